This is an optimization exercise on Yosys and OpenROAD, whose aim is a short achievable clock period and few clock cycles, not a production implementation.
The RTL was checked by simulation tests, not by an equivalence proof against the original design.
Runs are listed by start time; runs that overlapped did not see each other's results, and the first one shown may already differ from the original design.
Not every run is shown, and edits may drop behaviour that the tests do not exercise.
No activity file was given, so power comes from the tool's default toggle rates.

### design.v
module alu(
  input      [31:0]src_a,
  input      [31:0]src_b,
  input       [2:0]op,
  input            alt,
  output reg [31:0]res
);
wire signed [31:0]a_sign;
wire signed [31:0]b_sign;
assign a_sign = src_a;
assign b_sign = src_b;
wire [4:0]shamt = src_b[4:0];
always @(*) begin
  case (op)
    3'b000: res = src_a + (alt ? (~src_b + 1) : src_b);
    3'b001: res = src_a << shamt;
    3'b010: res = a_sign < b_sign;
    3'b011: res = src_a < src_b;
    3'b100: res = src_a ^ src_b;
    3'b101: if (alt) res = a_sign >>> shamt;
            else res = src_a >> shamt;
    3'b110: res = src_a | src_b;
    3'b111: res = src_a & src_b;
    default: res = 0;
  endcase
end
endmodule
module control(
  input      [31:0]instr,
  output reg       has_imm,
  output reg [11:0]imm12,
  output reg [19:0]imm20,
  output reg  [2:0]alu_op,
  output reg       alt,
  output reg       rf_we,
  output reg       mem_we,
  output reg       mem_re,
  output reg       is_branch,
  output reg       is_check_eq,
  output reg       is_jump
);
wire [6:0]opcode = instr[6:0];
wire [2:0]funct3 = instr[14:12];
wire [6:0]funct7 = instr[31:25];
always @(*) begin
  has_imm     = 1'b0;
  imm12       = 12'b0;
  imm20       = 20'b0;
  alu_op      = 3'b000;
  alt         = 1'b0;
  rf_we       = 1'b0;
  mem_we      = 1'b0;
  mem_re      = 1'b0;
  is_branch   = 1'b0;
  is_check_eq = 1'b0;
  is_jump     = 1'b0;
  casez (opcode)
    7'b0010011: begin  
      rf_we       = 1'b1;
      alu_op      = funct3;
      imm12       = instr[31:20];
      has_imm     = 1'b1;
      alt         = (funct3 == 3'b101) && funct7[5];
    end
    7'b0110011: begin  
      rf_we       = 1'b1;
      alu_op      = funct3;
      alt         = funct7[5];
    end
    7'b0100011: begin  
      imm12       = {instr[31:25], instr[11:7]};
      has_imm     = 1'b1;
      mem_we      = (funct3 == 3'b010);
    end
    7'b0000011: begin  
      imm12       = instr[31:20];
      has_imm     = 1'b1;
      mem_re      = 1'b1;
      rf_we       = 1'b1;
    end
    7'b1100011: begin  
      alt         = ~funct3[2];
      alu_op      = {1'b0, funct3[2:1]};
      imm12       = {instr[31], instr[31], instr[7],
                    instr[30:25], instr[11:9]};
      is_branch   = 1'b1;
      is_check_eq = funct3[0] ^ ~funct3[2]; 
    end
    7'b1101111: begin  
      imm20       = {instr[31], instr[31], instr[19:12],
                    instr[20], instr[30:22]};
      is_jump     = 1'b1;
      rf_we       = 1'b1;
    end
    7'b1100111: begin  
      imm12       = instr[31:20];
      has_imm     = 1'b1;
      is_jump     = 1'b1;
      rf_we       = 1'b1;
    end
    default: ;
  endcase
end
endmodule
module reg_file(
    input        clk,
    input   [4:0]raddr0,
    input   [4:0]raddr1,
    input   [4:0]waddr,
    input  [31:0]wdata,
    input        we,
    output [31:0]rdata0,
    output [31:0]rdata1
);
reg [31:0]x[31:0];
assign rdata0 = (raddr0 == 0) ? 0 : x[raddr0];
assign rdata1 = (raddr1 == 0) ? 0 : x[raddr1];
always @(posedge clk) begin
  if (we) begin
    x[waddr] <= wdata;
  end
end
endmodule
module core(
  input        clk,
  input        rst,
  output [31:0]instr_addr,
  input  [31:0]instr_data,
  output [31:0]ram_raddr,
  input  [31:0]ram_rdata,
  output [31:0]ram_waddr,
  output [31:0]ram_wdata,
  output       ram_we
);
wire [31:0]instr = instr_data;
wire  [4:0] rd   = instr[11:7];
wire  [4:0]rs1   = instr[19:15];
wire  [4:0]rs2   = instr[24:20];
wire       ram_re;
wire [31:0]alu_result;
wire       is_jump;
reg  [31:0]pc;
wire  [4:0]rf_raddr0 = rs1;
wire [31:0]rf_rdata0;
wire  [4:0]rf_raddr1 = rs2;
wire [31:0]rf_rdata1;
wire  [4:0]rf_waddr  = rd;
wire [31:0]rf_wdata  = is_jump
                        ? pc + 1
                        : ram_re
                          ? ram_rdata
                          : alu_result;
wire rf_we;
reg_file rf(
  .clk(clk),
  .raddr0(rf_raddr0), .rdata0(rf_rdata0),
  .raddr1(rf_raddr1), .rdata1(rf_rdata1),
  .waddr (rf_waddr ), .wdata (rf_wdata ), .we(rf_we)
);
assign ram_wdata = rf_rdata1;
assign ram_waddr = alu_result;
assign ram_raddr = alu_result;
wire has_imm;
wire [11:0]imm12;
wire [19:0]imm20;
wire [31:0]imm32 = (is_jump && !has_imm)
                    ? {{12{imm20[19]}}, imm20}
                    : {{20{imm12[11]}}, imm12};
wire [31:0]alu_a_src = rf_rdata0;
wire [31:0]alu_b_src = has_imm ? imm32 : rf_rdata1;
wire  [2:0]alu_op;
wire       alu_alt;
alu alu(
  .src_a (rf_rdata0 ),
  .src_b (alu_b_src ),
  .op    (alu_op    ),
  .alt   (alu_alt   ),
  .res   (alu_result)
);
wire is_branch;
wire is_check_eq;
control control(
  .instr       (instr      ),
  .has_imm     (has_imm    ),
  .imm12       (imm12      ),
  .imm20       (imm20      ),
  .alu_op      (alu_op     ),
  .alt         (alu_alt    ),
  .rf_we       (rf_we      ),
  .mem_we      (ram_we     ),
  .mem_re      (ram_re     ),
  .is_branch   (is_branch  ),
  .is_check_eq (is_check_eq),
  .is_jump     (is_jump     )
);
reg  [31:0]pc_next;
wire       is_taken      = is_branch
                            ? (is_check_eq ^ |alu_result)
                            : 1'b0;
wire [31:0]branch_target = pc + imm32;
wire [31:0]jump_target   = has_imm
                            ? alu_result
                            : branch_target;
always @(*) begin
  if (is_jump)
    pc_next = jump_target;
  else if (is_taken)
    pc_next = branch_target;
  else
    pc_next = pc + 1;
end
always @(posedge clk) begin
  if (rst)
    pc <= 32'b0;
  else
    pc <= pc_next;
end
assign instr_addr = pc;
endmodule
### run.sh
#!/bin/bash
# synth_recipe.tcl (not shown) runs the flow's synth.tcl, then flattens the netlist and writes it again
# the make line also repeats each setting of config.mk as NAME=value (left out here)
make -C /OpenROAD-flow-scripts/flow DESIGN_CONFIG=/design/flow/config.mk WORK_HOME=/design/flow/orfs CLKGATE_MAP_FILE= SYNTH_SCRIPT=/design/flow/synth_recipe.tcl finish
### config.mk
export PLATFORM = sky130hd
export DESIGN_NAME = core
export DESIGN_NICKNAME = core
export VERILOG_FILES = /design/flow/design.v
export SDC_FILE = /design/flow/constraint.sdc
export NUM_CORES = 4
export LEC_CHECK = 0
export CAP_MARGIN = 20
export CORE_MARGIN = 2
export CORE_UTILIZATION = 40
export SETUP_SLACK_MARGIN = 0.3
export SLEW_MARGIN = 20
### constraint.sdc
create_clock -name core_clock -period 12.0 [get_ports {clk}]
set_input_delay 2.4000 -clock core_clock [delete_from_list [all_inputs] [get_ports {clk}]]
set_output_delay 2.4000 -clock core_clock [all_outputs]
set_load 0.01 [all_outputs]
==> results of run 1 <==
==> power by group through the flow <==
stage	registers (mW)	logic, mW	clock network [mW]
CTS	4.60	3.38	3.58
detailed placement	4.68	3.35	0
global route	4.60	3.61	3.72
floorplan	4.70	1.62	0
global placement	4.68	3.33	0
finish	4.60	3.49	3.54
==> layer usage <==
metal,GRT usage,wire [um],vias to the layer above,part of all wire
met5,0,25,-,0.00010
met4,0.175,16000,4,0.064
met3,0.0571,25000,655,0.10
met2,0.498,116000,3112,0.46
met1,0.404,93200,24000,0.37
li1,-,-,19000,-
==> flip-flops by register name (all words and copies together), names as in the netlist <==
name,count
pc,32
rf.x,1024
==> metrics by stage <==
stage	setup WS (ns)	instances	instance area (sq um)
after global placement	-0.407	6844	69000
after global routing	0.143	7073	73300
after CTS	0.301	7061	73000
after detailed placement	-0.419	6845	69000
final	0.378	7074	73300
after floorplan	0.303	4448	61600
==> cell usage in the layout, fill, tap and decap left out, drive strengths merged, types with 20 or more instances in the layout <==
cell type | Yosys | final
nor2 | 248 | 248
xnor2 | 84 | 84
and2 | 20 | 20
o211ai | 35 | 35
nor3 | 75 | 75
mux2 | 34 | 34
nand3 | 117 | 117
a22oi | 122 | 122
nor2b | 22 | 22
nand4 | 26 | 26
clkbuf | 155 | 133
a211oi | 60 | 60
a221oi | 28 | 28
or2 | 22 | 22
ha | 160 | 160
a21oi | 203 | 203
mux4 | 496 | 496
clkinv | 2 | 47
dfxtp | 32 | 32
a31oi | 32 | 32
o21ai | 161 | 161
edfxtp | 1024 | 1024
clkdlybuf4s50 | 0 | 176
a21o | 50 | 50
xor2 | 33 | 33
inv | 107 | 115
and3 | 32 | 32
nand2b | 23 | 23
or3 | 23 | 23
mux2i | 248 | 248
nand2 | 239 | 239
buf | 194 | 549
o21a | 21 | 21
a22o | 27 | 27
o22ai | 39 | 39
==> cells by family (layout without fill, tap and decap cells) <==
kind of cell             after synthesis  count (layout)  synth area share
AND/OR/NAND/NOR                      916             916            0.0717
buffers and inverters                458            1052            0.0346
AO/OA/AOI/OAI                        961             961             0.106
adder cells (fa/ha/maj)              162             162            0.0332
multiplexers                         778             778             0.228
XOR/XNOR                             117             117            0.0166
other                                  0               2                 0
flip-flops                          1056            1056             0.510
==> final cells by class <==
class	instances	area [sq um]
multi-input cells	2934	28700
inverters	109	409
clock inverters	78	870
fillers	13200	79100
repair buffers	738	6490
well taps	2030	2540
diodes	2	5.00
flip-flops and latches	1056	31400
clock buffers	127	2860
==> repair_timing <==
item / CTS / global route
pin swaps: 10 / 15
setup buffers: 10 / 7
gates cloned: 1 / 4
resized for setup: 36 / 41
setup endpoints to repair: 14 / 14
==> worst paths after layout <==
kind | slack (ns) | end | cells after the start
worst min register to register | 0.71 | pc[0]$_SDFF_PP0_ | 2
worst max register to register | 2.95 | pc[14]$_SDFF_PP0_ | 40
worst max-delay path | 0.38 | ram_waddr[28] | 29
worst min-delay path | 0.71 | pc[0]$_SDFF_PP0_ | 2
==> worst register-to-register path: cells and delay by family (launching register included) <==
family / cells / cell delay (ns)
compound gates: 11 / 2.03
xor+xnor: 2 / 0.32
fa+ha+maj: 1 / 0.28
buf+inv: 13 / 2.11
flops: 1 / 0.40
mux: 5 / 1.72
simple gates: 8 / 2.02
==> qor.txt, run 1 <==
final clock period utilization by the worst path = 0.969
via count = 46800
final wirelength = 251 mm
utilization of the core after routing = 0.481
Largest delay share family, worst path = compound AO/OA/AOI/OAI gates
Area growth syn-to-layout = 19.0%
fraction of layout instances using a drive strength above 1 = 0.283
Mapped Avg Cell Area = 13.8 sq um
placeable core region = 0.152 sq mm
slew margin rel. = 0.242
Vert. Die Dim = 396 um
violation count after the first detailed-route iteration = 6350
buffer levels on the longest clock path = 3
crit path launch type = input port
count of mapped cells out of synthesis = 4448
setup repair after global routing missed its margin = yes
share of total power in the clock network = 0.304
portion of the post-synthesis area used by sequential elements = 0.510
Worst IR Drop VDD = 113 uV
starting utilization of the core area = 0.404
number of synthesized flops with an enable pin = 1024
detailed-route vias per instance = 6.62
final RePlAce weighted congestion = 1.03
Period minus WS final = 11.62 ns
Crit-path slowest cell = mux4_2
clk_skew = 0.0434 ns
largest net degree at the start of global routing = 68
number of hold buffers added after cts = 0
Die Area = 0.157 sq mm
clock root cell = clkbuf_16
worst slack on hold paths = 0.711 ns
cell-internal power = 7.82 mW
actual transition at the worst max-transition pin = 1.13 ns
power density normalized to cell area = 159 mW/mm^2
total number of placement rows = 143
maximum clock frequency = 0.0860 GHz
Hold Startpoint = pc[0]$_SDFF_PP0_
status = complete, no violations
Power, Total = 11.6 mW
critical path's largest stage delay = 0.49 ns
first-pass GRT wire length = 347 mm
Final nets = 5178
reg2reg start = rf.x[15][9]$_DFFE_PP_
class of the tightest hold or removal check = flip-flop to flip-flop
share of power burned in combinational logic = 0.300
area of the mapped netlist = 0.0616 sq mm
Routed WL per cell = 35.4 um
leakage power of the design = 25.7 nW
number of routed nets with antenna violations = 0
Die X = 396 um
number of slew-limit violations in the final report = 0
Setup Crit Path Kind = input port to output pin
First-pass DRT Iterations = 6
Buf/Inv on CP = 6
number of antenna violations at the first check in global routing = 6
Synth Warn # = 4
leading area contributor after synthesis = edfxtp_1
Syn Nets = 4676
Critical Path Fanout Max = 13
grt total ovfl = 0
Port Buffer Count = 194
TritonCTS buffer count = 111
clock input transition at the sequential cells of the worst setup and hold paths = 0.06 ns
total negative slack = 0 ns
final count of negative-setup-slack endpoints = 0
# Max-Cap Violations = 0
number of clock sinks seen by CTS = 1056
required time at the worst-slack endpoint = 9.60 ns
GRT Total Usage = 0.313
net load switching power = 3.81 mW
unique cell type count in the Yosys netlist = 93
drt drc = 0
vias in the first global route = 45400
share of flip-flops with an asynchronous set or reset after synthesis = 0
Clock Latency Late Sink = 0.75 ns
ports placed on the boundary = 195
proportion of power drawn by flip-flops and latches = 0.396
number of synthesized register bits = 1056
crit end category = output pin
count of endpoints failing hold in the final timing report = 0
most instantiated cells after synthesis = 1024 x edfxtp_1, 496 x mux4_2, 248 x mux2i_1
Sw Ratio = 0.328
Crit. Startpoint = instr_data[20]
cells taking the most area after synthesis = edfxtp_1 50%, mux4_2 18%, mux2i_1 4.0%, ha_1 3.3%, a21oi_1 1.7%
arrival time at the worst endpoint = 9.22 ns
H-Tree Depth = 3
top flip-flop cell by instance count after synthesis = edfxtp_1
fraction of post-synthesis cell area in the top cell type by area = 0.499
TritonCTS clock tree = done
Detail Placement HPWL = 167 mm
most common cell in the synthesized netlist = edfxtp_1
Testbench counts, summed over its fixed seeds: cycles 287,939.
==> run 2, diff against run 1 <==
==> design.v (replaced) <==
module core(
  input        clk,
  input        rst,
  output [31:0]instr_addr,
  input  [31:0]instr_data,
  output [31:0]ram_raddr,
  input  [31:0]ram_rdata,
  output [31:0]ram_waddr,
  output [31:0]ram_wdata,
  output       ram_we
);
localparam [6:0] OPC_IMM  = 7'b0010011;
localparam [6:0] OPC_REG  = 7'b0110011;
localparam [6:0] OPC_LD   = 7'b0000011;
localparam [6:0] OPC_ST   = 7'b0100011;
localparam [6:0] OPC_BR   = 7'b1100011;
localparam [6:0] OPC_JAL  = 7'b1101111;
localparam [6:0] OPC_JALR = 7'b1100111;
reg  [31:0]pc;
reg        d_v;
reg  [31:0]d_ir;
reg  [31:0]d_pc;
reg  [31:0]d_pred;
reg        d_hit;
reg   [1:0]d_ctr;
reg        e_v;
reg  [31:0]e_a, e_b, e_s;
reg        e_fw1, e_fw2, e_fws;
reg   [2:0]e_op;
reg        e_alt;
reg   [2:0]e_f3;
reg        e_br, e_jal, e_jalr, e_ld, e_st, e_wen, e_link;
reg   [4:0]e_rd;
reg  [11:0]e_pcl;      
reg  [31:0]e_pc1;      
reg  [31:0]e_tgt;      
reg  [31:0]e_pred;     
reg        e_mseq, e_mtgt;
reg        e_hit;
reg   [1:0]e_ctr;
reg        e_call, e_ret;
reg        m_wen, m_ld;
reg   [4:0]m_rd;
reg  [31:0]m_res;
reg  [31:0]m_raddr, m_waddr, m_wdata;
reg        m_we;
reg  [31:0]rf[1:31];
reg  [63:0]bt_v;
reg   [5:0]bt_tag[0:63];
reg  [11:0]bt_tgt[0:63];
reg   [1:0]bt_ctr[0:63];
reg        bt_ret[0:63];
reg  [31:0]ras;
assign instr_addr = pc;
wire  [5:0]f_idx  = pc[5:0];
wire       f_hit  = bt_v[f_idx] && (bt_tag[f_idx] == pc[11:6]);
wire  [1:0]f_ctr  = bt_ctr[f_idx];
wire       f_take = f_hit && f_ctr[1];
wire [31:0]f_inc  = pc + 32'd1;
wire [31:0]f_pred = !f_take        ? f_inc :
                    bt_ret[f_idx]  ? ras   : {pc[31:12], bt_tgt[f_idx]};
wire  [6:0]d_opc = d_ir[6:0];
wire  [2:0]d_f3  = d_ir[14:12];
wire  [4:0]d_rd  = d_ir[11:7];
wire  [4:0]d_rs1 = d_ir[19:15];
wire  [4:0]d_rs2 = d_ir[24:20];
wire d_imm  = (d_opc == OPC_IMM);
wire d_reg  = (d_opc == OPC_REG);
wire d_ld   = (d_opc == OPC_LD);
wire d_st   = (d_opc == OPC_ST);
wire d_br   = (d_opc == OPC_BR);
wire d_jal  = (d_opc == OPC_JAL);
wire d_jalr = (d_opc == OPC_JALR);
wire d_use1 = d_imm | d_reg | d_ld | d_st | d_br | d_jalr;
wire d_use2 = d_reg | d_st | d_br;
wire d_wen  = (d_imm | d_reg | d_ld | d_jal | d_jalr) && (d_rd != 5'd0);
wire [31:0]immI = {{20{d_ir[31]}}, d_ir[31:20]};
wire [31:0]immS = {{20{d_ir[31]}}, d_ir[31:25], d_ir[11:7]};
wire [31:0]immB = {{20{d_ir[31]}}, d_ir[31], d_ir[31], d_ir[7], d_ir[30:25], d_ir[11:9]};
wire [31:0]immJ = {{12{d_ir[31]}}, d_ir[31], d_ir[31], d_ir[19:12], d_ir[20], d_ir[30:22]};
wire [31:0]m_wdat = m_ld ? ram_rdata : m_res;
wire       byp1 = m_wen && (m_rd == d_rs1);
wire       byp2 = m_wen && (m_rd == d_rs2);
wire [31:0]rv1  = byp1 ? m_wdat : (d_rs1 == 5'd0) ? 32'd0 : rf[d_rs1];
wire [31:0]rv2  = byp2 ? m_wdat : (d_rs2 == 5'd0) ? 32'd0 : rf[d_rs2];
wire       d_bimm = d_imm | d_ld | d_st | d_jalr;
wire [31:0]d_b    = !d_bimm ? rv2 : d_st ? immS : immI;
wire [31:0]d_pc1  = d_pc + 32'd1;
wire [31:0]d_tgt  = d_pc + (d_jal ? immJ : immB);
wire e_fwd_ok = e_v && e_wen && !e_ld;
wire fw1      = e_fwd_ok && (e_rd == d_rs1);
wire fw2      = e_fwd_ok && (e_rd == d_rs2);
wire ld_haz = e_v && e_ld && e_wen &&
              ((d_use1 && (e_rd == d_rs1)) || (d_use2 && (e_rd == d_rs2)));
wire stall  = d_v && ld_haz;
wire [31:0]A = e_fw1 ? m_res : e_a;
wire [31:0]B = e_fw2 ? m_res : e_b;
wire [31:0]S = e_fws ? m_res : e_s;
wire [31:0]sum  = A + B;
wire [32:0]dif  = {1'b0, A} - {1'b0, B};
wire       ltu  = dif[32];
wire       lts  = (A[31] ^ B[31]) ? A[31] : ltu;
wire [31:0]shl  = A << B[4:0];
wire [31:0]shr  = A >> B[4:0];
wire signed [31:0]A_s = A;
wire [31:0]sra  = A_s >>> B[4:0];
reg  [31:0]alu;
always @(*) begin
  case (e_op)
    3'b000: alu = e_alt ? dif[31:0] : sum;
    3'b001: alu = shl;
    3'b010: alu = {31'b0, lts};
    3'b011: alu = {31'b0, ltu};
    3'b100: alu = A ^ B;
    3'b101: alu = e_alt ? sra : shr;
    3'b110: alu = A | B;
    default: alu = A & B;
  endcase
end
wire [31:0]e_res = e_link ? e_pc1 : alu;
reg        bx;
always @(*) begin
  case (e_f3[2:1])
    2'b00: bx = (A != B);
    2'b01: bx = |shl;
    2'b10: bx = lts;
    default: bx = ltu;
  endcase
end
wire       taken  = (e_f3[0] ^ ~e_f3[2]) ^ bx;
wire       e_take = e_jal | (e_br & taken);
wire       mis    = e_v && (e_jalr ? (sum != e_pred) :
                            e_take ? !e_mtgt : !e_mseq);
wire [31:0]redir  = e_jalr ? sum : e_take ? e_tgt : e_pc1;
wire       bt_taken = e_take | e_jalr;
wire       bt_upd   = e_v && (e_br | e_jal | e_jalr) && (e_hit | bt_taken);
wire  [5:0]bt_widx  = e_pcl[5:0];
wire  [5:0]bt_wtag  = e_pcl[11:6];
wire  [1:0]bt_nctr  = !e_hit ? 2'b11 :
                      bt_taken ? ((e_ctr == 2'b11) ? 2'b11 : e_ctr + 2'd1)
                               : ((e_ctr == 2'b00) ? 2'b00 : e_ctr - 2'd1);
assign ram_raddr = m_raddr;
assign ram_waddr = m_waddr;
assign ram_wdata = m_wdata;
assign ram_we    = m_we;
always @(posedge clk) begin
  if (rst) begin
    pc   <= 32'd0;
    d_v  <= 1'b0;
    e_v  <= 1'b0;
    m_wen <= 1'b0;
    m_we <= 1'b0;
    bt_v <= 64'd0;
  end else begin
    if (mis) begin
      pc  <= redir;
      d_v <= 1'b0;
    end else if (!stall) begin
      pc  <= f_pred;
      d_v <= 1'b1;
    end
    e_v <= d_v && !stall && !mis;
    m_wen <= e_v && e_wen;
    m_we  <= e_v && e_st;
    if (bt_upd) bt_v[bt_widx] <= 1'b1;
  end
  if (!stall && !mis) begin
    d_ir   <= instr_data;
    d_pc   <= pc;
    d_pred <= f_pred;
    d_hit  <= f_hit;
    d_ctr  <= f_ctr;
  end
  e_a    <= rv1;
  e_b    <= d_b;
  e_s    <= rv2;
  e_fw1  <= fw1;
  e_fw2  <= fw2 && !d_bimm;
  e_fws  <= fw2;
  e_op   <= (d_imm | d_reg) ? d_f3 : 3'b000;
  e_alt  <= (d_reg && d_ir[30]) || (d_imm && (d_f3 == 3'b101) && d_ir[30]);
  e_f3   <= d_f3;
  e_br   <= d_br;
  e_jal  <= d_jal;
  e_jalr <= d_jalr;
  e_ld   <= d_ld;
  e_st   <= d_st && (d_f3 == 3'b010);
  e_wen  <= d_wen;
  e_link <= d_jal | d_jalr;
  e_rd   <= d_rd;
  e_pcl  <= d_pc[11:0];
  e_pc1  <= d_pc1;
  e_tgt  <= d_tgt;
  e_pred <= d_pred;
  e_mseq <= (d_pred == d_pc1);
  e_mtgt <= (d_pred == d_tgt);
  e_hit  <= d_hit;
  e_ctr  <= d_ctr;
  e_call <= (d_jal | d_jalr) && (d_rd == 5'd1);
  e_ret  <= d_jalr && (d_rd == 5'd0) && (d_rs1 == 5'd1);
  m_ld  <= e_ld;
  m_rd  <= e_rd;
  m_res <= e_res;
  if (e_ld) m_raddr <= sum;
  if (e_st) begin
    m_waddr <= sum;
    m_wdata <= S;
  end
  if (m_wen) rf[m_rd] <= m_wdat;
  if (bt_upd) begin
    bt_tag[bt_widx] <= bt_wtag;
    bt_ctr[bt_widx] <= bt_nctr;
    bt_ret[bt_widx] <= e_ret;
  end
  if (bt_upd && bt_taken) bt_tgt[bt_widx] <= redir[11:0];
  if (e_v && e_call) ras <= e_pc1;
end
endmodule
--- a/config.mk
+++ b/config.mk
@@ -7,2 +7,3 @@
 export LEC_CHECK = 0
+export ABC_CLOCK_PERIOD_IN_PS = 3000
 export CAP_MARGIN = 20
@@ -10,3 +11,3 @@
 export CORE_UTILIZATION = 40
-export SETUP_SLACK_MARGIN = 0.3
+export SETUP_SLACK_MARGIN = 5
 export SLEW_MARGIN = 20
==> qor.txt, run 2 <==
status = complete, no violations
Largest register FFs = 992
TritonCTS buffer count = 311
power density normalized to cell area = 187 mW/mm^2
vias in the first global route = 80000
count of endpoints failing hold in the final timing report = 0
grt total ovfl = 0
detailed-route vias per instance = 6.24
total number of placement rows = 212
starting utilization of the core area = 0.401
GRT Total Usage = 0.255
arrival time at the worst endpoint = 7.40 ns
TritonCTS clock tree = done
Mapped Avg Cell Area = 16.4 sq um
final setup margin = 5.11 ns
via count = 81000
Syn Nets = 8354
crit path launch type = flip-flop
Setup Crit Path Kind = flip-flop to flip-flop
most common cell after layout, fill and taps aside = edfxtp_1
final RePlAce weighted congestion = 1.04
Die X = 581 um
Critical Path Fanout Max = 37
Hold Startpoint = d_hit$_DFFE_PP_
final clock period utilization by the worst path = 0.574
drt drc = 0
portion of the post-synthesis area used by sequential elements = 0.635
Die Area = 0.338 sq mm
fraction of post-synthesis cell area in the top cell type by area = 0.577
most instantiated cells after synthesis = 2563 x edfxtp_1, 1018 x mux4_2, 562 x nor2_1
largest net degree at the start of global routing = 124
number of slew-limit violations in the final report = 0
Final nets = 8539
Reg2Reg Setup Slack = 5.11 ns
number of synthesized register bits = 2950
clk_skew = 0.0896 ns
fraction of layout instances using a drive strength above 1 = 0.234
share of flip-flops with an asynchronous set or reset after synthesis = 0
reg2reg end = bt_tag[53][0]$_DFFE_PP_
Worst IR Drop VDD = 118 uV
area of the mapped netlist = 0.133 sq mm
most common cell in the synthesized netlist = edfxtp_1
number of routed nets with antenna violations = 0
ports placed on the boundary = 195
Vert. Die Dim = 581 um
Synth Warn # = 1
commonest cells after routing, fill and taps aside = 2563 x edfxtp_1, 1018 x mux4_2, 418 x nor2_1
class of the tightest hold or removal check = flip-flop to flip-flop
number of hold buffers added after cts = 0
First-pass DRT Iterations = 6
reg2reg start = e_fw2$_DFF_P_
Hold Path Stages = 0
Area growth syn-to-layout = 13.7%
# Max-Cap Violations = 0
registers with the highest flip-flop counts = rf (992), bt_tgt (768), bt_tag (384)
count of mapped cells out of synthesis = 8151
number of clock sinks seen by CTS = 2950
maximum clock frequency = 0.145 GHz
buffer levels on the longest clock path = 4
Biggest register = rf
final wirelength = 441 mm
H-Tree Depth = 5
top flip-flop cell by instance count after synthesis = edfxtp_1
number of filler instances in the final layout = 28500
required time at the worst-slack endpoint = 12.51 ns
number of antenna violations at the first check in global routing = 30
first-pass GRT wire length = 617 mm
number of synthesized flops with an enable pin = 2563
violation count after the first detailed-route iteration = 10600
final count of negative-setup-slack endpoints = 0
Detail Placement HPWL = 285 mm
clock input transition at the sequential cells of the worst setup and hold paths = 0.06 ns
Port Buffer Count = 194
clock root cell = clkbuf_16
r2r worst-path depth = 19
worst hold endpoint = e_hit$_DFF_P_
total negative slack = 0 ns
setup repair after global routing missed its margin = yes
Period minus WS final = 6.89 ns
crit end category = flip-flop
Clock Latency Late Sink = 0.90 ns
leakage power of the design = 49.3 nW
cells taking the most area after synthesis = edfxtp_1 58%, mux4_2 17%, dfxtp_1 5.8%, mux2i_1 2.7%, nor2_1 1.6%
worst slack on hold paths = 0.344 ns
Routed WL per cell = 34.0 um
slew margin rel. = 0.180
setup slack at placement = 3.69 ns
unique cell type count in the Yosys netlist = 93
actual transition at the worst max-transition pin = 1.22 ns
placeable core region = 0.333 sq mm
leading area contributor after synthesis = edfxtp_1
run 2: changes by cell type in the layout (fill, tap and decap cells not counted), moves of 106 or more:
| cell | delta |
|---|---|
| mux4_2 | +522 |
| mux2i_1 | +110 |
| dfxtp_1 | +323 |
| clkbuf_16 | +204 |
| edfxtp_1 | +1539 |
| a22oi_1 | -106 |
| o21ai_0 | +135 |
| buf_4 | -316 |
| nor2_1 | +212 |
| nand2_1 | +140 |
run 2: power by group:
part           internal (mW)  leakage (nW)  switching [mW]
combinational           1.98          17.8            4.17
sequential              12.1          26.6           0.511
clock                   5.51          4.83            4.01
total                   19.6          49.3            8.69
run 2: final cells by class:
type,count,area [sq um],share of cell area
antenna,9,22.5,0.000148
clock buffer,405,8430,0.0556
clock inverter,154,1490,0.00984
inverter,187,707,0.00466
multi-input combinational,4480,47000,0.310
sequential,2950,84800,0.559
tap,4387,5490,0.0362
timing repair buffer,406,3770,0.0248
run 2: repair_timing:
action                      CTS  global route
gates resized for setup     172            36
setup endpoints to repair  2371          1525
pin swaps                     0             1
buffers inserted              3             1
cloned                        1             2
run 2: critical path: stages, from the launching register on:
cell	delay, ns
dfxtp_4	0.51
mux2i_4	0.26
buf_4	0.47
clkinv_1	0.14
buf_4	0.30
nor2_1	0.34
buf_4	0.30
o21ai_0	0.11
nor4_1	0.70
a2111o_1	0.27
and2_1	0.20
nand3_1	0.14
nor3_2	0.50
nor2_1	0.20
xnor2_2	0.18
buf_4	0.26
a21oi_1	0.17
buf_4	0.26
nand3_4	0.34
nor2_1	0.85
run 2: worst max-delay path by stage:
| stage | start | endpoint | slack [ns] | cells past startpoint |
|---|---|---|---|---|
| 2_1_floorplan | e_fw2$_DFF_P_ | flip-flop | 5.06 | 25 |
| 3_3_place_gp | e_fw2$_DFF_P_ | bt_tgt[30][11]$_DFFE_PP_ | 3.64 | 18 |
| 3_5_place_dp | e_fw1$_DFF_P_ | bt_tgt[29][2]$_DFFE_PP_ | 3.69 | 19 |
| 4_1_cts | e_fw1$_DFF_P_ | bt_tgt[27][1]$_DFFE_PP_ | 4.89 | 19 |
| 5_1_grt | e_fw1$_DFF_P_ | flip-flop | 4.98 | 20 |
| 6_report | e_fw2$_DFF_P_ | bt_tag[53][0]$_DFFE_PP_ | 5.11 | 19 |
run 2: per-layer routing:
layer	wire, um	track usage
met3	34800	0.0404
met1	178000	0.348
met2	207000	0.406
met5	91	0
met4	21400	0.109
run 2: through the flow:
stage | power, mW | util | area [sq um] | cells
floorplan | 16.1 | - | 133000 | 8151
global placement | 18.7 | 0.423 | 141000 | 12400
detailed placement | 18.7 | 0.423 | 141000 | 12400
CTS | 28.2 | 0.455 | 151000 | 13000
global route | 29.1 | 0.456 | 152000 | 13000
finish | 28.3 | 0.456 | 152000 | 13000
run 2: cells by family (layout without fill, tap and decap cells):
kind of cell,Yosys count,in the layout,share of synthesized area
compound gates,1252,1252,0.0612
mux,1453,1453,0.206
buf+inv,721,1152,0.0212
flops,2950,2950,0.635
simple gates,1386,1386,0.0466
fa+ha+maj,138,138,0.0131
other cells,0,9,0
xor+xnor,251,251,0.0172
Testbench counts for the RTL of run 2, summed over its fixed seeds: cycles 313,131.
==> run 3, diff against run 2 <==
--- a/design.v
+++ b/design.v
@@ -28,3 +28,3 @@
 reg        e_fw1, e_fw2, e_fws;
-reg   [2:0]e_op;
+reg   [7:0]e_op;       
 reg        e_alt;
@@ -37,3 +37,3 @@
 reg  [31:0]e_pred;     
-reg        e_mseq, e_mtgt;
+reg  [31:0]e_pmi;      
 reg        e_hit;
@@ -53,2 +53,6 @@
 reg  [31:0]ras;
+reg        u_upd, u_taken, u_hit, u_ret, u_mis;
+reg   [5:0]u_idx, u_tag;
+reg   [1:0]u_ctr;
+reg  [11:0]u_pred;
 assign instr_addr = pc;
@@ -76,2 +80,3 @@
 wire d_wen  = (d_imm | d_reg | d_ld | d_jal | d_jalr) && (d_rd != 5'd0);
+wire d_brsh = d_br && (d_f3[2:1] == 2'b01);
 wire [31:0]immI = {{20{d_ir[31]}}, d_ir[31:20]};
@@ -94,3 +99,4 @@
               ((d_use1 && (e_rd == d_rs1)) || (d_use2 && (e_rd == d_rs2)));
-wire stall  = d_v && ld_haz;
+wire sh_haz = d_brsh && e_v && e_wen && ((e_rd == d_rs1) || (e_rd == d_rs2));
+wire stall  = d_v && (ld_haz || sh_haz);
 wire [31:0]A = e_fw1 ? m_res : e_a;
@@ -106,16 +112,22 @@
 wire [31:0]sra  = A_s >>> B[4:0];
-reg  [31:0]alu;
-always @(*) begin
-  case (e_op)
-    3'b000: alu = e_alt ? dif[31:0] : sum;
-    3'b001: alu = shl;
-    3'b010: alu = {31'b0, lts};
-    3'b011: alu = {31'b0, ltu};
-    3'b100: alu = A ^ B;
-    3'b101: alu = e_alt ? sra : shr;
-    3'b110: alu = A | B;
-    default: alu = A & B;
-  endcase
-end
+wire [31:0]alu = ({32{e_op[0]}} & (e_alt ? dif[31:0] : sum)) |
+                 ({32{e_op[1]}} & shl) |
+                 ({32{e_op[2]}} & {31'b0, lts}) |
+                 ({32{e_op[3]}} & {31'b0, ltu}) |
+                 ({32{e_op[4]}} & (A ^ B)) |
+                 ({32{e_op[5]}} & (e_alt ? sra : shr)) |
+                 ({32{e_op[6]}} & (A | B)) |
+                 ({32{e_op[7]}} & (A & B));
 wire [31:0]e_res = e_link ? e_pc1 : alu;
+wire [32:0]d00 = {1'b0, e_a}   - {1'b0, e_b};
+wire [32:0]d10 = {1'b0, m_res} - {1'b0, e_b};
+wire [32:0]d01 = {1'b0, e_a}   - {1'b0, m_res};
+wire ne00 = (e_a != e_b),   ltu00 = d00[32], lts00 = (e_a[31] ^ e_b[31])   ? e_a[31]   : ltu00;
+wire ne10 = (m_res != e_b), ltu10 = d10[32], lts10 = (m_res[31] ^ e_b[31]) ? m_res[31] : ltu10;
+wire ne01 = (e_a != m_res), ltu01 = d01[32], lts01 = (e_a[31] ^ m_res[31]) ? e_a[31]   : ltu01;
+wire bne  = e_fw1 ? (e_fw2 ? 1'b0 : ne10)  : (e_fw2 ? ne01  : ne00);
+wire bltu = e_fw1 ? (e_fw2 ? 1'b0 : ltu10) : (e_fw2 ? ltu01 : ltu00);
+wire blts = e_fw1 ? (e_fw2 ? 1'b0 : lts10) : (e_fw2 ? lts01 : lts00);
+wire [31:0]shmask = 32'hffffffff >> e_b[4:0];
+wire bsh  = |(e_a & shmask);
 reg        bx;
@@ -123,6 +135,6 @@
   case (e_f3[2:1])
-    2'b00: bx = (A != B);
-    2'b01: bx = |shl;
-    2'b10: bx = lts;
-    default: bx = ltu;
+    2'b00: bx = bne;
+    2'b01: bx = bsh;
+    2'b10: bx = blts;
+    default: bx = bltu;
   endcase
@@ -131,12 +143,9 @@
 wire       e_take = e_jal | (e_br & taken);
-wire       mis    = e_v && (e_jalr ? (sum != e_pred) :
-                            e_take ? !e_mtgt : !e_mseq);
-wire [31:0]redir  = e_jalr ? sum : e_take ? e_tgt : e_pc1;
-wire       bt_taken = e_take | e_jalr;
-wire       bt_upd   = e_v && (e_br | e_jal | e_jalr) && (e_hit | bt_taken);
-wire  [5:0]bt_widx  = e_pcl[5:0];
-wire  [5:0]bt_wtag  = e_pcl[11:6];
-wire  [1:0]bt_nctr  = !e_hit ? 2'b11 :
-                      bt_taken ? ((e_ctr == 2'b11) ? 2'b11 : e_ctr + 2'd1)
-                               : ((e_ctr == 2'b00) ? 2'b00 : e_ctr - 2'd1);
+wire       ne_seq  = (e_pred != e_pc1);
+wire       ne_tgt  = (e_pred != e_tgt);
+wire       ne_jalr = e_fw1 ? (m_res != e_pmi) : (e_a != e_pmi);
+wire       mis_j   = e_v && e_jalr && ne_jalr;
+wire       mis_t   = e_v && !e_jalr && e_take && ne_tgt;
+wire       mis_n   = e_v && !e_jalr && !e_take && ne_seq;
+wire       mis     = mis_j | mis_t | mis_n;
 assign ram_raddr = m_raddr;
@@ -145,24 +154,36 @@
 assign ram_we    = m_we;
+wire [11:0]u_tgt   = u_mis ? pc[11:0] : u_pred;
+wire  [1:0]u_nctr  = !u_hit ? 2'b11 :
+                     u_taken ? ((u_ctr == 2'b11) ? 2'b11 : u_ctr + 2'd1)
+                             : ((u_ctr == 2'b00) ? 2'b00 : u_ctr - 2'd1);
+wire       u_write = u_upd && (u_hit || u_taken);
 always @(posedge clk) begin
   if (rst) begin
-    pc   <= 32'd0;
-    d_v  <= 1'b0;
-    e_v  <= 1'b0;
+    pc    <= 32'd0;
+    d_v   <= 1'b0;
+    e_v   <= 1'b0;
     m_wen <= 1'b0;
-    m_we <= 1'b0;
-    bt_v <= 64'd0;
+    m_we  <= 1'b0;
+    u_upd <= 1'b0;
+    bt_v  <= 64'd0;
   end else begin
-    if (mis) begin
-      pc  <= redir;
+    if (mis_j)
+      pc <= sum;
+    else if (mis_t)
+      pc <= e_tgt;
+    else if (mis_n)
+      pc <= e_pc1;
+    else if (!stall)
+      pc <= f_pred;
+    if (mis)
       d_v <= 1'b0;
-    end else if (!stall) begin
-      pc  <= f_pred;
+    else if (!stall)
       d_v <= 1'b1;
-    end
-    e_v <= d_v && !stall && !mis;
+    e_v   <= d_v && !stall && !mis;
     m_wen <= e_v && e_wen;
     m_we  <= e_v && e_st;
-    if (bt_upd) bt_v[bt_widx] <= 1'b1;
-  end
-  if (!stall && !mis) begin
+    u_upd <= e_v && (e_br | e_jal | e_jalr);
+    if (u_write) bt_v[u_idx] <= 1'b1;
+  end
+  if (!stall) begin
     d_ir   <= instr_data;
@@ -179,3 +200,3 @@
   e_fws  <= fw2;
-  e_op   <= (d_imm | d_reg) ? d_f3 : 3'b000;
+  e_op   <= (d_imm | d_reg) ? (8'd1 << d_f3) : 8'd1;
   e_alt  <= (d_reg && d_ir[30]) || (d_imm && (d_f3 == 3'b101) && d_ir[30]);
@@ -194,4 +215,3 @@
   e_pred <= d_pred;
-  e_mseq <= (d_pred == d_pc1);
-  e_mtgt <= (d_pred == d_tgt);
+  e_pmi  <= d_pred - immI;
   e_hit  <= d_hit;
@@ -209,8 +229,16 @@
   if (m_wen) rf[m_rd] <= m_wdat;
-  if (bt_upd) begin
-    bt_tag[bt_widx] <= bt_wtag;
-    bt_ctr[bt_widx] <= bt_nctr;
-    bt_ret[bt_widx] <= e_ret;
-  end
-  if (bt_upd && bt_taken) bt_tgt[bt_widx] <= redir[11:0];
+  u_taken <= e_take | e_jalr;
+  u_hit   <= e_hit;
+  u_ctr   <= e_ctr;
+  u_ret   <= e_ret;
+  u_mis   <= mis;
+  u_pred  <= e_pred[11:0];
+  u_idx   <= e_pcl[5:0];
+  u_tag   <= e_pcl[11:6];
+  if (u_write) begin
+    bt_tag[u_idx] <= u_tag;
+    bt_ctr[u_idx] <= u_nctr;
+    bt_ret[u_idx] <= u_ret;
+  end
+  if (u_write && u_taken) bt_tgt[u_idx] <= u_tgt;
   if (e_v && e_call) ras <= e_pc1;
==> flow/run.sh (new file) <==
#!/bin/bash
set -euo pipefail
bash standard.sh SETUP_SLACK_MARGIN=8 finish > flow_make.log 2>&1
==> standard.sh (new file) <==
#!/bin/bash
# synth_recipe.tcl (not shown) runs the flow's synth.tcl, then flattens the netlist and writes it again
# the make line also repeats each setting of config.mk as NAME=value (left out here)
make -C /OpenROAD-flow-scripts/flow DESIGN_CONFIG=/design/flow/config.mk WORK_HOME=/design/flow/orfs CLKGATE_MAP_FILE= SYNTH_SCRIPT=/design/flow/synth_recipe.tcl "${@:-finish}"
--- a/config.mk
+++ b/config.mk
@@ -7,7 +7,6 @@
 export LEC_CHECK = 0
-export ABC_CLOCK_PERIOD_IN_PS = 3000
+export ABC_CLOCK_PERIOD_IN_PS = 1500
 export CAP_MARGIN = 20
 export CORE_MARGIN = 2
-export CORE_UTILIZATION = 40
-export SETUP_SLACK_MARGIN = 5
+export CORE_UTILIZATION = 30
 export SLEW_MARGIN = 20
removed: run.sh
==> qor.txt, run 3 <==
share of flip-flops with an asynchronous set or reset after synthesis = 0
number of antenna violations at the first check in global routing = 40
first-pass GRT wire length = 663 mm
final setup margin = 7.42 ns
ports placed on the boundary = 195
final count of negative-setup-slack endpoints = 0
clock root cell = clkbuf_16
area of the multi-input gates = 0.0500 sq mm
most common cell after layout, fill and taps aside = edfxtp_1
Hold Startpoint = e_ctr[0]$_DFF_P_
Non-Filler Cell Area, Final = 0.163 sq mm
setup repair after global routing missed its margin = yes
buffer levels on the longest clock path = 4
status = complete, no violations
final RePlAce weighted congestion = 0.950
instance count after placement with tap cells included = 14400
fraction of layout instances using a drive strength above 1 = 0.286
number of synthesized register bits = 3016
Setup Crit Path Kind = flip-flop to flip-flop
number of filler instances in the final layout = 42000
Worst IR Drop VDD = 125 uV
Syn Nets = 8859
count of endpoints failing hold in the final timing report = 0
actual transition at the worst max-transition pin = 1.21 ns
most instantiated cells after synthesis = 2563 x edfxtp_1, 959 x mux4_2, 612 x nor2_1
arrival time at the worst endpoint = 5.38 ns
TritonCTS buffer count = 322
reg2reg end = pc[9]$_SDFFE_PP0N_
number of clock sinks seen by CTS = 3016
Mapped Avg Cell Area = 16.0 sq um
Power, Total = 28.4 mW
clock input transition at the sequential cells of the worst setup and hold paths = 0.07 ns
total negative slack = 0 ns
number of synthesized flops with an enable pin = 2563
Detail Placement HPWL = 301 mm
registers with the highest flip-flop counts = rf (992), bt_tgt (768), bt_tag (384)
via count = 85900
Port Buffer Count = 194
Area growth syn-to-layout = 19.3%
crit path launch type = flip-flop
required time at the worst-slack endpoint = 12.80 ns
setup slack at placement = 5.31 ns
Routed WL per cell = 31.3 um
detailed-route vias per instance = 5.62
r2r worst-path depth = 14
vias in the first global route = 84900
area of the mapped netlist = 0.136 sq mm
H-Tree Depth = 5
# Max-Cap Violations = 0
Biggest register = rf
utilization of the core after routing = 0.360
TritonCTS clock tree = done
grt total ovfl = 0
most common cell in the synthesized netlist = edfxtp_1
Clock Latency Late Sink = 0.94 ns
clk_skew = 0.0889 ns
Vert. Die Dim = 678 um
slew margin rel. = 0.195
drt drc = 0
Critical Path Fanout Max = 7
placed cell area = 0.146 sq mm
area occupied by registers = 0.0863 sq mm
placeable core region = 0.453 sq mm
GRT Total Usage = 0.200
Period minus WS final = 4.58 ns
non-filler instance count after layout = 15300
leakage power of the design = 53.4 nW
starting utilization of the core area = 0.301
commonest cells after routing, fill and taps aside = 2563 x edfxtp_1, 959 x mux4_2, 512 x nor2_1
Hold Path Stages = 0
First-pass DRT Iterations = 9
Final nets = 9368
unique cell type count in the Yosys netlist = 91
power density normalized to cell area = 175 mW/mm^2
top flip-flop cell by instance count after synthesis = edfxtp_1
Die Area = 0.460 sq mm
portion of the post-synthesis area used by sequential elements = 0.630
Die X = 678 um
crit end category = flip-flop
number of slew-limit violations in the final report = 0
maximum clock frequency = 0.218 GHz
final clock period utilization by the worst path = 0.382
worst slack on hold paths = 0.331 ns
class of the tightest hold or removal check = flip-flop to flip-flop
final wirelength = 478 mm
largest net degree at the start of global routing = 85
leading area contributor after synthesis = edfxtp_1
violation count after the first detailed-route iteration = 11200
worst hold endpoint = u_ctr[0]$_DFF_P_
fraction of post-synthesis cell area in the top cell type by area = 0.564
Synth Warn # = 1
count of mapped cells out of synthesis = 8528
Reg2Reg Setup Slack = 7.42 ns
number of hold buffers added after cts = 0
number of routed nets with antenna violations = 0
cells taking the most area after synthesis = edfxtp_1 56%, mux4_2 16%, dfxtp_1 6.6%, mux2i_1 2.5%, ha_1 2.4%
Largest register FFs = 992
total number of placement rows = 247
==> run 3: changes by cell type in the layout (fill, tap and decap cells not counted), moves of 59 or more <==
| cell | previous run | this run |
|---|---|---|
| nand2_1 | 376 | 288 |
| ha_1 | 128 | 226 |
| buf_4 | 191 | 374 |
| clkdlybuf4s50_1 | 194 | 64 |
| o21ai_0 | 280 | 195 |
| xnor2_1 | 129 | 196 |
| nor2_1 | 418 | 512 |
| mux2i_1 | 355 | 292 |
| mux4_2 | 1018 | 959 |
| inv_1 | 170 | 270 |
==> run 3: worst max-delay path, stage by stage (launching register included) <==
cell and delay, ns:
dfxtp_4 0.45, buf_16 0.16, mux4_2 0.50, mux4_2 0.52, nor2b_4 0.16, or4_4 0.55
a2bb2oi_4 0.24, a211oi_4 0.06, or4_4 0.66, buf_12 0.20, buf_12 0.16, mux2i_2 0.21
o211a_1 0.18, o31ai_1 0.06, a311oi_1 0.31
==> run 3: cells by family after synthesis <==
kind of cell             count (synthesis)  share of synthesized area
flip-flops                            3016                      0.630
AND/OR/NAND/NOR                       1428                     0.0479
multiplexers                          1385                      0.191
AO/OA/AOI/OAI                         1357                     0.0661
buffers and inverters                  812                     0.0234
XOR/XNOR                               265                     0.0170
adder cells (fa/ha/maj)                265                     0.0245
==> run 3: power by group <==
part	leakage (nW)	switching [mW]	internal (mW)	total, mW
logic	21.3	3.62	2.16	5.78
registers	26.9	0.445	12.1	12.6
clock network	5.19	4.26	5.83	10.1
total	53.4	8.33	20.1	28.4
==> run 3: final cells by class <==
cell class              instances  share of cell area
repair inverters                2           0.0000615
diodes                         13            0.000200
multi-input cells            4703               0.307
clock buffers                 411              0.0542
inverters                     295             0.00731
flip-flops and latches       3016               0.530
clock inverters               172              0.0110
repair buffers                697              0.0447
well taps                    5976              0.0459
==> run 3: layer usage <==
metal,global-route usage,wire length [um],share of wire,up-vias
met5,0,138,0.00029,-
met1,0.264,187000,0.39,44900
li1,-,-,-,35200
met2,0.317,221000,0.46,4850
met3,0.0408,43600,0.091,1002
met4,0.0940,26100,0.055,18
==> run 3: timing repair <==
item                                    in CTS  in global routing
endpoints found under the hold margin        0                  0
resized for setup                          951                203
buffers inserted                           187                 77
cloned                                      33                  3
endpoints found under the setup margin     424                326
pin swaps                                   98                 74
==> run 3: worst max path at each step <==
stage,to,slack [ns],cells after the start,startpoint
2_1_floorplan,e_tgt[29]$_DFF_P_,7.97,17,d_ir[4]$_DFFE_PN_
3_3_place_gp,pc[30]$_SDFFE_PP0N_,5.40,14,m_res[28]$_DFF_P_
3_5_place_dp,pc[30]$_SDFFE_PP0N_,5.31,14,m_res[28]$_DFF_P_
4_1_cts,pc[4]$_SDFFE_PP0N_,7.51,16,flip-flop
5_1_grt,flip-flop,7.39,14,flip-flop
6_report,pc[9]$_SDFFE_PP0N_,7.42,14,flip-flop
Testbench counts for the RTL of run 3, summed over its fixed seeds: cycles 313,003.
==> run 4, diff against run 3 <==
--- a/config.mk
+++ b/config.mk
@@ -10,3 +10,3 @@
 export CORE_MARGIN = 2
-export CORE_UTILIZATION = 30
+export CORE_UTILIZATION = 40
 export SLEW_MARGIN = 20
==> qor.txt, run 4 <==
final count of negative-setup-slack endpoints = 0
commonest cells after routing, fill and taps aside = 2563 x edfxtp_1, 959 x mux4_2, 520 x nor2_1
crit path launch type = flip-flop
number of synthesized flops with an enable pin = 2563
leading area contributor after synthesis = edfxtp_1
class of the tightest hold or removal check = flip-flop to flip-flop
Syn Nets = 8859
final wirelength = 465 mm
grt total ovfl = 0
final clock period utilization by the worst path = 0.372
number of filler instances in the final layout = 28500
Buf/Inv on CP = 2
main combinational cell family by area after synthesis = multiplexers
violation count after the first detailed-route iteration = 11400
top flip-flop cell by instance count after synthesis = edfxtp_1
H-Tree Depth = 5
Mapped Avg Cell Area = 16.0 sq um
registers with the highest flip-flop counts = rf (992), bt_tgt (768), bt_tag (384)
total negative slack = 0 ns
complex-gate fraction of the synthesized area = 0.0661
Setup Crit Path Kind = flip-flop to flip-flop
Largest register FFs = 992
Worst path most repeated cell = mux4_2
count of endpoints failing hold in the final timing report = 0
final RePlAce weighted congestion = 0.991
clock input transition at the sequential cells of the worst setup and hold paths = 0.06 ns
cells taking the most area after synthesis = edfxtp_1 56%, mux4_2 16%, dfxtp_1 6.6%, mux2i_1 2.5%, ha_1 2.4%
Crit-path slowest cell = or4_4
Hold Startpoint = e_pcl[5]$_DFF_P_
detailed-route vias per instance = 6.19
Routed WL per cell = 33.5 um
Power, Total = 28.7 mW
leakage power of the design = 53.6 nW
share of synthesized cell area in full adder, half adder and majority cells = 0.0245
actual transition at the worst max-transition pin = 1.18 ns
area of the mapped netlist = 0.136 sq mm
Die Area = 0.346 sq mm
number of clock sinks seen by CTS = 3016
Area growth syn-to-layout = 18.6%
first-pass GRT wire length = 645 mm
clk_skew = 0.0892 ns
share of flip-flops with an asynchronous set or reset after synthesis = 0
drt drc = 0
multiplexer area fraction after synthesis = 0.191
Critical Path Fanout Max = 7
power density normalized to cell area = 177 mW/mm^2
Worst IR Drop VDD = 130 uV
count of mapped cells out of synthesis = 8528
area occupied by registers = 0.0863 sq mm
Non-Filler Cell Area, Final = 0.162 sq mm
total number of placement rows = 214
Period minus WS final = 4.47 ns
share of the synthesized netlist area taken by xor and xnor gates = 0.0170
required time at the worst-slack endpoint = 12.82 ns
number of synthesized register bits = 3016
instance count after placement with tap cells included = 12900
most common cell after layout, fill and taps aside = edfxtp_1
vias in the first global route = 84000
setup repair after global routing missed its margin = yes
clock root cell = clkbuf_16
portion of the post-synthesis area used by sequential elements = 0.630
maximum clock frequency = 0.224 GHz
slew margin rel. = 0.209
Synth Warn # = 1
fraction of layout instances using a drive strength above 1 = 0.288
Die X = 588 um
TritonCTS clock tree = done
area of the multi-input gates = 0.0503 sq mm
unique cell type count in the Yosys netlist = 91
cells traversed along the worst timing path = buf_12 > buf_8 > mux4_2 > mux4_2 > nor4bb_4 > nor4_4 > nand3_2 > o2111ai_4 > or4_4 > mux2_2 > o21ai_0 > a311o_1 > a311oi_2
placed cell area = 0.144 sq mm
Biggest register = rf
status = complete, no violations
Simple-Gate Fraction of Synth Area = 0.0479
TritonCTS buffer count = 326
non-filler instance count after layout = 13900
placeable core region = 0.340 sq mm
crit end category = flip-flop
most common cell in the synthesized netlist = edfxtp_1
number of slew-limit violations in the final report = 0
# Max-Cap Violations = 0
Largest delay share family, worst path = multiplexers
starting utilization of the core area = 0.402
Vert. Die Dim = 588 um
buffer levels on the longest clock path = 4
number of routed nets with antenna violations = 0
via count = 85900
Clock Latency Late Sink = 0.95 ns
Detail Placement HPWL = 286 mm
Port Buffer Count = 194
number of antenna violations at the first check in global routing = 27
largest net degree at the start of global routing = 132
arrival time at the worst endpoint = 5.29 ns
GRT Total Usage = 0.261
most instantiated cells after synthesis = 2563 x edfxtp_1, 959 x mux4_2, 612 x nor2_1
ports placed on the boundary = 195
First-pass DRT Iterations = 13
Final nets = 9382
fraction of post-synthesis cell area in the top cell type by area = 0.564
critical path's largest stage delay = 0.66 ns
## run 4: cell types whose count changed in the layout (fill, tap and decap cells not counted), sizes merged, moves of 2 or more
| cell | change |
|---|---|
| clkdlybuf4s15 | +26 |
| or4 | +4 |
| inv | +2 |
| bufinv | +5 |
| diode | +12 |
| bufbuf | -10 |
| dlygate4sd2 | +16 |
| clkinvlp | +3 |
| clkbuf | +11 |
| buf | -37 |
## run 4: cells by family after synthesis
group / after synthesis
multiplexers: 1385
AO/OA/AOI/OAI: 1357
flip-flops: 3016
XOR/XNOR: 265
buffers and inverters: 812
adder cells (fa/ha/maj): 265
AND/OR/NAND/NOR: 1428
## run 4: through the flow
step / hold WS, ns / util / setup WS (ns)
after global routing: 0.279 / 0.476 / 7.51
final: 0.275 / 0.476 / 7.53
after global placement: 0.311 / 0.425 / 5.37
after CTS: 0.267 / 0.469 / 7.59
after detailed placement: 0.313 / 0.425 / 5.44
after floorplan: 0.310 / - / 7.97
## run 4: cell type report
class                      instances  share of cell area
clock inverter                   182              0.0115
sequential                      3016               0.533
timing repair buffer             702              0.0465
multi-input combinational       4707               0.311
inverter                         295             0.00731
clock buffer                     412              0.0551
antenna                           25            0.000387
timing repair inverter             3            0.000131
tap                             4536              0.0351
## run 4: path summary, 6_finish.rpt
kind	to	slack, ns	cells after the start
min	u_idx[5]$_DFF_P_	0.28	0
min reg2reg	u_idx[5]$_DFF_P_	0.28	0
max reg2reg	pc[1]$_SDFFE_PP0N_	7.53	13
max	pc[1]$_SDFFE_PP0N_	7.53	13
## run 4: worst reg2reg max path, stage by stage (launching register included)
cell,delay (ns)
dfxtp_4,0.47
buf_12,0.18
buf_8,0.14
mux4_2,0.52
mux4_2,0.55
nor4bb_4,0.42
nor4_4,0.09
nand3_2,0.11
o2111ai_4,0.13
or4_4,0.66
mux2_2,0.29
o21ai_0,0.08
a311o_1,0.40
a311oi_2,0.31
## run 4: layer usage
metal	global-route usage	part of all wire
met5	0	0.000058
met4	0.121	0.053
met3	0.0442	0.086
met2	0.412	0.47
met1	0.352	0.39
## run 4: timing repair
action                                  in CTS  in global routing
pin swaps                                   86                144
endpoints found under the setup margin     487                259
cloned                                      32                 12
hold buffers                                 0                  0
gates resized for setup                    824                301
buffers inserted                           158                105
## run 4: report_power, final
part | total [mW] | switching, mW | internal, mW | leakage, nW
sequential | 12.5 | 0.382 | 12.1 | 26.9
clock | 10.3 | 4.28 | 5.98 | 5.28
combinational | 5.90 | 3.70 | 2.20 | 21.4
==> run 5, diff against run 4 <==
--- a/design.v
+++ b/design.v
@@ -59,3 +59,10 @@
 wire  [5:0]f_idx  = pc[5:0];
-wire       f_hit  = bt_v[f_idx] && (bt_tag[f_idx] == pc[11:6]);
+wire [63:0]f_match;
+genvar gi;
+generate
+  for (gi = 0; gi < 64; gi = gi + 1) begin : g_bt
+    assign f_match[gi] = bt_v[gi] && (bt_tag[gi] == pc[11:6]);
+  end
+endgenerate
+wire       f_hit  = f_match[f_idx];
 wire  [1:0]f_ctr  = bt_ctr[f_idx];
@@ -63,4 +70,4 @@
 wire [31:0]f_inc  = pc + 32'd1;
-wire [31:0]f_pred = !f_take        ? f_inc :
-                    bt_ret[f_idx]  ? ras   : {pc[31:12], bt_tgt[f_idx]};
+wire [31:0]f_tgt  = bt_ret[f_idx] ? ras : {pc[31:12], bt_tgt[f_idx]};
+wire [31:0]f_pred = f_take ? f_tgt : f_inc;
 wire  [6:0]d_opc = d_ir[6:0];
@@ -93,3 +100,5 @@
 wire [31:0]d_pc1  = d_pc + 32'd1;
-wire [31:0]d_tgt  = d_pc + (d_jal ? immJ : immB);
+wire [31:0]d_tgtJ = d_pc + immJ;
+wire [31:0]d_tgtB = d_pc + immB;
+wire [31:0]d_tgt  = d_jal ? d_tgtJ : d_tgtB;
 wire e_fwd_ok = e_v && e_wen && !e_ld;
==> qor.txt, run 5 <==
TritonCTS buffer count = 328
TritonCTS clock tree = done
setup repair after global routing missed its margin = yes
drt drc = 0
Biggest register = rf
r2r worst-path depth = 17
via count = 87700
Detail Placement HPWL = 293 mm
highest metal layer used by the detailed router = met5
total met3 wirelength after detailed routing = 43.6 mm
top flip-flop cell by instance count after synthesis = edfxtp_1
detailed-route vias per instance = 6.13
number of hold buffers added after cts = 0
status = complete, no violations
leakage power of the design = 55.2 nW
Vert. Die Dim = 590 um
# Max-Cap Violations = 0
instance count after placement with tap cells included = 13400
Area growth syn-to-layout = 18.5%
number of slew-limit violations in the final report = 0
ports placed on the boundary = 195
non-filler instance count after layout = 14300
registers with the highest flip-flop counts = rf (992), bt_tgt (768), bt_tag (384)
Worst IR Drop VDD = 197 uV
most instantiated cells after synthesis = 2563 x edfxtp_1, 860 x mux4_2, 591 x nor2_1
leading area contributor after synthesis = edfxtp_1
Synth Warn # = 1
number of filler instances in the final layout = 29000
final wirelength = 475 mm
final RePlAce weighted congestion = 0.955
share of flip-flops with an asynchronous set or reset after synthesis = 0
fraction of post-synthesis cell area in the top cell type by area = 0.560
cells taking the most area after synthesis = edfxtp_1 56%, mux4_2 14%, dfxtp_1 6.6%, ha_1 2.4%, xnor2_1 2.2%
largest net degree at the start of global routing = 154
clock root cell = clkbuf_16
fraction of layout instances using a drive strength above 1 = 0.264
slew margin rel. = 0.203
share of power burned in combinational logic = 0.273
Final nets = 9793
Sw Ratio = 0.328
most common cell after layout, fill and taps aside = edfxtp_1
number of synthesized flops with an enable pin = 2563
count of mapped cells out of synthesis = 8921
detailed-route wire length on metal 1 = 191 mm
number of clock sinks seen by CTS = 3016
crit end category = flip-flop
class of the tightest hold or removal check = flip-flop to flip-flop
portion of the post-synthesis area used by sequential elements = 0.627
Hold Path Stages = 0
placeable core region = 0.342 sq mm
Mapped Avg Cell Area = 15.4 sq um
net load switching power = 10.8 mW
power density normalized to cell area = 203 mW/mm^2
Setup Crit Path Kind = flip-flop to flip-flop
vias in the first global route = 85400
most common cell in the synthesized netlist = edfxtp_1
first-pass GRT wire length = 659 mm
clk_skew = 0.108 ns
Largest register FFs = 992
GRT Total Usage = 0.266
buffer levels on the longest clock path = 4
Port Buffer Count = 194
commonest cells after routing, fill and taps aside = 2563 x edfxtp_1, 860 x mux4_2, 514 x nor2_1
total negative slack = 0 ns
unique cell type count in the Yosys netlist = 93
starting utilization of the core area = 0.401
required time at the worst-slack endpoint = 12.78 ns
final count of negative-setup-slack endpoints = 0
met2 wire len = 215 mm
H-Tree Depth = 5
Routed WL per cell = 33.2 um
area of the mapped netlist = 0.137 sq mm
maximum clock frequency = 0.231 GHz
violation count after the first detailed-route iteration = 11200
First-pass DRT Iterations = 6
utilization of the core after routing = 0.475
crit path launch type = flip-flop
proportion of power drawn by flip-flops and latches = 0.416
number of synthesized register bits = 3016
share of total power in the clock network = 0.312
cell-internal power = 22.2 mW
number of antenna violations at the first check in global routing = 29
number of routed nets with antenna violations = 0
total number of placement rows = 215
clock input transition at the sequential cells of the worst setup and hold paths = 0.07 ns
Clock Latency Late Sink = 0.96 ns
count of endpoints failing hold in the final timing report = 0
actual transition at the worst max-transition pin = 1.20 ns
Period minus WS final = 4.34 ns
Critical Path Fanout Max = 6
Die X = 590 um
arrival time at the worst endpoint = 5.12 ns
Syn Nets = 9252
grt total ovfl = 0
Die Area = 0.348 sq mm
final clock period utilization by the worst path = 0.362
## run 5: cell families (layout without fill, tap and decap cells)
logic type | Yosys count | in the layout | share of synthesized area
multiplexers | 1165 | 1166 | 0.164
other | 0 | 19 | 0
flip-flops | 3016 | 3016 | 0.627
AO/OA/AOI/OAI | 1374 | 1374 | 0.0638
buffers and inverters | 810 | 1617 | 0.0236
adder cells (fa/ha/maj) | 266 | 266 | 0.0244
AND/OR/NAND/NOR | 1632 | 1633 | 0.0556
XOR/XNOR | 658 | 658 | 0.0420
## run 5: area by class of cell
cell class,instances,area (sq um),area share
flip-flops and latches,3016,86300,0.531
clock inverters,186,2020,0.0124
repair buffers,734,7880,0.0484
multi-input cells,5097,50700,0.312
well taps,4557,5700,0.0351
diodes,19,47.5,0.000292
inverters,285,1120,0.00688
clock buffers,412,8860,0.0545
## run 5: layer usage
| layer | up-vias | track usage |
|---|---|---|
| li1 | 36100 | - |
| met1 | 45800 | 0.368 |
| met2 | 4843 | 0.407 |
| met3 | 982 | 0.0482 |
| met4 | 4 | 0.124 |
| met5 | - | 0 |
## run 5: metrics by stage
stage	instance area [sq um]	hold WS (ns)	power [mW]	setup WS, ns
finish	163000	0.317	33.0	7.66
global route	163000	0.325	33.9	7.61
CTS	161000	0.323	32.7	7.81
detailed placement	145000	0.312	21.5	6.02
global placement	145000	0.309	21.4	6.03
floorplan	137000	0.310	18.1	8.00
## run 5: critical path, stage by stage, from the launching register on
cell and delay (ns):
dfxtp_4 0.43, inv_4 0.06, ha_4 0.26, nand4_1 0.13, or4_4 0.60, or4b_4 0.56
a31oi_4 0.23, a31oi_4 0.07, xor2_2 0.17, o21ai_2 0.09, o31a_4 0.44, or2_4 0.32
buf_12 0.17, a21oi_4 0.21, buf_12 0.16, buf_4 0.11, o2bb2ai_2 0.11, nor3_2 0.06
## run 5: worst paths after layout
path                     start                 end  slack, ns
min           e_pcl[5]$_DFF_P_    u_idx[5]$_DFF_P_       0.32
min reg2reg   e_pcl[5]$_DFF_P_    u_idx[5]$_DFF_P_       0.32
max reg2reg  m_res[31]$_DFF_P_  pc[5]$_SDFFE_PP0N_       7.66
max          m_res[31]$_DFF_P_  pc[5]$_SDFFE_PP0N_       7.66
## run 5: power by group through the flow
stage | clock (mW) | combinational [mW] | sequential (mW)
floorplan | 0 | 4.83 | 13.3
global placement | 0 | 7.36 | 14.0
detailed placement | 0 | 7.45 | 14.0
CTS | 10.4 | 8.62 | 13.7
global route | 10.8 | 9.41 | 13.7
finish | 10.3 | 8.99 | 13.7
## run 5: timing repair
action                                  4_1_cts  5_1_grt
endpoints found under the setup margin      430      264
pin swaps                                   101      124
gates resized for setup                     929      191
cloned                                       35        6
buffers inserted                            204       77
Testbench counts for the RTL of run 5, summed over its fixed seeds: cycles 313,003.
==> run 6, diff against run 5 <==
--- a/design.v
+++ b/design.v
@@ -46,2 +46,4 @@
 reg        m_we;
+reg        j_mis;      
+reg  [31:0]j_tgt;      
 reg  [31:0]rf[1:31];
@@ -53,3 +55,3 @@
 reg  [31:0]ras;
-reg        u_upd, u_taken, u_hit, u_ret, u_mis;
+reg        u_upd, u_taken, u_hit, u_ret, u_mis, u_jalr;
 reg   [5:0]u_idx, u_tag;
@@ -155,6 +157,6 @@
 wire       ne_jalr = e_fw1 ? (m_res != e_pmi) : (e_a != e_pmi);
-wire       mis_j   = e_v && e_jalr && ne_jalr;
-wire       mis_t   = e_v && !e_jalr && e_take && ne_tgt;
-wire       mis_n   = e_v && !e_jalr && !e_take && ne_seq;
-wire       mis     = mis_j | mis_t | mis_n;
+wire       e_ok    = e_v && !j_mis;
+wire       mis_t   = e_ok && !e_jalr && e_take && ne_tgt;
+wire       mis_n   = e_ok && !e_jalr && !e_take && ne_seq;
+wire       mis     = mis_t | mis_n;
 assign ram_raddr = m_raddr;
@@ -163,3 +165,3 @@
 assign ram_we    = m_we;
-wire [11:0]u_tgt   = u_mis ? pc[11:0] : u_pred;
+wire [11:0]u_tgt   = u_jalr ? j_tgt[11:0] : u_mis ? pc[11:0] : u_pred;
 wire  [1:0]u_nctr  = !u_hit ? 2'b11 :
@@ -176,6 +178,7 @@
     u_upd <= 1'b0;
+    j_mis <= 1'b0;
     bt_v  <= 64'd0;
   end else begin
-    if (mis_j)
-      pc <= sum;
+    if (j_mis)
+      pc <= j_tgt;
     else if (mis_t)
@@ -186,3 +189,3 @@
       pc <= f_pred;
-    if (mis)
+    if (mis || j_mis)
       d_v <= 1'b0;
@@ -190,6 +193,7 @@
       d_v <= 1'b1;
-    e_v   <= d_v && !stall && !mis;
-    m_wen <= e_v && e_wen;
-    m_we  <= e_v && e_st;
-    u_upd <= e_v && (e_br | e_jal | e_jalr);
+    e_v   <= d_v && !stall && !mis && !j_mis;
+    m_wen <= e_ok && e_wen;
+    m_we  <= e_ok && e_st;
+    u_upd <= e_ok && (e_br | e_jal | e_jalr);
+    j_mis <= e_ok && e_jalr && ne_jalr;
     if (u_write) bt_v[u_idx] <= 1'b1;
@@ -243,2 +247,4 @@
   u_mis   <= mis;
+  u_jalr  <= e_jalr;
+  j_tgt   <= sum;
   u_pred  <= e_pred[11:0];
@@ -252,3 +258,3 @@
   if (u_write && u_taken) bt_tgt[u_idx] <= u_tgt;
-  if (e_v && e_call) ras <= e_pc1;
+  if (e_ok && e_call) ras <= e_pc1;
 end
==> qor.txt, run 6 <==
r2r worst-path depth = 18
non-filler instance count after layout = 14300
most common cell in the synthesized netlist = edfxtp_1
share of flip-flops with an asynchronous set or reset after synthesis = 0
First-pass DRT Iterations = 6
unique cell type count in the Yosys netlist = 94
Largest register FFs = 992
arrival time at the worst endpoint = 5.32 ns
clock root cell = clkbuf_16
final setup margin = 7.49 ns
crit path launch type = flip-flop
detailed-route vias per instance = 6.14
Synth Warn # = 1
Hold Path Stages = 0
GRT Total Usage = 0.263
drt drc = 0
Mapped Avg Cell Area = 15.5 sq um
count of mapped cells out of synthesis = 8915
H-Tree Depth = 5
required time at the worst-slack endpoint = 12.81 ns
buffer levels on the longest clock path = 4
number of synthesized register bits = 3050
global-route met2 utilization = 0.402
# Max-Cap Violations = 0
Area growth syn-to-layout = 18.2%
fraction of post-synthesis cell area in the top cell type by area = 0.558
cells taking the most area after synthesis = edfxtp_1 56%, mux4_2 14%, dfxtp_1 7.1%, xnor2_1 2.8%, ha_1 2.4%
fraction of layout instances using a drive strength above 1 = 0.260
via count = 87700
area of the mapped netlist = 0.138 sq mm
setup slack at placement = 6.21 ns
registers with the highest flip-flop counts = rf (992), bt_tgt (768), bt_tag (384)
total negative slack = 0 ns
power density normalized to cell area = 180 mW/mm^2
maximum clock frequency = 0.222 GHz
most common cell after layout, fill and taps aside = edfxtp_1
clock input transition at the sequential cells of the worst setup and hold paths = 0.06 ns
grt total ovfl = 0
number of hold buffers added after cts = 0
final count of negative-setup-slack endpoints = 0
portion of the post-synthesis area used by sequential elements = 0.629
reg2reg start = d_ir[4]$_DFFE_PN_
number of routed nets with antenna violations = 0
TritonCTS clock tree = done
largest net degree at the start of global routing = 135
top flip-flop cell by instance count after synthesis = edfxtp_1
Biggest register = rf
Clock Latency Late Sink = 0.94 ns
first-pass GRT wire length = 656 mm
leakage power of the design = 54.7 nW
commonest cells after routing, fill and taps aside = 2563 x edfxtp_1, 870 x mux4_2, 524 x nor2_1
Port Buffer Count = 194
Routed WL per cell = 32.9 um
Detail Placement HPWL = 285 mm
number of antenna violations at the first check in global routing = 45
Final nets = 9773
number of synthesized flops with an enable pin = 2563
Syn Nets = 9246
number of clock sinks seen by CTS = 3050
global route hottest layer = met2
GR Layer Usage met1 = 0.358
Vert. Die Dim = 591 um
starting utilization of the core area = 0.402
Critical Path Fanout Max = 5
violation count after the first detailed-route iteration = 11300
reg2reg end = e_tgt[29]$_DFF_P_
setup repair after global routing missed its margin = yes
final RePlAce weighted congestion = 0.968
TritonCTS buffer count = 320
actual transition at the worst max-transition pin = 1.32 ns
instance count after placement with tap cells included = 13400
final wirelength = 470 mm
Period minus WS final = 4.51 ns
worst hold endpoint = u_idx[4]$_DFF_P_
total number of placement rows = 215
leading area contributor after synthesis = edfxtp_1
met3 demand-to-capacity share in global routing = 0.0516
placeable core region = 0.343 sq mm
clk_skew = 0.0713 ns
number of slew-limit violations in the final report = 0
class of the tightest hold or removal check = flip-flop to flip-flop
Worst IR Drop VDD = 108 uV
most instantiated cells after synthesis = 2563 x edfxtp_1, 870 x mux4_2, 617 x nor2_1
Hold Startpoint = e_pcl[4]$_DFF_P_
status = complete, no violations
crit end category = flip-flop
Die Area = 0.349 sq mm
Reg2Reg Setup Slack = 7.49 ns
utilization of the core after routing = 0.475
final clock period utilization by the worst path = 0.376
count of endpoints failing hold in the final timing report = 0
ports placed on the boundary = 195
Setup Crit Path Kind = flip-flop to flip-flop
vias in the first global route = 85500
slew margin rel. = 0.115
Die X = 591 um
[run 6: worst max path at each step]
| stage | startpoint | end | slack (ns) | cells past startpoint |
|---|---|---|---|---|
| 2_1_floorplan | d_ir[4]$_DFFE_PN_ | e_tgt[29]$_DFF_P_ | 7.64 | 19 |
| 3_3_place_gp | e_fw1$_DFF_P_ | m_res[24]$_DFF_P_ | 5.99 | 16 |
| 3_5_place_dp | flip-flop | flip-flop | 6.21 | 11 |
| 4_1_cts | d_ir[4]$_DFFE_PN_ | e_tgt[31]$_DFF_P_ | 7.53 | 18 |
| 5_1_grt | d_ir[4]$_DFFE_PN_ | e_tgt[31]$_DFF_P_ | 7.30 | 18 |
| 6_report | d_ir[4]$_DFFE_PN_ | e_tgt[29]$_DFF_P_ | 7.49 | 18 |
[run 6: kinds of logic after synthesis]
logic type | Yosys count | synth area share
multiplexers | 1170 | 0.164
adder cells (fa/ha/maj) | 266 | 0.0243
AND/OR/NAND/NOR | 1638 | 0.0544
flip-flops | 3050 | 0.629
XOR/XNOR | 653 | 0.0415
buffers and inverters | 798 | 0.0237
AO/OA/AOI/OAI | 1340 | 0.0631
[run 6: worst max-delay path: stages, from the launching register on]
cell and delay, ns:
edfxtp_1 0.42, nor3b_2 0.22, nand3_2 0.10, inv_2 0.08, and2_4 0.17, mux2_4 0.33
ha_4 0.21, a21o_1 0.16, a21o_1 0.21, a2111oi_4 0.36, or4_1 0.18, nand3_2 0.08
o211a_1 0.24, o21a_1 0.25, a221o_1 0.39, a41o_1 0.23, o41a_1 0.40, a211oi_2 0.26
xnor2_1 0.14
[run 6: where the power goes]
group | switching, mW | internal [mW] | total (mW)
Clock | 4.24 | 5.77 | 10.0
Combinational | 3.95 | 2.21 | 6.17
Sequential | 0.563 | 12.6 | 13.1
Total | 8.75 | 20.5 | 29.3
[run 6: routing by layer]
layer  vias to the layer above  part of all wire
met1                     45800              0.39
li1                      36100                 -
met4                        12             0.055
met2                      4864              0.46
met5                         -           0.00016
met3                       982             0.096
[run 6: final cells by class]
type	instances	area [sq um]
clock inverter	176	1720
sequential	3050	87000
antenna	31	77.6
inverter	277	1090
multi-input combinational	5068	50800
fill	29000	180000
timing repair inverter	1	5.00
timing repair buffer	724	7860
clock buffer	407	8760
tap	4557	5700
[run 6: metrics by stage]
step	cell area, sq um	hold slack (ns)	total power, mW
global placement	146000	0.310	18.5
global route	163000	0.292	30.2
detailed placement	146000	0.312	18.6
floorplan	138000	0.310	16.2
finish	163000	0.270	29.3
CTS	161000	0.285	29.0
[run 6: repair_timing]
action                     CTS  global route
pin swaps                   73           124
cloned                      38             8
setup endpoints to repair  445           208
resized for setup          819           265
setup buffers              165           107
Testbench counts for the RTL of run 6, summed over its fixed seeds: cycles 314,772.
==> run 7, diff against run 6 <==
==> flow/run.sh (replaced) <==
#!/bin/bash
set -euo pipefail
bash standard.sh SETUP_SLACK_MARGIN=9.5 finish > flow_make.log 2>&1
==> qor.txt, run 7 <==
proportion of power drawn by flip-flops and latches = 0.414
number of clock sinks seen by CTS = 3050
share of total power in the clock network = 0.329
Setup Crit Path Kind = flip-flop to flip-flop
Mapped Avg Cell Area = 15.5 sq um
Synth Warn # = 1
crit end category = flip-flop
Buf/Inv on CP = 1
critical path's largest stage delay = 0.42 ns
Critical Path Fanout Max = 4
final setup margin = 7.40 ns
First-pass DRT Iterations = 6
leakage power of the design = 61.4 nW
Worst path most repeated cell = a21o_1
Sw Ratio = 0.305
final count of negative-setup-slack endpoints = 0
registers with the highest flip-flop counts = rf (992), bt_tgt (768), bt_tag (384)
required time at the worst-slack endpoint = 12.80 ns
Die Area = 0.349 sq mm
portion of the post-synthesis area used by sequential elements = 0.629
cells traversed along the worst timing path = nor3b_2 > nand3_1 > inv_2 > and2_4 > mux2_4 > ha_4 > a21o_1 > a21o_1 > a2111oi_4 > or4_4 > nand3_4 > o211a_1 > o21a_1 > a221o_1 > a41o_1 > o41a_1 > a211oi_2 > xnor2_1
Worst IR Drop VDD = 131 uV
setup slack at placement = 6.27 ns
Vert. Die Dim = 591 um
TritonCTS clock tree = done
number of synthesized register bits = 3050
via count = 93200
Power, Total = 31.6 mW
crit path launch type = flip-flop
top flip-flop cell by instance count after synthesis = edfxtp_1
number of filler instances in the final layout = 27200
most common cell after layout, fill and taps aside = edfxtp_1
power density normalized to cell area = 175 mW/mm^2
total negative slack = 0 ns
GRT Total Usage = 0.281
Largest register FFs = 992
clk_skew = 0.0943 ns
Port Buffer Count = 194
cells taking the most area after synthesis = edfxtp_1 56%, mux4_2 14%, dfxtp_1 7.1%, xnor2_1 2.8%, ha_1 2.4%
share of flip-flops with an asynchronous set or reset after synthesis = 0
leading area contributor after synthesis = edfxtp_1
total met3 wirelength after detailed routing = 53.4 mm
Final nets = 10600
Period minus WS final = 4.60 ns
setup repair after global routing missed its margin = yes
Area growth syn-to-layout = 30.5%
count of mapped cells out of synthesis = 8915
area of the mapped netlist = 0.138 sq mm
Detail Placement HPWL = 287 mm
Die X = 591 um
number of synthesized flops with an enable pin = 2563
status = complete, no violations
cell-internal power = 21.9 mW
Largest delay share family, worst path = compound AO/OA/AOI/OAI gates
slew margin rel. = 0.237
share of power burned in combinational logic = 0.257
placeable core region = 0.343 sq mm
total number of placement rows = 215
largest net degree at the start of global routing = 73
fraction of layout instances using a drive strength above 1 = 0.395
# Max-Cap Violations = 0
vias in the first global route = 89300
Syn Nets = 9246
number of routed nets with antenna violations = 0
maximum clock frequency = 0.218 GHz
final clock period utilization by the worst path = 0.383
grt total ovfl = 0
starting utilization of the core area = 0.402
count of endpoints failing hold in the final timing report = 0
Biggest register = rf
arrival time at the worst endpoint = 5.40 ns
commonest cells after routing, fill and taps aside = 2563 x edfxtp_1, 870 x mux4_2, 660 x buf_4
final wirelength = 511 mm
H-Tree Depth = 5
met2 wire len = 232 mm
number of slew-limit violations in the final report = 0
ports placed on the boundary = 195
first-pass GRT wire length = 696 mm
actual transition at the worst max-transition pin = 1.14 ns
violation count after the first detailed-route iteration = 12800
Routed WL per cell = 33.8 um
most common cell in the synthesized netlist = edfxtp_1
detailed-route vias per instance = 6.16
class of the tightest hold or removal check = flip-flop to flip-flop
Clock Latency Late Sink = 0.97 ns
TritonCTS buffer count = 330
buffer levels on the longest clock path = 4
most instantiated cells after synthesis = 2563 x edfxtp_1, 870 x mux4_2, 617 x nor2_1
number of antenna violations at the first check in global routing = 40
highest metal layer used by the detailed router = met5
clock root cell = clkbuf_16
fraction of post-synthesis cell area in the top cell type by area = 0.558
final RePlAce weighted congestion = 0.986
drt drc = 0
clock input transition at the sequential cells of the worst setup and hold paths = 0.07 ns
worst slack on hold paths = 0.321 ns
detailed-route wire length on metal 1 = 197 mm
unique cell type count in the Yosys netlist = 94
Crit-path slowest cell = a2111oi_4
net load switching power = 9.63 mW
-- run 7: changes by cell type in the layout (fill, tap and decap cells not counted), moves of 96 or more --
cell and delta:
buf_4 +289, buf_6 +202, buf_12 +176, nor2_1 -128, nor2_4 +96
-- run 7: routing by layer --
metal / GRT usage / up-vias
li1: - / 37800
met1: 0.383 / 48300
met2: 0.433 / 5842
met3: 0.0543 / 1205
met4: 0.136 / 12
met5: 0 / -
-- run 7: what timing repair did --
| action | 4_1_cts | 5_1_grt |
|---|---|---|
| resized for setup | 2038 | 724 |
| hold buffers | 0 | 0 |
| hold endpoints to repair | 0 | 0 |
| endpoints found under the setup margin | 3799 | 1978 |
| buffers inserted | 625 | 374 |
| cloned | 106 | 41 |
| pin swaps | 312 | 293 |
-- run 7: final cells by class --
type / instances / area (sq um) / area share
clock buffer: 432 / 9040 / 0.0502
inverter: 277 / 1340 / 0.00744
sequential: 3050 / 87100 / 0.484
timing repair inverter: 17 / 211 / 0.00117
tap: 4557 / 5700 / 0.0317
clock inverter: 173 / 1890 / 0.0105
antenna: 47 / 118 / 0.000653
multi-input combinational: 5076 / 56300 / 0.313
timing repair buffer: 1494 / 18400 / 0.102
-- run 7: power groups by stage --
stage          registers, mW  logic [mW]  clock network (mW)
2_1_floorplan           13.0        3.56                   0
3_3_place_gp            13.3        5.43                   0
3_5_place_dp            13.3        5.47                   0
4_1_cts                 13.1        7.18                10.5
5_1_grt                 13.1        8.42                10.9
6_report                13.1        8.12                10.4
-- run 7: cells by family (layout without fill, tap and decap cells) --
group | count (synthesis) | count (layout) | share of synthesized area
XOR/XNOR | 653 | 653 | 0.0415
multiplexers | 1170 | 1170 | 0.164
buffers and inverters | 798 | 2393 | 0.0237
AND/OR/NAND/NOR | 1638 | 1643 | 0.0544
other | 0 | 47 | 0
flip-flops | 3050 | 3050 | 0.629
AO/OA/AOI/OAI | 1340 | 1344 | 0.0631
adder cells (fa/ha/maj) | 266 | 266 | 0.0243
-- run 7: metrics by stage --
step           area [sq um]  instances   util
2_1_floorplan        141000       8915      -
3_3_place_gp         147000      13300  0.428
3_5_place_dp         147000      13300  0.428
4_1_cts              173000      14700  0.504
5_1_grt              180000      15100  0.525
6_report             180000      15100  0.525
-- run 7: path summary, 6_finish.rpt --
| path | startpoint | to | slack, ns | cells past startpoint |
|---|---|---|---|---|
| worst min register to register | e_pcl[10]$_DFF_P_ | u_tag[4]$_DFF_P_ | 0.32 | 0 |
| worst max register to register | d_ir[4]$_DFFE_PN_ | e_tgt[29]$_DFF_P_ | 7.40 | 18 |
| worst min-delay path | e_pcl[10]$_DFF_P_ | u_tag[4]$_DFF_P_ | 0.32 | 0 |
| worst max-delay path | d_ir[4]$_DFFE_PN_ | e_tgt[29]$_DFF_P_ | 7.40 | 18 |
==> run 8, diff against run 7 <==
--- a/design.v
+++ b/design.v
@@ -27,3 +27,3 @@
 reg  [31:0]e_a, e_b, e_s;
-reg        e_fw1, e_fw2, e_fws;
+reg        e_fw1, e_fw2, e_fws, e_fwsl;
 reg   [7:0]e_op;       
@@ -104,3 +104,3 @@
 wire [31:0]d_tgtB = d_pc + immB;
-wire [31:0]d_tgt  = d_jal ? d_tgtJ : d_tgtB;
+wire [31:0]d_tgt  = d_ir[2] ? d_tgtJ : d_tgtB;
 wire e_fwd_ok = e_v && e_wen && !e_ld;
@@ -109,3 +109,4 @@
 wire ld_haz = e_v && e_ld && e_wen &&
-              ((d_use1 && (e_rd == d_rs1)) || (d_use2 && (e_rd == d_rs2)));
+              ((d_use1 && (e_rd == d_rs1)) || (d_use2 && !d_st && (e_rd == d_rs2)));
+wire fwsl   = e_v && e_ld && e_wen && (e_rd == d_rs2);
 wire sh_haz = d_brsh && e_v && e_wen && ((e_rd == d_rs1) || (e_rd == d_rs2));
@@ -213,2 +214,3 @@
   e_fws  <= fw2;
+  e_fwsl <= fwsl;
   e_op   <= (d_imm | d_reg) ? (8'd1 << d_f3) : 8'd1;
@@ -239,3 +241,3 @@
     m_waddr <= sum;
-    m_wdata <= S;
+    m_wdata <= e_fwsl ? ram_rdata : S;
   end
==> qor.txt, run 8 <==
status = complete, no violations
Worst path most repeated cell = buf_6
starting utilization of the core area = 0.403
leakage power of the design = 61.4 nW
arrival time at the worst endpoint = 4.94 ns
cells traversed along the worst timing path = buf_12 > mux2i_4 > buf_12 > inv_12 > ha_4 > buf_6 > buf_6 > a21o_1 > a21oi_4 > o21ai_4 > a41o_1 > o2111ai_4 > a31o_4 > o211ai_1 > a31o_2 > buf_6 > a31oi_4 > o21ai_2 > mux2i_2 > o32a_1
unique cell type count in the Yosys netlist = 89
portion of the post-synthesis area used by sequential elements = 0.627
cells taking the most area after synthesis = edfxtp_1 56%, mux4_2 14%, dfxtp_1 7.1%, ha_1 2.4%, xnor2_1 2.2%
Mapped Avg Cell Area = 15.3 sq um
area of the mapped netlist = 0.138 sq mm
grt total ovfl = 0
maximum clock frequency = 0.239 GHz
clock root cell = clkbuf_16
leading area contributor after synthesis = edfxtp_1
fraction of post-synthesis cell area in the top cell type by area = 0.556
Biggest register = rf
Worst IR Drop VDD = 127 uV
clock input transition at the sequential cells of the worst setup and hold paths = 0.06 ns
final setup margin = 7.82 ns
Final nets = 10600
commonest cells after routing, fill and taps aside = 2563 x edfxtp_1, 863 x mux4_2, 582 x buf_4
placed cell area = 0.148 sq mm
Routed WL per cell = 34.1 um
ports placed on the boundary = 195
top flip-flop cell by instance count after synthesis = edfxtp_1
GRT Total Usage = 0.284
number of clock sinks seen by CTS = 3051
Area growth syn-to-layout = 28.9%
Syn Nets = 9400
number of routed nets with antenna violations = 0
count of mapped cells out of synthesis = 9069
Power, Total = 29.8 mW
number of slew-limit violations in the final report = 0
total negative slack = 0 ns
clk_skew = 0.0849 ns
largest net degree at the start of global routing = 69
vias in the first global route = 90400
number of filler instances in the final layout = 27500
actual transition at the worst max-transition pin = 1.14 ns
crit path launch type = flip-flop
Critical Path Fanout Max = 5
worst slack on hold paths = 0.282 ns
registers with the highest flip-flop counts = rf (992), bt_tgt (768), bt_tag (384)
share of flip-flops with an asynchronous set or reset after synthesis = 0
final count of negative-setup-slack endpoints = 0
Largest register FFs = 992
crit end category = flip-flop
Non-Filler Cell Area, Final = 0.178 sq mm
violation count after the first detailed-route iteration = 12600
Synth Warn # = 1
fraction of layout instances using a drive strength above 1 = 0.370
final RePlAce weighted congestion = 0.959
required time at the worst-slack endpoint = 12.76 ns
Vert. Die Dim = 592 um
class of the tightest hold or removal check = flip-flop to flip-flop
number of synthesized flops with an enable pin = 2563
detailed-route vias per instance = 6.18
Die Area = 0.351 sq mm
slew margin rel. = 0.239
number of antenna violations at the first check in global routing = 30
number of synthesized register bits = 3051
Die X = 592 um
first-pass GRT wire length = 703 mm
drt drc = 0
Detail Placement HPWL = 290 mm
critical path's largest stage delay = 0.38 ns
TritonCTS clock tree = done
final wirelength = 516 mm
H-Tree Depth = 5
First-pass DRT Iterations = 8
via count = 93500
most common cell in the synthesized netlist = edfxtp_1
total number of placement rows = 215
Setup Crit Path Kind = flip-flop to flip-flop
most instantiated cells after synthesis = 2563 x edfxtp_1, 863 x mux4_2, 629 x nor2_1
Port Buffer Count = 194
Crit-path slowest cell = o32a_1
setup slack at placement = 5.81 ns
most common cell after layout, fill and taps aside = edfxtp_1
# Max-Cap Violations = 0
TritonCTS buffer count = 329
Clock Latency Late Sink = 0.95 ns
setup repair after global routing missed its margin = yes
count of endpoints failing hold in the final timing report = 0
power density normalized to cell area = 167 mW/mm^2
final clock period utilization by the worst path = 0.348
Period minus WS final = 4.18 ns
buffer levels on the longest clock path = 4
placeable core region = 0.344 sq mm
## run 8: cell types whose count changed after synthesis, moves of 23 or more
cell | previous run | this run
a21oi_1 | 383 | 407
mux2_2 | 42 | 12
nand2_1 | 410 | 439
o21ai_0 | 261 | 284
xnor2_1 | 439 | 349
xor2_1 | 214 | 311
## run 8: kinds of logic (layout without fill, tap and decap cells)
logic type / count (synthesis) / after routing / share of synthesized area
other cells: 0 / 34 / 0
mux: 1159 / 1159 / 0.162
simple gates: 1744 / 1747 / 0.0581
fa+ha+maj: 267 / 267 / 0.0243
buf+inv: 815 / 2276 / 0.0235
flops: 3051 / 3051 / 0.627
compound gates: 1373 / 1374 / 0.0632
xor+xnor: 660 / 660 / 0.0418
## run 8: repair_timing
item / 4_1_cts / 5_1_grt
hold buffers: 0 / 0
setup endpoints to repair: 3886 / 1446
resized for setup: 2149 / 467
pin swaps: 269 / 226
setup buffers: 599 / 219
gates cloned: 132 / 47
## run 8: area by class of cell
type	instances	area (sq um)	area share
inverter	280	1280	0.00715
multi-input combinational	5207	56000	0.314
antenna	34	85.1	0.000477
clock buffer	434	9080	0.0509
sequential	3051	87100	0.488
timing repair buffer	1367	17300	0.0970
clock inverter	157	1590	0.00893
tap	4557	5700	0.0320
timing repair inverter	38	275	0.00154
## run 8: final timing paths
check,start,end,slack (ns),cells past startpoint
max,e_fw2$_DFF_P_,m_res[25]$_DFF_P_,7.82,20
min,e_ret$_DFF_P_,u_ret$_DFF_P_,0.28,0
max reg2reg,e_fw2$_DFF_P_,m_res[25]$_DFF_P_,7.82,20
min reg2reg,e_ret$_DFF_P_,u_ret$_DFF_P_,0.28,0
## run 8: metal layers
metal / global-route usage / share of wire / up-vias
met5: 0 / 0.00015 / -
met1: 0.374 / 0.38 / 48500
met3: 0.0685 / 0.11 / 1157
met2: 0.443 / 0.45 / 5831
li1: - / - / 38000
met4: 0.140 / 0.060 / 12
## run 8: worst max-delay path: cells and delay by family, from the launching register on
family	cells	cell delay [ns]
AO/OA/AOI/OAI	11	2.35
adder cells (fa/ha/maj)	1	0.16
buffers and inverters	6	0.67
flip-flops	1	0.37
multiplexers	2	0.49
## run 8: through the flow
| step | utilization | cells |
|---|---|---|
| floorplan | - | 9069 |
| global placement | 0.430 | 13500 |
| detailed placement | 0.431 | 13500 |
| CTS | 0.505 | 14800 |
| global route | 0.519 | 15100 |
| finish | 0.519 | 15100 |
## run 8: report_power, final
| group | switching, mW | internal, mW |
|---|---|---|
| Clock | 4.29 | 5.91 |
| Combinational | 3.96 | 2.86 |
| Sequential | 0.435 | 12.3 |
Testbench counts for the RTL of run 8, summed over its fixed seeds: cycles 313,943.
==> run 9, diff against run 8 <==
--- a/design.v
+++ b/design.v
@@ -27,3 +27,3 @@
 reg  [31:0]e_a, e_b, e_s;
-reg        e_fw1, e_fw2, e_fws, e_fwsl;
+reg        e_fwsl;
 reg   [7:0]e_op;       
@@ -89,3 +89,2 @@
 wire d_wen  = (d_imm | d_reg | d_ld | d_jal | d_jalr) && (d_rd != 5'd0);
-wire d_brsh = d_br && (d_f3[2:1] == 2'b01);
 wire [31:0]immI = {{20{d_ir[31]}}, d_ir[31:20]};
@@ -111,7 +110,6 @@
 wire fwsl   = e_v && e_ld && e_wen && (e_rd == d_rs2);
-wire sh_haz = d_brsh && e_v && e_wen && ((e_rd == d_rs1) || (e_rd == d_rs2));
-wire stall  = d_v && (ld_haz || sh_haz);
-wire [31:0]A = e_fw1 ? m_res : e_a;
-wire [31:0]B = e_fw2 ? m_res : e_b;
-wire [31:0]S = e_fws ? m_res : e_s;
+wire stall  = d_v && ld_haz;
+wire [31:0]A = e_a;
+wire [31:0]B = e_b;
+wire [31:0]S = e_s;
 wire [31:0]sum  = A + B;
@@ -133,13 +131,7 @@
 wire [31:0]e_res = e_link ? e_pc1 : alu;
-wire [32:0]d00 = {1'b0, e_a}   - {1'b0, e_b};
-wire [32:0]d10 = {1'b0, m_res} - {1'b0, e_b};
-wire [32:0]d01 = {1'b0, e_a}   - {1'b0, m_res};
-wire ne00 = (e_a != e_b),   ltu00 = d00[32], lts00 = (e_a[31] ^ e_b[31])   ? e_a[31]   : ltu00;
-wire ne10 = (m_res != e_b), ltu10 = d10[32], lts10 = (m_res[31] ^ e_b[31]) ? m_res[31] : ltu10;
-wire ne01 = (e_a != m_res), ltu01 = d01[32], lts01 = (e_a[31] ^ m_res[31]) ? e_a[31]   : ltu01;
-wire bne  = e_fw1 ? (e_fw2 ? 1'b0 : ne10)  : (e_fw2 ? ne01  : ne00);
-wire bltu = e_fw1 ? (e_fw2 ? 1'b0 : ltu10) : (e_fw2 ? ltu01 : ltu00);
-wire blts = e_fw1 ? (e_fw2 ? 1'b0 : lts10) : (e_fw2 ? lts01 : lts00);
-wire [31:0]shmask = 32'hffffffff >> e_b[4:0];
-wire bsh  = |(e_a & shmask);
+wire bne  = (A != B);
+wire bltu = ltu;
+wire blts = lts;
+wire [31:0]shmask = 32'hffffffff >> B[4:0];
+wire bsh  = |(A & shmask);
 reg        bx;
@@ -157,3 +149,3 @@
 wire       ne_tgt  = (e_pred != e_tgt);
-wire       ne_jalr = e_fw1 ? (m_res != e_pmi) : (e_a != e_pmi);
+wire       ne_jalr = (A != e_pmi);
 wire       e_ok    = e_v && !j_mis;
@@ -208,8 +200,5 @@
   end
-  e_a    <= rv1;
-  e_b    <= d_b;
-  e_s    <= rv2;
-  e_fw1  <= fw1;
-  e_fw2  <= fw2 && !d_bimm;
-  e_fws  <= fw2;
+  e_a    <= fw1 ? e_res : rv1;
+  e_b    <= (fw2 && !d_bimm) ? e_res : d_b;
+  e_s    <= fw2 ? e_res : rv2;
   e_fwsl <= fwsl;
==> flow/run.sh (replaced) <==
#!/bin/bash
set -euo pipefail
bash standard.sh SETUP_SLACK_MARGIN=8 finish > flow_make.log 2>&1
==> qor.txt, run 9 <==
number of slew-limit violations in the final report = 0
net load switching power = 10.4 mW
required time at the worst-slack endpoint = 12.72 ns
Die X = 588 um
number of filler instances in the final layout = 29000
instance count after placement with tap cells included = 13000
cells traversed along the worst timing path = buf_4 > inv_1 > ha_1 > nor2_4 > o22ai_2 > a21oi_4 > o21a_4 > o2111a_1 > or3_4 > buf_12 > nor3_4 > buf_6 > nand2_8 > nand2_4 > a221oi_1
TritonCTS clock tree = done
Hold Path Stages = 0
Synth Warn # = 1
clock input transition at the sequential cells of the worst setup and hold paths = 0.06 ns
share of flip-flops with an asynchronous set or reset after synthesis = 0
Mapped Avg Cell Area = 15.9 sq um
number of synthesized register bits = 3048
most common cell in the synthesized netlist = edfxtp_1
Port Buffer Count = 194
detailed-route vias per instance = 6.13
number of routed nets with antenna violations = 0
setup repair after global routing missed its margin = yes
count of mapped cells out of synthesis = 8580
H-Tree Depth = 5
reg2reg start = e_a[31]$_DFF_P_
reg2reg end = pc[29]$_SDFFE_PP0N_
starting utilization of the core area = 0.402
top flip-flop cell by instance count after synthesis = edfxtp_1
most common cell after layout, fill and taps aside = edfxtp_1
actual transition at the worst max-transition pin = 1.30 ns
buffer levels on the longest clock path = 4
Largest delay share family, worst path = simple AND/OR/NAND/NOR gates
leakage power of the design = 53.4 nW
count of endpoints failing hold in the final timing report = 0
Period minus WS final = 4.16 ns
Sw Ratio = 0.321
cells taking the most area after synthesis = edfxtp_1 56%, mux4_2 15%, dfxtp_1 7.1%, xnor2_1 2.6%, mux2i_1 1.8%
placeable core region = 0.340 sq mm
number of clock sinks seen by CTS = 3048
area occupied by registers = 0.0869 sq mm
Vert. Die Dim = 588 um
clk_skew = 0.0657 ns
via count = 84700
arrival time at the worst endpoint = 4.88 ns
First-pass DRT Iterations = 8
total negative slack = 0 ns
Crit. Startpoint = e_a[31]$_DFF_P_
GRT Total Usage = 0.261
non-filler instance count after layout = 13800
number of hold buffers added after cts = 0
violation count after the first detailed-route iteration = 11100
largest net degree at the start of global routing = 118
registers with the highest flip-flop counts = rf (992), bt_tgt (768), bt_tag (384)
maximum clock frequency = 0.241 GHz
Clock Latency Late Sink = 0.93 ns
final clock period utilization by the worst path = 0.346
final wirelength = 464 mm
r2r worst-path depth = 15
Syn Nets = 8815
portion of the post-synthesis area used by sequential elements = 0.635
commonest cells after routing, fill and taps aside = 2563 x edfxtp_1, 889 x mux4_2, 518 x nor2_1
# Max-Cap Violations = 0
ports placed on the boundary = 195
status = complete, no violations
Setup Crit Path Kind = flip-flop to flip-flop
most instantiated cells after synthesis = 2563 x edfxtp_1, 889 x mux4_2, 598 x nor2_1
Critical Path Fanout Max = 13
Worst IR Drop VDD = 124 uV
critical path's largest stage delay = 0.86 ns
proportion of power drawn by flip-flops and latches = 0.430
share of power burned in combinational logic = 0.265
Biggest register = rf
TritonCTS buffer count = 315
final count of negative-setup-slack endpoints = 0
final RePlAce weighted congestion = 0.969
crit end category = flip-flop
number of antenna violations at the first check in global routing = 39
crit path launch type = flip-flop
worst hold endpoint = u_tag[4]$_DFF_P_
fraction of layout instances using a drive strength above 1 = 0.260
drt drc = 0
cell-internal power = 21.9 mW
first-pass GRT wire length = 644 mm
Die Area = 0.346 sq mm
share of total power in the clock network = 0.305
number of synthesized flops with an enable pin = 2563
power density normalized to cell area = 202 mW/mm^2
Crit-path slowest cell = ha_1
Buf/Inv on CP = 4
clock root cell = clkbuf_16
slew margin rel. = 0.129
Largest register FFs = 992
total number of placement rows = 214
leading area contributor after synthesis = edfxtp_1
fraction of post-synthesis cell area in the top cell type by area = 0.564
area of the multi-input gates = 0.0488 sq mm
grt total ovfl = 0
vias in the first global route = 82900
Routed WL per cell = 33.6 um
class of the tightest hold or removal check = flip-flop to flip-flop
area of the mapped netlist = 0.136 sq mm
Final nets = 9247
unique cell type count in the Yosys netlist = 98
Reg2Reg Setup Slack = 7.84 ns
Detail Placement HPWL = 286 mm
Hold Startpoint = e_pcl[10]$_DFF_P_
Area growth syn-to-layout = 17.0%
==> run 9: worst max-delay path by stage <==
stage	depth (start not counted)	end
after floorplan	18	flip-flop
after detailed placement	15	pc[24]$_SDFFE_PP0N_
after global placement	15	pc[24]$_SDFFE_PP0N_
final	15	pc[29]$_SDFFE_PP0N_
after global routing	19	flip-flop
after CTS	18	pc[23]$_SDFFE_PP0N_
==> run 9: kinds of logic (layout without fill, tap and decap cells) <==
| family | after synthesis | in the layout | share of synthesized area |
|---|---|---|---|
| simple gates | 1477 | 1483 | 0.0511 |
| flops | 3048 | 3048 | 0.635 |
| compound gates | 1267 | 1267 | 0.0619 |
| other cells | 0 | 18 | 0 |
| fa+ha+maj | 171 | 171 | 0.0159 |
| mux | 1201 | 1201 | 0.170 |
| buf+inv | 767 | 1452 | 0.0238 |
| xor+xnor | 649 | 649 | 0.0417 |
==> run 9: area by class of cell <==
class                   count  share of cell area
diodes                     18            0.000282
clock buffers             413              0.0540
clock inverters           163              0.0103
inverters                 215             0.00531
multi-input cells        4771               0.306
flip-flops and latches   3048               0.545
well taps                4536              0.0356
repair buffers            660              0.0443
repair inverters            1           0.0000313
==> run 9: power by group through the flow <==
| stage | registers (mW) | clock network (mW) | logic, mW |
|---|---|---|---|
| finish | 13.9 | 9.86 | 8.56 |
| detailed placement | 14.2 | 0 | 6.94 |
| global placement | 14.2 | 0 | 6.84 |
| global route | 13.9 | 10.4 | 8.93 |
| floorplan | 13.5 | 0 | 4.73 |
| CTS | 13.9 | 9.99 | 8.09 |
==> run 9: what timing repair did <==
action,4_1_cts,5_1_grt
cloned,23,9
setup endpoints to repair,390,255
resized for setup,692,221
setup buffers,183,51
pin swaps,57,80
==> run 9: per-stage QoR <==
stage	util	area [sq um]	total power, mW	hold slack [ns]	worst slack [ns]
after global routing	0.470	160000	33.2	0.329	7.80
final	0.470	160000	32.3	0.325	7.84
after floorplan	-	136000	18.2	0.310	8.00
after global placement	0.424	144000	21.1	0.312	6.09
after CTS	0.465	158000	31.9	0.326	7.94
after detailed placement	0.424	144000	21.2	0.312	5.86
==> run 9: worst reg2reg max path, cell delays in order, from the launching register on <==
cell      delay [ns]
dfxtp_1         0.31
buf_4           0.32
inv_1           0.15
ha_1            0.86
nor2_4          0.15
o22ai_2         0.24
a21oi_4         0.09
o21a_4          0.26
o2111a_1        0.28
or3_4           0.39
buf_12          0.17
nor3_4          0.23
buf_6           0.20
nand2_8         0.11
nand2_4         0.14
a221oi_1        0.10
==> run 9: per-layer routing <==
layer / share of wire / GRT usage / up-vias
met5: 0.00036 / 0 / -
met4: 0.053 / 0.126 / 22
met3: 0.095 / 0.0544 / 917
met2: 0.46 / 0.402 / 4705
met1: 0.39 / 0.353 / 44300
li1: - / - / 34800
Testbench counts for the RTL of run 9, summed over its fixed seeds: cycles 313,943.
==> run 10, diff against run 9 <==
--- a/design.v
+++ b/design.v
@@ -39,2 +39,3 @@
 reg        e_hit;
+reg        e_nseq;     
 reg   [1:0]e_ctr;
@@ -147,3 +148,3 @@
 wire       e_take = e_jal | (e_br & taken);
-wire       ne_seq  = (e_pred != e_pc1);
+wire       ne_seq  = e_nseq;
 wire       ne_tgt  = (e_pred != e_tgt);
@@ -151,5 +152,11 @@
 wire       e_ok    = e_v && !j_mis;
-wire       mis_t   = e_ok && !e_jalr && e_take && ne_tgt;
-wire       mis_n   = e_ok && !e_jalr && !e_take && ne_seq;
-wire       mis     = mis_t | mis_n;
+wire       mis_nb  = e_ok && !e_br && !e_jalr && (e_jal ? ne_tgt : ne_seq);
+wire       mis_bt  = e_ok && e_br && ne_tgt;    
+wire       mis_bn  = e_ok && e_br && ne_seq;    
+wire       btaken  = e_br && taken;
+wire       mis     = btaken ? mis_bt : (mis_bn | mis_nb);
+wire [31:0]pc_hold = stall ? pc : f_pred;
+wire [31:0]pc_nb   = mis_nb ? (e_jal ? e_tgt : e_pc1) : pc_hold;
+wire [31:0]pc_t    = mis_bt ? e_tgt : pc_nb;
+wire [31:0]pc_n    = mis_bn ? e_pc1 : pc_nb;
 assign ram_raddr = m_raddr;
@@ -176,8 +183,4 @@
       pc <= j_tgt;
-    else if (mis_t)
-      pc <= e_tgt;
-    else if (mis_n)
-      pc <= e_pc1;
-    else if (!stall)
-      pc <= f_pred;
+    else
+      pc <= btaken ? pc_t : pc_n;
     if (mis || j_mis)
@@ -219,2 +222,3 @@
   e_pred <= d_pred;
+  e_nseq <= (d_pred != d_pc1);
   e_pmi  <= d_pred - immI;
==> qor.txt, run 10 <==
violation count after the first detailed-route iteration = 11300
drt drc = 0
clk_skew = 0.0921 ns
grt total ovfl = 0
Setup Crit Path Kind = flip-flop to output pin
reg2reg start = pc[1]$_SDFF_PP0_
cell-internal power = 23.5 mW
worst hold endpoint = u_ret$_DFF_P_
number of filler instances in the final layout = 28600
Largest register FFs = 992
Reg2Reg Setup Slack = 7.84 ns
Sw Ratio = 0.337
number of hold buffers added after cts = 0
first-pass GRT wire length = 663 mm
Worst IR Drop VDD = 205 uV
TritonCTS clock tree = done
slew margin rel. = 0.174
portion of the post-synthesis area used by sequential elements = 0.634
final RePlAce weighted congestion = 0.963
number of synthesized register bits = 3043
share of flip-flops with an asynchronous set or reset after synthesis = 0
top flip-flop cell by instance count after synthesis = edfxtp_1
cells taking the most area after synthesis = edfxtp_1 56%, mux4_2 15%, dfxtp_1 7.0%, xnor2_1 2.8%, mux2i_1 1.9%
crit path launch type = flip-flop
Die Area = 0.346 sq mm
First-pass DRT Iterations = 6
area occupied by registers = 0.0868 sq mm
Mapped Avg Cell Area = 15.8 sq um
most common cell in the synthesized netlist = edfxtp_1
leading area contributor after synthesis = edfxtp_1
clock root cell = clkbuf_16
Biggest register = rf
Hold Startpoint = e_ret$_DFF_P_
area of the mapped netlist = 0.136 sq mm
clock input transition at the sequential cells of the worst setup and hold paths = 0.06 ns
vias in the first global route = 84400
buffer levels on the longest clock path = 4
detailed-route wire length on metal 1 = 185 mm
Port Buffer Count = 194
number of synthesized flops with an enable pin = 2563
final wirelength = 479 mm
maximum clock frequency = 0.233 GHz
number of antenna violations at the first check in global routing = 27
arrival time at the worst endpoint = 1.90 ns
Final nets = 9372
Vert. Die Dim = 588 um
actual transition at the worst max-transition pin = 1.23 ns
commonest cells after routing, fill and taps aside = 2563 x edfxtp_1, 893 x mux4_2, 505 x nor2_1
Clock Latency Late Sink = 0.96 ns
leakage power of the design = 54.2 nW
proportion of power drawn by flip-flops and latches = 0.396
Die X = 588 um
share of total power in the clock network = 0.291
r2r worst-path depth = 16
Period minus WS final = 4.30 ns
Syn Nets = 8862
largest net degree at the start of global routing = 141
ports placed on the boundary = 195
H-Tree Depth = 5
share of power burned in combinational logic = 0.312
net load switching power = 12.0 mW
Critical Path Fanout Max = 2
Power, Total = 35.5 mW
reg2reg end = pc[1]$_SDFF_PP0_
count of endpoints failing hold in the final timing report = 0
status = complete, no violations
total met3 wirelength after detailed routing = 49.1 mm
# Max-Cap Violations = 0
count of mapped cells out of synthesis = 8627
fraction of post-synthesis cell area in the top cell type by area = 0.564
number of slew-limit violations in the final report = 0
via count = 86600
total number of placement rows = 214
most instantiated cells after synthesis = 2563 x edfxtp_1, 893 x mux4_2, 585 x nor2_1
starting utilization of the core area = 0.402
placeable core region = 0.340 sq mm
registers with the highest flip-flop counts = rf (992), bt_tgt (768), bt_tag (384)
utilization of the core after routing = 0.476
TritonCTS buffer count = 329
area of the multi-input gates = 0.0491 sq mm
GRT Total Usage = 0.269
highest metal layer used by the detailed router = met5
setup repair after global routing missed its margin = yes
Hold Path Stages = 0
met2 wire len = 214 mm
final clock period utilization by the worst path = 0.358
most common cell after layout, fill and taps aside = edfxtp_1
Detail Placement HPWL = 288 mm
class of the tightest hold or removal check = flip-flop to flip-flop
required time at the worst-slack endpoint = 9.60 ns
final count of negative-setup-slack endpoints = 0
total negative slack = 0 ns
power density normalized to cell area = 220 mW/mm^2
crit end category = output pin
number of clock sinks seen by CTS = 3043
Synth Warn # = 1
Area growth syn-to-layout = 18.4%
number of routed nets with antenna violations = 0
fraction of layout instances using a drive strength above 1 = 0.273
detailed-route vias per instance = 6.20
unique cell type count in the Yosys netlist = 88
Routed WL per cell = 34.3 um
run 10: cell types whose count changed in the layout (fill, tap and decap cells not counted), moves of 18 or more:
| cell | before | now |
|---|---|---|
| clkbuf_1 | 74 | 56 |
| a211oi_1 | 130 | 78 |
| nand3_1 | 119 | 143 |
| buf_4 | 310 | 355 |
| clkdlybuf4s15_1 | 46 | 24 |
| xor2_1 | 242 | 222 |
| bufbuf_16 | 14 | 32 |
| buf_2 | 29 | 63 |
| inv_1 | 202 | 221 |
| xnor2_1 | 399 | 426 |
| o221ai_1 | 27 | 59 |
| nand2_1 | 268 | 304 |
| o22ai_1 | 15 | 36 |
| dlygate4sd2_1 | 33 | 0 |
run 10: layer usage:
metal	up-vias	GRT usage
li1	35100	-
met2	5053	0.409
met3	1123	0.0577
met4	22	0.141
met1	45300	0.364
met5	-	0
run 10: how the worst max path moves through the flow:
stage                     startpoint                end  slack, ns  cells after the start
floorplan             e_b[2]$_DFF_P_  pc[16]$_SDFF_PP0_       8.02                     19
global placement    pc[9]$_SDFF_PP0_  pc[23]$_SDFF_PP0_       5.36                     14
CTS                 pc[1]$_SDFF_PP0_      instr_addr[1]       7.68                      4
detailed placement  pc[9]$_SDFF_PP0_  pc[23]$_SDFF_PP0_       5.35                     14
finish              pc[1]$_SDFF_PP0_      instr_addr[1]       7.70                      4
global route        pc[1]$_SDFF_PP0_      instr_addr[1]       7.71                      4
run 10: area by class of cell:
| cell class | instances | share of cell area |
|---|---|---|
| antenna | 23 | 0.000356 |
| clock buffer | 408 | 0.0548 |
| clock inverter | 192 | 0.0127 |
| inverter | 238 | 0.00600 |
| multi-input combinational | 4807 | 0.304 |
| sequential | 3043 | 0.537 |
| tap | 4536 | 0.0351 |
| timing repair buffer | 717 | 0.0501 |
| timing repair inverter | 1 | 0.0000310 |
run 10: worst max-delay path: stages, from the launching register on:
cell and delay (ns):
dfxtp_4 0.40, buf_16 0.17, buf_16 0.14, buf_16 0.12, buf_6 0.11
run 10: timing repair:
action | in CTS | in global routing
gates cloned | 43 | 7
setup buffers | 192 | 71
pin swaps | 87 | 97
resized for setup | 988 | 191
setup endpoints to repair | 432 | 294
run 10: power by group through the flow:
stage | sequential [mW] | combinational [mW] | clock, mW
3_3_place_gp | 14.4 | 8.41 | 0
5_1_grt | 14.1 | 11.5 | 10.8
6_report | 14.1 | 11.1 | 10.3
2_1_floorplan | 13.8 | 5.50 | 0
4_1_cts | 14.0 | 10.5 | 10.4
3_5_place_dp | 14.4 | 8.53 | 0
run 10: kinds of logic after synthesis:
logic type | share of synthesized area
buf+inv | 0.0238
mux | 0.171
fa+ha+maj | 0.0158
simple gates | 0.0522
compound gates | 0.0605
flops | 0.634
xor+xnor | 0.0419
run 10: through the flow:
| step | cell area, sq um | setup slack (ns) | instances | hold WS, ns |
|---|---|---|---|---|
| 2_1_floorplan | 137000 | 8.02 | 8627 | 0.310 |
| 3_3_place_gp | 144000 | 5.36 | 13000 | 0.310 |
| 3_5_place_dp | 144000 | 5.35 | 13000 | 0.312 |
| 4_1_cts | 160000 | 7.68 | 13900 | 0.301 |
| 5_1_grt | 162000 | 7.71 | 14000 | 0.303 |
| 6_report | 162000 | 7.70 | 14000 | 0.285 |
Testbench counts for the RTL of run 10, summed over its fixed seeds: cycles 313,943.
==> run 11, diff against run 10 <==
--- a/design.v
+++ b/design.v
@@ -39,3 +39,2 @@
 reg        e_hit;
-reg        e_nseq;     
 reg   [1:0]e_ctr;
@@ -148,3 +147,3 @@
 wire       e_take = e_jal | (e_br & taken);
-wire       ne_seq  = e_nseq;
+wire       ne_seq  = (e_pred != e_pc1);
 wire       ne_tgt  = (e_pred != e_tgt);
@@ -152,11 +151,5 @@
 wire       e_ok    = e_v && !j_mis;
-wire       mis_nb  = e_ok && !e_br && !e_jalr && (e_jal ? ne_tgt : ne_seq);
-wire       mis_bt  = e_ok && e_br && ne_tgt;    
-wire       mis_bn  = e_ok && e_br && ne_seq;    
-wire       btaken  = e_br && taken;
-wire       mis     = btaken ? mis_bt : (mis_bn | mis_nb);
-wire [31:0]pc_hold = stall ? pc : f_pred;
-wire [31:0]pc_nb   = mis_nb ? (e_jal ? e_tgt : e_pc1) : pc_hold;
-wire [31:0]pc_t    = mis_bt ? e_tgt : pc_nb;
-wire [31:0]pc_n    = mis_bn ? e_pc1 : pc_nb;
+wire       mis_t   = e_ok && !e_jalr && e_take && ne_tgt;
+wire       mis_n   = e_ok && !e_jalr && !e_take && ne_seq;
+wire       mis     = mis_t | mis_n;
 assign ram_raddr = m_raddr;
@@ -183,4 +176,8 @@
       pc <= j_tgt;
-    else
-      pc <= btaken ? pc_t : pc_n;
+    else if (mis_t)
+      pc <= e_tgt;
+    else if (mis_n)
+      pc <= e_pc1;
+    else if (!stall)
+      pc <= f_pred;
     if (mis || j_mis)
@@ -222,3 +219,2 @@
   e_pred <= d_pred;
-  e_nseq <= (d_pred != d_pc1);
   e_pmi  <= d_pred - immI;
--- a/config.mk
+++ b/config.mk
@@ -10,3 +10,3 @@
 export CORE_MARGIN = 2
-export CORE_UTILIZATION = 40
+export CORE_UTILIZATION = 50
 export SLEW_MARGIN = 20
==> qor.txt, run 11 <==
Syn Nets = 8815
setup repair after global routing missed its margin = yes
clock root cell = clkbuf_16
total negative slack = 0 ns
count of endpoints failing hold in the final timing report = 0
Detail Placement HPWL = 277 mm
clock input transition at the sequential cells of the worst setup and hold paths = 0.06 ns
actual transition at the worst max-transition pin = 1.36 ns
critical path's largest stage delay = 0.58 ns
area of the mapped netlist = 0.136 sq mm
fraction of post-synthesis cell area in the top cell type by area = 0.564
class of the tightest hold or removal check = flip-flop to flip-flop
registers with the highest flip-flop counts = rf (992), bt_tgt (768), bt_tag (384)
drt drc = 0
status = complete, no violations
GRT Total Usage = 0.323
leakage power of the design = 53.6 nW
number of synthesized flops with an enable pin = 2563
number of slew-limit violations in the final report = 0
final clock period utilization by the worst path = 0.347
slew margin rel. = 0.0910
arrival time at the worst endpoint = 4.93 ns
cells traversed along the worst timing path = buf_12 > clkinvlp_4 > buf_12 > o41ai_1 > o2111ai_1 > or4bb_1 > o21ai_4 > nor3b_4 > or3_4 > buf_12 > buf_16 > a222oi_1 > a211oi_1
via count = 85600
number of antenna violations at the first check in global routing = 39
number of routed nets with antenna violations = 0
top flip-flop cell by instance count after synthesis = edfxtp_1
Period minus WS final = 4.16 ns
Die Area = 0.277 sq mm
Routed WL per cell = 35.5 um
Worst path most repeated cell = buf_12
number of synthesized register bits = 3048
Buf/Inv on CP = 5
cells taking the most area after synthesis = edfxtp_1 56%, mux4_2 15%, dfxtp_1 7.1%, xnor2_1 2.6%, mux2i_1 1.8%
Port Buffer Count = 194
required time at the worst-slack endpoint = 12.77 ns
total number of placement rows = 191
Area growth syn-to-layout = 16.5%
most common cell after layout, fill and taps aside = edfxtp_1
# Max-Cap Violations = 0
Synth Warn # = 1
First-pass DRT Iterations = 8
Biggest register = rf
placeable core region = 0.271 sq mm
most instantiated cells after synthesis = 2563 x edfxtp_1, 889 x mux4_2, 598 x nor2_1
commonest cells after routing, fill and taps aside = 2563 x edfxtp_1, 890 x mux4_2, 518 x nor2_1
buffer levels on the longest clock path = 4
unique cell type count in the Yosys netlist = 98
vias in the first global route = 82900
violation count after the first detailed-route iteration = 11600
maximum clock frequency = 0.240 GHz
final RePlAce weighted congestion = 0.988
final wirelength = 458 mm
Die X = 526 um
share of flip-flops with an asynchronous set or reset after synthesis = 0
Largest register FFs = 992
portion of the post-synthesis area used by sequential elements = 0.635
Setup Crit Path Kind = flip-flop to flip-flop
power density normalized to cell area = 207 mW/mm^2
crit end category = flip-flop
first-pass GRT wire length = 635 mm
Crit-path slowest cell = or4bb_1
Clock Latency Late Sink = 0.92 ns
Final nets = 9260
final count of negative-setup-slack endpoints = 0
detailed-route vias per instance = 6.64
Critical Path Fanout Max = 16
starting utilization of the core area = 0.503
Worst IR Drop VDD = 151 uV
TritonCTS buffer count = 325
leading area contributor after synthesis = edfxtp_1
count of mapped cells out of synthesis = 8580
utilization of the core after routing = 0.586
Vert. Die Dim = 526 um
clk_skew = 0.0674 ns
ports placed on the boundary = 195
number of clock sinks seen by CTS = 3048
H-Tree Depth = 5
grt total ovfl = 0
most common cell in the synthesized netlist = edfxtp_1
largest net degree at the start of global routing = 112
Mapped Avg Cell Area = 15.9 sq um
crit path launch type = flip-flop
fraction of layout instances using a drive strength above 1 = 0.259
TritonCTS clock tree = done
Largest delay share family, worst path = compound AO/OA/AOI/OAI gates
run 11: cell families (layout without fill, tap and decap cells):
kind of cell	Yosys count	count (layout)	share of synthesized area
DFF	3048	3048	0.635
and+or+nand+nor	1477	1481	0.0511
AOI/OAI and AO/OA	1267	1267	0.0619
muxes	1201	1202	0.170
buffers and inverters	767	1481	0.0238
xor gates and xnor gates	649	649	0.0417
adders and majority gates	171	171	0.0159
other	0	15	0
run 11: layout make-up:
type,count,area [sq um]
fill,20600,112000
sequential,3048,86900
multi-input combinational,4770,48700
clock buffer,423,8850
timing repair buffer,665,7240
tap,3570,4470
clock inverter,178,1760
inverter,215,843
antenna,15,37.5
run 11: power by group:
group          switching, mW  leakage (nW)  total [mW]  internal, mW
registers              0.966          27.6        14.0          13.0
logic                   5.41          20.8        8.80          3.39
clock network           4.28          5.20        10.1          5.84
total                   10.7          53.6        32.9          22.2
run 11: worst paths after layout:
check	startpoint	slack (ns)	depth (start not counted)	endpoint
worst min register to register	e_pcl[9]$_DFF_P_	0.32	0	u_tag[3]$_DFF_P_
worst min-delay path	e_pcl[9]$_DFF_P_	0.32	0	u_tag[3]$_DFF_P_
worst max register to register	e_b[4]$_DFF_P_	7.84	13	pc[8]$_SDFFE_PP0N_
worst max-delay path	e_b[4]$_DFF_P_	7.84	13	pc[8]$_SDFFE_PP0N_
run 11: per-stage QoR:
step	setup slack (ns)	hold slack [ns]	std cells	total power, mW	area, sq um
after global placement	6.26	0.310	12000	21.4	143000
final	7.84	0.320	12900	32.9	159000
after CTS	7.90	0.318	12800	32.4	157000
after global routing	7.79	0.329	12900	33.8	159000
after floorplan	8.00	0.310	8580	18.2	136000
after detailed placement	6.13	0.312	12000	21.5	143000
run 11: metal layers:
layer / vias up / global-route usage / part of all wire
met2: 5042 / 0.487 / 0.45
li1: 34800 / - / -
met4: 18 / 0.144 / 0.052
met1: 44700 / 0.458 / 0.40
met5: - / 0 / 0.00022
met3: 1013 / 0.0654 / 0.10
run 11: timing repair:
item | CTS | global route
buffers inserted | 151 | 87
endpoints found under the setup margin | 363 | 197
resized for setup | 631 | 233
hold buffers | 0 | 0
pin swaps | 54 | 61
cloned | 24 | 11
Testbench counts for the RTL of run 11, summed over its fixed seeds: cycles 313,943.
==> run 12, diff against run 11 <==
--- a/design.v
+++ b/design.v
@@ -46,3 +46,2 @@
 reg        m_we;
-reg        j_mis;      
 reg  [31:0]j_tgt;      
@@ -150,6 +149,7 @@
 wire       ne_jalr = (A != e_pmi);
-wire       e_ok    = e_v && !j_mis;
+wire       e_ok    = e_v;
+wire       mis_j   = e_ok && e_jalr && ne_jalr;
 wire       mis_t   = e_ok && !e_jalr && e_take && ne_tgt;
 wire       mis_n   = e_ok && !e_jalr && !e_take && ne_seq;
-wire       mis     = mis_t | mis_n;
+wire       mis     = mis_j | mis_t | mis_n;
 assign ram_raddr = m_raddr;
@@ -171,7 +171,6 @@
     u_upd <= 1'b0;
-    j_mis <= 1'b0;
     bt_v  <= 64'd0;
   end else begin
-    if (j_mis)
-      pc <= j_tgt;
+    if (mis_j)
+      pc <= sum;
     else if (mis_t)
@@ -182,3 +181,3 @@
       pc <= f_pred;
-    if (mis || j_mis)
+    if (mis)
       d_v <= 1'b0;
@@ -186,3 +185,3 @@
       d_v <= 1'b1;
-    e_v   <= d_v && !stall && !mis && !j_mis;
+    e_v   <= d_v && !stall && !mis;
     m_wen <= e_ok && e_wen;
@@ -190,3 +189,2 @@
     u_upd <= e_ok && (e_br | e_jal | e_jalr);
-    j_mis <= e_ok && e_jalr && ne_jalr;
     if (u_write) bt_v[u_idx] <= 1'b1;
==> qor.txt, run 12 <==
status = complete, no violations
ports placed on the boundary = 195
leading area contributor after synthesis = edfxtp_1
Die Area = 0.275 sq mm
Final nets = 9194
final clock period utilization by the worst path = 0.359
H-Tree Depth = 5
Port Buffer Count = 194
Synth Warn # = 1
top flip-flop cell by instance count after synthesis = edfxtp_1
Largest register FFs = 992
total number of placement rows = 191
net load switching power = 8.76 mW
cells taking the most area after synthesis = edfxtp_1 57%, mux4_2 15%, dfxtp_1 6.9%, xnor2_1 2.4%, xor2_1 1.8%
violation count after the first detailed-route iteration = 11800
Area growth syn-to-layout = 16.7%
share of power burned in combinational logic = 0.210
Die X = 524 um
count of endpoints failing hold in the final timing report = 0
instance count after placement with tap cells included = 12000
Biggest register = rf
actual transition at the worst max-transition pin = 1.26 ns
maximum clock frequency = 0.232 GHz
fraction of post-synthesis cell area in the top cell type by area = 0.568
Critical Path Fanout Max = 6
via count = 85000
worst hold endpoint = u_tag[1]$_DFF_P_
cell-internal power = 20.5 mW
share of flip-flops with an asynchronous set or reset after synthesis = 0
final count of negative-setup-slack endpoints = 0
first-pass GRT wire length = 639 mm
number of antenna violations at the first check in global routing = 24
most instantiated cells after synthesis = 2563 x edfxtp_1, 889 x mux4_2, 614 x nor2_1
most common cell after layout, fill and taps aside = edfxtp_1
crit path launch type = flip-flop
number of clock sinks seen by CTS = 3027
reg2reg start = e_a[10]$_DFF_P_
Period minus WS final = 4.31 ns
Syn Nets = 8761
unique cell type count in the Yosys netlist = 94
registers with the highest flip-flop counts = rf (992), bt_tgt (768), bt_tag (384)
drt drc = 0
most common cell in the synthesized netlist = edfxtp_1
Reg2Reg Setup Slack = 7.69 ns
number of slew-limit violations in the final report = 0
r2r worst-path depth = 18
number of synthesized flops with an enable pin = 2563
number of routed nets with antenna violations = 0
clock root cell = clkbuf_16
non-filler instance count after layout = 12800
final wirelength = 461 mm
required time at the worst-slack endpoint = 12.78 ns
grt total ovfl = 0
Routed WL per cell = 36.0 um
GRT Total Usage = 0.328
placeable core region = 0.270 sq mm
Power, Total = 29.2 mW
Hold Startpoint = e_pcl[7]$_DFF_P_
First-pass DRT Iterations = 8
largest net degree at the start of global routing = 89
Detail Placement HPWL = 282 mm
utilization of the core after routing = 0.585
TritonCTS clock tree = done
proportion of power drawn by flip-flops and latches = 0.443
share of total power in the clock network = 0.347
crit end category = flip-flop
area of the mapped netlist = 0.135 sq mm
arrival time at the worst endpoint = 5.09 ns
count of mapped cells out of synthesis = 8526
detailed-route vias per instance = 6.64
Sw Ratio = 0.299
Mapped Avg Cell Area = 15.9 sq um
reg2reg end = pc[29]$_SDFFE_PP0N_
TritonCTS buffer count = 321
number of synthesized register bits = 3027
Hold Path Stages = 0
Worst IR Drop VDD = 117 uV
Vert. Die Dim = 524 um
clk_skew = 0.0766 ns
leakage power of the design = 52.9 nW
starting utilization of the core area = 0.502
portion of the post-synthesis area used by sequential elements = 0.637
setup repair after global routing missed its margin = yes
clock input transition at the sequential cells of the worst setup and hold paths = 0.07 ns
vias in the first global route = 82400
commonest cells after routing, fill and taps aside = 2563 x edfxtp_1, 889 x mux4_2, 536 x nor2_1
total negative slack = 0 ns
buffer levels on the longest clock path = 4
fraction of layout instances using a drive strength above 1 = 0.264
Clock Latency Late Sink = 0.94 ns
class of the tightest hold or removal check = flip-flop to flip-flop
power density normalized to cell area = 185 mW/mm^2
Setup Crit Path Kind = flip-flop to flip-flop
slew margin rel. = 0.155
final RePlAce weighted congestion = 0.992
# Max-Cap Violations = 0
==> run 12: stage by stage <==
step                area (sq um)  setup WS, ns  hold WS (ns)
floorplan                 136000          8.02         0.310
global placement          142000          5.88         0.310
detailed placement        142000          5.97         0.312
CTS                       157000          7.79         0.327
global route              158000          7.71         0.330
finish                    158000          7.69         0.326
==> run 12: routing by layer <==
| layer | up-vias | track usage | share of wire |
|---|---|---|---|
| li1 | 34600 | - | - |
| met5 | - | 0 | 0.00022 |
| met1 | 44300 | 0.468 | 0.40 |
| met2 | 5080 | 0.488 | 0.44 |
| met4 | 16 | 0.147 | 0.055 |
| met3 | 1015 | 0.0696 | 0.10 |
==> run 12: logic make-up (layout without fill, tap and decap cells) <==
family / after synthesis / after routing / synth area share
xor gates and xnor gates: 652 / 652 / 0.0422
and+or+nand+nor: 1500 / 1500 / 0.0520
AOI/OAI and AO/OA: 1263 / 1263 / 0.0618
muxes: 1179 / 1179 / 0.170
other: 0 / 8 / 0
buffers and inverters: 735 / 1435 / 0.0213
adders and majority gates: 170 / 170 / 0.0159
DFF: 3027 / 3027 / 0.637
==> run 12: power by group through the flow <==
stage | Combinational, mW | Clock, mW | Sequential, mW
after floorplan | 3.16 | 0 | 12.9
after global placement | 5.15 | 0 | 13.2
after detailed placement | 5.22 | 0 | 13.2
after CTS | 5.81 | 10.2 | 12.9
after global routing | 6.38 | 10.6 | 13.0
final | 6.15 | 10.1 | 12.9
==> run 12: worst max path at each step <==
| stage | from | end | slack (ns) | cells after the start |
|---|---|---|---|---|
| after floorplan | e_b[2]$_DFF_P_ | pc[20]$_SDFFE_PP0N_ | 8.02 | 20 |
| after global placement | e_b[3]$_DFF_P_ | e_b[22]$_DFF_P_ | 5.88 | 15 |
| after detailed placement | e_b[3]$_DFF_P_ | pc[20]$_SDFFE_PP0N_ | 5.97 | 17 |
| after CTS | e_a[26]$_DFF_P_ | pc[29]$_SDFFE_PP0N_ | 7.79 | 19 |
| after global routing | e_a[10]$_DFF_P_ | pc[29]$_SDFFE_PP0N_ | 7.71 | 18 |
| final | e_a[10]$_DFF_P_ | pc[29]$_SDFFE_PP0N_ | 7.69 | 18 |
==> run 12: layout make-up <==
cell class                      count  area [sq um]
Fill cell                       20300        112000
Clock buffer                      410          8670
Antenna cell                        8          20.0
Tap cell                         3570          4470
Multi-Input combinational cell   4764         48600
Timing Repair Buffer              642          6910
Timing Repair inverter              2          10.0
Clock inverter                    180          2040
Inverter                          201           803
Sequential cell                  3027         86500
==> run 12: worst max-delay path: stages (launching register included) <==
cell	delay (ns)
dfxtp_4	0.39
clkinvlp_4	0.14
ha_4	0.26
or4_4	0.49
nor3_4	0.18
nand4b_1	0.26
o31ai_4	0.43
a41oi_4	0.12
and4_4	0.26
o31a_1	0.32
buf_12	0.15
or2_4	0.28
nor2_8	0.11
inv_4	0.06
nor2_8	0.15
nor3_4	0.08
buf_6	0.18
a32oi_2	0.18
o211ai_1	0.11
==> run 12: repair_timing <==
action,in CTS,in global routing
setup endpoints to repair,489,214
endpoints found under the hold margin,0,0
buffers inserted,146,63
hold buffers,0,0
cloned,23,11
pin swaps,72,101
resized for setup,770,171
Testbench counts for the RTL of run 12, summed over its fixed seeds: cycles 312,174.
==> run 13, diff against run 12 <==
--- a/config.mk
+++ b/config.mk
@@ -10,3 +10,3 @@
 export CORE_MARGIN = 2
-export CORE_UTILIZATION = 50
+export CORE_UTILIZATION = 60
 export SLEW_MARGIN = 20
==> qor.txt, run 13 <==
area of the mapped netlist = 0.135 sq mm
placeable core region = 0.225 sq mm
class of the tightest hold or removal check = flip-flop to flip-flop
grt total ovfl = 0
number of filler instances in the final layout = 14500
Vert. Die Dim = 479 um
buffer levels on the longest clock path = 4
violation count after the first detailed-route iteration = 13600
ports placed on the boundary = 195
final wirelength = 451 mm
vias in the first global route = 83400
Biggest register = rf
Area growth syn-to-layout = 16.2%
most common cell in the synthesized netlist = edfxtp_1
number of slew-limit violations in the final report = 0
Worst IR Drop VDD = 172 uV
setup repair after global routing missed its margin = yes
final count of negative-setup-slack endpoints = 0
TritonCTS buffer count = 325
total number of placement rows = 174
most instantiated cells after synthesis = 2563 x edfxtp_1, 889 x mux4_2, 614 x nor2_1
# Max-Cap Violations = 0
Critical Path Fanout Max = 64
maximum clock frequency = 0.229 GHz
largest net degree at the start of global routing = 124
TritonCTS clock tree = done
non-filler instance count after layout = 12200
slew margin rel. = 0.155
total negative slack = 0 ns
H-Tree Depth = 5
area occupied by registers = 0.0865 sq mm
area of the multi-input gates = 0.0487 sq mm
leakage power of the design = 52.9 nW
crit path launch type = flip-flop
Mapped Avg Cell Area = 15.9 sq um
fraction of post-synthesis cell area in the top cell type by area = 0.568
first-pass GRT wire length = 629 mm
top flip-flop cell by instance count after synthesis = edfxtp_1
status = complete, no violations
unique cell type count in the Yosys netlist = 94
most common cell after layout, fill and taps aside = edfxtp_1
Routed WL per cell = 36.9 um
leading area contributor after synthesis = edfxtp_1
instance count after placement with tap cells included = 11400
Die X = 479 um
Synth Warn # = 1
fraction of layout instances using a drive strength above 1 = 0.262
via count = 87000
global-route met2 utilization = 0.561
number of synthesized register bits = 3027
global route hottest layer = met2
drt drc = 0
clk_skew = 0.0912 ns
number of hold buffers added after cts = 0
Detail Placement HPWL = 269 mm
Final nets = 9230
Die Area = 0.230 sq mm
met3 demand-to-capacity share in global routing = 0.105
final RePlAce weighted congestion = 0.993
Setup Crit Path Kind = flip-flop to flip-flop
number of routed nets with antenna violations = 0
clock root cell = clkbuf_16
GRT Total Usage = 0.389
Clock Latency Late Sink = 0.96 ns
worst slack on hold paths = 0.309 ns
crit end category = flip-flop
Hold Path Stages = 0
count of mapped cells out of synthesis = 8526
registers with the highest flip-flop counts = rf (992), bt_tgt (768), bt_tag (384)
GR Layer Usage met1 = 0.558
Syn Nets = 8761
share of flip-flops with an asynchronous set or reset after synthesis = 0
final clock period utilization by the worst path = 0.363
detailed-route vias per instance = 7.10
Port Buffer Count = 194
commonest cells after routing, fill and taps aside = 2563 x edfxtp_1, 889 x mux4_2, 524 x nor2_1
power density normalized to cell area = 183 mW/mm^2
placed cell area = 0.141 sq mm
arrival time at the worst endpoint = 5.15 ns
Period minus WS final = 4.36 ns
Non-Filler Cell Area, Final = 0.157 sq mm
clock input transition at the sequential cells of the worst setup and hold paths = 0.07 ns
number of antenna violations at the first check in global routing = 16
Largest register FFs = 992
starting utilization of the core area = 0.603
cells taking the most area after synthesis = edfxtp_1 57%, mux4_2 15%, dfxtp_1 6.9%, xnor2_1 2.4%, xor2_1 1.8%
First-pass DRT Iterations = 8
number of clock sinks seen by CTS = 3027
actual transition at the worst max-transition pin = 1.25 ns
number of synthesized flops with an enable pin = 2563
r2r worst-path depth = 18
count of endpoints failing hold in the final timing report = 0
portion of the post-synthesis area used by sequential elements = 0.637
required time at the worst-slack endpoint = 12.79 ns
-- run 13: cell counts after synthesis --
No cell type changed its count.
-- run 13: kinds of logic after synthesis --
kind of cell | after synthesis | share of synthesized area
flops | 3027 | 0.637
simple gates | 1500 | 0.0520
compound gates | 1263 | 0.0618
mux | 1179 | 0.170
buf+inv | 735 | 0.0213
xor+xnor | 652 | 0.0422
fa+ha+maj | 170 | 0.0159
-- run 13: per-layer routing --
layer	vias to the layer above	wire length, um	share of wire
met5	-	20	0.000044
met3	1178	60100	0.13
met4	2	25800	0.057
met2	6477	196000	0.44
li1	34600	-	-
met1	44700	169000	0.37
-- run 13: report_power, final --
group	switching [mW]	leakage (nW)	internal, mW
clock network	4.12	5.03	5.72
registers	0.418	27.3	12.5
logic	3.92	20.6	2.18
total	8.46	52.9	20.4
-- run 13: timing repair --
action                                  4_1_cts  5_1_grt
endpoints found under the setup margin      453      267
gates cloned                                 26        7
pin swaps                                    73       88
hold endpoints to repair                      0        0
setup buffers                               186       61
gates resized for setup                     720      195
-- run 13: area by class of cell --
class	count	share of cell area
Antenna cell	9	0.000143
Clock buffer	409	0.0554
Clock inverter	165	0.0100
Inverter	201	0.00536
Multi-Input combinational cell	4765	0.309
Sequential cell	3027	0.550
Tap cell	2992	0.0238
Timing Repair Buffer	671	0.0458
Timing Repair inverter	4	0.000239
-- run 13: worst max-delay path: stages, from the launching register on --
cell      delay [ns]
dfxtp_4         0.42
buf_6           0.44
o211ai_1        0.22
a221oi_1        0.64
a41o_1          0.30
a41oi_2         0.13
buf_6           0.18
and4_4          0.17
o31a_1          0.32
buf_12          0.15
or2_4           0.29
nor2_8          0.11
inv_4           0.06
nor2_8          0.19
nor3_4          0.11
buf_4           0.17
buf_6           0.12
nand3_2         0.06
nand2b_1        0.06
-- run 13: worst paths after layout --
check                                 startpoint             endpoint  slack, ns
worst max-delay path              e_b[3]$_DFF_P_  pc[31]$_SDFFE_PP0N_       7.64
worst min-delay path            e_ctr[0]$_DFF_P_     u_ctr[0]$_DFF_P_       0.31
worst min register to register  e_ctr[0]$_DFF_P_     u_ctr[0]$_DFF_P_       0.31
worst max register to register    e_b[3]$_DFF_P_  pc[31]$_SDFFE_PP0N_       7.64
-- run 13: through the flow --
step / total power [mW] / utilization / setup slack [ns]
3_5_place_dp: 18.3 / 0.629 / 5.39
5_1_grt: 29.5 / 0.700 / 7.64
4_1_cts: 28.5 / 0.694 / 7.82
3_3_place_gp: 18.2 / 0.629 / 5.52
6_report: 28.9 / 0.700 / 7.64
2_1_floorplan: 16.1 / - / 8.02
==> run 14, diff against run 13 <==
--- a/design.v
+++ b/design.v
@@ -46,2 +46,3 @@
 reg        m_we;
+reg        j_mis;      
 reg  [31:0]j_tgt;      
@@ -149,7 +150,6 @@
 wire       ne_jalr = (A != e_pmi);
-wire       e_ok    = e_v;
-wire       mis_j   = e_ok && e_jalr && ne_jalr;
+wire       e_ok    = e_v && !j_mis;
 wire       mis_t   = e_ok && !e_jalr && e_take && ne_tgt;
 wire       mis_n   = e_ok && !e_jalr && !e_take && ne_seq;
-wire       mis     = mis_j | mis_t | mis_n;
+wire       mis     = mis_t | mis_n;
 assign ram_raddr = m_raddr;
@@ -171,6 +171,7 @@
     u_upd <= 1'b0;
+    j_mis <= 1'b0;
     bt_v  <= 64'd0;
   end else begin
-    if (mis_j)
-      pc <= sum;
+    if (j_mis)
+      pc <= j_tgt;
     else if (mis_t)
@@ -181,3 +182,3 @@
       pc <= f_pred;
-    if (mis)
+    if (mis || j_mis)
       d_v <= 1'b0;
@@ -185,3 +186,3 @@
       d_v <= 1'b1;
-    e_v   <= d_v && !stall && !mis;
+    e_v   <= d_v && !stall && !mis && !j_mis;
     m_wen <= e_ok && e_wen;
@@ -189,2 +190,3 @@
     u_upd <= e_ok && (e_br | e_jal | e_jalr);
+    j_mis <= e_ok && e_jalr && ne_jalr;
     if (u_write) bt_v[u_idx] <= 1'b1;
==> qor.txt, run 14 <==
number of antenna violations at the first check in global routing = 16
required time at the worst-slack endpoint = 12.76 ns
clk_skew = 0.113 ns
Synth Warn # = 1
Port Buffer Count = 194
class of the tightest hold or removal check = flip-flop to flip-flop
crit path launch type = flip-flop
Sw Ratio = 0.320
first-pass GRT wire length = 627 mm
Setup Crit Path Kind = flip-flop to flip-flop
Routed WL per cell = 36.8 um
final count of negative-setup-slack endpoints = 0
total number of placement rows = 175
actual transition at the worst max-transition pin = 1.18 ns
registers with the highest flip-flop counts = rf (992), bt_tgt (768), bt_tag (384)
portion of the post-synthesis area used by sequential elements = 0.635
final wirelength = 452 mm
detailed-route vias per instance = 7.05
maximum clock frequency = 0.222 GHz
Detail Placement HPWL = 274 mm
Biggest register = rf
starting utilization of the core area = 0.602
net load switching power = 10.3 mW
Final nets = 9247
Area growth syn-to-layout = 15.5%
number of slew-limit violations in the final report = 0
top flip-flop cell by instance count after synthesis = edfxtp_1
setup repair after global routing missed its margin = yes
most instantiated cells after synthesis = 2563 x edfxtp_1, 889 x mux4_2, 598 x nor2_1
fraction of post-synthesis cell area in the top cell type by area = 0.564
violation count after the first detailed-route iteration = 13700
Die Area = 0.231 sq mm
commonest cells after routing, fill and taps aside = 2563 x edfxtp_1, 889 x mux4_2, 522 x nor2_1
clock input transition at the sequential cells of the worst setup and hold paths = 0.06 ns
proportion of power drawn by flip-flops and latches = 0.436
leakage power of the design = 53.4 nW
Power, Total = 32.0 mW
arrival time at the worst endpoint = 5.26 ns
number of clock sinks seen by CTS = 3048
number of synthesized flops with an enable pin = 2563
Critical Path Fanout Max = 10
Period minus WS final = 4.50 ns
area of the mapped netlist = 0.136 sq mm
share of total power in the clock network = 0.302
unique cell type count in the Yosys netlist = 98
TritonCTS buffer count = 328
clock root cell = clkbuf_16
via count = 86600
drt drc = 0
count of endpoints failing hold in the final timing report = 0
# Max-Cap Violations = 0
GRT Total Usage = 0.387
number of filler instances in the final layout = 14800
count of mapped cells out of synthesis = 8580
largest net degree at the start of global routing = 88
leading area contributor after synthesis = edfxtp_1
vias in the first global route = 82300
Worst IR Drop VDD = 166 uV
Largest register FFs = 992
most common cell in the synthesized netlist = edfxtp_1
ports placed on the boundary = 195
H-Tree Depth = 5
total negative slack = 0 ns
status = complete, no violations
share of flip-flops with an asynchronous set or reset after synthesis = 0
most common cell after layout, fill and taps aside = edfxtp_1
number of synthesized register bits = 3048
Clock Latency Late Sink = 0.99 ns
worst slack on hold paths = 0.307 ns
final RePlAce weighted congestion = 0.992
crit end category = flip-flop
TritonCTS clock tree = done
buffer levels on the longest clock path = 4
cell-internal power = 21.8 mW
cells taking the most area after synthesis = edfxtp_1 56%, mux4_2 15%, dfxtp_1 7.1%, xnor2_1 2.6%, mux2i_1 1.8%
Syn Nets = 8815
placeable core region = 0.227 sq mm
Mapped Avg Cell Area = 15.9 sq um
fraction of layout instances using a drive strength above 1 = 0.258
power density normalized to cell area = 203 mW/mm^2
Die X = 481 um
number of routed nets with antenna violations = 0
Vert. Die Dim = 481 um
grt total ovfl = 0
First-pass DRT Iterations = 7
share of power burned in combinational logic = 0.261
final clock period utilization by the worst path = 0.375
slew margin rel. = 0.211
-- run 14: cell count changes after synthesis, sizes merged, moves of 17 or more --
cell	before	now
and3	36	55
buf	191	208
nor3	102	83
dfxtp	464	485
o21a	62	42
a211oi	108	140
mux2i	217	242
xnor2	370	404
xor2	282	245
-- run 14: metrics by stage --
stage,std cells,area [sq um],setup slack [ns],util
floorplan,8580,136000,8.00,-
global placement,11400,142000,5.79,0.626
detailed placement,11400,142000,5.71,0.626
CTS,12200,156000,7.60,0.687
global route,12300,158000,7.48,0.695
finish,12300,158000,7.50,0.695
-- run 14: final timing paths --
path | start | endpoint | slack [ns] | depth (start not counted)
setup / recovery | e_a[11]$_DFF_P_ | pc[4]$_SDFFE_PP0N_ | 7.50 | 16
hold / removal | e_hit$_DFF_P_ | u_hit$_DFF_P_ | 0.31 | 0
setup reg to reg | e_a[11]$_DFF_P_ | pc[4]$_SDFFE_PP0N_ | 7.50 | 16
hold reg to reg | e_hit$_DFF_P_ | u_hit$_DFF_P_ | 0.31 | 0
-- run 14: cell families after synthesis --
group,after synthesis,synth area share
and+or+nand+nor,1477,0.0511
adders and majority gates,171,0.0159
DFF,3048,0.635
muxes,1201,0.170
buffers and inverters,767,0.0238
xor gates and xnor gates,649,0.0417
AOI/OAI and AO/OA,1267,0.0619
-- run 14: layout make-up --
type                            count  area [sq um]  area share
Sequential cell                  3048         87000       0.552
Multi-Input combinational cell   4770         48600       0.309
Clock buffer                      436          8950      0.0568
Timing Repair Buffer              649          7190      0.0456
Tap cell                         3009          3760      0.0239
Clock inverter                    145          1190     0.00755
Inverter                          215           835     0.00530
Antenna cell                       11          27.5    0.000175
-- run 14: power groups by stage --
stage | clock network (mW) | registers (mW) | logic, mW
after floorplan | 0 | 13.5 | 4.73
final | 9.69 | 14.0 | 8.37
after global routing | 10.2 | 14.0 | 8.68
after global placement | 0 | 14.3 | 6.65
after CTS | 9.76 | 13.9 | 7.77
after detailed placement | 0 | 14.3 | 6.75
-- run 14: timing repair --
action                                  4_1_cts  5_1_grt
pin swaps                                    42       94
endpoints found under the setup margin      441      224
buffers inserted                            147       76
gates cloned                                 30        6
gates resized for setup                     657      259
hold buffers                                  0        0
-- run 14: layer usage --
layer	track usage	part of all wire
met4	0.168	0.052
met1	0.566	0.38
met2	0.552	0.44
met5	0	0.000029
met3	0.101	0.13
-- run 14: worst max-delay path, cell delays in order (launching register included) --
cell and delay [ns]:
dfxtp_4 0.46, inv_1 0.11, ha_2 0.50, inv_1 0.07
a21oi_1 0.23, a21oi_2 0.14, o31ai_2 0.25, buf_4 0.18
a21oi_4 0.06, buf_12 0.14, buf_6 0.11, o21a_4 0.21
o211a_1 0.14, or3_4 0.40, buf_12 0.15, a222oi_1 0.93
a311oi_2 0.25
Testbench counts for the RTL of run 14, summed over its fixed seeds: cycles 313,943.
==> run 15, diff against run 14 <==
--- a/design.v
+++ b/design.v
@@ -46,3 +46,2 @@
 reg        m_we;
-reg        j_mis;      
 reg  [31:0]j_tgt;      
@@ -150,6 +149,7 @@
 wire       ne_jalr = (A != e_pmi);
-wire       e_ok    = e_v && !j_mis;
+wire       e_ok    = e_v;
+wire       mis_j   = e_ok && e_jalr && ne_jalr;
 wire       mis_t   = e_ok && !e_jalr && e_take && ne_tgt;
 wire       mis_n   = e_ok && !e_jalr && !e_take && ne_seq;
-wire       mis     = mis_t | mis_n;
+wire       mis     = mis_j | mis_t | mis_n;
 assign ram_raddr = m_raddr;
@@ -171,7 +171,6 @@
     u_upd <= 1'b0;
-    j_mis <= 1'b0;
     bt_v  <= 64'd0;
   end else begin
-    if (j_mis)
-      pc <= j_tgt;
+    if (mis_j)
+      pc <= sum;
     else if (mis_t)
@@ -182,3 +181,3 @@
       pc <= f_pred;
-    if (mis || j_mis)
+    if (mis)
       d_v <= 1'b0;
@@ -186,3 +185,3 @@
       d_v <= 1'b1;
-    e_v   <= d_v && !stall && !mis && !j_mis;
+    e_v   <= d_v && !stall && !mis;
     m_wen <= e_ok && e_wen;
@@ -190,3 +189,2 @@
     u_upd <= e_ok && (e_br | e_jal | e_jalr);
-    j_mis <= e_ok && e_jalr && ne_jalr;
     if (u_write) bt_v[u_idx] <= 1'b1;
--- a/config.mk
+++ b/config.mk
@@ -10,3 +10,3 @@
 export CORE_MARGIN = 2
-export CORE_UTILIZATION = 60
+export CORE_UTILIZATION = 40
 export SLEW_MARGIN = 20
==> qor.txt, run 15 <==
status = complete, no violations
starting utilization of the core area = 0.402
setup repair after global routing missed its margin = yes
Setup Crit Path Kind = flip-flop to flip-flop
commonest cells after routing, fill and taps aside = 2563 x edfxtp_1, 889 x mux4_2, 534 x nor2_1
cells traversed along the worst timing path = inv_1 > ha_4 > or4_4 > nor3_4 > nand4b_1 > o31ai_4 > a41oi_4 > and4_4 > o31a_1 > buf_12 > or2_4 > nor2_8 > inv_4 > nor2_8 > nor3_4 > buf_6 > buf_4 > a31o_4
leakage power of the design = 52.8 nW
share of power burned in combinational logic = 0.209
instance count after placement with tap cells included = 12900
registers with the highest flip-flop counts = rf (992), bt_tgt (768), bt_tag (384)
crit path launch type = flip-flop
final setup margin = 7.67 ns
Detail Placement HPWL = 290 mm
met3 demand-to-capacity share in global routing = 0.0581
drt drc = 0
count of mapped cells out of synthesis = 8526
setup slack at placement = 5.65 ns
clock input transition at the sequential cells of the worst setup and hold paths = 0.06 ns
First-pass DRT Iterations = 7
Synth Warn # = 1
final wirelength = 472 mm
largest net degree at the start of global routing = 95
Power, Total = 29.2 mW
Mapped Avg Cell Area = 15.9 sq um
Port Buffer Count = 194
fraction of layout instances using a drive strength above 1 = 0.260
reg2reg end = pc[27]$_SDFFE_PP0N_
most instantiated cells after synthesis = 2563 x edfxtp_1, 889 x mux4_2, 614 x nor2_1
most common cell in the synthesized netlist = edfxtp_1
vias in the first global route = 83300
Reg2Reg Setup Slack = 7.67 ns
Vert. Die Dim = 586 um
GR Layer Usage met1 = 0.375
critical path's largest stage delay = 0.50 ns
Syn Nets = 8761
Crit-path slowest cell = or4_4
buffer levels on the longest clock path = 4
final count of negative-setup-slack endpoints = 0
via count = 85800
Die X = 586 um
number of hold buffers added after cts = 0
number of antenna violations at the first check in global routing = 34
Die Area = 0.343 sq mm
total negative slack = 0 ns
placed cell area = 0.143 sq mm
final RePlAce weighted congestion = 0.992
H-Tree Depth = 5
power density normalized to cell area = 184 mW/mm^2
TritonCTS buffer count = 322
clock root cell = clkbuf_16
Sw Ratio = 0.297
actual transition at the worst max-transition pin = 1.38 ns
fraction of post-synthesis cell area in the top cell type by area = 0.568
proportion of power drawn by flip-flops and latches = 0.442
clk_skew = 0.0559 ns
cells taking the most area after synthesis = edfxtp_1 57%, mux4_2 15%, dfxtp_1 6.9%, xnor2_1 2.4%, xor2_1 1.8%
Biggest register = rf
cell-internal power = 20.5 mW
top flip-flop cell by instance count after synthesis = edfxtp_1
grt total ovfl = 0
Largest register FFs = 992
GRT Total Usage = 0.269
number of routed nets with antenna violations = 0
global route hottest layer = met2
net load switching power = 8.70 mW
number of synthesized flops with an enable pin = 2563
arrival time at the worst endpoint = 5.17 ns
required time at the worst-slack endpoint = 12.83 ns
r2r worst-path depth = 18
# Max-Cap Violations = 0
first-pass GRT wire length = 653 mm
Non-Filler Cell Area, Final = 0.159 sq mm
share of total power in the clock network = 0.349
Period minus WS final = 4.33 ns
count of endpoints failing hold in the final timing report = 0
Area growth syn-to-layout = 17.5%
Worst IR Drop VDD = 127 uV
portion of the post-synthesis area used by sequential elements = 0.637
Routed WL per cell = 34.2 um
final clock period utilization by the worst path = 0.361
crit end category = flip-flop
ports placed on the boundary = 195
reg2reg start = e_a[10]$_DFF_P_
class of the tightest hold or removal check = flip-flop to flip-flop
Clock Latency Late Sink = 0.95 ns
leading area contributor after synthesis = edfxtp_1
placeable core region = 0.337 sq mm
violation count after the first detailed-route iteration = 11700
most common cell after layout, fill and taps aside = edfxtp_1
number of slew-limit violations in the final report = 0
area of the mapped netlist = 0.135 sq mm
capturing element of the worst setup path = pc[27]$_SDFFE_PP0N_
TritonCTS clock tree = done
total number of placement rows = 213
global-route met2 utilization = 0.405
non-filler instance count after layout = 13800
Crit. Startpoint = e_a[10]$_DFF_P_
number of clock sinks seen by CTS = 3027
Critical Path Fanout Max = 9
maximum clock frequency = 0.231 GHz
unique cell type count in the Yosys netlist = 94
detailed-route vias per instance = 6.22
number of synthesized register bits = 3027
share of flip-flops with an asynchronous set or reset after synthesis = 0
slew margin rel. = 0.0697
Final nets = 9229
run 15: cell count changes after synthesis, moves of 15 or more:
cell,previous run,this run
nor3_1,81,100
buf_2,68,83
and3_1,55,36
mux2i_1,242,217
xnor2_1,404,370
buf_1,84,105
buf_4,38,2
a211oi_1,136,108
dfxtp_1,485,464
buf_6,18,1
nor2_1,598,614
xor2_1,245,282
o21a_1,42,62
run 15: cells by family (layout without fill, tap and decap cells):
kind of cell / Yosys count / after routing / synth area share
AO/OA/AOI/OAI: 1263 / 1263 / 0.0618
flip-flops: 3027 / 3027 / 0.637
adder cells (fa/ha/maj): 170 / 170 / 0.0159
AND/OR/NAND/NOR: 1500 / 1500 / 0.0520
other: 0 / 25 / 0
multiplexers: 1179 / 1179 / 0.170
buffers and inverters: 735 / 1466 / 0.0213
XOR/XNOR: 652 / 652 / 0.0422
run 15: layout make-up:
cell class | instances | area, sq um
Multi-Input combinational cell | 4764 | 48400
Fill cell | 28600 | 178000
Timing Repair Buffer | 677 | 7090
Timing Repair inverter | 1 | 5.00
Antenna cell | 25 | 62.6
Inverter | 201 | 795
Clock inverter | 167 | 1880
Clock buffer | 420 | 8830
Tap cell | 4515 | 5650
Sequential cell | 3027 | 86500
run 15: metal layers:
metal | vias to the layer above | share of wire
li1 | 34700 | -
met1 | 44800 | 0.40
met2 | 5199 | 0.45
met3 | 1015 | 0.11
met4 | 14 | 0.050
met5 | - | 0.00018
run 15: repair_timing:
| action | in CTS | in global routing |
|---|---|---|
| gates resized for setup | 778 | 153 |
| setup buffers | 168 | 65 |
| pin swaps | 56 | 63 |
| gates cloned | 20 | 4 |
| setup endpoints to repair | 403 | 130 |
run 15: per-stage QoR:
stage / utilization / hold slack (ns)
2_1_floorplan: - / 0.310
3_3_place_gp: 0.426 / 0.311
3_5_place_dp: 0.426 / 0.312
4_1_cts: 0.468 / 0.306
5_1_grt: 0.472 / 0.309
6_report: 0.473 / 0.296
run 15: worst min-delay path by stage:
stage                     start                to  slack, ns  depth (start not counted)
4_1_cts        e_pcl[3]$_DFF_P_  u_idx[3]$_DFF_P_       0.31                          0
3_3_place_gp   e_pcl[8]$_DFF_P_  u_tag[2]$_DFF_P_       0.31                          0
3_5_place_dp   e_ctr[0]$_DFF_P_  u_ctr[0]$_DFF_P_       0.31                          0
2_1_floorplan  e_ctr[0]$_DFF_P_  u_ctr[0]$_DFF_P_       0.31                          0
6_report       e_pcl[3]$_DFF_P_  u_idx[3]$_DFF_P_       0.30                          0
5_1_grt        e_pcl[3]$_DFF_P_  u_idx[3]$_DFF_P_       0.31                          0
run 15: critical path: cells and delay by family, from the launching register on:
kind	cells	cell delay (ns)
and+or+nand+nor	8	1.85
AOI/OAI and AO/OA	4	1.07
buffers and inverters	5	0.62
DFF	1	0.40
adders and majority gates	1	0.29
run 15: power by group through the flow:
stage               clock network (mW)  logic, mW  registers, mW
finish                            10.2       6.12           12.9
global route                      10.7       6.35           12.9
CTS                               10.3       5.81           12.9
detailed placement                   0       5.22           13.2
global placement                     0       5.16           13.2
floorplan                            0       3.16           12.9
Testbench counts for the RTL of run 15, summed over its fixed seeds: cycles 312,174.
==> run 16, diff against run 15 <==
--- a/design.v
+++ b/design.v
@@ -46,2 +46,3 @@
 reg        m_we;
+reg        j_mis;      
 reg  [31:0]j_tgt;      
@@ -149,7 +150,6 @@
 wire       ne_jalr = (A != e_pmi);
-wire       e_ok    = e_v;
-wire       mis_j   = e_ok && e_jalr && ne_jalr;
+wire       e_ok    = e_v && !j_mis;
 wire       mis_t   = e_ok && !e_jalr && e_take && ne_tgt;
 wire       mis_n   = e_ok && !e_jalr && !e_take && ne_seq;
-wire       mis     = mis_j | mis_t | mis_n;
+wire       mis     = mis_t | mis_n;
 assign ram_raddr = m_raddr;
@@ -171,6 +171,7 @@
     u_upd <= 1'b0;
+    j_mis <= 1'b0;
     bt_v  <= 64'd0;
   end else begin
-    if (mis_j)
-      pc <= sum;
+    if (j_mis)
+      pc <= j_tgt;
     else if (mis_t)
@@ -181,3 +182,3 @@
       pc <= f_pred;
-    if (mis)
+    if (mis || j_mis)
       d_v <= 1'b0;
@@ -185,3 +186,3 @@
       d_v <= 1'b1;
-    e_v   <= d_v && !stall && !mis;
+    e_v   <= d_v && !stall && !mis && !j_mis;
     m_wen <= e_ok && e_wen;
@@ -189,2 +190,3 @@
     u_upd <= e_ok && (e_br | e_jal | e_jalr);
+    j_mis <= e_ok && e_jalr && ne_jalr;
     if (u_write) bt_v[u_idx] <= 1'b1;
--- a/config.mk
+++ b/config.mk
@@ -10,3 +10,3 @@
 export CORE_MARGIN = 2
-export CORE_UTILIZATION = 40
+export CORE_UTILIZATION = 45
 export SLEW_MARGIN = 20
==> qor.txt, run 16 <==
# Max-Cap Violations = 0
total negative slack = 0 ns
portion of the post-synthesis area used by sequential elements = 0.635
share of total power in the clock network = 0.310
placeable core region = 0.302 sq mm
Buf/Inv on CP = 6
cell-internal power = 21.8 mW
first-pass GRT wire length = 638 mm
Crit. Startpoint = e_b[20]$_DFF_P_
vias in the first global route = 82700
grt total ovfl = 0
Crit-path slowest cell = dfxtp_1
Detail Placement HPWL = 284 mm
arrival time at the worst endpoint = 5.01 ns
Hold Startpoint = e_pcl[7]$_DFF_P_
Syn Nets = 8815
cells traversed along the worst timing path = inv_1 > ha_4 > a221o_1 > a221oi_4 > nor3_1 > a21oi_2 > buf_6 > o31ai_2 > a32o_2 > or3_4 > buf_12 > nor2_4 > clkinvlp_4 > o21ai_4 > buf_6 > buf_12 > o32ai_1
worst slack on hold paths = 0.260 ns
placed cell area = 0.143 sq mm
number of hold buffers added after cts = 0
most common cell after layout, fill and taps aside = edfxtp_1
proportion of power drawn by flip-flops and latches = 0.425
Die Area = 0.308 sq mm
Period minus WS final = 4.21 ns
Die X = 555 um
Routed WL per cell = 34.7 um
most common cell in the synthesized netlist = edfxtp_1
power density normalized to cell area = 203 mW/mm^2
count of mapped cells out of synthesis = 8580
share of power burned in combinational logic = 0.265
Setup Crit Path Kind = flip-flop to flip-flop
final clock period utilization by the worst path = 0.351
setup repair after global routing missed its margin = yes
total number of placement rows = 202
final wirelength = 460 mm
Biggest register = rf
drt drc = 0
clk_skew = 0.0876 ns
status = complete, no violations
TritonCTS buffer count = 328
maximum clock frequency = 0.237 GHz
clock input transition at the sequential cells of the worst setup and hold paths = 0.06 ns
Worst IR Drop VDD = 166 uV
GRT Total Usage = 0.292
H-Tree Depth = 5
most instantiated cells after synthesis = 2563 x edfxtp_1, 889 x mux4_2, 598 x nor2_1
crit path launch type = flip-flop
violation count after the first detailed-route iteration = 11800
commonest cells after routing, fill and taps aside = 2563 x edfxtp_1, 889 x mux4_2, 527 x nor2_1
fraction of post-synthesis cell area in the top cell type by area = 0.564
count of endpoints failing hold in the final timing report = 0
Largest delay share family, worst path = compound AO/OA/AOI/OAI gates
final setup margin = 7.79 ns
slew margin rel. = 0.162
final count of negative-setup-slack endpoints = 0
final RePlAce weighted congestion = 0.992
Largest register FFs = 992
fraction of layout instances using a drive strength above 1 = 0.253
net load switching power = 10.4 mW
Area growth syn-to-layout = 16.3%
via count = 85100
reg2reg start = e_b[20]$_DFF_P_
top flip-flop cell by instance count after synthesis = edfxtp_1
non-filler instance count after layout = 13300
registers with the highest flip-flop counts = rf (992), bt_tgt (768), bt_tag (384)
area of the mapped netlist = 0.136 sq mm
Vert. Die Dim = 555 um
largest net degree at the start of global routing = 95
Port Buffer Count = 194
share of flip-flops with an asynchronous set or reset after synthesis = 0
detailed-route vias per instance = 6.42
required time at the worst-slack endpoint = 12.80 ns
Synth Warn # = 1
crit end category = flip-flop
ports placed on the boundary = 195
clock root cell = clkbuf_16
number of clock sinks seen by CTS = 3048
Non-Filler Cell Area, Final = 0.159 sq mm
leading area contributor after synthesis = edfxtp_1
number of synthesized register bits = 3048
instance count after placement with tap cells included = 12400
starting utilization of the core area = 0.451
Sw Ratio = 0.322
actual transition at the worst max-transition pin = 1.25 ns
Critical Path Fanout Max = 10
class of the tightest hold or removal check = flip-flop to flip-flop
Mapped Avg Cell Area = 15.9 sq um
Final nets = 9226
number of antenna violations at the first check in global routing = 35
cells taking the most area after synthesis = edfxtp_1 56%, mux4_2 15%, dfxtp_1 7.1%, xnor2_1 2.6%, mux2i_1 1.8%
First-pass DRT Iterations = 9
number of slew-limit violations in the final report = 0
unique cell type count in the Yosys netlist = 98
critical path's largest stage delay = 0.51 ns
leakage power of the design = 53.3 nW
TritonCTS clock tree = done
Clock Latency Late Sink = 0.95 ns
number of routed nets with antenna violations = 0
setup slack at placement = 5.93 ns
number of synthesized flops with an enable pin = 2563
buffer levels on the longest clock path = 4
==> run 16: cell count changes after synthesis, moves of 15 or more <==
cell,change
nor2_1,-16
mux2i_1,+25
buf_1,-21
nor3_1,-19
and3_1,+19
dfxtp_1,+21
buf_6,+17
a211oi_1,+28
xnor2_1,+34
buf_4,+36
xor2_1,-37
buf_2,-15
o21a_1,-20
==> run 16: final timing paths <==
| check | to | slack, ns | depth (start not counted) |
|---|---|---|---|
| max | pc[26]$_SDFFE_PP0N_ | 7.79 | 17 |
| min | u_tag[1]$_DFF_P_ | 0.26 | 0 |
| max reg2reg | pc[26]$_SDFFE_PP0N_ | 7.79 | 17 |
| min reg2reg | u_tag[1]$_DFF_P_ | 0.26 | 0 |
==> run 16: repair_timing <==
item | CTS | global route
cloned | 22 | 14
buffers inserted | 143 | 40
endpoints found under the setup margin | 349 | 230
gates resized for setup | 636 | 191
pin swaps | 39 | 59
==> run 16: worst reg2reg max path, stage by stage (launching register included) <==
cell and delay (ns):
dfxtp_1 0.51, inv_1 0.17, ha_4 0.30, a221o_1 0.40, a221oi_4 0.38, nor3_1 0.10, a21oi_2 0.16, buf_6 0.15
o31ai_2 0.09, a32o_2 0.31, or3_4 0.39, buf_12 0.16, nor2_4 0.25, clkinvlp_4 0.21, o21ai_4 0.20, buf_6 0.13
buf_12 0.12, o32ai_1 0.09
==> run 16: metrics by stage <==
step	utilization	power, mW
CTS	0.520	31.9
global placement	0.474	21.0
global route	0.525	33.1
floorplan	-	18.2
detailed placement	0.474	21.1
finish	0.525	32.2
==> run 16: area by class of cell <==
type	count	area (sq um)
Inverter	215	830
Tap cell	3978	4980
Fill cell	24200	144000
Timing Repair inverter	1	5.00
Clock inverter	182	1610
Clock buffer	418	8840
Timing Repair Buffer	627	6950
Antenna cell	12	30.0
Sequential cell	3048	86900
Multi-Input combinational cell	4770	48500
==> run 16: power by group through the flow <==
stage | registers, mW | clock network, mW | logic [mW]
after floorplan | 13.5 | 0 | 4.73
after global placement | 14.1 | 0 | 6.99
after detailed placement | 14.1 | 0 | 7.08
after CTS | 13.7 | 10.1 | 8.11
after global routing | 13.7 | 10.5 | 8.87
final | 13.7 | 9.98 | 8.53
==> run 16: metal layers <==
layer	GRT usage	part of all wire	up-vias
li1	-	-	34800
met1	0.406	0.40	44300
met2	0.444	0.45	5035
met3	0.0645	0.10	934
met4	0.122	0.049	16
met5	0.000625	0.00022	-
==> run 16: kinds of logic after synthesis <==
group,Yosys count,synth area share
adder cells (fa/ha/maj),171,0.0159
flip-flops,3048,0.635
XOR/XNOR,649,0.0417
AND/OR/NAND/NOR,1477,0.0511
multiplexers,1201,0.170
AO/OA/AOI/OAI,1267,0.0619
buffers and inverters,767,0.0238
Testbench counts for the RTL of run 16, summed over its fixed seeds: cycles 313,943.

port drivers added, routing unchanged:
Ports are ideal in the flow. The routed layouts listed here were re-timed in OpenROAD.
Step 1, drivers: a clkbuf_16 drives clk and a buf_2 each remaining input, both assumed.
Step 2 also shifts input and output timing later by t, the mid clock arrival at the registers, as if the neighbouring blocks saw the same clock.
a / b / c = no drivers / after step 1 / after step 2; a / b = the first two.
run | t (ns) | setup slack, ns | worst setup path after step 2 | clock arrival spread, ns
run 1 | 0.814 | 0.378 / 0.290 / 0.290 | input to output | 0.043 / 0.043
run 2 | 0.958 | 5.113 / 5.113 / 5.113 | register to register | 0.090 / 0.090
run 3 | 1.027 | 7.422 / 7.422 / 7.053 | input to register | 0.132 / 0.132
run 4 | 1.005 | 7.531 / 7.531 / 7.186 | input to register | 0.089 / 0.090
run 5 | 1.014 | 7.662 / 7.662 / 7.031 | input to register | 0.110 / 0.111
run 6 | 1.010 | 7.488 / 7.488 / 6.955 | input to register | 0.076 / 0.076
run 7 | 1.018 | 7.404 / 7.404 / 7.301 | input to register | 0.095 / 0.094
run 8 | 1.008 | 7.820 / 7.820 / 7.820 | register to register | 0.103 / 0.103
run 9 | 1.003 | 7.842 / 7.800 / 6.930 | input to register | 0.068 / 0.068
run 10 | 1.007 | 7.701 / 7.608 / 7.027 | input to register | 0.104 / 0.104
run 11 | 0.991 | 7.836 / 7.836 / 7.043 | input to register | 0.086 / 0.086
run 12 | 0.999 | 7.688 / 7.688 / 7.138 | input to register | 0.084 / 0.084
run 13 | 1.014 | 7.638 / 7.638 / 6.984 | input to register | 0.100 / 0.100
run 14 | 1.024 | 7.502 / 7.502 / 7.099 | input to register | 0.117 / 0.117
run 15 | 1.030 | 7.666 / 7.666 / 7.064 | input to register | 0.057 / 0.057
run 16 | 1.022 | 7.786 / 7.785 / 7.012 | input to register | 0.093 / 0.093
After both steps setup and hold are still met in every run listed. For run 9, which loses most, drivers alone change the setup slack by -0.042 ns; drivers and shift together by -0.912 ns.
